This design comes from an exercise in tuning for small area on the open sky130 flow, not from production work. Where RTL was checked, it was by simulation tests only, not by an equivalence proof against the original. Order is by start time. A run may have started before the one above it ended, and the first run may already hold edits. Some runs may be left out. An edit can pass the tests and still lose a function that they never use. The RTL of run 5 was laid out without a check of its function. In runs 8, 10 and 12 to 23 the design's own scripts or RTL, not TritonCTS, make the clock network. No driver is modelled on the clock port, so clock power and skew are understated where the tree is cut down; a real chip needs a root buffer or a tree.

==> flow/config.mk <==
export PLATFORM = sky130hd
export DESIGN_NAME = pingpong_fft_controller
export DESIGN_NICKNAME = pingpong_fft_controller
export VERILOG_FILES = /design/flow/design.v
export SDC_FILE = /design/flow/constraint.sdc
export NUM_CORES = 4
export LEC_CHECK = 0
export CAP_MARGIN = 20
export CORE_MARGIN = 2
export CORE_UTILIZATION = 40
export SLEW_MARGIN = 20
==> flow/constraint.sdc <==
create_clock -name core_clock -period 5.0 [get_ports {clk}]
set_input_delay 1.0000 -clock core_clock [delete_from_list [all_inputs] [get_ports {clk}]]
set_output_delay 1.0000 -clock core_clock [all_outputs]
set_load 0.01 [all_outputs]
==> flow/design.v <==
`timescale 1ns / 1ps
module pingpong_fft_controller (
    input  wire        clk,
    input  wire        rst,
    input  wire [31:0] fft_data_in,
    input  wire        fft_data_valid,
    output reg  [14:0] bram_addra,
    output reg  [31:0] bram_dina,
    output reg         bram_wea,
    output reg         bram_ena,
    input  wire [31:0] bram_douta,
    output reg  [14:0] bram_addrb,
    output reg  [31:0] bram_dinb,
    output reg         bram_web,
    output reg         bram_enb,
    input  wire [31:0] bram_doutb,
    output reg  [31:0] fft_doppler_input,
    output reg         fft_doppler_valid,
    output reg         fft_doppler_last      
);
    localparam RESET       = 2'd0;
    localparam FILL_FIRST  = 2'd1;
    localparam ACTIVE      = 2'd2;
    reg [1:0]  state;
    reg        active_write_buf;   
    reg        active_read_buf;    
    reg [15:0] wr_counter;
    reg [6:0]  col;
    reg [7:0]  row;
    always @(posedge clk or posedge rst) begin
        if (rst) begin
            state             <= RESET;
            active_write_buf  <= 0;
            active_read_buf   <= 1;
            wr_counter        <= 0;
            col               <= 0;
            row               <= 0;
            fft_doppler_valid <= 0;
            fft_doppler_last  <= 0;
            bram_wea <= 0; bram_ena <= 0; bram_addra <= 0; bram_dina <= 0;
            bram_web <= 0; bram_enb <= 0; bram_addrb <= 0; bram_dinb <= 0;
        end else begin
            fft_doppler_valid <= 0;
            fft_doppler_last  <= 0;
            case (state)
                RESET: begin
                    if (fft_data_valid) begin
                        state      <= FILL_FIRST;
                        wr_counter <= 0;
                    end
                end
                FILL_FIRST: begin
                    if (fft_data_valid) begin
                        bram_addra <= wr_counter;
                        bram_dina  <= fft_data_in;
                        bram_wea   <= 1;
                        bram_ena   <= 1;
                        wr_counter <= wr_counter + 1;
                        if (wr_counter == 32767) begin
                            wr_counter        <= 0;
                            active_write_buf  <= 1;
                            active_read_buf   <= 0;
                            state             <= ACTIVE;
                            col               <= 0;
                            row               <= 0;
                        end
                    end else begin
                        bram_wea <= 0;
                        bram_ena <= 0;
                    end
                end
                ACTIVE: begin
                    if (fft_data_valid) begin
                        wr_counter <= wr_counter + 1;
                        if (active_write_buf == 0) begin
                            bram_addra <= wr_counter;
                            bram_dina  <= fft_data_in;
                            bram_wea   <= 1;
                            bram_ena   <= 1;
                            bram_web   <= 0;
                            bram_enb   <= 0;
                        end else begin
                            bram_addrb <= wr_counter;
                            bram_dinb  <= fft_data_in;
                            bram_web   <= 1;
                            bram_enb   <= 1;
                            bram_wea   <= 0;
                            bram_ena   <= 0;
                        end
                        if (wr_counter == 32767) begin
                            wr_counter       <= 0;
                            active_write_buf <= ~active_write_buf;
                            active_read_buf  <= ~active_read_buf;
                            col              <= 0;
                            row              <= 0;
                        end
                    end else begin
                        bram_wea <= 0; bram_web <= 0;
                        bram_ena <= 0; bram_enb <= 0;
                    end
                    fft_doppler_valid <= 1;
                    fft_doppler_last  <= (row == 8'd255);   
                    if (active_read_buf == 0) begin
                        bram_addra <= col + row * 128;
                        bram_ena   <= 1;
                        fft_doppler_input <= bram_douta;
                    end else begin
                        bram_addrb <= col + row * 128;
                        bram_enb   <= 1;
                        fft_doppler_input <= bram_doutb;
                    end
                    if (row == 8'd255 && col == 7'd127) begin
                        row <= 0;
                        col <= 0;
                        fft_doppler_valid <= 0;
                        fft_doppler_last  <= 0;
                    end else if (row == 8'd255) begin
                        row <= 0;
                        col <= col + 1;
                    end else begin
                        row <= row + 1;
                    end
                end
            endcase
        end
    end
endmodule
==> flow/run.sh <==
#!/bin/bash
# synth_recipe.tcl (not shown) runs the flow's synth.tcl, then flattens the netlist and writes it again
# the make line also repeats each setting of config.mk as NAME=value (left out here)
make -C /OpenROAD-flow-scripts/flow DESIGN_CONFIG=/design/flow/config.mk WORK_HOME=/design/flow/orfs CLKGATE_MAP_FILE= SYNTH_SCRIPT=/design/flow/synth_recipe.tcl finish
==> results.py, run 1 <==
metrics = {
    "drt": {
        "wl_per_cell_um": 18.4,
        "via_per_inst": 5.25,
        "vias": 5423,
        "post-route-drc-count": 0,
        "drtIter0Drc": 269,
        "ant_nets": 0,
        "wl_um": 19100,
        "dr.pass1.iters": 4,
    },
    "global_route": {
        "grt_pass1_wl_um": 30700,
        "antenna_found_initial": 0,
        "grt_max_degree": 85,
        "grt_use_total_pct": 19.8,
        "overflow": 0,
        "grt_pass1_vias": 5668,
    },
    "clocking": {
        "cts_htree_levels": 4,
        "clockRootBuffer": "clkbuf_16",
        "cts_tree": "built",
        "cts_made_buffers": 17,
        "post-cts-setup-buffers": 0,
        "path_clk_slew_ns": 0.06,
        "clock_latency_ns": 0.42,
        "ctsHoldBuffers": 0,
        "cts_resized": 0,
        "cts.sinks": 167,
        "clock_path_buffers": 2,
    },
    "floorplan": {
        "dieArea_mm2": 0.0195,
        "core_mm2": 0.0180,
        "io_pins": 231,
        "die_w_um": 140,
        "row_count": 49,
        "fp.dieH_um": 140,
        "start_util_pct": 40.9,
    },
    "min_path": {
        "hold_path_end": "bram_dinb[28]$_DFFE_PP0P_",
        "min_path_cells": 1,
        "hp-start": "bram_dinb[28]$_DFFE_PP0P_",
        "hold_path.class": "reg -> reg",
    },
    "synth": {
        "synth_edf_count": 32,
        "ys.flop_type": "dfrtp_1",
        "ys_ff_latch": 167,
        "synth.avg_cell_area_um2": 13.0,
        "ys_seq_area_share_pct": 58.9,
        "synth-async-reset-ratio_pct": 80.8,
        "synthesis.area_mm2": 0.00737,
        "yosysWarnings": 1,
        "yosysUniqueCellTypes": 58,
        "syn-num-nets": 675,
        "syn_inst": 569,
    },
    "sta": {
        "setup_viol": 0,
        "fmax_ghz": 0.339,
        "slew_viol_final": 0,
        "clock_skew_ns": 0.00652,
        "worst_pin_slew_ns": 0.986,
        "fin_crit_ns": 2.95,
        "slew_headroom_pct": 34.1,
        "setup_tns_ns": 0,
        "hold_viol": 0,
        "layout_setup_ws_ns": 2.05,
        "post-route-period-util_pct": 59.0,
        "rsz0062_at_grt": "no",
    },
    "placement": {
        "dpl.cell_count": 1001,
        "portBuffers": 230,
        "pre_cts_slack_ns": 1.60,
        "gp_congestion": 0.809,
        "dp_hpwl_um": 13700,
    },
    "worst_setup_path": {
        "r2r-start": "state[0]$_DFFE_PP0P_",
        "start_kind": "input port",
        "worst-path-max-fanout": 21,
        "rr_endpoint": "bram_addrb[5]$_DFFE_PP0P_",
        "critPathCaptureType": "register",
        "critPathRequiredTime_ns": 5.30,
        "worst_r2r_path_depth": 7,
        "worstSetupPathType": "in -> reg",
        "r2r_setup_slack_ns": 2.10,
        "arrival_ns": 3.25,
    },
    "cells_and_area": {
        "n_fill_cell": 1455,
        "insertedDiodeCount": 0,
        "fin_nets": 897,
        "synthToLayoutAreaGrowth_pct": 43.2,
        "instances_no_fill": 1033,
        "post_route_cells_drive_above_1_share_pct": 18.7,
        "postLayoutCoreUtil_pct": 58.6,
    },
    "run": {
        "max_cap_viol_count": 0,
    },
    "run_status": {
        "status": "complete, no violations",
    },
}
synth_stat cells, types with 2 or more instances:
cell	n	area [µm²]
a21oi_1	42	210
a221o_1	3	30.0
a22o_1	6	52.6
a31oi_1	2	12.5
and2_1	2	12.5
and3_1	9	56.3
buf_1	4	15.0
buf_2	7	35.0
clkbuf_1	20	75.1
dfrtp_1	134	3350
edfxtp_1	32	961
ha_1	7	87.6
inv_1	13	48.8
mux2_2	97	1090
mux2i_1	36	360
nand2_1	16	60.1
nand2b_1	4	25.0
nand3_1	17	85.1
nand4_1	6	37.5
nand4_4	2	42.5
nor2_1	41	154
nor2b_1	3	18.8
nor3_1	3	15.0
nor4_1	2	12.5
o21a_1	2	15.0
o21ai_0	12	60.1
o22ai_1	2	12.5
o2bb2ai_1	2	17.5
o311ai_0	2	17.5
o31ai_1	6	45.0
or4_1	6	45.0
xnor2_1	3	26.3
metrics by stage:
stage / area (µm²) / hold slack, ns
floorplan: 7370 / 0.481
CTS: 10600 / 0.507
global placement: 9900 / 0.489
finish: 10600 / 0.504
global route: 10600 / 0.513
detailed placement: 9910 / 0.493
critical path, stage by stage:
cell,delay (ns)
clkdlybuf4s50_1,0.64
a21bo_2,0.31
nor2_2,0.50
buf_4,0.40
mux2_2,0.38
cell families after synthesis:
kind of cell	after synthesis	synth area share, %
xor+xnor	3	0.356
fa+ha+maj	7	1.19
buf+inv	45	2.43
simple gates	121	9.13
compound gates	93	8.35
flops	167	58.9
mux	133	19.7
placed cells by master (no fill, tap or decap), types with 3 or more instances in the layout:
cell type	netlist	layout
clkdlybuf4s50_1	0	230
dfrtp_1	134	134
mux2_2	97	97
a21oi_1	42	41
nor2_1	41	39
mux2i_1	36	36
edfxtp_1	32	32
clkbuf_16	0	18
nand3_1	17	16
nand2_1	16	16
inv_1	13	12
o21ai_0	12	11
and3_1	9	9
ha_1	7	7
nand4_1	6	6
a22o_1	6	6
o31ai_1	6	6
or4_1	6	6
nand2b_1	4	4
bufinv_16	0	4
buf_4	0	4
nor2b_1	3	3
nor3_1	3	3
a221o_1	3	3
xnor2_1	3	3
clkinv_4	0	3
worst max path at each step:
stage / start / endpoint / slack, ns / cells past startpoint
5_1_grt: state[0]$_DFFE_PP0P_ / bram_addrb[4]$_DFFE_PP0P_ / 1.79 / 7
3_5_place_dp: fft_data_valid / bram_dina[29]$_DFFE_PP0P_ / 1.60 / 5
6_report: fft_data_valid / bram_dina[5]$_DFFE_PP0P_ / 2.05 / 5
4_1_cts: fft_data_valid / bram_dina[29]$_DFFE_PP0P_ / 2.03 / 5
2_1_floorplan: rst / active_write_buf$_DFFE_PP0P_ / 0.39 / 1
3_3_place_gp: fft_data_valid / bram_dina[2]$_DFFE_PP0P_ / 1.63 / 5
routing by layer:
layer,up-vias,routed length (µm),GRT usage [%]
li1,2533,-,-
met1,2658,7950,24.8
met2,212,9140,32.5
met3,20,1730,7.33
met4,0,234,5.53
met5,-,0,0
registers in the layout, indices dropped and copies added (netlist names), 2 cells and up:
signal / cells
bram_dinb: 32
wr_counter: 16
row: 8
bram_dina: 32
bram_addra: 15
state: 2
col: 7
fft_doppler_input: 32
bram_addrb: 15
final cells by class:
cell class,instances,area [µm²],area share [%]
Sequential cell,167,4340,41.1
Multi-Input combinational cell,357,2880,27.3
Timing Repair Buffer,235,2350,22.3
Clock buffer,22,485,4.60
Tap cell,229,287,2.71
Clock inverter,10,166,1.58
Inverter,13,51.3,0.486
Power of run 1 is not shown: the default activity estimate is doubtful for this run.
==> inputs of run 2 (changes only) <==
==> flow/design.v (replaced) <==
`timescale 1ns / 1ps
module pingpong_fft_controller (
    input  wire        clk,
    input  wire        rst,
    input  wire [31:0] fft_data_in,
    input  wire        fft_data_valid,
    output wire [14:0] bram_addra,
    output wire [31:0] bram_dina,
    output wire        bram_wea,
    output wire        bram_ena,
    input  wire [31:0] bram_douta,
    output wire [14:0] bram_addrb,
    output wire [31:0] bram_dinb,
    output wire        bram_web,
    output wire        bram_enb,
    input  wire [31:0] bram_doutb,
    output reg  [31:0] fft_doppler_input,
    output wire        fft_doppler_valid,
    output wire        fft_doppler_last
);
    reg        started;    
    reg        act;        
    reg        wr;         
    reg        rp;         
    reg [14:0] wlast;      
    reg [14:0] rlast;      
    reg [31:0] din;
    wire swapped   = wr & (&wlast);         
    wire active    = act | swapped;         
    wire rbuf      = rp ^ swapped;          
    wire row_wrap  = &rlast[14:7];
    always @(posedge clk or posedge rst) begin
        if (rst) begin
            started <= 1'b0;
            act     <= 1'b0;
            wr      <= 1'b0;
            rp      <= 1'b1;
            wlast   <= 15'h7fff;
            rlast   <= 15'h7fff;
        end else begin
            started <= started | fft_data_valid;
            act     <= active;
            wr      <= started & fft_data_valid;
            rp      <= rbuf;
            if (started & fft_data_valid)
                wlast <= wlast + 15'd1;
            if (active) begin
                rlast[14:7] <= rlast[14:7] + 8'd1;
                if (row_wrap)
                    rlast[6:0] <= rlast[6:0] + 7'd1;
                else if (swapped)
                    rlast[6:0] <= 7'd0;
            end
        end
    end
    always @(posedge clk) begin
        din               <= fft_data_in;
        fft_doppler_input <= rbuf ? bram_doutb : bram_douta;
    end
    assign bram_addra = rp ? wlast : rlast;
    assign bram_addrb = rp ? rlast : wlast;
    assign bram_dina  = din;
    assign bram_dinb  = din;
    assign bram_wea   = rp;
    assign bram_web   = ~rp;
    assign bram_ena   = (act & ~rp) | (wr & rp);
    assign bram_enb   = (act & rp) | (wr & ~rp);
    assign fft_doppler_valid = ~(&rlast);
    assign fft_doppler_last  = row_wrap;
endmodule
==> run 2 against run 1 <==
Net effect:
- setup slack got worse by 0.63 ns
- via count decreased by 43%
- synthesized area decreased by 45%
- die area decreased by 44%
- maximum frequency decreased by 18%
- critical path type is now reg -> out
- critical endpoint is now fft_doppler_valid
- largest cell class is now non-clock buffers
- highest routed layer unchanged
==> results.py, run 2 <==
metrics = {
    "synth": {
        "ys_ff_latch": 98,
        "synth_fa_ha_area_share_pct": 0.930,
        "synth.avg_cell_area_um2": 12.6,
        "synth_common_cells": "dfxtp_1, buf_4, mux2_2",
        "yosysUniqueCellTypes": 30,
        "syn-num-nets": 422,
        "synth_edf_count": 0,
        "synth_area_leaders": "dfxtp_1, dfstp_2, mux2_4",
        "ys.flop_type": "dfxtp_1",
        "synthDominantCellAreaShare_pct": 31.8,
        "yosysWarnings": 1,
        "ys_seq_area_share_pct": 53.8,
        "synth_top_family_by_area": "multiplexers",
        "synth_compound_area_share_pct": 0.837,
        "synthesis.area_mm2": 0.00404,
        "synth-xor-area-share_pct": 5.24,
        "yosysMostFrequentCell": "dfxtp_1",
        "synthMuxAreaShare_pct": 20.0,
        "syn_inst": 320,
        "synth_top_area_cell": "dfxtp_1",
        "synthSimpleGateAreaFrac_pct": 10.6,
        "synth-async-reset-ratio_pct": 34.7,
    },
    "worst_setup_path": {
        "start_kind": "register",
        "slowest_delay_ns": 0.59,
        "worstSetupPathType": "reg -> out",
        "rr_endpoint": "fft_doppler_input[5]$_DFF_P_",
        "r2r-start": "wlast[0]$_DFFE_PP1P_",
        "path_depth": 5,
        "cp.buffers_inverters": 1,
        "critPathCaptureType": "output port",
        "critPathRequiredTime_ns": 4.00,
        "cp_cell_sequence": "ha_1, nand3_1, or2_2, or4_1, clkdlybuf4s50_1",
        "critPathTopFamily": "simple AND/OR/NAND/NOR gates",
        "worst-path-max-fanout": 5,
        "arrival_ns": 2.58,
        "r2r_setup_slack_ns": 1.74,
        "cpMaxStageDelayCell": "dfstp_2",
        "worst_r2r_path_depth": 6,
    },
    "drt": {
        "post-route-drc-count": 0,
        "vias": 3104,
        "dr.max_layer_used": "met4",
        "wl_per_cell_um": 17.3,
        "via_per_inst": 4.72,
        "dr_wl_met3_um": 731,
        "m1WireLength_um": 4590,
        "ant_nets": 0,
        "drtIter0Drc": 129,
        "wl_um": 11400,
        "dr.pass1.iters": 4,
        "wl_met2_um": 5790,
    },
    "placement": {
        "gp_congestion": 0.769,
        "portBuffers": 230,
        "dp_hpwl_um": 9030,
        "placedInstanceArea_mm2": 0.00620,
        "pre_cts_slack_ns": 1.73,
    },
    "sta": {
        "setup_viol": 0,
        "layout_setup_ws_ns": 1.42,
        "slew_headroom_pct": 38.4,
        "clock_skew_ns": 0.00831,
        "post-route-period-util_pct": 71.7,
        "setup_tns_ns": 0,
        "fin_crit_ns": 3.58,
        "worst_pin_slew_ns": 0.918,
        "slew_viol_final": 0,
        "fmax_ghz": 0.279,
        "hold_viol": 0,
        "rsz0062_at_grt": "no",
    },
    "global_route": {
        "grt_pass1_vias": 2975,
        "grt_use_total_pct": 20.7,
        "grt_pass1_wl_um": 17200,
        "overflow": 0,
        "grt_max_degree": 38,
        "antenna_found_initial": 0,
    },
    "clocking": {
        "cts_made_buffers": 9,
        "clock_latency_ns": 0.36,
        "clock_path_buffers": 2,
        "post-cts-setup-buffers": 0,
        "cts_htree_levels": 3,
        "clockRootBuffer": "clkbuf_8",
        "cts.sinks": 98,
        "cts_tree": "built",
        "cts_resized": 0,
        "path_clk_slew_ns": 0.09,
        "ctsHoldBuffers": 0,
    },
    "min_path": {
        "hold_path_end": "rlast[8]$_DFFE_PP1P_",
        "hold_path.class": "reg -> reg",
        "hp-start": "rlast[8]$_DFFE_PP1P_",
        "min_path_cells": 2,
    },
    "cells_and_area": {
        "post_route_cells_drive_above_1_share_pct": 21.7,
        "postLayoutCoreUtil_pct": 65.4,
        "layout_commonest_cell": "clkdlybuf4s50_1",
        "fin_nets": 622,
        "insertedDiodeCount": 0,
        "synthToLayoutAreaGrowth_pct": 58.4,
        "final_cell_mix": "clkdlybuf4s50_1, dfxtp_1, mux2_2",
        "reg.largest.list": "din: 32 flops, fft_doppler_input: 32 flops",
        "final_cell_area_mm2": 0.00639,
    },
    "run_status": {
        "status": "complete, no violations",
    },
    "floorplan": {
        "fp.dieH_um": 104,
        "dieArea_mm2": 0.0109,
        "start_util_pct": 41.3,
        "die_w_um": 104,
        "row_count": 36,
        "core_mm2": 0.00977,
        "io_pins": 231,
    },
    "run": {
        "max_cap_viol_count": 0,
    },
}
## run 2: changes by cell type in the layout (fill, tap and decap cells not counted), sizes merged, moves of 10 or more
| cell | delta |
|---|---|
| clkbuf | -11 |
| xnor2 | +15 |
| dfstp | +30 |
| mux2 | -35 |
| dfrtp | -131 |
| nor2 | -36 |
| mux2i | -36 |
| edfxtp | -32 |
| o21ai | -10 |
| a21oi | -42 |
| dfxtp | +64 |
## run 2: worst min-delay path, delay by kind of cell (launching register included)
family	cells	cell delay [ns]
flops	1	0.40
simple gates	2	0.10
## run 2: per-layer routing
layer / vias to the layer above / GRT usage, %
li1: 1471 / -
met1: 1484 / 24.3
met2: 130 / 35.7
met3: 19 / 5.64
met4: 0 / 8.11
met5: - / 0
## run 2: stage by stage
step	hold WS, ns	instances
6_report	0.498	658
2_1_floorplan	0.445	320
4_1_cts	0.502	658
3_3_place_gp	0.475	642
3_5_place_dp	0.487	642
5_1_grt	0.539	658
## run 2: cell families (layout without fill, tap and decap cells)
logic type | count (synthesis) | after routing
buffers and inverters | 51 | 256
AO/OA/AOI/OAI | 5 | 5
flip-flops | 98 | 98
XOR/XNOR | 22 | 22
adder cells (fa/ha/maj) | 3 | 3
multiplexers | 62 | 62
AND/OR/NAND/NOR | 79 | 79
## run 2: worst max path at each step
| stage | slack (ns) | from | to |
|---|---|---|---|
| global route | 1.32 | rlast[0]$_DFFE_PP1P_ | fft_doppler_valid |
| global placement | 1.79 | wlast[0]$_DFFE_PP1P_ | fft_doppler_input[14]$_DFF_P_ |
| finish | 1.42 | rlast[1]$_DFFE_PP1P_ | fft_doppler_valid |
| floorplan | 2.36 | rlast[0]$_DFFE_PP1P_ | fft_doppler_valid |
| CTS | 1.39 | rlast[0]$_DFFE_PP1P_ | fft_doppler_valid |
| detailed placement | 1.73 | wlast[0]$_DFFE_PP1P_ | fft_doppler_input[8]$_DFF_P_ |
## run 2: final cells by class
cell class / instances / area, µm²
clock buffers: 11 / 131
clock inverters: 5 / 56.3
fillers: 797 / 3380
inverters: 8 / 30.0
multi-input cells: 171 / 1520
flip-flops and latches: 98 / 2170
well taps: 133 / 166
repair buffers: 232 / 2320
Power of run 2 is not shown: the default activity estimate is doubtful for this run.
==> inputs of run 3 (changes only) <==
--- a/flow/design.v
+++ b/flow/design.v
@@ -22,34 +22,34 @@
     reg        act;        
     reg        wr;         
     reg        rp;         
-    reg [14:0] wlast;      
-    reg [14:0] rlast;      
+    reg [14:0] wn;         
+    reg [14:0] rn;         
     reg [31:0] din;
-    wire swapped   = wr & (&wlast);         
+    wire swapped   = wr & ~(|wn);           
     wire active    = act | swapped;         
     wire rbuf      = rp ^ swapped;          
-    wire row_wrap  = &rlast[14:7];
+    wire row_wrap  = ~(|rn[14:7]);
     always @(posedge clk or posedge rst) begin
         if (rst) begin
             started <= 1'b0;
             act     <= 1'b0;
             wr      <= 1'b0;
             rp      <= 1'b1;
-            wlast   <= 15'h7fff;
-            rlast   <= 15'h7fff;
+            wn      <= 15'd0;
+            rn      <= 15'd0;
         end else begin
             started <= started | fft_data_valid;
             act     <= active;
             wr      <= started & fft_data_valid;
             rp      <= rbuf;
             if (started & fft_data_valid)
-                wlast <= wlast + 15'd1;
+                wn <= wn - 15'd1;
             if (active) begin
-                rlast[14:7] <= rlast[14:7] + 8'd1;
+                rn[14:7] <= rn[14:7] - 8'd1;
                 if (row_wrap)
-                    rlast[6:0] <= rlast[6:0] + 7'd1;
+                    rn[6:0] <= rn[6:0] - 7'd1;
                 else if (swapped)
-                    rlast[6:0] <= 7'd0;
+                    rn[6:0] <= 7'h7f;
             end
         end
     end
@@ -57,14 +57,14 @@
         din               <= fft_data_in;
         fft_doppler_input <= rbuf ? bram_doutb : bram_douta;
     end
-    assign bram_addra = rp ? wlast : rlast;
-    assign bram_addrb = rp ? rlast : wlast;
+    assign bram_addra = ~(rp ? wn : rn);
+    assign bram_addrb = ~(rp ? rn : wn);
     assign bram_dina  = din;
     assign bram_dinb  = din;
     assign bram_wea   = rp;
     assign bram_web   = ~rp;
     assign bram_ena   = (act & ~rp) | (wr & rp);
     assign bram_enb   = (act & rp) | (wr & ~rp);
-    assign fft_doppler_valid = ~(&rlast);
+    assign fft_doppler_valid = |rn;
     assign fft_doppler_last  = row_wrap;
 endmodule
==> run 3 against run 2 <==
Net effect:
- hold slack better by 0.019 ns
- clock-buffer cell count unchanged
- setup slack better by 0.078 ns
- die area grew 0.77%
- still clean on timing, DRC and antenna
- via count is 0.68% lower
- non-clock buffer count is the same
- maximum frequency up 2.2%
- largest cell class unchanged
- flip-flop and latch count is the same
- critical path type unchanged
==> results.py, run 3 <==
metrics = {
    "run_status": {
        "status": "complete, no violations",
    },
    "floorplan": {
        "die_w_um": 105,
        "row_count": 36,
        "core_mm2": 0.00982,
        "start_util_pct": 41.4,
        "fp.dieH_um": 105,
        "dieArea_mm2": 0.0110,
        "io_pins": 231,
    },
    "synth": {
        "synth_edf_count": 0,
        "syn-num-nets": 423,
        "ys_seq_area_share_pct": 52.4,
        "yosysMostFrequentCell": "dfxtp_1",
        "yosysUniqueCellTypes": 51,
        "synth.avg_cell_area_um2": 12.8,
        "synth_common_cells": "dfxtp_1, dfrtp_1, buf_4",
        "yosysWarnings": 1,
        "synthesis.area_mm2": 0.00407,
        "synth_area_leaders": "dfxtp_1, dfrtp_1, mux2_4",
        "synth_top_area_cell": "dfxtp_1",
        "synth-async-reset-ratio_pct": 34.7,
        "ys.flop_type": "dfxtp_1",
        "synthDominantCellAreaShare_pct": 31.5,
        "syn_inst": 319,
        "ys_ff_latch": 98,
    },
    "cells_and_area": {
        "seq_area_mm2": 0.00213,
        "reg.largest.list": "din: 32 flops, fft_doppler_input: 32 flops",
        "multi_input_area_mm2": 0.00157,
        "n_fill_cell": 829,
        "post_route_cells_drive_above_1_share_pct": 11.7,
        "final_cell_mix": "clkdlybuf4s50_1, dfxtp_1, dfrtp_1",
        "layout_commonest_cell": "clkdlybuf4s50_1",
        "instances_no_fill": 655,
        "fin_nets": 621,
        "insertedDiodeCount": 0,
        "synthToLayoutAreaGrowth_pct": 58.4,
    },
    "global_route": {
        "overflow": 0,
        "antenna_found_initial": 1,
        "grt_pass1_wl_um": 17500,
        "grt_use_total_pct": 21.0,
        "grt_pass1_vias": 2988,
        "grt_max_degree": 36,
    },
    "clocking": {
        "cts_made_buffers": 9,
        "clock_latency_ns": 0.36,
        "post-cts-setup-buffers": 0,
        "path_clk_slew_ns": 0.09,
        "clockRootBuffer": "clkbuf_8",
        "cts_htree_levels": 3,
        "cts.sinks": 98,
        "clock_path_buffers": 2,
        "ctsHoldBuffers": 0,
        "cts_resized": 0,
        "cts_tree": "built",
    },
    "drt": {
        "via_per_inst": 4.71,
        "wl_per_cell_um": 17.6,
        "vias": 3083,
        "post-route-drc-count": 0,
        "dr.pass1.iters": 4,
        "wl_um": 11500,
        "ant_nets": 0,
        "drtIter0Drc": 82,
    },
    "worst_setup_path": {
        "r2r-start": "wn[0]$_DFFE_PP0P_",
        "worstSetupStartpoint": "rn[9]$_DFFE_PP0P_",
        "worst-path-max-fanout": 8,
        "worstSetupPathType": "reg -> out",
        "critPathCaptureType": "output port",
        "arrival_ns": 2.51,
        "start_kind": "register",
        "critPathRequiredTime_ns": 4.00,
    },
    "sta": {
        "worst_pin_slew_ns": 1.04,
        "rsz0062_at_grt": "no",
        "fin_crit_ns": 3.51,
        "setup_viol": 0,
        "setup_tns_ns": 0,
        "post-route-period-util_pct": 70.1,
        "hold_viol": 0,
        "layout_setup_ws_ns": 1.49,
        "slew_viol_final": 0,
        "fmax_ghz": 0.285,
        "slew_headroom_pct": 30.6,
        "clock_skew_ns": 0.0151,
    },
    "min_path": {
        "hold_path.class": "reg -> reg",
        "hp-start": "started$_DFF_PP0_",
    },
    "placement": {
        "pre_cts_slack_ns": 1.89,
        "portBuffers": 230,
        "gp_congestion": 0.799,
        "dp_hpwl_um": 9430,
        "dpl.cell_count": 639,
    },
    "run": {
        "max_cap_viol_count": 0,
    },
}
[run 3: layer usage]
metal	up-vias	wire [µm]	GRT usage [%]
met2	127	6050	38.1
met1	1459	4420	23.2
li1	1474	-	-
met4	2	286	8.00
met3	21	767	5.55
met5	-	13	0
[run 3: path summary, 6_finish.rpt]
check	slack (ns)	cells after the start	to
max in group asynchronous	3.61	3	rp$_DFF_PP1_
min	0.52	1	started$_DFF_PP0_
max reg2reg	2.23	7	fft_doppler_input[1]$_DFF_P_
max	1.49	3	fft_doppler_valid
min in group asynchronous	1.03	3	rn[10]$_DFFE_PP0P_
min reg2reg	0.52	1	started$_DFF_PP0_
[run 3: area by class of cell]
class / count / area share (%)
multi-input combinational: 164 / 24.4
clock inverter: 5 / 0.932
tap: 133 / 2.58
inverter: 12 / 0.699
sequential: 98 / 33.1
clock buffer: 11 / 2.35
timing repair buffer: 232 / 36.0
[run 3: logic make-up after synthesis]
group           count (synthesis)  synth area share (%)
simple gates                   56                  9.20
fa+ha+maj                       5                  1.54
xor+xnor                       20                  4.77
compound gates                 19                  3.63
buf+inv                        57                  8.95
mux                            64                  19.5
flops                          98                  52.4
[run 3: critical path: stages, from the launching register on]
cell and delay, ns:
dfrtp_1 0.44, or4_1 0.71, or4_1 0.51, clkdlybuf4s50_1 0.49
[run 3: through the flow]
step,util [%],instance area (µm²),hold WS [ns]
final,65.6,6440,0.517
after global routing,65.6,6440,0.531
after CTS,65.6,6440,0.520
after detailed placement,63.5,6230,0.504
after global placement,63.5,6230,0.490
after floorplan,-,4070,0.468
Power of run 3 is not shown: the default activity estimate is doubtful for this run.
==> inputs of run 4 (changes only) <==
==> flow/flow/run.sh (new file) <==
#!/bin/bash
# Own layout flow: the standard ORFS flow, with two changes:
#  - the port buffers that global placement inserts use sky130_fd_sc_hd__buf_1;
#  - after repair_design, cells on paths with slack to spare are downsized.
set -euo pipefail
here=$(pwd)
export BUFFER_PORTS_ARGS="-buffer_cell sky130_fd_sc_hd__buf_1"
export POST_RESIZE_TCL="$here/flow/post_resize.tcl"
bash standard.sh synth > "$here/synth.log" 2>&1
bash standard.sh finish > "$here/layout.log" 2>&1
==> flow/flow/post_resize.tcl (new file) <==
# Downsize cells that have timing slack to spare.
log_cmd repair_timing -setup -recover_power 100 -match_cell_footprint
==> flow/standard.sh (new file) <==
#!/bin/bash
# synth_recipe.tcl (not shown) runs the flow's synth.tcl, then flattens the netlist and writes it again
# the make line also repeats each setting of config.mk as NAME=value (left out here)
make -C /OpenROAD-flow-scripts/flow DESIGN_CONFIG=/design/flow/config.mk WORK_HOME=/design/flow/orfs CLKGATE_MAP_FILE= SYNTH_SCRIPT=/design/flow/synth_recipe.tcl "${@:-finish}"
removed: flow/run.sh
==> run 4 against run 3 <==
Net effect:
- first-iteration DRC count rose by 29%
- synthesized cell count stayed put
- global-route usage down 3.1 points
- critical path depth stayed put
- synthesized area unchanged
- flip-flop and latch count unchanged
- die area is the same
- wire length down 15%
- sequential share of layout area grew 10 points
- clock skew down 0.00097 ns
- non-clock buffer count rose by 2
- register-to-register slack improved by 0.09 ns
- critical endpoint unchanged
- highest routed layer unchanged
==> results.py, run 4 <==
metrics = {
    "synth": {
        "synth-async-reset-ratio_pct": 34.7,
        "ys.flop_type": "dfxtp_1",
        "synth_common_cells": "dfxtp_1, dfrtp_1, buf_4",
        "synthDominantCellAreaShare_pct": 31.5,
        "synth_top_area_cell": "dfxtp_1",
        "syn-num-nets": 423,
        "yosysWarnings": 1,
        "synth_area_leaders": "dfxtp_1, dfrtp_1, mux2_4",
        "synth_edf_count": 0,
        "yosysMostFrequentCell": "dfxtp_1",
        "yosysUniqueCellTypes": 51,
        "synth.avg_cell_area_um2": 12.8,
        "synthesis.area_mm2": 0.00407,
        "syn_inst": 319,
        "ys_seq_area_share_pct": 52.4,
        "ys_ff_latch": 98,
    },
    "cells_and_area": {
        "instances_no_fill": 657,
        "reg.largest.list": "din: 32 flops, fft_doppler_input: 32 flops",
        "post_route_cells_drive_above_1_share_pct": 8.21,
        "synthToLayoutAreaGrowth_pct": 21.6,
        "n_fill_cell": 951,
        "layout_commonest_cell": "buf_1",
        "insertedDiodeCount": 0,
        "fin_nets": 623,
        "final_cell_mix": "buf_1, dfxtp_1, dfrtp_1",
    },
    "sta": {
        "fin_crit_ns": 3.17,
        "slew_viol_final": 0,
        "fmax_ghz": 0.316,
        "worst_pin_slew_ns": 1.02,
        "rsz0062_at_grt": "no",
        "hold_viol": 0,
        "setup_viol": 0,
        "post-route-period-util_pct": 63.4,
        "setup_tns_ns": 0,
        "layout_setup_ws_ns": 1.83,
        "slew_headroom_pct": 32.2,
        "clock_skew_ns": 0.0141,
        "finalHoldWorstSlack_ns": 0.520,
    },
    "clocking": {
        "path_clk_slew_ns": 0.10,
        "ctsHoldBuffers": 0,
        "clockRootBuffer": "clkbuf_8",
        "cts_tree": "built",
        "cts_resized": 0,
        "cts_made_buffers": 9,
        "post-cts-setup-buffers": 0,
        "clock_path_buffers": 2,
        "clock_latency_ns": 0.36,
        "cts_htree_levels": 3,
        "cts.sinks": 98,
    },
    "placement": {
        "gp_congestion": 0.834,
        "portBuffers": 230,
        "pre_cts_slack_ns": 1.28,
        "dpl.cell_count": 639,
        "dp_hpwl_um": 7900,
    },
    "global_route": {
        "grt_pass1_vias": 2862,
        "grt_pass1_wl_um": 15300,
        "grt_use_total_pct": 17.9,
        "overflow": 0,
        "grt_max_degree": 36,
        "antenna_found_initial": 1,
    },
    "floorplan": {
        "die_w_um": 105,
        "fp.dieH_um": 105,
        "core_mm2": 0.00982,
        "row_count": 36,
        "io_pins": 231,
        "dieArea_mm2": 0.0110,
        "start_util_pct": 41.4,
    },
    "worst_setup_path": {
        "slowest_delay_ns": 0.69,
        "start_kind": "register",
        "critPathCaptureType": "output port",
        "worstSetupPathType": "reg -> out",
        "worst-path-max-fanout": 8,
        "cp_common_cell": "or4_1",
        "critPathRequiredTime_ns": 4.00,
        "cpMaxStageDelayCell": "or4_1",
        "arrival_ns": 2.17,
        "cp_cell_sequence": "or4_1, or4_1, buf_1",
    },
    "drt": {
        "via_per_inst": 4.57,
        "wl_per_cell_um": 15.0,
        "vias": 3000,
        "drtIter0Drc": 106,
        "post-route-drc-count": 0,
        "dr.pass1.iters": 4,
        "ant_nets": 0,
        "wl_um": 9850,
    },
    "min_path": {
        "hold_path.class": "reg -> reg",
    },
    "run": {
        "max_cap_viol_count": 0,
    },
    "run_status": {
        "status": "complete, no violations",
    },
}
==> run 4: cell counts after synthesis <==
No cell type changed its count.
==> run 4: through the flow <==
stage          util, %  instance area, µm²
5_1_grt           50.4                4950
3_3_place_gp      48.8                4790
6_report          50.4                4950
2_1_floorplan        -                4070
3_5_place_dp      47.9                4700
4_1_cts           49.9                4900
==> run 4: layout make-up <==
type	instances	area (µm²)	area share, %
Inverter	12	45.0	0.910
Timing Repair Buffer	234	913	18.5
Tap cell	133	166	3.36
Clock buffer	9	124	2.50
Sequential cell	98	2130	43.1
Clock inverter	7	81.3	1.64
Multi-Input combinational cell	164	1480	30.0
==> run 4: final timing paths <==
path | start | end | slack [ns] | cells past startpoint
max | rn[9]$_DFFE_PP0P_ | fft_doppler_valid | 1.83 | 3
max reg2reg | wn[1]$_DFFE_PP0P_ | fft_doppler_input[2]$_DFF_P_ | 2.32 | 8
min reg2reg | rn[12]$_DFFE_PP0P_ | rn[12]$_DFFE_PP0P_ | 0.52 | 1
min in group asynchronous | rst | rn[10]$_DFFE_PP0P_ | 0.62 | 3
max in group asynchronous | rst | rp$_DFF_PP1_ | 3.89 | 4
min | rn[12]$_DFFE_PP0P_ | rn[12]$_DFFE_PP0P_ | 0.52 | 1
==> run 4: routing by layer <==
metal  vias to the layer above  global-route usage, %  wire (µm)
met5                         -                      0         13
met4                         2                   7.43        208
met3                        16                   3.49        585
met2                       120                   30.8       4970
met1                      1385                   21.8       4070
li1                       1477                      -          -
==> run 4: worst max-delay path, delay by kind of cell (launching register included) <==
kind	cells	cell delay, ns
buffers and inverters	1	0.15
flip-flops	1	0.44
AND/OR/NAND/NOR	2	1.22
==> run 4: cell families (layout without fill, tap and decap cells) <==
kind of cell               Yosys count  in the layout  synth area share (%)
buffers and inverters               57            262                  8.95
and+or+nand+nor                     56             56                  9.20
muxes                               64             64                  19.5
xor gates and xnor gates            20             20                  4.77
AOI/OAI and AO/OA                   19             19                  3.63
adders and majority gates            5              5                  1.54
DFF                                 98             98                  52.4
Power of run 4 is not shown: the default activity estimate is doubtful for this run.
==> inputs of run 5 (changes only) <==
==> flow/design.v (replaced) <==
`timescale 1ns / 1ps
module pingpong_fft_controller (
    input  wire        clk,
    input  wire        rst,
    input  wire [31:0] fft_data_in,
    input  wire        fft_data_valid,
    output wire [14:0] bram_addra,
    output wire [31:0] bram_dina,
    output wire        bram_wea,
    output wire        bram_ena,
    input  wire [31:0] bram_douta,
    output wire [14:0] bram_addrb,
    output wire [31:0] bram_dinb,
    output wire        bram_web,
    output wire        bram_enb,
    input  wire [31:0] bram_doutb,
    output reg  [31:0] fft_doppler_input,
    output wire        fft_doppler_valid,
    output wire        fft_doppler_last
);
    reg        started;    
    reg        act;        
    reg        wr;         
    reg        sw;         
    reg        nx_a;       
    reg        nx_b;       
    reg        rd_a;       
    reg        rd_b;       
    reg [14:0] wn;         
    reg [14:0] rn;         
    reg [31:0] din;
    wire write     = started & fft_data_valid;       
    wire swap      = write & (wn == 15'd1);          
    wire row_wrap  = ~(|rn[14:7]);
    always @(posedge clk or posedge rst) begin
        if (rst) begin
            started <= 1'b0;
            act     <= 1'b0;
            wr      <= 1'b0;
            sw      <= 1'b0;
            nx_a    <= 1'b0;
            nx_b    <= 1'b1;
            rd_a    <= 1'b0;
            rd_b    <= 1'b1;
            wn      <= 15'd0;
        end else begin
            started <= started | fft_data_valid;
            act     <= act | sw;
            wr      <= write;
            sw      <= swap;
            if (swap) begin
                nx_a <= nx_b;
                nx_b <= nx_a;
            end
            rd_a    <= nx_a;
            rd_b    <= nx_b;
            if (write)
                wn <= wn - 15'd1;
        end
    end
    always @(posedge clk) begin
        if (!act) begin
            rn <= 15'h7fff;
        end else begin
            rn[14:7] <= rn[14:7] - 8'd1;
            if (row_wrap)
                rn[6:0] <= rn[6:0] - 7'd1;
            else if (sw)
                rn[6:0] <= 7'h7f;
        end
    end
    always @(posedge clk) begin
        din               <= fft_data_in;
        fft_doppler_input <= ({32{nx_a}} & bram_douta) | ({32{nx_b}} & bram_doutb);
    end
    assign bram_addra = ~(({15{rd_b}} & wn) | ({15{rd_a}} & rn));
    assign bram_addrb = ~(({15{rd_a}} & wn) | ({15{rd_b}} & rn));
    assign bram_dina  = din;
    assign bram_dinb  = din;
    assign bram_wea   = rd_b;
    assign bram_web   = rd_a;
    assign bram_ena   = (act & rd_a) | (wr & rd_b);
    assign bram_enb   = (act & rd_b) | (wr & rd_a);
    assign fft_doppler_valid = act & (|rn);
    assign fft_doppler_last  = row_wrap;
endmodule
==> flow/flow/run.sh (replaced) <==
#!/bin/bash
# Own layout flow: the standard ORFS flow (standard.sh), with these changes:
#  - synthesis maps logic with an area-oriented ABC script (flow/abc_area.script)
#    instead of ORFS's speed script; everything else in synthesis is the standard flow's own
#    script (synth_recipe.tcl), so the registers are the standard ones;
#  - the port buffers that global placement inserts are sky130_fd_sc_hd__buf_1;
#  - after repair_design, cells on paths with slack to spare are downsized;
#  - CTS inserts no dummy loads.
# Each step's full output goes to a log file in this folder (and ORFS's own logs
# under orfs/logs).
set -euo pipefail
here=$(pwd)
{
  echo 'proc abc {args} {'
  echo '  set i [lsearch -exact $args -script]'
  echo "  if {\$i >= 0} { lset args [expr {\$i + 1}] {$here/flow/abc_area.script} }"
  echo '  yosys abc {*}$args'
  echo '}'
  cat "$here/synth_recipe.tcl"
} > "$here/own_synth.tcl"
export BUFFER_PORTS_ARGS="-buffer_cell sky130_fd_sc_hd__buf_1"
export POST_RESIZE_TCL="$here/flow/post_resize.tcl"
export CTS_ARGS="-sink_clustering_enable -repair_clock_nets -dont_use_dummy_load"
bash standard.sh SYNTH_SCRIPT="$here/own_synth.tcl" synth > "$here/synth.log" 2>&1
bash standard.sh SYNTH_SCRIPT="$here/own_synth.tcl" finish > "$here/layout.log" 2>&1
==> flow/flow/abc_area.script (new file) <==
strash
&get -n
&fraig -x
&put
dc2
strash
&get -n
&dch -f
&nf -R 1000
&put
buffer -c
topo
dnsize -c
==> run 5 against run 4 <==
Net effect:
- via count is 3.0% higher
- critical path type unchanged
- core utilization is 0.61 points higher
- largest cell class unchanged
- non-clock buffer count is 3 lower
- sequential share of layout area is 5.0 points higher
- synthesized cell count is 2.2% higher
- die area is 9.4% lower
==> results.py, run 5 <==
metrics = {
    "worst_setup_path": {
        "worst-path-max-fanout": 33,
        "critPathCaptureType": "output port",
        "arrival_ns": 1.97,
        "worstSetupPathType": "reg -> out",
        "critPathRequiredTime_ns": 4.00,
        "start_kind": "register",
    },
    "cells_and_area": {
        "multi_input_area_mm2": 0.00116,
        "reg.largest.list": "din: 32 flops, fft_doppler_input: 32 flops",
        "postLayoutCoreUtil_pct": 51.0,
        "synthToLayoutAreaGrowth_pct": 22.4,
        "insertedDiodeCount": 0,
        "post_route_cells_drive_above_1_share_pct": 2.91,
        "layout_commonest_cell": "buf_1",
        "final_cell_mix": "buf_1, dfxtp_1, a22o_1",
        "n_fill_cell": 842,
        "seq_area_mm2": 0.00216,
        "fin_nets": 621,
    },
    "sta": {
        "rsz0062_at_grt": "no",
        "worst_pin_slew_ns": 1.05,
        "setup_viol": 0,
        "setup_tns_ns": 0,
        "fin_crit_ns": 2.97,
        "post-route-period-util_pct": 59.4,
        "slew_headroom_pct": 30.3,
        "clock_skew_ns": 0.0230,
        "hold_viol": 0,
        "slew_viol_final": 0,
        "fmax_ghz": 0.336,
    },
    "synth": {
        "ys.flop_type": "dfxtp_1",
        "synth.avg_cell_area_um2": 11.3,
        "synth_top_area_cell": "dfxtp_1",
        "ys_seq_area_share_pct": 58.9,
        "syn_inst": 326,
        "synth_area_leaders": "dfxtp_1, dfrtp_1, a22o_1",
        "synth-async-reset-ratio_pct": 22.5,
        "yosysUniqueCellTypes": 35,
        "synth_common_cells": "dfxtp_1, a22o_1, buf_4",
        "synthDominantCellAreaShare_pct": 43.1,
        "yosysMostFrequentCell": "dfxtp_1",
        "yosysWarnings": 1,
        "ys_ff_latch": 102,
        "synth_edf_count": 0,
        "synthesis.area_mm2": 0.00367,
        "syn-num-nets": 430,
    },
    "clocking": {
        "path_clk_slew_ns": 0.08,
        "ctsHoldBuffers": 0,
        "clockRootBuffer": "clkbuf_8",
        "post-cts-setup-buffers": 0,
        "clock_latency_ns": 0.36,
        "cts.sinks": 102,
        "cts_resized": 0,
        "cts_htree_levels": 3,
        "cts_tree": "built",
        "clock_path_buffers": 2,
        "cts_made_buffers": 9,
    },
    "placement": {
        "portBuffers": 230,
        "dp_hpwl_um": 6810,
        "gp_congestion": 0.816,
    },
    "drt": {
        "via_per_inst": 4.96,
        "ant_nets": 0,
        "post-route-drc-count": 0,
        "wl_um": 8820,
        "vias": 3089,
        "drtIter0Drc": 78,
        "wl_per_cell_um": 14.2,
        "dr.pass1.iters": 5,
    },
    "floorplan": {
        "core_mm2": 0.00881,
        "start_util_pct": 41.7,
        "row_count": 34,
        "die_w_um": 99.8,
        "dieArea_mm2": 0.00995,
        "io_pins": 231,
        "fp.dieH_um": 99.8,
    },
    "global_route": {
        "grt_pass1_wl_um": 13200,
        "grt_pass1_vias": 2857,
        "antenna_found_initial": 0,
        "overflow": 0,
        "grt_max_degree": 36,
        "grt_use_total_pct": 16.9,
    },
    "run_status": {
        "status": "complete, no violations",
    },
    "min_path": {
        "hold_path.class": "reg -> reg",
    },
    "run": {
        "max_cap_viol_count": 0,
    },
}
run 5: cell count changes after synthesis, moves of 5 or more:
cell      before  now
a22oi_1        0   30
clkbuf_1       8   19
dfxtp_1       64   79
dfrtp_1       33   21
mux2i_1       30    0
nand2_1        5   14
nand3_1        1    8
o21ai_0        2   10
mux2_4        29    0
xnor2_1       12    7
a22o_1         0   34
run 5: final timing paths:
path | to | start | slack (ns) | cells past startpoint
max in group asynchronous | wn[8]$_DFFE_PP0P_ | rst | 3.64 | 2
max | bram_enb | rd_b$_DFF_PP1_ | 2.03 | 2
max reg2reg | rn[6]$_SDFFE_PN1P_ | rn[12]$_SDFF_PN1_ | 2.88 | 6
min in group asynchronous | act$_DFF_PP0_ | rst | 0.80 | 2
min | rn[7]$_SDFF_PN1_ | rn[7]$_SDFF_PN1_ | 0.46 | 1
min reg2reg | rn[7]$_SDFF_PN1_ | rn[7]$_SDFF_PN1_ | 0.46 | 1
run 5: worst max-delay path, cell delays in order, from the launching register on:
cell	delay (ns)
dfstp_1	1.21
a22o_1	0.27
buf_1	0.15
run 5: cells by family after synthesis:
logic type,Yosys count,share of synthesized area (%)
AOI/OAI and AO/OA,83,17.5
xor gates and xnor gates,15,3.58
adders and majority gates,5,1.71
buffers and inverters,60,9.41
DFF,102,58.9
muxes,2,0.614
and+or+nand+nor,59,8.29
run 5: metal layers:
metal / part of all wire [%] / vias to the layer above / GRT usage [%] / routed length [µm]
li1: - / 1498 / - / -
met1: 39 / 1414 / 20.2 / 3420
met2: 51 / 160 / 28.4 / 4460
met3: 8.4 / 17 / 4.57 / 739
met4: 2.2 / 0 / 7.48 / 194
met5: 0 / - / 0 / 0
run 5: final cells by class:
cell class / instances / share of cell area (%)
clock buffers: 9 / 2.76
well taps: 108 / 3.01
flip-flops and latches: 102 / 48.1
repair buffers: 231 / 19.5
multi-input cells: 164 / 25.9
inverters: 9 / 0.752
run 5: metrics by stage:
stage	hold WS (ns)	cell area [µm²]	setup slack, ns	instances
floorplan	0.352	3670	2.82	326
global placement	0.427	4360	2.56	613
detailed placement	0.433	4360	2.41	613
CTS	0.454	4480	2.02	622
global route	0.477	4490	1.87	623
finish	0.455	4490	2.03	623
Power of run 5 is not shown: the default activity estimate is doubtful for this run.
==> inputs of run 6 (changes only) <==
--- a/flow/design.v
+++ b/flow/design.v
@@ -40,9 +40,6 @@
             sw      <= 1'b0;
             nx_a    <= 1'b0;
             nx_b    <= 1'b1;
-            rd_a    <= 1'b0;
-            rd_b    <= 1'b1;
-            wn      <= 15'd0;
         end else begin
             started <= started | fft_data_valid;
             act     <= act | sw;
@@ -52,11 +49,17 @@
                 nx_a <= nx_b;
                 nx_b <= nx_a;
             end
-            rd_a    <= nx_a;
-            rd_b    <= nx_b;
-            if (write)
-                wn <= wn - 15'd1;
         end
+    end
+    always @(posedge clk) begin
+        rd_a <= nx_a;
+        rd_b <= nx_b;
+    end
+    always @(posedge clk) begin
+        if (!started)
+            wn <= 15'd0;
+        else if (write)
+            wn <= wn - 15'd1;
     end
     always @(posedge clk) begin
         if (!act) begin
==> flow/flow/abc_area.script (replaced) <==
strash
dc2
balance
rewrite
refactor
balance
rewrite
rewrite -z
balance
refactor -z
rewrite -z
balance
&get -n
&dch -f
&nf -R 1000
&put
topo
dnsize -c
==> run 6 against run 5 <==
Net effect:
- still clean on timing, DRC and antenna
- maximum frequency rose by 7.0%
- setup slack improved by 0.20 ns
- die area down 3.3%
- final cell count up 2.7%
- global-route usage is 1.8 points higher
- hold slack got worse by 0.019 ns
- critical path depth is 4 higher
- clock skew is 0.0036 ns higher
- first-iteration DRC count increased by 67%
- register-to-register slack lost 0.29 ns
- sequential share of layout area down 1.2 points
- critical path type unchanged
==> results.py, run 6 <==
metrics = {
    "run_status": {
        "status": "complete, no violations",
    },
    "worst_setup_path": {
        "critPathTopFamily": "simple AND/OR/NAND/NOR gates",
        "critPathRequiredTime_ns": 4.00,
        "critPathCaptureType": "output port",
        "worst-path-max-fanout": 6,
        "slowest_delay_ns": 0.37,
        "cp_cell_sequence": "nor3_1, and2_0, nand2_1, o21ai_0, nand2_1, buf_1",
        "worstSetupPathType": "reg -> out",
        "cp.buffers_inverters": 1,
        "cp_common_cell": "nand2_1",
        "start_kind": "register",
        "r2r_setup_slack_ns": 2.59,
        "cpMaxStageDelayCell": "dfxtp_1",
        "arrival_ns": 1.78,
    },
    "cells_and_area": {
        "final_cell_mix": "buf_1, dfxtp_1, a22o_1",
        "insertedDiodeCount": 0,
        "fin_nets": 638,
        "synthToLayoutAreaGrowth_pct": 25.1,
        "multi_input_area_mm2": 0.00119,
        "final_cell_area_mm2": 0.00443,
        "layout_commonest_cell": "buf_1",
        "postLayoutCoreUtil_pct": 51.3,
        "seq_area_mm2": 0.00208,
        "post_route_cells_drive_above_1_share_pct": 2.44,
        "reg.largest.list": "din: 32 flops, fft_doppler_input: 32 flops",
        "n_fill_cell": 839,
    },
    "floorplan": {
        "row_count": 34,
        "die_w_um": 98.1,
        "core_mm2": 0.00864,
        "start_util_pct": 41.0,
        "dieArea_mm2": 0.00963,
        "io_pins": 231,
        "fp.dieH_um": 98.1,
    },
    "synth": {
        "synth_common_cells": "dfxtp_1, a22o_1, buf_4",
        "synth_area_leaders": "dfxtp_1, a22o_1, buf_4",
        "synth_top_area_cell": "dfxtp_1",
        "ys_ff_latch": 102,
        "synth.avg_cell_area_um2": 10.9,
        "synthesis.area_mm2": 0.00354,
        "synthDominantCellAreaShare_pct": 54.2,
        "ys.flop_type": "dfxtp_1",
        "yosysWarnings": 1,
        "synth_edf_count": 0,
        "syn_inst": 324,
        "ys_seq_area_share_pct": 58.5,
        "synth-async-reset-ratio_pct": 5.88,
        "yosysUniqueCellTypes": 30,
        "syn-num-nets": 428,
        "yosysMostFrequentCell": "dfxtp_1",
    },
    "placement": {
        "portBuffers": 230,
        "placedInstanceArea_mm2": 0.00431,
        "gp_congestion": 0.810,
        "dp_hpwl_um": 7100,
        "pre_cts_slack_ns": 2.34,
    },
    "drt": {
        "dr.pass1.iters": 4,
        "via_per_inst": 4.91,
        "vias": 3142,
        "wl_per_cell_um": 14.5,
        "ant_nets": 0,
        "wl_um": 9280,
        "post-route-drc-count": 0,
        "drtIter0Drc": 130,
    },
    "sta": {
        "hold_viol": 0,
        "post-route-period-util_pct": 55.5,
        "layout_setup_ws_ns": 2.22,
        "fin_crit_ns": 2.78,
        "clock_skew_ns": 0.0266,
        "worst_pin_slew_ns": 0.639,
        "setup_tns_ns": 0,
        "fmax_ghz": 0.360,
        "slew_viol_final": 0,
        "setup_viol": 0,
        "rsz0062_at_grt": "no",
        "slew_headroom_pct": 57.4,
    },
    "run": {
        "max_cap_viol_count": 0,
    },
    "clocking": {
        "cts_tree": "built",
        "clockRootBuffer": "clkbuf_8",
        "cts_resized": 0,
        "cts_htree_levels": 3,
        "cts_made_buffers": 9,
        "cts.sinks": 102,
        "path_clk_slew_ns": 0.09,
        "post-cts-setup-buffers": 0,
        "ctsHoldBuffers": 0,
        "clock_path_buffers": 2,
        "clock_latency_ns": 0.36,
    },
    "global_route": {
        "use_met2_pct": 31.2,
        "busiest_layer": "met2",
        "use_met1_pct": 24.1,
        "grt_use_total_pct": 18.6,
        "grtUsageMet3_pct": 4.01,
        "overflow": 0,
        "grt_max_degree": 36,
        "grt_pass1_wl_um": 14400,
        "grt_pass1_vias": 2920,
        "antenna_found_initial": 0,
    },
    "min_path": {
        "hold_path.class": "reg -> reg",
    },
}
==> run 6: cell types whose count changed after synthesis, sizes merged, moves of 7 or more <==
| cell | before | now |
|---|---|---|
| clkinv | 0 | 10 |
| dfrtp | 21 | 5 |
| dfxtp | 79 | 96 |
| xor2 | 8 | 0 |
| nand2 | 14 | 28 |
| clkbuf | 19 | 0 |
| inv | 9 | 0 |
| a21oi | 0 | 7 |
| o21ai | 10 | 17 |
==> run 6: stage by stage <==
| stage | hold WS (ns) | instances |
|---|---|---|
| after floorplan | 0.399 | 324 |
| after global placement | 0.428 | 631 |
| after detailed placement | 0.426 | 631 |
| after CTS | 0.443 | 640 |
| after global routing | 0.485 | 640 |
| final | 0.437 | 640 |
==> run 6: layout make-up <==
cell class | count | share of cell area (%)
flip-flops and latches | 102 | 46.9
multi-input cells | 180 | 26.9
repair buffers | 231 | 19.6
well taps | 108 | 3.05
clock buffers | 9 | 2.79
inverters | 10 | 0.847
==> run 6: cells by family after synthesis <==
group / Yosys count / synth area share, %
compound gates: 101 / 21.0
xor+xnor: 6 / 1.48
fa+ha+maj: 5 / 1.77
buf+inv: 42 / 7.84
flops: 102 / 58.5
simple gates: 68 / 9.43
==> run 6: final timing paths <==
path                       cells after the start         startpoint            endpoint
setup / recovery                               6   rn[9]$_SDFF_PN1_   fft_doppler_valid
hold / removal                                 1   rn[7]$_SDFF_PN1_    rn[7]$_SDFF_PN1_
setup reg to reg                               9  rn[12]$_SDFF_PN1_  rn[6]$_SDFFE_PN1P_
hold reg to reg                                1   rn[7]$_SDFF_PN1_    rn[7]$_SDFF_PN1_
max in group asynchronous                      2                rst    nx_b$_DFFE_PP1P_
min in group asynchronous                      2                rst       act$_DFF_PP0_
==> run 6: layer usage <==
metal	vias to the layer above	part of all wire, %
li1	1567	-
met1	1442	42
met2	123	50
met3	10	6.3
met4	0	1.2
met5	-	0
==> run 6: worst reg2reg max path, delay by kind of cell, from the launching register on <==
family,cells,cell delay [ns]
AO/OA/AOI/OAI,3,0.46
buffers and inverters,1,0.29
flip-flops,1,0.36
AND/OR/NAND/NOR,5,1.16
Power of run 6 is not shown: the default activity estimate is doubtful for this run.
==> inputs of run 7 (changes only) <==
--- a/flow/config.mk
+++ b/flow/config.mk
@@ -7,5 +7,5 @@
 export LEC_CHECK = 0
 export CAP_MARGIN = 20
 export CORE_MARGIN = 2
-export CORE_UTILIZATION = 40
+export CORE_UTILIZATION = 65
 export SLEW_MARGIN = 20
==> run 7 against run 6 <==
Net effect:
- maximum frequency decreased by 4.5%
- synthesized area unchanged
- final cell count decreased by 6.1%
- critical path depth unchanged
- non-clock buffer count decreased by 1
- first-iteration DRC count increased by 37%
- register-to-register slack got worse by 0.07 ns
- die area decreased by 37%
- still clean on timing, DRC and antenna
- wire length increased by 13%
- sequential share of layout area increased by 0.47 points
- flip-flop and latch count unchanged
- critical endpoint unchanged
==> results.py, run 7 <==
metrics = {
    "run_status": {
        "status": "complete, no violations",
    },
    "clocking": {
        "cts_htree_levels": 3,
        "post-cts-setup-buffers": 0,
        "cts_tree": "built",
        "clockRootBuffer": "clkbuf_8",
        "clock_path_buffers": 2,
        "clock_latency_ns": 0.34,
        "cts.sinks": 102,
        "cts_made_buffers": 9,
        "cts_resized": 0,
        "ctsHoldBuffers": 0,
        "path_clk_slew_ns": 0.07,
    },
    "cells_and_area": {
        "reg.largest.list": "din: 32 flops, fft_doppler_input: 32 flops",
        "synthToLayoutAreaGrowth_pct": 23.8,
        "multi_input_area_mm2": 0.00120,
        "insertedDiodeCount": 0,
        "seq_area_mm2": 0.00208,
        "n_fill_cell": 298,
        "layout_commonest_cell": "buf_1",
        "fin_nets": 637,
        "final_cell_mix": "buf_1, dfxtp_1, a22o_1",
        "post_route_cells_drive_above_1_share_pct": 2.45,
    },
    "global_route": {
        "grt_max_degree": 36,
        "antenna_found_initial": 0,
        "grt_pass1_vias": 3005,
        "grt_use_total_pct": 32.3,
        "use_met1_pct": 38.2,
        "use_met2_pct": 55.2,
        "grt_pass1_wl_um": 15000,
        "grtUsageMet3_pct": 7.56,
        "busiest_layer": "met2",
        "overflow": 0,
    },
    "worst_setup_path": {
        "critPathRequiredTime_ns": 4.00,
        "cpMaxStageDelayCell": "dfxtp_1",
        "cp_common_cell": "nand2_1",
        "slowest_delay_ns": 0.38,
        "critPathCaptureType": "output port",
        "start_kind": "register",
        "cp_cell_sequence": "nor3_1, and2_0, nand2_1, o21ai_0, nand2_1, buf_1",
        "worst-path-max-fanout": 6,
        "arrival_ns": 1.91,
        "worstSetupPathType": "reg -> out",
    },
    "placement": {
        "dp_hpwl_um": 7940,
        "gp_congestion": 0.865,
        "portBuffers": 230,
    },
    "sta": {
        "rsz0062_at_grt": "no",
        "worst_pin_slew_ns": 1.09,
        "fin_crit_ns": 2.91,
        "slew_headroom_pct": 27.1,
        "setup_viol": 0,
        "slew_viol_final": 0,
        "hold_viol": 0,
        "clock_skew_ns": 0.0233,
        "fmax_ghz": 0.344,
        "post-route-period-util_pct": 58.1,
        "setup_tns_ns": 0,
    },
    "floorplan": {
        "core_mm2": 0.00517,
        "row_count": 26,
        "io_pins": 231,
        "die_w_um": 77.8,
        "dieArea_mm2": 0.00606,
        "fp.dieH_um": 77.8,
        "start_util_pct": 68.5,
    },
    "synth": {
        "synthDominantCellAreaShare_pct": 54.2,
        "synth_common_cells": "dfxtp_1, a22o_1, buf_4",
        "synth_top_area_cell": "dfxtp_1",
        "syn_inst": 324,
        "synth.avg_cell_area_um2": 10.9,
        "yosysWarnings": 1,
        "ys.flop_type": "dfxtp_1",
        "yosysMostFrequentCell": "dfxtp_1",
        "synth-async-reset-ratio_pct": 5.88,
        "ys_ff_latch": 102,
        "synth_edf_count": 0,
        "syn-num-nets": 428,
        "synthesis.area_mm2": 0.00354,
        "synth_area_leaders": "dfxtp_1, a22o_1, buf_4",
        "ys_seq_area_share_pct": 58.5,
        "yosysUniqueCellTypes": 30,
    },
    "drt": {
        "via_per_inst": 5.60,
        "drtIter0Drc": 178,
        "post-route-drc-count": 0,
        "ant_nets": 0,
        "vias": 3367,
        "wl_per_cell_um": 17.4,
        "wl_um": 10500,
        "dr.pass1.iters": 5,
    },
    "min_path": {
        "hold_path.class": "reg -> reg",
    },
    "run": {
        "max_cap_viol_count": 0,
    },
}
==> run 7: layout make-up <==
class	instances	area share, %
Clock buffer	9	2.82
Sequential cell	102	47.3
Timing Repair Buffer	230	19.7
Inverter	10	0.856
Tap cell	70	2.00
Multi-Input combinational cell	180	27.3
==> run 7: final timing paths <==
| check | startpoint | endpoint | slack, ns | cells past startpoint |
|---|---|---|---|---|
| setup / recovery | rn[9]$_SDFF_PN1_ | fft_doppler_valid | 2.09 | 6 |
| hold / removal | rn[7]$_SDFF_PN1_ | rn[7]$_SDFF_PN1_ | 0.44 | 1 |
| setup reg to reg | rn[12]$_SDFF_PN1_ | rn[6]$_SDFFE_PN1P_ | 2.52 | 8 |
| hold reg to reg | rn[7]$_SDFF_PN1_ | rn[7]$_SDFF_PN1_ | 0.44 | 1 |
| max in group asynchronous | rst | nx_b$_DFFE_PP1P_ | 4.23 | 2 |
| min in group asynchronous | rst | act$_DFF_PP0_ | 0.54 | 2 |
==> run 7: cell families (layout without fill, tap and decap cells) <==
family | Yosys count | count (layout) | synth area share [%]
adder cells (fa/ha/maj) | 5 | 5 | 1.77
AND/OR/NAND/NOR | 68 | 68 | 9.43
AO/OA/AOI/OAI | 101 | 101 | 21.0
buffers and inverters | 42 | 249 | 7.84
XOR/XNOR | 6 | 6 | 1.48
flip-flops | 102 | 102 | 58.5
==> run 7: routing by layer <==
metal  part of all wire [%]  wire length [µm]  vias up
li1                       -                 -     1560
met4                    4.1               429        0
met1                     37              3820     1580
met5                      0                 0        -
met2                     52              5390      195
met3                    7.8               814       32
==> run 7: stage by stage <==
step	std cells	hold slack, ns	cell area (µm²)	utilization, %	worst slack (ns)
after global routing	601	0.468	4390	84.8	1.98
final	601	0.439	4390	84.8	2.09
after global placement	592	0.412	4250	82.2	2.39
after detailed placement	592	0.423	4250	82.2	2.21
after floorplan	324	0.399	3540	-	2.46
after CTS	601	0.440	4380	84.6	1.92
==> run 7: critical path, delay by kind of cell, from the launching register on <==
kind                   cells  cell delay (ns)
AND/OR/NAND/NOR            4             0.81
AO/OA/AOI/OAI              1             0.25
buffers and inverters      1             0.14
flip-flops                 1             0.38
Power of run 7 is not shown: the default activity estimate is doubtful for this run.
==> inputs of run 8 (changes only) <==
--- a/flow/design.v
+++ b/flow/design.v
@@ -18,10 +18,8 @@
     output wire        fft_doppler_valid,
     output wire        fft_doppler_last
 );
-    reg        started;    
     reg        act;        
     reg        wr;         
-    reg        sw;         
     reg        nx_a;       
     reg        nx_b;       
     reg        rd_a;       
@@ -29,25 +27,25 @@
     reg [14:0] wn;         
     reg [14:0] rn;         
     reg [31:0] din;
+    wire started   = nx_a | nx_b;                    
     wire write     = started & fft_data_valid;       
     wire swap      = write & (wn == 15'd1);          
+    wire sw        = wr & (wn == 15'd0);             
     wire row_wrap  = ~(|rn[14:7]);
     always @(posedge clk or posedge rst) begin
         if (rst) begin
-            started <= 1'b0;
             act     <= 1'b0;
             wr      <= 1'b0;
-            sw      <= 1'b0;
             nx_a    <= 1'b0;
-            nx_b    <= 1'b1;
+            nx_b    <= 1'b0;
         end else begin
-            started <= started | fft_data_valid;
             act     <= act | sw;
             wr      <= write;
-            sw      <= swap;
             if (swap) begin
                 nx_a <= nx_b;
                 nx_b <= nx_a;
+            end else if (!started && fft_data_valid) begin
+                nx_b <= 1'b1;
             end
         end
     end
--- a/flow/flow/run.sh
+++ b/flow/flow/run.sh
@@ -5,7 +5,8 @@
 #    script (synth_recipe.tcl), so the registers are the standard ones;
 #  - the port buffers that global placement inserts are sky130_fd_sc_hd__buf_1;
 #  - after repair_design, cells on paths with slack to spare are downsized;
-#  - CTS inserts no dummy loads.
+#  - CTS inserts no dummy loads, and after CTS the clock tree is rebuilt as one
+#    root buffer and a few leaf buffers (flow/post_cts.tcl).
 # Each step's full output goes to a log file in this folder (and ORFS's own logs
 # under orfs/logs).
 set -euo pipefail
@@ -21,5 +22,7 @@
 export BUFFER_PORTS_ARGS="-buffer_cell sky130_fd_sc_hd__buf_1"
 export POST_RESIZE_TCL="$here/flow/post_resize.tcl"
 export CTS_ARGS="-sink_clustering_enable -repair_clock_nets -dont_use_dummy_load"
+export POST_CTS_TCL="$here/flow/post_cts.tcl"
+export CT_ROOT=sky130_fd_sc_hd__clkbuf_4 CT_LEAF=sky130_fd_sc_hd__clkbuf_8 CT_LEAVES=5
 bash standard.sh SYNTH_SCRIPT="$here/own_synth.tcl" synth > "$here/synth.log" 2>&1
 bash standard.sh SYNTH_SCRIPT="$here/own_synth.tcl" finish > "$here/layout.log" 2>&1
==> flow/flow/clock_tree.tcl (new file) <==
# Rebuild the clock tree as one root buffer driving CT_LEAVES leaf buffers,
# each placed at the centre of a cluster of flip-flops (k-means on position).
proc ct_rebuild {root_master leaf_master nleaves} {
  set block [ord::get_db_block]
  set db [ord::get_db]
  set clk [$block findNet clk]
  # Collect sinks below the existing clock buffers and remove those buffers.
  set sinks {}
  set todo [list $clk]
  set dead_insts {}
  set dead_nets {}
  while {[llength $todo]} {
    set net [lindex $todo 0]
    set todo [lrange $todo 1 end]
    foreach it [$net getITerms] {
      if {![$it isInputSignal] && [$it getIoType] ne "INPUT"} continue
      set inst [$it getInst]
      set m [[$inst getMaster] getName]
      if {[string match "sky130_fd_sc_hd__clkbuf_*" $m] || [string match "sky130_fd_sc_hd__clkinv*" $m] || [string match "clkload*" [$inst getName]]} {
        lappend dead_insts $inst
        foreach o [$inst getITerms] {
          if {[$o isOutputSignal] && [$o getNet] ne "NULL"} { lappend todo [$o getNet]; lappend dead_nets [$o getNet] }
        }
      } else {
        lappend sinks $it
      }
    }
  }
  foreach it $sinks { $it disconnect }
  foreach inst $dead_insts { odb::dbInst_destroy $inst }
  foreach net $dead_nets { odb::dbNet_destroy $net }
  # Sink positions.
  set pts {}
  foreach it $sinks {
    set bb [[$it getInst] getBBox]
    lappend pts [list [expr {([$bb xMin] + [$bb xMax]) / 2}] [expr {([$bb yMin] + [$bb yMax]) / 2}]]
  }
  set n [llength $sinks]
  # k-means, seeded by sorting on angle around the centre.
  set cx 0; set cy 0
  foreach p $pts { set cx [expr {$cx + [lindex $p 0]}]; set cy [expr {$cy + [lindex $p 1]}] }
  set cx [expr {double($cx) / $n}]; set cy [expr {double($cy) / $n}]
  set cent {}
  for {set k 0} {$k < $nleaves} {incr k} {
    set a [expr {2 * 3.14159265 * ($k + 0.5) / $nleaves}]
    lappend cent [list [expr {$cx + 20000 * cos($a)}] [expr {$cy + 20000 * sin($a)}]]
  }
  set cap [expr {int(ceil(double($n) / $nleaves)) + 2}]
  for {set iter 0} {$iter < 30} {incr iter} {
    # balanced assignment: greedy by distance with a size cap
    set pairs {}
    for {set i 0} {$i < $n} {incr i} {
      for {set k 0} {$k < $nleaves} {incr k} {
        set d [expr {abs([lindex $pts $i 0] - [lindex $cent $k 0]) + abs([lindex $pts $i 1] - [lindex $cent $k 1])}]
        lappend pairs [list $d $i $k]
      }
    }
    set pairs [lsort -real -index 0 $pairs]
    set asg [lrepeat $n -1]
    set cnt [lrepeat $nleaves 0]
    foreach pr $pairs {
      lassign $pr d i k
      if {[lindex $asg $i] >= 0 || [lindex $cnt $k] >= $cap} continue
      lset asg $i $k
      lset cnt $k [expr {[lindex $cnt $k] + 1}]
    }
    set newc {}
    for {set k 0} {$k < $nleaves} {incr k} {
      set sx 0; set sy 0; set c 0
      for {set i 0} {$i < $n} {incr i} {
        if {[lindex $asg $i] == $k} { set sx [expr {$sx + [lindex $pts $i 0]}]; set sy [expr {$sy + [lindex $pts $i 1]}]; incr c }
      }
      if {$c} { lappend newc [list [expr {double($sx) / $c}] [expr {double($sy) / $c}]] } else { lappend newc [lindex $cent $k] }
    }
    set cent $newc
  }
  # Root buffer.
  set rnet [odb::dbNet_create $block clknet_root]
  $rnet setSigType CLOCK
  set root [odb::dbInst_create $block [$db findMaster $root_master] clkbuf_root]
  [$root findITerm A] connect $clk
  [$root findITerm X] connect $rnet
  set rx 0; set ry 0
  for {set k 0} {$k < $nleaves} {incr k} {
    set lnet [odb::dbNet_create $block clknet_leaf_$k]
    $lnet setSigType CLOCK
    set leaf [odb::dbInst_create $block [$db findMaster $leaf_master] clkbuf_leaf_$k]
    [$leaf findITerm A] connect $rnet
    [$leaf findITerm X] connect $lnet
    for {set i 0} {$i < $n} {incr i} {
      if {[lindex $asg $i] == $k} { [lindex $sinks $i] connect $lnet }
    }
    set x [expr {int([lindex $cent $k 0])}]; set y [expr {int([lindex $cent $k 1])}]
    $leaf setLocation $x $y
    $leaf setPlacementStatus PLACED
    set rx [expr {$rx + $x}]; set ry [expr {$ry + $y}]
    puts "clock leaf $k: [lindex $cnt $k] sinks at $x $y"
  }
  $root setLocation [expr {$rx / $nleaves}] [expr {$ry / $nleaves}]
  $root setPlacementStatus PLACED
}
==> flow/flow/post_cts.tcl (new file) <==
# Replace the clock tree that CTS built with a two-level tree: one root buffer
# driving a few leaf buffers, each at the centre of a cluster of flip-flops.
source [file join [file dirname [info script]] clock_tree.tcl]
ct_rebuild $::env(CT_ROOT) $::env(CT_LEAF) $::env(CT_LEAVES)
detailed_placement
check_placement -verbose
estimate_parasitics -placement
report_clock_skew
report_worst_slack -max
report_worst_slack -min
==> run 8 against run 7 <==
Net effect:
- maximum frequency decreased by 2.4%
- still clean on timing, DRC and antenna
- synthesized cell count up 2.5%
- setup slack lost 0.073 ns
- final cell count increased by 1.2%
- hold slack worse by 0.023 ns
==> results.py, run 8 <==
metrics = {
    "synth": {
        "yosysMostFrequentCell": "dfxtp_1",
        "syn-num-nets": 436,
        "synthDominantCellAreaShare_pct": 54.8,
        "synth_top_area_cell": "dfxtp_1",
        "ys_seq_area_share_pct": 57.6,
        "synth-async-reset-ratio_pct": 4.00,
        "yosysWarnings": 1,
        "yosysUniqueCellTypes": 27,
        "synth_common_cells": "dfxtp_1, a22o_1, buf_4",
        "ys_ff_latch": 100,
        "synth.avg_cell_area_um2": 10.6,
        "synthesis.area_mm2": 0.00351,
        "ys.flop_type": "dfxtp_1",
        "syn_inst": 332,
        "synth_edf_count": 0,
        "synth_area_leaders": "dfxtp_1, a22o_1, buf_4",
    },
    "floorplan": {
        "dieArea_mm2": 0.00600,
        "start_util_pct": 67.9,
        "io_pins": 231,
        "row_count": 26,
        "core_mm2": 0.00517,
        "fp.dieH_um": 77.5,
        "die_w_um": 77.5,
    },
    "sta": {
        "clock_skew_ns": 0.0175,
        "setup_tns_ns": 0,
        "hold_viol": 0,
        "setup_viol": 0,
        "fin_crit_ns": 2.98,
        "worst_pin_slew_ns": 1.05,
        "slew_viol_final": 0,
        "fmax_ghz": 0.336,
        "rsz0062_at_grt": "no",
        "slew_headroom_pct": 30.1,
        "post-route-period-util_pct": 59.6,
    },
    "drt": {
        "post-route-drc-count": 0,
        "dr.pass1.iters": 6,
        "via_per_inst": 5.56,
        "wl_per_cell_um": 17.1,
        "ant_nets": 0,
        "wl_um": 10400,
        "drtIter0Drc": 235,
        "vias": 3381,
    },
    "worst_setup_path": {
        "worstSetupPathType": "reg -> out",
        "rr_endpoint": "wn[13]$_SDFFE_PN0P_",
        "slowest_delay_ns": 0.43,
        "critPathRequiredTime_ns": 4.00,
        "worst_r2r_path_depth": 10,
        "r2r-start": "nx_a$_DFFE_PP0P_",
        "r2r_setup_slack_ns": 2.22,
        "cp_common_cell": "clkinv_1",
        "arrival_ns": 1.98,
        "cp.buffers_inverters": 3,
        "critPathCaptureType": "output port",
        "critPathTopFamily": "buffers and inverters",
        "worst-path-max-fanout": 7,
        "cpMaxStageDelayCell": "dfxtp_1",
        "start_kind": "register",
        "cp_cell_sequence": "clkinv_1, ha_1, nand2_1, or2_0, clkinv_1, buf_1",
    },
    "min_path": {
        "hold_path.class": "in -> async",
    },
    "global_route": {
        "grt_pass1_wl_um": 15600,
        "antenna_found_initial": 0,
        "overflow": 0,
        "grt_max_degree": 37,
        "use_met1_pct": 37.9,
        "grt_use_total_pct": 33.4,
        "grt_pass1_vias": 3059,
        "grtUsageMet3_pct": 9.30,
        "busiest_layer": "met2",
        "use_met2_pct": 60.3,
    },
    "placement": {
        "portBuffers": 230,
        "gp_congestion": 0.874,
        "dp_hpwl_um": 7960,
    },
    "run": {
        "max_cap_viol_count": 0,
    },
    "run_status": {
        "status": "complete, no violations",
    },
    "cells_and_area": {
        "fin_nets": 644,
        "final_cell_mix": "buf_1, dfxtp_1, a22o_1",
        "insertedDiodeCount": 0,
        "reg.largest.list": "din: 32 flops, fft_doppler_input: 32 flops",
        "synthToLayoutAreaGrowth_pct": 22.7,
        "layout_commonest_cell": "buf_1",
        "post_route_cells_drive_above_1_share_pct": 1.67,
        "postLayoutCoreUtil_pct": 83.3,
    },
    "clocking": {
        "cts.sinks": 100,
        "path_clk_slew_ns": 0.12,
        "clock_latency_ns": 0.41,
    },
}
run 8: worst max path at each step:
stage                     start                   to  slack (ns)  cells after the start
2_1_floorplan  nx_b$_DFFE_PP0P_  wn[13]$_SDFFE_PN0P_        2.14                     10
3_3_place_gp     fft_data_valid  wn[13]$_SDFFE_PN0P_        1.96                     10
3_5_place_dp     fft_data_valid  wn[13]$_SDFFE_PN0P_        1.83                     10
5_1_grt        rn[7]$_SDFF_PN1_     fft_doppler_last        1.84                      6
6_report       rn[7]$_SDFF_PN1_     fft_doppler_last        2.02                      6
run 8: kinds of logic (layout without fill, tap and decap cells):
kind of cell	after synthesis	count (layout)	synth area share [%]
adder cells (fa/ha/maj)	5	5	1.78
flip-flops	100	100	57.6
AND/OR/NAND/NOR	72	72	10.2
AO/OA/AOI/OAI	108	108	21.6
buffers and inverters	44	250	8.13
XOR/XNOR	3	3	0.749
run 8: worst reg2reg max path, cell delays in order, from the launching register on:
cell and delay, ns:
dfrtp_1 0.37, or2_0 0.32, nand2_1 0.17, clkinv_1 0.11, nand2_1 0.10, or4_1 0.48
or2_0 0.27, or3_1 0.37, nor4_1 0.27, o21ai_0 0.13, a21oi_1 0.13
run 8: final cells by class:
cell class / count / area [µm²]
Sequential cell: 100 / 2020
Inverter: 12 / 45.0
Fill cell: 312 / 865
Timing Repair Buffer: 232 / 873
Tap cell: 70 / 87.6
Buffer: 6 / 76.3
Multi-Input combinational cell: 188 / 1200
run 8: routing by layer:
| layer | up-vias | wire (µm) |
|---|---|---|
| met5 | - | 0 |
| met4 | 0 | 354 |
| met3 | 22 | 881 |
| met2 | 188 | 5440 |
| met1 | 1573 | 3710 |
| li1 | 1598 | - |
run 8: stage by stage:
step | instances | hold slack [ns] | instance area (µm²) | setup WS [ns]
global placement | 602 | 0.415 | 4240 | 1.96
detailed placement | 602 | 0.432 | 4230 | 1.83
finish | 608 | 0.416 | 4310 | 2.02
floorplan | 332 | 0.399 | 3510 | 2.14
global route | 608 | 0.421 | 4310 | 1.84
Power of run 8 is not shown: the default activity estimate is doubtful for this run.
==> inputs of run 9 (changes only) <==
--- a/flow/flow/run.sh
+++ b/flow/flow/run.sh
@@ -5,8 +5,7 @@
 #    script (synth_recipe.tcl), so the registers are the standard ones;
 #  - the port buffers that global placement inserts are sky130_fd_sc_hd__buf_1;
 #  - after repair_design, cells on paths with slack to spare are downsized;
-#  - CTS inserts no dummy loads, and after CTS the clock tree is rebuilt as one
-#    root buffer and a few leaf buffers (flow/post_cts.tcl).
+#  - CTS inserts no dummy loads.
 # Each step's full output goes to a log file in this folder (and ORFS's own logs
 # under orfs/logs).
 set -euo pipefail
@@ -22,7 +21,5 @@
 export BUFFER_PORTS_ARGS="-buffer_cell sky130_fd_sc_hd__buf_1"
 export POST_RESIZE_TCL="$here/flow/post_resize.tcl"
 export CTS_ARGS="-sink_clustering_enable -repair_clock_nets -dont_use_dummy_load"
-export POST_CTS_TCL="$here/flow/post_cts.tcl"
-export CT_ROOT=sky130_fd_sc_hd__clkbuf_4 CT_LEAF=sky130_fd_sc_hd__clkbuf_8 CT_LEAVES=5
 bash standard.sh SYNTH_SCRIPT="$here/own_synth.tcl" synth > "$here/synth.log" 2>&1
 bash standard.sh SYNTH_SCRIPT="$here/own_synth.tcl" finish > "$here/layout.log" 2>&1
removed: flow/flow/clock_tree.tcl
removed: flow/flow/post_cts.tcl
==> run 9 against run 8 <==
Net effect:
- register-to-register slack better by 0.03 ns
- first-iteration DRC count is 7.2% higher
- synthesized area stayed put
- flip-flop and latch count stayed put
- setup slack better by 0.068 ns
- core utilization is 0.92 points higher
==> results.py, run 9 <==
metrics = {
    "clocking": {
        "cts_made_buffers": 9,
        "clock_path_buffers": 2,
        "clockRootBuffer": "clkbuf_8",
        "cts_tree": "built",
        "path_clk_slew_ns": 0.07,
        "cts_htree_levels": 3,
        "cts_resized": 0,
        "clock_latency_ns": 0.36,
        "post-cts-setup-buffers": 0,
        "ctsHoldBuffers": 0,
        "cts.sinks": 100,
    },
    "worst_setup_path": {
        "cp_cell_sequence": "clkinv_1, ha_1, nand2_1, or2_0, clkinv_1, buf_1",
        "cpMaxStageDelayCell": "dfxtp_1",
        "worstSetupStartpoint": "rn[7]$_SDFF_PN1_",
        "worstSetupPathType": "reg -> out",
        "start_kind": "register",
        "slowest_delay_ns": 0.42,
        "cp_common_cell": "clkinv_1",
        "r2r_setup_slack_ns": 2.25,
        "critPathCaptureType": "output port",
        "worst-path-max-fanout": 7,
        "rr_endpoint": "wn[13]$_SDFFE_PN0P_",
        "worst_r2r_path_depth": 10,
        "critPathRequiredTime_ns": 4.00,
        "r2r-start": "nx_a$_DFFE_PP0P_",
        "arrival_ns": 1.91,
    },
    "synth": {
        "syn-num-nets": 436,
        "yosysWarnings": 1,
        "synth_top_area_cell": "dfxtp_1",
        "synthDominantCellAreaShare_pct": 54.8,
        "syn_inst": 332,
        "yosysUniqueCellTypes": 27,
        "ys.flop_type": "dfxtp_1",
        "synthesis.area_mm2": 0.00351,
        "ys_seq_area_share_pct": 57.6,
        "synth_area_leaders": "dfxtp_1, a22o_1, buf_4",
        "synth-async-reset-ratio_pct": 4.00,
        "ys_ff_latch": 100,
        "synth_edf_count": 0,
        "synth.avg_cell_area_um2": 10.6,
        "synth_common_cells": "dfxtp_1, a22o_1, buf_4",
        "yosysMostFrequentCell": "dfxtp_1",
    },
    "floorplan": {
        "row_count": 26,
        "dieArea_mm2": 0.00600,
        "die_w_um": 77.5,
        "io_pins": 231,
        "fp.dieH_um": 77.5,
        "start_util_pct": 67.9,
        "core_mm2": 0.00517,
    },
    "drt": {
        "wl_per_cell_um": 16.9,
        "drtIter0Drc": 252,
        "vias": 3399,
        "post-route-drc-count": 0,
        "wl_um": 10300,
        "via_per_inst": 5.56,
        "ant_nets": 0,
        "dr.pass1.iters": 7,
    },
    "global_route": {
        "antenna_found_initial": 0,
        "grt_use_total_pct": 34.4,
        "overflow": 0,
        "grt_pass1_vias": 3129,
        "grt_max_degree": 37,
        "grt_pass1_wl_um": 15600,
    },
    "run_status": {
        "status": "complete, no violations",
    },
    "sta": {
        "fin_crit_ns": 2.91,
        "slew_viol_final": 0,
        "setup_viol": 0,
        "clock_skew_ns": 0.0230,
        "worst_pin_slew_ns": 1.06,
        "post-route-period-util_pct": 58.2,
        "slew_headroom_pct": 29.3,
        "hold_viol": 0,
        "fmax_ghz": 0.343,
        "rsz0062_at_grt": "no",
        "setup_tns_ns": 0,
    },
    "cells_and_area": {
        "final_cell_mix": "buf_1, dfxtp_1, a22o_1",
        "insertedDiodeCount": 0,
        "fin_nets": 647,
        "reg.largest.list": "din: 32 flops, fft_doppler_input: 32 flops",
        "post_route_cells_drive_above_1_share_pct": 2.22,
        "synthToLayoutAreaGrowth_pct": 24.1,
        "n_fill_cell": 309,
        "layout_commonest_cell": "buf_1",
    },
    "placement": {
        "gp_congestion": 0.874,
        "dp_hpwl_um": 7960,
        "portBuffers": 230,
    },
    "min_path": {
        "min_path_cells": 1,
        "hp-start": "rn[7]$_SDFF_PN1_",
        "hold_path.class": "reg -> reg",
        "hold_path_end": "rn[7]$_SDFF_PN1_",
    },
    "run": {
        "max_cap_viol_count": 0,
    },
}
## run 9: worst max-delay path by stage
stage                          end  depth (start not counted)
3_3_place_gp   wn[13]$_SDFFE_PN0P_                         10
2_1_floorplan  wn[13]$_SDFFE_PN0P_                         10
5_1_grt           fft_doppler_last                          6
4_1_cts          fft_doppler_valid                          8
3_5_place_dp   wn[13]$_SDFFE_PN0P_                         10
6_report          fft_doppler_last                          6
## run 9: metrics by stage
| step | cell area [µm²] | cells | setup WS (ns) | hold slack (ns) | util (%) |
|---|---|---|---|---|---|
| floorplan | 3510 | 332 | 2.14 | 0.399 | - |
| global placement | 4240 | 602 | 1.96 | 0.415 | 81.9 |
| detailed placement | 4230 | 602 | 1.83 | 0.432 | 81.7 |
| CTS | 4350 | 611 | 2.12 | 0.447 | 84.1 |
| global route | 4360 | 611 | 1.92 | 0.464 | 84.2 |
| finish | 4360 | 611 | 2.09 | 0.452 | 84.2 |
## run 9: kinds of logic (layout without fill, tap and decap cells)
family | count (synthesis) | in the layout | synth area share (%)
buf+inv | 44 | 253 | 8.13
compound gates | 108 | 108 | 21.6
simple gates | 72 | 72 | 10.2
flops | 100 | 100 | 57.6
xor+xnor | 3 | 3 | 0.749
fa+ha+maj | 5 | 5 | 1.78
## run 9: layout make-up
class                      count  area (µm²)  area share, %
inverter                      12        45.0           1.03
timing repair buffer         232         873           20.1
tap                           70        87.6           2.01
sequential                   100        2020           46.5
clock buffer                   9         124           2.84
multi-input combinational    188        1200           27.6
## run 9: metal layers
layer	share of wire, %	vias to the layer above	GRT usage [%]
met2	52	207	59.6
met5	0	-	0
li1	-	1605	-
met1	36	1555	37.9
met4	4.4	0	18.4
met3	8.4	32	10.3
## run 9: critical path: cells and delay by family, from the launching register on
kind                     cells  cell delay (ns)
buffers and inverters        3             0.57
flip-flops                   1             0.42
AND/OR/NAND/NOR              2             0.36
adder cells (fa/ha/maj)      1             0.22
Power of run 9 is not shown: the default activity estimate is doubtful for this run.
==> inputs of run 10 (changes only) <==
==> flow/flow/run.sh (replaced) <==
#!/bin/bash
# Own layout flow: the standard ORFS flow (standard.sh), with these changes:
#  - synthesis maps logic with an area-oriented ABC script (flow/abc_area.script)
#    instead of ORFS's speed script; everything else in synthesis is the standard flow's own
#    script (synth_recipe.tcl), so the registers are the standard ones;
#  - half and full adder cells are not used (added to the platform's
#    DONT_USE_CELLS), which leaves adders to ABC as plain logic;
#  - the port buffers that global placement inserts are sky130_fd_sc_hd__buf_1;
#  - after repair_design, cells on paths with slack to spare are downsized;
#  - CTS inserts no dummy loads, and after CTS the clock tree is rebuilt as one
#    root buffer and a few leaf buffers (flow/post_cts.tcl).
# Each step's full output goes to a log file in this folder (and ORFS's own logs
# under orfs/logs).
set -euo pipefail
here=$(pwd)
{
  echo 'proc abc {args} {'
  echo '  set i [lsearch -exact $args -script]'
  echo "  if {\$i >= 0} { lset args [expr {\$i + 1}] {$here/flow/abc_area.script} }"
  echo '  yosys abc {*}$args'
  echo '}'
  cat "$here/synth_recipe.tcl"
} > "$here/own_synth.tcl"
# The platform's own DONT_USE_CELLS, then the adder cells.
dont_use="sky130_fd_sc_hd__probe_p_8 sky130_fd_sc_hd__probec_p_8 sky130_fd_sc_hd__lpflow_bleeder_1 sky130_fd_sc_hd__lpflow_clkbufkapwr_1 sky130_fd_sc_hd__lpflow_clkbufkapwr_16 sky130_fd_sc_hd__lpflow_clkbufkapwr_2 sky130_fd_sc_hd__lpflow_clkbufkapwr_4 sky130_fd_sc_hd__lpflow_clkbufkapwr_8 sky130_fd_sc_hd__lpflow_clkinvkapwr_1 sky130_fd_sc_hd__lpflow_clkinvkapwr_16 sky130_fd_sc_hd__lpflow_clkinvkapwr_2 sky130_fd_sc_hd__lpflow_clkinvkapwr_4 sky130_fd_sc_hd__lpflow_clkinvkapwr_8 sky130_fd_sc_hd__lpflow_decapkapwr_12 sky130_fd_sc_hd__lpflow_decapkapwr_3 sky130_fd_sc_hd__lpflow_decapkapwr_4 sky130_fd_sc_hd__lpflow_decapkapwr_6 sky130_fd_sc_hd__lpflow_decapkapwr_8 sky130_fd_sc_hd__lpflow_inputiso0n_1 sky130_fd_sc_hd__lpflow_inputiso0p_1 sky130_fd_sc_hd__lpflow_inputiso1n_1 sky130_fd_sc_hd__lpflow_inputiso1p_1 sky130_fd_sc_hd__lpflow_inputisolatch_1 sky130_fd_sc_hd__lpflow_isobufsrc_1 sky130_fd_sc_hd__lpflow_isobufsrc_16 sky130_fd_sc_hd__lpflow_isobufsrc_2 sky130_fd_sc_hd__lpflow_isobufsrc_4 sky130_fd_sc_hd__lpflow_isobufsrc_8 sky130_fd_sc_hd__lpflow_isobufsrckapwr_16 sky130_fd_sc_hd__lpflow_lsbuf_lh_hl_isowell_tap_1 sky130_fd_sc_hd__lpflow_lsbuf_lh_hl_isowell_tap_2 sky130_fd_sc_hd__lpflow_lsbuf_lh_hl_isowell_tap_4 sky130_fd_sc_hd__lpflow_lsbuf_lh_isowell_4 sky130_fd_sc_hd__lpflow_lsbuf_lh_isowell_tap_1 sky130_fd_sc_hd__lpflow_lsbuf_lh_isowell_tap_2 sky130_fd_sc_hd__lpflow_lsbuf_lh_isowell_tap_4"
dont_use+=" sky130_fd_sc_hd__ha_1 sky130_fd_sc_hd__ha_2 sky130_fd_sc_hd__ha_4 sky130_fd_sc_hd__fa_1 sky130_fd_sc_hd__fa_2 sky130_fd_sc_hd__fa_4 sky130_fd_sc_hd__fah_1 sky130_fd_sc_hd__fahcin_1 sky130_fd_sc_hd__fahcon_1"
export BUFFER_PORTS_ARGS="-buffer_cell sky130_fd_sc_hd__buf_1"
export POST_RESIZE_TCL="$here/flow/post_resize.tcl"
export CTS_ARGS="-sink_clustering_enable -repair_clock_nets -dont_use_dummy_load"
export POST_CTS_TCL="$here/flow/post_cts.tcl"
export CT_ROOT=sky130_fd_sc_hd__clkbuf_4 CT_LEAF=sky130_fd_sc_hd__clkbuf_8 CT_LEAVES=6
bash standard.sh SYNTH_SCRIPT="$here/own_synth.tcl" "DONT_USE_CELLS=$dont_use" synth > "$here/synth.log" 2>&1
bash standard.sh SYNTH_SCRIPT="$here/own_synth.tcl" "DONT_USE_CELLS=$dont_use" finish > "$here/layout.log" 2>&1
==> flow/flow/clock_tree.tcl: back to that of run 8 <==
==> flow/flow/post_cts.tcl (new file) <==
# Replace the clock tree that CTS built with a two-level tree: one root buffer
# driving a few leaf buffers, each at the centre of a cluster of flip-flops.
source [file join [file dirname [info script]] clock_tree.tcl]
ct_rebuild $::env(CT_ROOT) $::env(CT_LEAF) $::env(CT_LEAVES)
detailed_placement
check_placement -verbose
estimate_parasitics -placement
report_clock_skew
report_worst_slack -max
report_worst_slack -min
==> run 10 against run 9 <==
Net effect:
- sequential share of layout area grew 2.2 points
- first-iteration DRC count shrank 46%
- clock skew shrank 0.0035 ns
- core utilization shrank 1.8 points
- synthesized area shrank 4.7%
- critical path depth grew 3
- hold slack lost 0.0030 ns
- via count shrank 10%
- final cell count shrank 5.4%
- flip-flop and latch count is the same
- critical path type unchanged
==> results.py, run 10 <==
metrics = {
    "run_status": {
        "status": "complete, no violations",
    },
    "worst_setup_path": {
        "critPathRequiredTime_ns": 4.00,
        "arrival_ns": 3.07,
        "worstSetupPathType": "reg -> out",
        "worst-path-max-fanout": 6,
        "start_kind": "register",
        "critPathCaptureType": "output port",
    },
    "cells_and_area": {
        "synthToLayoutAreaGrowth_pct": 24.2,
        "reg.largest.list": "din: 32 flops, fft_doppler_input: 32 flops",
        "n_fill_cell": 354,
        "final_cell_mix": "buf_1, dfxtp_1, a22o_1",
        "layout_commonest_cell": "buf_1",
        "insertedDiodeCount": 0,
        "fin_nets": 609,
        "post_route_cells_drive_above_1_share_pct": 1.77,
    },
    "placement": {
        "gp_congestion": 0.887,
        "dp_hpwl_um": 6690,
        "portBuffers": 230,
    },
    "sta": {
        "rsz0062_at_grt": "no",
        "setup_tns_ns": 0,
        "fin_crit_ns": 4.07,
        "slew_viol_final": 0,
        "clock_skew_ns": 0.0195,
        "post-route-period-util_pct": 81.3,
        "setup_viol": 0,
        "hold_viol": 0,
        "worst_pin_slew_ns": 1.06,
        "slew_headroom_pct": 28.9,
        "fmax_ghz": 0.246,
    },
    "floorplan": {
        "die_w_um": 75.7,
        "row_count": 26,
        "fp.dieH_um": 75.7,
        "core_mm2": 0.00504,
        "io_pins": 231,
        "start_util_pct": 66.4,
        "dieArea_mm2": 0.00574,
    },
    "synth": {
        "yosysWarnings": 1,
        "syn_inst": 301,
        "synthesis.area_mm2": 0.00335,
        "synth-async-reset-ratio_pct": 4.00,
        "yosysUniqueCellTypes": 25,
        "synth_common_cells": "dfxtp_1, a22o_1, buf_4",
        "synth_edf_count": 0,
        "ys.flop_type": "dfxtp_1",
        "ys_ff_latch": 100,
        "synth.avg_cell_area_um2": 11.1,
        "syn-num-nets": 400,
        "synthDominantCellAreaShare_pct": 57.4,
        "ys_seq_area_share_pct": 60.4,
        "synth_top_area_cell": "dfxtp_1",
        "synth_area_leaders": "dfxtp_1, a22o_1, buf_4",
        "yosysMostFrequentCell": "dfxtp_1",
    },
    "global_route": {
        "grt_pass1_vias": 2452,
        "grt_max_degree": 39,
        "grt_pass1_wl_um": 11700,
        "antenna_found_initial": 0,
        "grt_use_total_pct": 26.6,
        "overflow": 0,
    },
    "drt": {
        "drtIter0Drc": 135,
        "vias": 3049,
        "ant_nets": 0,
        "post-route-drc-count": 0,
        "via_per_inst": 5.28,
        "wl_per_cell_um": 15.3,
        "wl_um": 8860,
        "dr.pass1.iters": 4,
    },
    "min_path": {
        "hold_path.class": "in -> async",
    },
    "clocking": {
        "cts.sinks": 100,
        "clock_latency_ns": 0.40,
        "path_clk_slew_ns": 0.11,
    },
    "run": {
        "max_cap_viol_count": 0,
    },
}
[run 10: metal layers]
metal | track usage [%] | wire length [µm]
met5 | 0 | 0
met4 | 4.48 | 83
met3 | 9.13 | 915
met2 | 44.3 | 4320
met1 | 34.1 | 3540
[run 10: through the flow]
stage / instance area [µm²] / worst slack (ns) / hold WS, ns / cells / util [%]
after floorplan: 3350 / 1.62 / 0.408 / 301 / -
after global placement: 4070 / 1.47 / 0.426 / 571 / 80.7
after detailed placement: 4060 / 1.40 / 0.433 / 571 / 80.6
after global routing: 4160 / 0.726 / 0.454 / 578 / 82.4
final: 4160 / 0.934 / 0.449 / 578 / 82.4
[run 10: layout make-up]
cell class                      instances  area (µm²)  area share, %
Buffer                                  7        90.1           2.17
Inverter                                4        15.0          0.361
Multi-Input combinational cell        165        1070           25.7
Sequential cell                       100        2020           48.6
Tap cell                               70        87.6           2.11
Timing Repair Buffer                  232         873           21.0
[run 10: worst paths after layout]
check,startpoint,to,depth (start not counted),slack (ns)
max,rn[8]$_SDFF_PN1_,fft_doppler_valid,9,0.93
min,rst,act$_DFF_PP0_,2,0.45
max reg2reg,rn[8]$_SDFF_PN1_,rn[4]$_SDFFE_PN1P_,9,2.19
min reg2reg,rn[7]$_SDFF_PN1_,rn[7]$_SDFF_PN1_,1,0.46
max in group asynchronous,rst,nx_a$_DFFE_PP0P_,2,4.40
min in group core_clock,rn[7]$_SDFF_PN1_,rn[7]$_SDFF_PN1_,1,0.46
[run 10: kinds of logic (layout without fill, tap and decap cells)]
| family | after synthesis | after routing | synth area share (%) |
|---|---|---|---|
| AND/OR/NAND/NOR | 59 | 59 | 8.60 |
| buffers and inverters | 36 | 243 | 7.63 |
| AO/OA/AOI/OAI | 98 | 98 | 21.2 |
| XOR/XNOR | 8 | 8 | 2.09 |
| flip-flops | 100 | 100 | 60.4 |
[run 10: critical path: stages (launching register included)]
cell      delay [ns]
dfxtp_1         0.36
or3_1           0.39
or2_0           0.27
or3_1           0.38
or3_1           0.43
clkinv_1        0.13
nand3_1         0.11
or2_0           0.28
o21a_1          0.19
buf_1           0.12
Power of run 10 is not shown: the default activity estimate is doubtful for this run.
==> inputs of run 11 (changes only) <==
--- a/flow/config.mk
+++ b/flow/config.mk
@@ -7,5 +7,5 @@
 export LEC_CHECK = 0
 export CAP_MARGIN = 20
 export CORE_MARGIN = 2
-export CORE_UTILIZATION = 65
+export CORE_UTILIZATION = 80
 export SLEW_MARGIN = 20
==> run 11 against run 10 <==
Net effect:
- the run now fails in global placement
- synthesized cell count did not move
- synthesized area is the same
==> results.py, run 11 <==
metrics = {
    "synth": {
        "yosysMostFrequentCell": "dfxtp_1",
        "syn-num-nets": 400,
        "ys_seq_area_share_pct": 60.4,
        "synth_top_area_cell": "dfxtp_1",
        "synthDominantCellAreaShare_pct": 57.4,
        "synth_area_leaders": "dfxtp_1, a22o_1, buf_4",
        "ys_ff_latch": 100,
        "synth.avg_cell_area_um2": 11.1,
        "ys.flop_type": "dfxtp_1",
        "synth_edf_count": 0,
        "yosysWarnings": 1,
        "yosysUniqueCellTypes": 25,
        "syn_inst": 301,
        "synth-async-reset-ratio_pct": 4.00,
        "synth_common_cells": "dfxtp_1, a22o_1, buf_4",
        "synthesis.area_mm2": 0.00335,
    },
    "placement": {
        "portBuffers": 230,
    },
    "floorplan": {
        "die_w_um": 68.7,
        "io_pins": 231,
        "fp.dieH_um": 68.7,
        "row_count": 23,
        "start_util_pct": 83.6,
    },
    "run_status": {
        "status": "aborted with a tool error",
        "stop_stage": "global placement",
        "error": "[ERROR GPL-0301] Utilization 106.724 % exceeds 100%.",
    },
}
## run 11: cell counts after synthesis
Identical to the previous run, type by type.
## run 11: logic make-up after synthesis
kind of cell	share of synthesized area, %
AO/OA/AOI/OAI	21.2
XOR/XNOR	2.09
buffers and inverters	7.63
flip-flops	60.4
AND/OR/NAND/NOR	8.60
==> inputs of run 12 (changes only) <==
--- a/flow/flow/run.sh
+++ b/flow/flow/run.sh
@@ -28,6 +28,6 @@
 export POST_RESIZE_TCL="$here/flow/post_resize.tcl"
 export CTS_ARGS="-sink_clustering_enable -repair_clock_nets -dont_use_dummy_load"
 export POST_CTS_TCL="$here/flow/post_cts.tcl"
-export CT_ROOT=sky130_fd_sc_hd__clkbuf_4 CT_LEAF=sky130_fd_sc_hd__clkbuf_8 CT_LEAVES=6
+export CT_ROOT=sky130_fd_sc_hd__clkbuf_4 CT_LEAF=sky130_fd_sc_hd__clkbuf_8 CT_LEAVES=5
 bash standard.sh SYNTH_SCRIPT="$here/own_synth.tcl" "DONT_USE_CELLS=$dont_use" synth > "$here/synth.log" 2>&1
 bash standard.sh SYNTH_SCRIPT="$here/own_synth.tcl" "DONT_USE_CELLS=$dont_use" finish > "$here/layout.log" 2>&1
--- a/flow/config.mk
+++ b/flow/config.mk
@@ -7,5 +7,5 @@
 export LEC_CHECK = 0
 export CAP_MARGIN = 20
 export CORE_MARGIN = 2
-export CORE_UTILIZATION = 80
+export CORE_UTILIZATION = 72
 export SLEW_MARGIN = 20
==> run 12 against run 11 <==
Net effect:
- now clean on timing, DRC and antenna
- synthesized cell count is the same
- synthesized area did not move
==> results.py, run 12 <==
metrics = {
    "synth": {
        "synth.avg_cell_area_um2": 11.1,
        "synth-xor-area-share_pct": 2.09,
        "ys_seq_area_share_pct": 60.4,
        "synthSimpleGateAreaFrac_pct": 8.60,
        "synthDominantCellAreaShare_pct": 57.4,
        "synth_top_family_by_area": "compound AO/OA/AOI/OAI gates",
        "yosysUniqueCellTypes": 25,
        "yosysWarnings": 1,
        "synth_common_cells": "dfxtp_1, a22o_1, buf_4",
        "syn_inst": 301,
        "synth_area_leaders": "dfxtp_1, a22o_1, buf_4",
        "synth_edf_count": 0,
        "synth_top_area_cell": "dfxtp_1",
        "ys_ff_latch": 100,
        "synthesis.area_mm2": 0.00335,
        "synth_fa_ha_area_share_pct": 0,
        "ys.flop_type": "dfxtp_1",
        "synth-async-reset-ratio_pct": 4.00,
        "yosysMostFrequentCell": "dfxtp_1",
        "synth_compound_area_share_pct": 21.2,
        "synthMuxAreaShare_pct": 0,
        "syn-num-nets": 400,
    },
    "drt": {
        "wl_per_cell_um": 20.7,
        "vias": 3396,
        "dr.pass1.iters": 6,
        "ant_nets": 0,
        "wl_um": 11600,
        "via_per_inst": 6.08,
        "post-route-drc-count": 0,
        "drtIter0Drc": 331,
    },
    "global_route": {
        "grt_pass1_vias": 3201,
        "antenna_found_initial": 0,
        "overflow": 0,
        "grt_max_degree": 40,
        "grt_use_total_pct": 43.5,
        "grt_pass1_wl_um": 17100,
    },
    "worst_setup_path": {
        "worstSetupPathType": "reg -> out",
        "start_kind": "register",
        "worst-path-max-fanout": 6,
        "critPathCaptureType": "output port",
        "arrival_ns": 3.09,
        "critPathRequiredTime_ns": 4.00,
    },
    "sta": {
        "hold_viol": 0,
        "fmax_ghz": 0.244,
        "fin_crit_ns": 4.09,
        "clock_skew_ns": 0.0162,
        "rsz0062_at_grt": "no",
        "worst_pin_slew_ns": 0.813,
        "setup_tns_ns": 0,
        "finalHoldWorstSlack_ns": 0.430,
        "setup_viol": 0,
        "post-route-period-util_pct": 81.8,
        "slew_headroom_pct": 45.8,
        "slew_viol_final": 0,
    },
    "cells_and_area": {
        "layout_commonest_cell": "buf_1",
        "fin_nets": 608,
        "n_fill_cell": 151,
        "insertedDiodeCount": 0,
        "post_route_cells_drive_above_1_share_pct": 1.97,
        "final_cell_mix": "buf_1, dfxtp_1, a22o_1",
        "reg.largest.list": "din: 32 flops, fft_doppler_input: 32 flops",
        "synthToLayoutAreaGrowth_pct": 23.2,
    },
    "clocking": {
        "clock_latency_ns": 0.41,
        "path_clk_slew_ns": 0.12,
        "cts.sinks": 100,
    },
    "min_path": {
        "hold_path.class": "in -> async",
    },
    "placement": {
        "dp_hpwl_um": 7930,
        "portBuffers": 230,
        "gp_congestion": 0.870,
    },
    "floorplan": {
        "core_mm2": 0.00441,
        "fp.dieH_um": 72.2,
        "row_count": 24,
        "io_pins": 231,
        "dieArea_mm2": 0.00521,
        "start_util_pct": 75.8,
        "die_w_um": 72.2,
    },
    "run": {
        "max_cap_viol_count": 0,
    },
    "run_status": {
        "status": "complete, no violations",
    },
}
[run 12: through the flow]
stage                     setup slack (ns)  cells  cell area (µm²)  utilization (%)
after floorplan                       1.62    301             3350                -
after global placement                1.50    553             4050             91.7
after detailed placement             0.806    553             4040             91.6
after global routing                 0.802    559             4120             93.4
final                                0.909    559             4120             93.4
[run 12: area by class of cell]
| class | count | area, µm² | area share [%] |
|---|---|---|---|
| plain buffers | 6 | 76.3 | 1.85 |
| flip-flops and latches | 100 | 2020 | 49.1 |
| repair buffers | 232 | 873 | 21.2 |
| multi-input cells | 165 | 1070 | 25.9 |
| well taps | 52 | 65.1 | 1.58 |
| inverters | 4 | 15.0 | 0.364 |
[run 12: critical path: stages, from the launching register on]
cell and delay, ns:
dfxtp_1 0.35, or3_1 0.42, or2_0 0.28, or3_1 0.38
or3_1 0.43, clkinv_1 0.13, nand3_1 0.11, or2_0 0.28
o21a_1 0.19, buf_1 0.12
[run 12: worst paths after layout]
check / endpoint / cells after the start / slack (ns) / from
setup / recovery: fft_doppler_valid / 9 / 0.91 / rn[9]$_SDFF_PN1_
hold / removal: nx_a$_DFFE_PP0P_ / 2 / 0.43 / rst
setup reg to reg: wn[13]$_SDFFE_PN0P_ / 10 / 1.42 / nx_a$_DFFE_PP0P_
hold reg to reg: rn[7]$_SDFF_PN1_ / 1 / 0.46 / rn[7]$_SDFF_PN1_
max in group asynchronous: act$_DFF_PP0_ / 2 / 4.42 / rst
min in group core_clock: rn[7]$_SDFF_PN1_ / 1 / 0.46 / rn[7]$_SDFF_PN1_
[run 12: routing by layer]
metal | vias up | global-route usage [%] | share of wire (%)
met4 | 0 | 20.1 | 4.4
met3 | 55 | 13.3 | 12
li1 | 1488 | - | -
met1 | 1574 | 52.1 | 34
met2 | 279 | 71.8 | 50
met5 | - | 0 | 0
[run 12: cell families after synthesis]
| kind of cell | after synthesis |
|---|---|
| flops | 100 |
| compound gates | 98 |
| simple gates | 59 |
| buf+inv | 36 |
| xor+xnor | 8 |
Power of run 12 is not shown: the default activity estimate is doubtful for this run.
==> inputs of run 13 (changes only) <==
--- a/flow/flow/run.sh
+++ b/flow/flow/run.sh
@@ -28,6 +28,6 @@
 export POST_RESIZE_TCL="$here/flow/post_resize.tcl"
 export CTS_ARGS="-sink_clustering_enable -repair_clock_nets -dont_use_dummy_load"
 export POST_CTS_TCL="$here/flow/post_cts.tcl"
-export CT_ROOT=sky130_fd_sc_hd__clkbuf_4 CT_LEAF=sky130_fd_sc_hd__clkbuf_8 CT_LEAVES=5
+export CT_ROOT=sky130_fd_sc_hd__inv_6 CT_LEAF=sky130_fd_sc_hd__inv_8 CT_LEAVES=5
 bash standard.sh SYNTH_SCRIPT="$here/own_synth.tcl" "DONT_USE_CELLS=$dont_use" synth > "$here/synth.log" 2>&1
 bash standard.sh SYNTH_SCRIPT="$here/own_synth.tcl" "DONT_USE_CELLS=$dont_use" finish > "$here/layout.log" 2>&1
--- a/flow/flow/clock_tree.tcl
+++ b/flow/flow/clock_tree.tcl
@@ -1,5 +1,13 @@
 # Rebuild the clock tree as one root buffer driving CT_LEAVES leaf buffers,
 # each placed at the centre of a cluster of flip-flops (k-means on position).
+# The output pin of a one-input cell (X of a buffer, Y of an inverter).
+proc ct_out {inst} {
+  foreach it [$inst getITerms] {
+    if {[$it isOutputSignal]} { return $it }
+  }
+  error "no output pin on [$inst getName]"
+}
+
 proc ct_rebuild {root_master leaf_master nleaves} {
   set block [ord::get_db_block]
   set db [ord::get_db]
@@ -16,7 +24,7 @@
       if {![$it isInputSignal] && [$it getIoType] ne "INPUT"} continue
       set inst [$it getInst]
       set m [[$inst getMaster] getName]
-      if {[string match "sky130_fd_sc_hd__clkbuf_*" $m] || [string match "sky130_fd_sc_hd__clkinv*" $m] || [string match "clkload*" [$inst getName]]} {
+      if {[string match "clkbuf_*" [$inst getName]] || [string match "clkload*" [$inst getName]] || [string match "clkinv*" [$inst getName]]} {
         lappend dead_insts $inst
         foreach o [$inst getITerms] {
           if {[$o isOutputSignal] && [$o getNet] ne "NULL"} { lappend todo [$o getNet]; lappend dead_nets [$o getNet] }
@@ -79,14 +87,14 @@
   $rnet setSigType CLOCK
   set root [odb::dbInst_create $block [$db findMaster $root_master] clkbuf_root]
   [$root findITerm A] connect $clk
-  [$root findITerm X] connect $rnet
+  [ct_out $root] connect $rnet
   set rx 0; set ry 0
   for {set k 0} {$k < $nleaves} {incr k} {
     set lnet [odb::dbNet_create $block clknet_leaf_$k]
     $lnet setSigType CLOCK
     set leaf [odb::dbInst_create $block [$db findMaster $leaf_master] clkbuf_leaf_$k]
     [$leaf findITerm A] connect $rnet
-    [$leaf findITerm X] connect $lnet
+    [ct_out $leaf] connect $lnet
     for {set i 0} {$i < $n} {incr i} {
       if {[lindex $asg $i] == $k} { [lindex $sinks $i] connect $lnet }
     }
--- a/flow/config.mk
+++ b/flow/config.mk
@@ -7,5 +7,5 @@
 export LEC_CHECK = 0
 export CAP_MARGIN = 20
 export CORE_MARGIN = 2
-export CORE_UTILIZATION = 72
+export CORE_UTILIZATION = 65
 export SLEW_MARGIN = 20
==> run 13 against run 12 <==
Net effect:
- still clean
- die area up 10%
- first-iteration DRC count is 66% lower
- sequential share of layout area shrank 0.16 points
- global-route usage shrank 17 points
- synthesized cell count stayed put
==> results.py, run 13 <==
metrics = {
    "run_status": {
        "status": "complete, no violations",
    },
    "drt": {
        "wl_per_cell_um": 15.5,
        "dr.pass1.iters": 4,
        "post-route-drc-count": 0,
        "dr_wl_met3_um": 808,
        "dr.max_layer_used": "met4",
        "ant_nets": 0,
        "wl_met2_um": 4410,
        "via_per_inst": 5.27,
        "m1WireLength_um": 3600,
        "wl_um": 8920,
        "vias": 3042,
        "drtIter0Drc": 112,
    },
    "clocking": {
        "cts.sinks": 100,
        "path_clk_slew_ns": 0.09,
        "clock_latency_ns": 0.19,
    },
    "sta": {
        "slew_viol_final": 0,
        "post-route-period-util_pct": 77.0,
        "rsz0062_at_grt": "no",
        "setup_tns_ns": 0,
        "worst_pin_slew_ns": 1.06,
        "fmax_ghz": 0.260,
        "fin_crit_ns": 3.85,
        "hold_viol": 0,
        "slew_headroom_pct": 29.1,
        "setup_viol": 0,
        "clock_skew_ns": 0.0121,
    },
    "cells_and_area": {
        "n_fill_cell": 360,
        "instances_no_fill": 577,
        "postLayoutCoreUtil_pct": 81.9,
        "layout_commonest_cell": "buf_1",
        "final_cell_area_mm2": 0.00413,
        "insertedDiodeCount": 0,
        "fin_nets": 608,
        "post_route_cells_drive_above_1_share_pct": 1.58,
        "reg.largest.list": "din: 32 flops, fft_doppler_input: 32 flops",
        "final_cell_mix": "buf_1, dfxtp_1, a22o_1",
        "synthToLayoutAreaGrowth_pct": 23.5,
    },
    "floorplan": {
        "start_util_pct": 66.4,
        "io_pins": 231,
        "row_count": 26,
        "dieArea_mm2": 0.00574,
        "core_mm2": 0.00504,
        "die_w_um": 75.7,
        "fp.dieH_um": 75.7,
    },
    "synth": {
        "syn-num-nets": 400,
        "yosysMostFrequentCell": "dfxtp_1",
        "synth_edf_count": 0,
        "ys_ff_latch": 100,
        "synthDominantCellAreaShare_pct": 57.4,
        "ys.flop_type": "dfxtp_1",
        "synth-async-reset-ratio_pct": 4.00,
        "yosysWarnings": 1,
        "synth.avg_cell_area_um2": 11.1,
        "synthesis.area_mm2": 0.00335,
        "synth_top_area_cell": "dfxtp_1",
        "synth_area_leaders": "dfxtp_1, a22o_1, buf_4",
        "ys_seq_area_share_pct": 60.4,
        "synth_common_cells": "dfxtp_1, a22o_1, buf_4",
        "yosysUniqueCellTypes": 25,
        "syn_inst": 301,
    },
    "worst_setup_path": {
        "critPathRequiredTime_ns": 4.00,
        "worstSetupPathType": "reg -> out",
        "arrival_ns": 2.85,
        "critPathTopFamily": "simple AND/OR/NAND/NOR gates",
        "cp_cell_sequence": "or3_1, or2_0, or3_1, or3_1, clkinv_1, nand3_1, or2_0, o21a_1, buf_1",
        "cp_common_cell": "or3_1",
        "slowest_delay_ns": 0.44,
        "worst-path-max-fanout": 6,
        "critPathCaptureType": "output port",
        "cp.buffers_inverters": 2,
        "cpMaxStageDelayCell": "or3_1",
        "start_kind": "register",
    },
    "placement": {
        "dpl.cell_count": 571,
        "portBuffers": 230,
        "gp_congestion": 0.887,
        "dp_hpwl_um": 6690,
        "placedInstanceArea_mm2": 0.00406,
    },
    "global_route": {
        "antenna_found_initial": 0,
        "grt_pass1_vias": 2461,
        "grt_use_total_pct": 26.9,
        "overflow": 0,
        "grt_pass1_wl_um": 11800,
        "grt_max_degree": 39,
    },
    "min_path": {
        "hold_path.class": "reg -> reg",
    },
    "run": {
        "max_cap_viol_count": 0,
    },
}
## run 13: worst paths after layout
path	startpoint	end	slack (ns)	depth (start not counted)
min in group asynchronous	rst	act$_DFF_PP0_	0.69	2
worst min register to register	rn[7]$_SDFF_PN1_	rn[7]$_SDFF_PN1_	0.46	1
worst min-delay path	rn[7]$_SDFF_PN1_	rn[7]$_SDFF_PN1_	0.46	1
worst max register to register	rn[8]$_SDFF_PN1_	rn[4]$_SDFFE_PN1P_	2.19	9
max in group asynchronous	rst	nx_b$_DFFE_PP0P_	4.19	2
worst max-delay path	rn[8]$_SDFF_PN1_	fft_doppler_valid	1.15	9
## run 13: metrics by stage
stage	hold WS [ns]	setup slack [ns]
global placement	0.426	1.47
global route	0.487	0.969
detailed placement	0.433	1.40
floorplan	0.408	1.62
finish	0.456	1.15
## run 13: metal layers
layer  up-vias  global-route usage [%]
met3        10                    8.20
met4         0                    4.87
li1       1493                       -
met1      1407                    34.7
met5         -                       0
met2       132                    45.3
## run 13: worst reg2reg max path, delay by kind of cell (launching register included)
kind	cells	cell delay, ns
buf+inv	1	0.13
flops	1	0.36
simple gates	7	2.01
compound gates	1	0.18
## run 13: final cells by class
type	count	area [µm²]	area share, %
inverter	10	80.1	1.94
multi-input combinational	165	1070	25.9
sequential	100	2020	48.9
timing repair buffer	232	873	21.1
tap	70	87.6	2.12
## run 13: kinds of logic after synthesis
| family | synth area share, % |
|---|---|
| flip-flops | 60.4 |
| XOR/XNOR | 2.09 |
| AND/OR/NAND/NOR | 8.60 |
| AO/OA/AOI/OAI | 21.2 |
| buffers and inverters | 7.63 |
Power of run 13 is not shown: the default activity estimate is doubtful for this run.
==> inputs of run 14 (changes only) <==
--- a/flow/flow/run.sh
+++ b/flow/flow/run.sh
@@ -28,6 +28,6 @@
 export POST_RESIZE_TCL="$here/flow/post_resize.tcl"
 export CTS_ARGS="-sink_clustering_enable -repair_clock_nets -dont_use_dummy_load"
 export POST_CTS_TCL="$here/flow/post_cts.tcl"
-export CT_ROOT=sky130_fd_sc_hd__inv_6 CT_LEAF=sky130_fd_sc_hd__inv_8 CT_LEAVES=5
+export CT_ROOT=sky130_fd_sc_hd__inv_6 CT_LEAF=sky130_fd_sc_hd__inv_8 CT_LEAVES=6
 bash standard.sh SYNTH_SCRIPT="$here/own_synth.tcl" "DONT_USE_CELLS=$dont_use" synth > "$here/synth.log" 2>&1
 bash standard.sh SYNTH_SCRIPT="$here/own_synth.tcl" "DONT_USE_CELLS=$dont_use" finish > "$here/layout.log" 2>&1
==> run 14 against run 13 <==
Net effect:
- flip-flop and latch count stayed put
- critical path type unchanged
- critical endpoint unchanged
- still clean
- largest cell class unchanged
- first-iteration DRC count is 12% lower
- register-to-register slack hardly changed
==> results.py, run 14 <==
metrics = {
    "run_status": {
        "status": "complete, no violations",
    },
    "synth": {
        "yosysMostFrequentCell": "dfxtp_1",
        "synth_edf_count": 0,
        "yosysWarnings": 1,
        "synth_area_leaders": "dfxtp_1, a22o_1, buf_4",
        "syn-num-nets": 400,
        "synth_top_area_cell": "dfxtp_1",
        "yosysUniqueCellTypes": 25,
        "syn_inst": 301,
        "ys.flop_type": "dfxtp_1",
        "synth.avg_cell_area_um2": 11.1,
        "synthesis.area_mm2": 0.00335,
        "synthDominantCellAreaShare_pct": 57.4,
        "ys_seq_area_share_pct": 60.4,
        "ys_ff_latch": 100,
        "synth-async-reset-ratio_pct": 4.00,
        "synth_common_cells": "dfxtp_1, a22o_1, buf_4",
    },
    "placement": {
        "gp_congestion": 0.887,
        "placedInstanceArea_mm2": 0.00406,
        "dp_hpwl_um": 6690,
        "portBuffers": 230,
        "pre_cts_slack_ns": 1.40,
    },
    "cells_and_area": {
        "final_cell_area_mm2": 0.00414,
        "fin_nets": 609,
        "post_route_cells_drive_above_1_share_pct": 1.77,
        "synthToLayoutAreaGrowth_pct": 23.8,
        "n_fill_cell": 354,
        "reg.largest.list": "din: 32 flops, fft_doppler_input: 32 flops",
        "insertedDiodeCount": 0,
        "seq_area_mm2": 0.00202,
        "final_cell_mix": "buf_1, dfxtp_1, a22o_1",
        "layout_commonest_cell": "buf_1",
        "multi_input_area_mm2": 0.00107,
    },
    "global_route": {
        "grt_pass1_vias": 2454,
        "grt_use_total_pct": 26.5,
        "grt_pass1_wl_um": 11600,
        "overflow": 0,
        "grt_max_degree": 39,
        "antenna_found_initial": 0,
    },
    "sta": {
        "worst_pin_slew_ns": 1.09,
        "layout_setup_ws_ns": 1.14,
        "post-route-period-util_pct": 77.3,
        "hold_viol": 0,
        "setup_tns_ns": 0,
        "clock_skew_ns": 0.0178,
        "fmax_ghz": 0.259,
        "rsz0062_at_grt": "no",
        "fin_crit_ns": 3.86,
        "slew_headroom_pct": 26.9,
        "slew_viol_final": 0,
        "setup_viol": 0,
    },
    "floorplan": {
        "row_count": 26,
        "io_pins": 231,
        "start_util_pct": 66.4,
        "fp.dieH_um": 75.7,
        "die_w_um": 75.7,
        "core_mm2": 0.00504,
        "dieArea_mm2": 0.00574,
    },
    "drt": {
        "drtIter0Drc": 99,
        "vias": 3069,
        "via_per_inst": 5.31,
        "wl_per_cell_um": 15.2,
        "dr.pass1.iters": 4,
        "post-route-drc-count": 0,
        "wl_um": 8800,
        "ant_nets": 0,
    },
    "worst_setup_path": {
        "worst_r2r_path_depth": 9,
        "start_kind": "register",
        "worst-path-max-fanout": 6,
        "critPathCaptureType": "output port",
        "worstSetupPathType": "reg -> out",
        "arrival_ns": 2.86,
        "critPathRequiredTime_ns": 4.00,
    },
    "min_path": {
        "min_path_cells": 1,
        "hold_path.class": "reg -> reg",
    },
    "run": {
        "max_cap_viol_count": 0,
    },
    "clocking": {
        "clock_latency_ns": 0.20,
        "cts.sinks": 100,
        "path_clk_slew_ns": 0.09,
    },
}
-- run 14: worst paths after layout --
check	from	to	slack, ns
min	rn[7]$_SDFF_PN1_	rn[7]$_SDFF_PN1_	0.45
max in group asynchronous	rst	nx_a$_DFFE_PP0P_	4.18
max	rn[8]$_SDFF_PN1_	fft_doppler_valid	1.14
min reg2reg	rn[7]$_SDFF_PN1_	rn[7]$_SDFF_PN1_	0.45
max reg2reg	rn[8]$_SDFF_PN1_	rn[4]$_SDFFE_PN1P_	2.19
min in group asynchronous	rst	act$_DFF_PP0_	0.68
-- run 14: kinds of logic (layout without fill, tap and decap cells) --
logic type,after synthesis,after routing,synth area share (%)
xor+xnor,8,8,2.09
simple gates,59,59,8.60
buf+inv,36,243,7.63
flops,100,100,60.4
compound gates,98,98,21.2
-- run 14: layout make-up --
| cell class | instances | area share (%) |
|---|---|---|
| well taps | 70 | 2.11 |
| multi-input cells | 165 | 25.8 |
| inverters | 11 | 2.20 |
| repair buffers | 232 | 21.1 |
| flip-flops and latches | 100 | 48.8 |
-- run 14: metal layers --
metal  global-route usage [%]  share of wire, %
met1                     33.5                40
met5                        0                 0
met2                     44.4                49
met3                     9.26               9.7
met4                     4.87              0.85
-- run 14: critical path, cell delays in order (launching register included) --
cell,delay (ns)
dfxtp_1,0.36
or3_1,0.39
or2_0,0.27
or3_1,0.38
or3_1,0.44
clkinv_1,0.13
nand3_1,0.11
or2_0,0.28
o21a_1,0.19
buf_1,0.12
-- run 14: per-stage QoR --
step	utilization [%]	cells	hold WS, ns
finish	82.2	578	0.455
global route	82.2	578	0.485
detailed placement	80.6	571	0.433
global placement	80.7	571	0.426
floorplan	-	301	0.408
Power of run 14 is not shown: the default activity estimate is doubtful for this run.
==> inputs of run 15 (changes only) <==
--- a/flow/flow/run.sh
+++ b/flow/flow/run.sh
@@ -28,6 +28,6 @@
 export POST_RESIZE_TCL="$here/flow/post_resize.tcl"
 export CTS_ARGS="-sink_clustering_enable -repair_clock_nets -dont_use_dummy_load"
 export POST_CTS_TCL="$here/flow/post_cts.tcl"
-export CT_ROOT=sky130_fd_sc_hd__inv_6 CT_LEAF=sky130_fd_sc_hd__inv_8 CT_LEAVES=6
+export CT_ROOT=sky130_fd_sc_hd__inv_6 CT_LEAF=sky130_fd_sc_hd__inv_8 CT_LEAVES=5
 bash standard.sh SYNTH_SCRIPT="$here/own_synth.tcl" "DONT_USE_CELLS=$dont_use" synth > "$here/synth.log" 2>&1
 bash standard.sh SYNTH_SCRIPT="$here/own_synth.tcl" "DONT_USE_CELLS=$dont_use" finish > "$here/layout.log" 2>&1
--- a/flow/config.mk
+++ b/flow/config.mk
@@ -8,4 +8,5 @@
 export CAP_MARGIN = 20
 export CORE_MARGIN = 2
 export CORE_UTILIZATION = 65
+export GPL_TIMING_DRIVEN = 0
 export SLEW_MARGIN = 20
==> run 15 against run 14 <==
Net effect:
- die area did not move
- hold slack improved by 0.033 ns
- first-iteration DRC count rose by 55%
- critical path type unchanged
- critical endpoint unchanged
==> results.py, run 15 <==
metrics = {
    "drt": {
        "dr.pass1.iters": 5,
        "vias": 3230,
        "drtIter0Drc": 153,
        "dr_wl_met3_um": 920,
        "dr.max_layer_used": "met4",
        "wl_met2_um": 4890,
        "m1WireLength_um": 3860,
        "wl_per_cell_um": 16.2,
        "post-route-drc-count": 0,
        "ant_nets": 0,
        "via_per_inst": 5.32,
        "wl_um": 9800,
    },
    "synth": {
        "syn-num-nets": 400,
        "yosysMostFrequentCell": "dfxtp_1",
        "yosysWarnings": 1,
        "ys_ff_latch": 100,
        "ys.flop_type": "dfxtp_1",
        "synth_common_cells": "dfxtp_1, a22o_1, buf_4",
        "synth_top_area_cell": "dfxtp_1",
        "syn_inst": 301,
        "ys_seq_area_share_pct": 60.4,
        "synth.avg_cell_area_um2": 11.1,
        "synth-async-reset-ratio_pct": 4.00,
        "synthDominantCellAreaShare_pct": 57.4,
        "yosysUniqueCellTypes": 25,
        "synthesis.area_mm2": 0.00335,
        "synth_area_leaders": "dfxtp_1, a22o_1, buf_4",
        "synth_edf_count": 0,
    },
    "global_route": {
        "grt_use_total_pct": 30.4,
        "grt_pass1_wl_um": 13100,
        "grt_pass1_vias": 2697,
        "grt_max_degree": 40,
        "antenna_found_initial": 0,
        "overflow": 0,
    },
    "floorplan": {
        "core_mm2": 0.00504,
        "dieArea_mm2": 0.00574,
        "fp.dieH_um": 75.7,
        "io_pins": 231,
        "row_count": 26,
        "start_util_pct": 66.4,
        "die_w_um": 75.7,
    },
    "clocking": {
        "path_clk_slew_ns": 0.09,
        "cts.sinks": 100,
        "clock_latency_ns": 0.20,
    },
    "placement": {
        "gp_congestion": 0.847,
        "placedInstanceArea_mm2": 0.00430,
        "portBuffers": 230,
        "dp_hpwl_um": 7190,
    },
    "sta": {
        "post-route-period-util_pct": 78.5,
        "hold_viol": 0,
        "worst_pin_slew_ns": 0.860,
        "rsz0062_at_grt": "no",
        "slew_viol_final": 0,
        "fmax_ghz": 0.255,
        "setup_tns_ns": 0,
        "clock_skew_ns": 0.0150,
        "setup_viol": 0,
        "slew_headroom_pct": 42.5,
        "fin_crit_ns": 3.92,
    },
    "run_status": {
        "status": "complete, no violations",
    },
    "worst_setup_path": {
        "start_kind": "register",
        "arrival_ns": 2.92,
        "critPathRequiredTime_ns": 4.00,
        "critPathCaptureType": "output port",
        "worst-path-max-fanout": 6,
        "worstSetupPathType": "reg -> out",
    },
    "run": {
        "max_cap_viol_count": 0,
    },
    "cells_and_area": {
        "final_cell_mix": "buf_1, dfxtp_1, a22o_1",
        "reg.largest.list": "din: 32 flops, fft_doppler_input: 32 flops",
        "n_fill_cell": 296,
        "fin_nets": 638,
        "synthToLayoutAreaGrowth_pct": 30.5,
        "postLayoutCoreUtil_pct": 86.6,
        "final_cell_area_mm2": 0.00437,
        "post_route_cells_drive_above_1_share_pct": 7.82,
        "layout_commonest_cell": "buf_1",
        "insertedDiodeCount": 0,
    },
    "min_path": {
        "hold_path.class": "reg -> reg",
    },
}
==> run 15: cell counts after synthesis <==
Identical to the previous run, type by type.
==> run 15: cell type report <==
cell class / count / area [µm²] / area share, %
plain buffers: 32 / 240 / 5.50
inverters: 10 / 80.1 / 1.83
multi-input cells: 165 / 1070 / 24.5
flip-flops and latches: 100 / 2030 / 46.4
well taps: 70 / 87.6 / 2.01
repair buffers: 230 / 863 / 19.8
==> run 15: final timing paths <==
check	start	endpoint	slack, ns	cells after the start
worst max-delay path	rn[9]$_SDFF_PN1_	fft_doppler_valid	1.08	9
worst min-delay path	rn[7]$_SDFF_PN1_	rn[7]$_SDFF_PN1_	0.49	1
worst max register to register	nx_b$_DFFE_PP0P_	wn[13]$_SDFFE_PN0P_	1.62	9
worst min register to register	rn[7]$_SDFF_PN1_	rn[7]$_SDFF_PN1_	0.49	1
max in group asynchronous	rst	nx_b$_DFFE_PP0P_	4.19	2
min in group asynchronous	rst	nx_a$_DFFE_PP0P_	0.68	2
==> run 15: cells by family (layout without fill, tap and decap cells) <==
logic type	after synthesis	in the layout	synth area share [%]
flip-flops	100	100	60.4
buffers and inverters	36	272	7.63
AND/OR/NAND/NOR	59	59	8.60
XOR/XNOR	8	8	2.09
AO/OA/AOI/OAI	98	98	21.2
==> run 15: through the flow <==
step / cells / hold slack (ns) / setup slack [ns]
2_1_floorplan: 301 / 0.408 / 1.62
3_3_place_gp: 601 / 0.433 / 1.41
3_5_place_dp: 601 / 0.462 / 1.27
5_1_grt: 607 / 0.516 / 0.880
6_report: 607 / 0.488 / 1.08
==> run 15: routing by layer <==
| layer | GRT usage [%] | vias to the layer above |
|---|---|---|
| met3 | 8.99 | 12 |
| met2 | 53.6 | 154 |
| met5 | 0 | - |
| li1 | - | 1552 |
| met1 | 36.9 | 1512 |
| met4 | 6.04 | 0 |
==> run 15: worst max-delay path, stage by stage, from the launching register on <==
cell	delay, ns
dfxtp_1	0.34
or3_1	0.43
or2_0	0.30
or3_1	0.39
or3_1	0.43
clkinv_1	0.12
nand3_1	0.11
or2_0	0.29
o21a_1	0.19
buf_1	0.12
Power of run 15 is not shown: the default activity estimate is doubtful for this run.
==> inputs of run 16 (changes only) <==
--- a/flow/flow/abc_area.script
+++ b/flow/flow/abc_area.script
@@ -14,5 +14,10 @@
 &dch -f
 &nf -R 1000
 &put
+strash
+&get -n
+&dch -f
+&nf -R 1000
+&put
 topo
 dnsize -c
==> run 16 against run 15 <==
Net effect:
- clock skew shrank 0.0087 ns
- setup slack improved by 0.21 ns
- critical endpoint unchanged
- critical path depth shrank 1
- via count increased by 1.8%
- largest cell class unchanged
- register-to-register slack improved by 0.50 ns
- hold slack got worse by 0.028 ns
- global-route usage grew 1.2 points
- die area about the same
- wire length shrank 1.9%
- sequential share of layout area about the same
- still clean
- maximum frequency rose by 5.7%
- critical path type unchanged
- core utilization hardly changed
==> results.py, run 16 <==
metrics = {
    "sta": {
        "worst_pin_slew_ns": 0.842,
        "setup_viol": 0,
        "fmax_ghz": 0.269,
        "hold_viol": 0,
        "clock_skew_ns": 0.00630,
        "slew_viol_final": 0,
        "finalHoldWorstSlack_ns": 0.460,
        "fin_crit_ns": 3.71,
        "rsz0062_at_grt": "no",
        "setup_tns_ns": 0,
        "slew_headroom_pct": 43.6,
        "post-route-period-util_pct": 74.3,
    },
    "worst_setup_path": {
        "worstSetupPathType": "reg -> out",
        "critPathTopFamily": "simple AND/OR/NAND/NOR gates",
        "worst-path-max-fanout": 6,
        "slowest_delay_ns": 0.44,
        "cpMaxStageDelayCell": "or3_1",
        "cp_common_cell": "or3_1",
        "start_kind": "register",
        "worstSetupStartpoint": "rn[8]$_SDFF_PN1_",
        "critPathRequiredTime_ns": 4.00,
        "r2r-start": "rn[8]$_SDFF_PN1_",
        "critPathCaptureType": "output port",
        "arrival_ns": 2.71,
        "cp_cell_sequence": "or3_1, or2_0, or3_1, or3_1, clkinv_1, nand3_1, o31a_1, buf_1",
        "cp.buffers_inverters": 2,
    },
    "run_status": {
        "status": "complete, no violations",
    },
    "placement": {
        "dp_hpwl_um": 7460,
        "portBuffers": 230,
        "gp_congestion": 0.847,
        "dpl.cell_count": 600,
    },
    "synth": {
        "synth_edf_count": 0,
        "ys_ff_latch": 100,
        "synth-async-reset-ratio_pct": 4.00,
        "syn-num-nets": 399,
        "syn_inst": 300,
        "synthDominantCellAreaShare_pct": 57.4,
        "synth_top_area_cell": "dfxtp_1",
        "yosysMostFrequentCell": "dfxtp_1",
        "ys.flop_type": "dfxtp_1",
        "synthesis.area_mm2": 0.00335,
        "yosysWarnings": 1,
        "yosysUniqueCellTypes": 27,
        "ys_seq_area_share_pct": 60.4,
        "synth.avg_cell_area_um2": 11.2,
        "synth_area_leaders": "dfxtp_1, a22o_1, buf_4",
        "synth_common_cells": "dfxtp_1, a22o_1, buf_4",
    },
    "global_route": {
        "grt_use_total_pct": 31.6,
        "antenna_found_initial": 0,
        "grt_max_degree": 41,
        "grt_pass1_vias": 2894,
        "overflow": 0,
        "grt_pass1_wl_um": 13600,
    },
    "drt": {
        "vias": 3288,
        "drtIter0Drc": 143,
        "post-route-drc-count": 0,
        "ant_nets": 0,
        "dr.pass1.iters": 4,
        "wl_um": 9620,
        "wl_per_cell_um": 15.9,
        "via_per_inst": 5.43,
    },
    "run": {
        "max_cap_viol_count": 0,
    },
    "floorplan": {
        "fp.dieH_um": 75.8,
        "core_mm2": 0.00504,
        "dieArea_mm2": 0.00574,
        "row_count": 26,
        "io_pins": 231,
        "die_w_um": 75.8,
        "start_util_pct": 66.4,
    },
    "cells_and_area": {
        "post_route_cells_drive_above_1_share_pct": 7.84,
        "insertedDiodeCount": 0,
        "seq_area_mm2": 0.00203,
        "synthToLayoutAreaGrowth_pct": 30.5,
        "multi_input_area_mm2": 0.00107,
        "final_cell_mix": "buf_1, dfxtp_1, a22o_1",
        "n_fill_cell": 277,
        "instances_no_fill": 606,
        "fin_nets": 637,
        "postLayoutCoreUtil_pct": 86.7,
        "layout_commonest_cell": "buf_1",
        "reg.largest.list": "din: 32 flops, fft_doppler_input: 32 flops",
    },
    "min_path": {
        "hp-start": "rn[7]$_SDFF_PN1_",
        "hold_path.class": "reg -> reg",
    },
    "clocking": {
        "cts.sinks": 100,
        "path_clk_slew_ns": 0.09,
        "clock_latency_ns": 0.19,
    },
}
[run 16: cell types whose count changed in the layout (fill, tap and decap cells not counted), sizes merged, moves of 2 or more]
| cell | previous run | this run |
|---|---|---|
| nand2 | 12 | 10 |
| nand2b | 0 | 2 |
| nor2b | 0 | 2 |
| nor3 | 5 | 3 |
| or2 | 4 | 1 |
[run 16: worst register-to-register path, stage by stage (launching register included)]
cell      delay (ns)
dfxtp_1         0.36
or3_1           0.40
or2_0           0.29
or3_1           0.40
or3_1           0.44
and2_0          0.20
nand2b_1        0.19
or3_1           0.34
nand2_1         0.08
nand3_1         0.07
[run 16: kinds of logic (layout without fill, tap and decap cells)]
family,count (synthesis),after routing,share of synthesized area [%]
compound gates,98,98,21.3
xor+xnor,8,8,2.09
buf+inv,36,272,7.62
flops,100,100,60.4
mux,1,1,0.336
simple gates,57,57,8.30
[run 16: final timing paths]
path                                       to  slack (ns)  depth (start not counted)
max in group asynchronous    nx_a$_DFFE_PP0P_        4.24                          2
setup reg to reg           rn[4]$_SDFFE_PN1P_        2.12                          9
min in group asynchronous    nx_b$_DFFE_PP0P_        0.62                          2
hold / removal               rn[7]$_SDFF_PN1_        0.46                          1
hold reg to reg              rn[7]$_SDFF_PN1_        0.46                          1
setup / recovery            fft_doppler_valid        1.29                          8
[run 16: layer usage]
metal / routed length (µm) / track usage, %
met5: 0 / 0
met3: 772 / 7.94
met4: 452 / 16.4
met2: 5000 / 57.8
met1: 3400 / 33.0
[run 16: cell type report]
| type | count | share of cell area [%] |
|---|---|---|
| flip-flops and latches | 100 | 46.4 |
| multi-input cells | 164 | 24.5 |
| repair buffers | 230 | 19.8 |
| plain buffers | 32 | 5.50 |
| well taps | 70 | 2.00 |
| inverters | 10 | 1.83 |
[run 16: stage by stage]
| stage | cell area [µm²] | setup WS (ns) |
|---|---|---|
| 5_1_grt | 4370 | 1.17 |
| 3_5_place_dp | 4300 | 1.53 |
| 6_report | 4370 | 1.29 |
| 3_3_place_gp | 4300 | 1.58 |
| 2_1_floorplan | 3350 | 1.79 |
Power of run 16 is not shown: the default activity estimate is doubtful for this run.
==> inputs of run 17 (changes only) <==
--- a/flow/flow/run.sh
+++ b/flow/flow/run.sh
@@ -25,6 +25,7 @@
 dont_use="sky130_fd_sc_hd__probe_p_8 sky130_fd_sc_hd__probec_p_8 sky130_fd_sc_hd__lpflow_bleeder_1 sky130_fd_sc_hd__lpflow_clkbufkapwr_1 sky130_fd_sc_hd__lpflow_clkbufkapwr_16 sky130_fd_sc_hd__lpflow_clkbufkapwr_2 sky130_fd_sc_hd__lpflow_clkbufkapwr_4 sky130_fd_sc_hd__lpflow_clkbufkapwr_8 sky130_fd_sc_hd__lpflow_clkinvkapwr_1 sky130_fd_sc_hd__lpflow_clkinvkapwr_16 sky130_fd_sc_hd__lpflow_clkinvkapwr_2 sky130_fd_sc_hd__lpflow_clkinvkapwr_4 sky130_fd_sc_hd__lpflow_clkinvkapwr_8 sky130_fd_sc_hd__lpflow_decapkapwr_12 sky130_fd_sc_hd__lpflow_decapkapwr_3 sky130_fd_sc_hd__lpflow_decapkapwr_4 sky130_fd_sc_hd__lpflow_decapkapwr_6 sky130_fd_sc_hd__lpflow_decapkapwr_8 sky130_fd_sc_hd__lpflow_inputiso0n_1 sky130_fd_sc_hd__lpflow_inputiso0p_1 sky130_fd_sc_hd__lpflow_inputiso1n_1 sky130_fd_sc_hd__lpflow_inputiso1p_1 sky130_fd_sc_hd__lpflow_inputisolatch_1 sky130_fd_sc_hd__lpflow_isobufsrc_1 sky130_fd_sc_hd__lpflow_isobufsrc_16 sky130_fd_sc_hd__lpflow_isobufsrc_2 sky130_fd_sc_hd__lpflow_isobufsrc_4 sky130_fd_sc_hd__lpflow_isobufsrc_8 sky130_fd_sc_hd__lpflow_isobufsrckapwr_16 sky130_fd_sc_hd__lpflow_lsbuf_lh_hl_isowell_tap_1 sky130_fd_sc_hd__lpflow_lsbuf_lh_hl_isowell_tap_2 sky130_fd_sc_hd__lpflow_lsbuf_lh_hl_isowell_tap_4 sky130_fd_sc_hd__lpflow_lsbuf_lh_isowell_4 sky130_fd_sc_hd__lpflow_lsbuf_lh_isowell_tap_1 sky130_fd_sc_hd__lpflow_lsbuf_lh_isowell_tap_2 sky130_fd_sc_hd__lpflow_lsbuf_lh_isowell_tap_4"
 dont_use+=" sky130_fd_sc_hd__ha_1 sky130_fd_sc_hd__ha_2 sky130_fd_sc_hd__ha_4 sky130_fd_sc_hd__fa_1 sky130_fd_sc_hd__fa_2 sky130_fd_sc_hd__fa_4 sky130_fd_sc_hd__fah_1 sky130_fd_sc_hd__fahcin_1 sky130_fd_sc_hd__fahcon_1"
 export BUFFER_PORTS_ARGS="-buffer_cell sky130_fd_sc_hd__buf_1"
+export PRE_GLOBAL_PLACE_TCL="$here/flow/pre_global_place.tcl"
 export POST_RESIZE_TCL="$here/flow/post_resize.tcl"
 export CTS_ARGS="-sink_clustering_enable -repair_clock_nets -dont_use_dummy_load"
 export POST_CTS_TCL="$here/flow/post_cts.tcl"
==> flow/flow/abc_area.script (replaced) <==
strash
dc2
balance
rewrite
refactor
balance
rewrite
rewrite -z
balance
refactor -z
rewrite -z
balance
&get -n
&dch -f
&nf -R 1000
&put
topo
dnsize -c
==> flow/flow/pre_global_place.tcl (new file) <==
# Global placement is not timing driven here, so remove the buffers that
# synthesis inserted, as timing-driven global placement would.
remove_buffers
==> run 17 against run 16 <==
Net effect:
- still clean on timing, DRC and antenna
- via count is 7.8% lower
- synthesized cell count increased by 0.33%
- wire length is 6.3% lower
- hold slack improved by 0.0062 ns
- flip-flop and latch count did not move
- global-route usage fell by 3.3 points
- clock skew rose by 0.0086 ns
- synthesized area hardly changed
- setup slack worse by 0.24 ns
- critical endpoint unchanged
- highest routed layer unchanged
==> results.py, run 17 <==
metrics = {
    "run_status": {
        "status": "complete, no violations",
    },
    "cells_and_area": {
        "insertedDiodeCount": 0,
        "final_cell_mix": "buf_1, dfxtp_1, a22o_1",
        "n_fill_cell": 339,
        "fin_nets": 606,
        "post_route_cells_drive_above_1_share_pct": 1.78,
        "layout_commonest_cell": "buf_1",
        "synthToLayoutAreaGrowth_pct": 23.3,
        "reg.largest.list": "din: 32 flops, fft_doppler_input: 32 flops",
    },
    "clocking": {
        "path_clk_slew_ns": 0.10,
        "cts.sinks": 100,
        "clock_latency_ns": 0.19,
    },
    "sta": {
        "hold_viol": 0,
        "post-route-period-util_pct": 79.1,
        "slew_headroom_pct": 28.9,
        "layout_setup_ws_ns": 1.04,
        "clock_skew_ns": 0.0149,
        "fmax_ghz": 0.253,
        "finalHoldWorstSlack_ns": 0.466,
        "fin_crit_ns": 3.96,
        "setup_tns_ns": 0,
        "rsz0062_at_grt": "no",
        "slew_viol_final": 0,
        "setup_viol": 0,
        "worst_pin_slew_ns": 1.07,
    },
    "run": {
        "max_cap_viol_count": 0,
    },
    "worst_setup_path": {
        "start_kind": "register",
        "cpMaxStageDelayCell": "or3_1",
        "critPathCaptureType": "output port",
        "arrival_ns": 2.96,
        "critPathRequiredTime_ns": 4.00,
        "slowest_delay_ns": 0.44,
        "cp_common_cell": "or3_1",
        "worstSetupPathType": "reg -> out",
        "worst-path-max-fanout": 6,
        "cp_cell_sequence": "or3_1, or2_0, or3_1, or3_1, clkinv_1, nand3_1, or2_0, o21a_1, buf_1",
    },
    "global_route": {
        "grt_pass1_wl_um": 12300,
        "antenna_found_initial": 0,
        "grt_max_degree": 40,
        "grt_use_total_pct": 28.2,
        "overflow": 0,
        "grt_pass1_vias": 2569,
    },
    "synth": {
        "synth_fa_ha_area_share_pct": 0,
        "synth_top_area_cell": "dfxtp_1",
        "yosysMostFrequentCell": "dfxtp_1",
        "synth_area_leaders": "dfxtp_1, a22o_1, buf_4",
        "synth_compound_area_share_pct": 21.2,
        "synth.avg_cell_area_um2": 11.1,
        "synth_edf_count": 0,
        "ys.flop_type": "dfxtp_1",
        "synthesis.area_mm2": 0.00335,
        "synth-async-reset-ratio_pct": 4.00,
        "synth-xor-area-share_pct": 2.09,
        "ys_ff_latch": 100,
        "synthDominantCellAreaShare_pct": 57.4,
        "yosysUniqueCellTypes": 25,
        "synth_common_cells": "dfxtp_1, a22o_1, buf_4",
        "yosysWarnings": 1,
        "synth_top_family_by_area": "compound AO/OA/AOI/OAI gates",
        "syn_inst": 301,
        "synthSimpleGateAreaFrac_pct": 8.60,
        "syn-num-nets": 400,
        "synthMuxAreaShare_pct": 0,
        "ys_seq_area_share_pct": 60.4,
    },
    "min_path": {
        "hold_path.class": "reg -> reg",
    },
    "drt": {
        "ant_nets": 0,
        "drtIter0Drc": 173,
        "post-route-drc-count": 0,
        "wl_um": 9010,
        "vias": 3030,
        "dr.pass1.iters": 4,
        "via_per_inst": 5.27,
        "wl_per_cell_um": 15.7,
    },
    "placement": {
        "pre_cts_slack_ns": 1.28,
        "dp_hpwl_um": 6580,
        "gp_congestion": 0.833,
        "portBuffers": 230,
    },
    "floorplan": {
        "die_w_um": 75.7,
        "row_count": 26,
        "io_pins": 231,
        "start_util_pct": 66.4,
        "dieArea_mm2": 0.00574,
        "fp.dieH_um": 75.7,
        "core_mm2": 0.00504,
    },
}
==> run 17: cell count changes after synthesis, sizes merged, moves of 2 or more <==
cell / previous run / this run
or2: 1 / 4
nand2: 10 / 12
nand2b: 2 / 0
nor2b: 2 / 0
nor3: 3 / 5
==> run 17: path summary, 6_finish.rpt <==
kind	startpoint	cells past startpoint	endpoint	slack [ns]
worst max-delay path	rn[9]$_SDFF_PN1_	9	fft_doppler_valid	1.04
worst min-delay path	rn[7]$_SDFF_PN1_	1	rn[7]$_SDFF_PN1_	0.47
worst max register to register	nx_b$_DFFE_PP0P_	9	wn[13]$_SDFFE_PN0P_	1.69
worst min register to register	rn[7]$_SDFF_PN1_	1	rn[7]$_SDFF_PN1_	0.47
max in group asynchronous	rst	2	act$_DFF_PP0_	4.21
min in group asynchronous	rst	2	nx_a$_DFFE_PP0P_	0.65
==> run 17: routing by layer <==
metal | share of wire, % | global-route usage [%]
met2 | 50 | 47.4
met4 | 1.4 | 6.04
met1 | 40 | 36.3
met3 | 9.1 | 8.20
met5 | 0 | 0
==> run 17: per-stage QoR <==
stage,util [%],instance area [µm²],std cells
2_1_floorplan,-,3350,301
3_3_place_gp,80.4,4060,569
3_5_place_dp,80.4,4060,569
5_1_grt,81.8,4130,575
6_report,81.8,4130,575
==> run 17: critical path, delay by kind of cell, from the launching register on <==
kind / cells / cell delay [ns]
AND/OR/NAND/NOR: 6 / 1.96
flip-flops: 1 / 0.34
buffers and inverters: 2 / 0.25
AO/OA/AOI/OAI: 1 / 0.20
==> run 17: final cells by class <==
| cell class | instances | area (µm²) | area share, % |
|---|---|---|---|
| multi-input combinational | 165 | 1070 | 25.9 |
| inverter | 10 | 80.1 | 1.94 |
| timing repair buffer | 230 | 863 | 20.9 |
| sequential | 100 | 2030 | 49.1 |
| tap | 70 | 87.6 | 2.12 |
==> run 17: logic make-up after synthesis <==
group           count (synthesis)
compound gates                 98
xor+xnor                        8
buf+inv                        36
flops                         100
simple gates                   59
Power of run 17 is not shown: the default activity estimate is doubtful for this run.
==> inputs of run 18 (changes only) <==
--- a/flow/flow/run.sh
+++ b/flow/flow/run.sh
@@ -8,7 +8,8 @@
 #  - the port buffers that global placement inserts are sky130_fd_sc_hd__buf_1;
 #  - after repair_design, cells on paths with slack to spare are downsized;
 #  - CTS inserts no dummy loads, and after CTS the clock tree is rebuilt as one
-#    root buffer and a few leaf buffers (flow/post_cts.tcl).
+#    root inverter driving a few leaf inverters, each at the centre of a
+#    cluster of flip-flops (flow/post_cts.tcl); the two inversions cancel.
 # Each step's full output goes to a log file in this folder (and ORFS's own logs
 # under orfs/logs).
 set -euo pipefail
@@ -25,7 +26,6 @@
 dont_use="sky130_fd_sc_hd__probe_p_8 sky130_fd_sc_hd__probec_p_8 sky130_fd_sc_hd__lpflow_bleeder_1 sky130_fd_sc_hd__lpflow_clkbufkapwr_1 sky130_fd_sc_hd__lpflow_clkbufkapwr_16 sky130_fd_sc_hd__lpflow_clkbufkapwr_2 sky130_fd_sc_hd__lpflow_clkbufkapwr_4 sky130_fd_sc_hd__lpflow_clkbufkapwr_8 sky130_fd_sc_hd__lpflow_clkinvkapwr_1 sky130_fd_sc_hd__lpflow_clkinvkapwr_16 sky130_fd_sc_hd__lpflow_clkinvkapwr_2 sky130_fd_sc_hd__lpflow_clkinvkapwr_4 sky130_fd_sc_hd__lpflow_clkinvkapwr_8 sky130_fd_sc_hd__lpflow_decapkapwr_12 sky130_fd_sc_hd__lpflow_decapkapwr_3 sky130_fd_sc_hd__lpflow_decapkapwr_4 sky130_fd_sc_hd__lpflow_decapkapwr_6 sky130_fd_sc_hd__lpflow_decapkapwr_8 sky130_fd_sc_hd__lpflow_inputiso0n_1 sky130_fd_sc_hd__lpflow_inputiso0p_1 sky130_fd_sc_hd__lpflow_inputiso1n_1 sky130_fd_sc_hd__lpflow_inputiso1p_1 sky130_fd_sc_hd__lpflow_inputisolatch_1 sky130_fd_sc_hd__lpflow_isobufsrc_1 sky130_fd_sc_hd__lpflow_isobufsrc_16 sky130_fd_sc_hd__lpflow_isobufsrc_2 sky130_fd_sc_hd__lpflow_isobufsrc_4 sky130_fd_sc_hd__lpflow_isobufsrc_8 sky130_fd_sc_hd__lpflow_isobufsrckapwr_16 sky130_fd_sc_hd__lpflow_lsbuf_lh_hl_isowell_tap_1 sky130_fd_sc_hd__lpflow_lsbuf_lh_hl_isowell_tap_2 sky130_fd_sc_hd__lpflow_lsbuf_lh_hl_isowell_tap_4 sky130_fd_sc_hd__lpflow_lsbuf_lh_isowell_4 sky130_fd_sc_hd__lpflow_lsbuf_lh_isowell_tap_1 sky130_fd_sc_hd__lpflow_lsbuf_lh_isowell_tap_2 sky130_fd_sc_hd__lpflow_lsbuf_lh_isowell_tap_4"
 dont_use+=" sky130_fd_sc_hd__ha_1 sky130_fd_sc_hd__ha_2 sky130_fd_sc_hd__ha_4 sky130_fd_sc_hd__fa_1 sky130_fd_sc_hd__fa_2 sky130_fd_sc_hd__fa_4 sky130_fd_sc_hd__fah_1 sky130_fd_sc_hd__fahcin_1 sky130_fd_sc_hd__fahcon_1"
 export BUFFER_PORTS_ARGS="-buffer_cell sky130_fd_sc_hd__buf_1"
-export PRE_GLOBAL_PLACE_TCL="$here/flow/pre_global_place.tcl"
 export POST_RESIZE_TCL="$here/flow/post_resize.tcl"
 export CTS_ARGS="-sink_clustering_enable -repair_clock_nets -dont_use_dummy_load"
 export POST_CTS_TCL="$here/flow/post_cts.tcl"
==> flow/flow/post_cts.tcl (replaced) <==
# Replace the clock tree that CTS built with a two-level tree: one root cell
# driving a few leaf cells (buffers, or inverters at both levels), each leaf at
# the centre of a cluster of flip-flops.
source [file join [file dirname [info script]] clock_tree.tcl]
ct_rebuild $::env(CT_ROOT) $::env(CT_LEAF) $::env(CT_LEAVES)
detailed_placement
check_placement -verbose
estimate_parasitics -placement
report_clock_skew
report_worst_slack -max
report_worst_slack -min
--- a/flow/config.mk
+++ b/flow/config.mk
@@ -8,5 +8,4 @@
 export CAP_MARGIN = 20
 export CORE_MARGIN = 2
 export CORE_UTILIZATION = 65
-export GPL_TIMING_DRIVEN = 0
 export SLEW_MARGIN = 20
removed: flow/flow/pre_global_place.tcl
==> run 18 against run 17 <==
Net effect:
- die area unchanged
- synthesized area is the same
- final cell count rose by 0.35%
- sequential share of layout area is 0.17 points lower
- largest cell class unchanged
- setup slack better by 0.11 ns
- critical path depth unchanged
- global-route usage shrank 1.3 points
- wire length decreased by 0.99%
- register-to-register slack better by 0.50 ns
- core utilization up 0.12 points
==> results.py, run 18 <==
metrics = {
    "synth": {
        "ys_seq_area_share_pct": 60.4,
        "synth_compound_area_share_pct": 21.2,
        "synth-xor-area-share_pct": 2.09,
        "ys_ff_latch": 100,
        "ys.flop_type": "dfxtp_1",
        "synthMuxAreaShare_pct": 0,
        "yosysMostFrequentCell": "dfxtp_1",
        "synth_top_area_cell": "dfxtp_1",
        "synth_edf_count": 0,
        "synth.avg_cell_area_um2": 11.1,
        "syn-num-nets": 400,
        "yosysUniqueCellTypes": 25,
        "yosysWarnings": 1,
        "syn_inst": 301,
        "synthesis.area_mm2": 0.00335,
        "synth_area_leaders": "dfxtp_1, a22o_1, buf_4",
        "synth-async-reset-ratio_pct": 4.00,
        "synth_fa_ha_area_share_pct": 0,
        "synthDominantCellAreaShare_pct": 57.4,
        "synthSimpleGateAreaFrac_pct": 8.60,
        "synth_top_family_by_area": "compound AO/OA/AOI/OAI gates",
        "synth_common_cells": "dfxtp_1, a22o_1, buf_4",
    },
    "clocking": {
        "clock_latency_ns": 0.19,
        "cts.sinks": 100,
        "path_clk_slew_ns": 0.09,
    },
    "cells_and_area": {
        "synthToLayoutAreaGrowth_pct": 23.5,
        "fin_nets": 608,
        "post_route_cells_drive_above_1_share_pct": 1.58,
        "layout_commonest_cell": "buf_1",
        "reg.largest.list": "din: 32 flops, fft_doppler_input: 32 flops",
        "final_cell_mix": "buf_1, dfxtp_1, a22o_1",
        "insertedDiodeCount": 0,
    },
    "sta": {
        "worst_pin_slew_ns": 1.06,
        "slew_headroom_pct": 29.1,
        "clock_skew_ns": 0.0121,
        "slew_viol_final": 0,
        "layout_setup_ws_ns": 1.15,
        "post-route-period-util_pct": 77.0,
        "fin_crit_ns": 3.85,
        "rsz0062_at_grt": "no",
        "fmax_ghz": 0.260,
        "hold_viol": 0,
        "setup_tns_ns": 0,
        "setup_viol": 0,
    },
    "floorplan": {
        "core_mm2": 0.00504,
        "start_util_pct": 66.4,
        "row_count": 26,
        "io_pins": 231,
        "die_w_um": 75.7,
        "fp.dieH_um": 75.7,
        "dieArea_mm2": 0.00574,
    },
    "worst_setup_path": {
        "slowest_delay_ns": 0.44,
        "start_kind": "register",
        "cp_common_cell": "or3_1",
        "cp_cell_sequence": "or3_1, or2_0, or3_1, or3_1, clkinv_1, nand3_1, or2_0, o21a_1, buf_1",
        "cpMaxStageDelayCell": "or3_1",
        "critPathCaptureType": "output port",
        "worstSetupPathType": "reg -> out",
        "critPathRequiredTime_ns": 4.00,
        "worst-path-max-fanout": 6,
        "arrival_ns": 2.85,
    },
    "min_path": {
        "hold_path.class": "reg -> reg",
    },
    "global_route": {
        "grt_pass1_vias": 2461,
        "grt_pass1_wl_um": 11800,
        "antenna_found_initial": 0,
        "overflow": 0,
        "grt_use_total_pct": 26.9,
        "grt_max_degree": 39,
    },
    "run_status": {
        "status": "complete, no violations",
    },
    "placement": {
        "gp_congestion": 0.887,
        "pre_cts_slack_ns": 1.40,
        "portBuffers": 230,
        "dp_hpwl_um": 6690,
    },
    "drt": {
        "wl_met2_um": 4410,
        "via_per_inst": 5.27,
        "drtIter0Drc": 112,
        "dr_wl_met3_um": 808,
        "vias": 3042,
        "dr.pass1.iters": 4,
        "wl_um": 8920,
        "wl_per_cell_um": 15.5,
        "post-route-drc-count": 0,
        "dr.max_layer_used": "met4",
        "ant_nets": 0,
        "m1WireLength_um": 3600,
    },
    "run": {
        "max_cap_viol_count": 0,
    },
}
==> run 18: cell counts after synthesis <==
Identical to the previous run, type by type.
==> run 18: path summary, 6_finish.rpt <==
check	start	to	slack [ns]	cells past startpoint
worst max-delay path	rn[8]$_SDFF_PN1_	fft_doppler_valid	1.15	9
worst min-delay path	rn[7]$_SDFF_PN1_	rn[7]$_SDFF_PN1_	0.46	1
worst max register to register	rn[8]$_SDFF_PN1_	rn[4]$_SDFFE_PN1P_	2.19	9
worst min register to register	rn[7]$_SDFF_PN1_	rn[7]$_SDFF_PN1_	0.46	1
max in group asynchronous	rst	nx_b$_DFFE_PP0P_	4.19	2
min in group asynchronous	rst	act$_DFF_PP0_	0.69	2
==> run 18: stage by stage <==
step | std cells | utilization [%] | cell area, µm² | hold slack (ns)
6_report | 577 | 81.9 | 4130 | 0.456
5_1_grt | 577 | 81.9 | 4130 | 0.487
3_5_place_dp | 571 | 80.6 | 4060 | 0.433
3_3_place_gp | 571 | 80.7 | 4070 | 0.426
2_1_floorplan | 301 | - | 3350 | 0.408
==> run 18: cell families after synthesis <==
logic type,Yosys count
simple gates,59
buf+inv,36
xor+xnor,8
compound gates,98
flops,100
==> run 18: critical path, delay by kind of cell, from the launching register on <==
family / cells / cell delay, ns
AO/OA/AOI/OAI: 1 / 0.19
buffers and inverters: 2 / 0.25
flip-flops: 1 / 0.36
AND/OR/NAND/NOR: 6 / 1.87
==> run 18: area by class of cell <==
class | count | area, µm²
inverters | 10 | 80.1
flip-flops and latches | 100 | 2020
well taps | 70 | 87.6
repair buffers | 232 | 873
multi-input cells | 165 | 1070
fillers | 360 | 911
==> run 18: metal layers <==
metal	track usage [%]	up-vias
li1	-	1493
met1	34.7	1407
met2	45.3	132
met3	8.20	10
met4	4.87	0
met5	0	-
Power of run 18 is not shown: the default activity estimate is doubtful for this run.
==> inputs of run 19 (changes only) <==
--- a/flow/flow/run.sh
+++ b/flow/flow/run.sh
@@ -26,6 +26,7 @@
 dont_use="sky130_fd_sc_hd__probe_p_8 sky130_fd_sc_hd__probec_p_8 sky130_fd_sc_hd__lpflow_bleeder_1 sky130_fd_sc_hd__lpflow_clkbufkapwr_1 sky130_fd_sc_hd__lpflow_clkbufkapwr_16 sky130_fd_sc_hd__lpflow_clkbufkapwr_2 sky130_fd_sc_hd__lpflow_clkbufkapwr_4 sky130_fd_sc_hd__lpflow_clkbufkapwr_8 sky130_fd_sc_hd__lpflow_clkinvkapwr_1 sky130_fd_sc_hd__lpflow_clkinvkapwr_16 sky130_fd_sc_hd__lpflow_clkinvkapwr_2 sky130_fd_sc_hd__lpflow_clkinvkapwr_4 sky130_fd_sc_hd__lpflow_clkinvkapwr_8 sky130_fd_sc_hd__lpflow_decapkapwr_12 sky130_fd_sc_hd__lpflow_decapkapwr_3 sky130_fd_sc_hd__lpflow_decapkapwr_4 sky130_fd_sc_hd__lpflow_decapkapwr_6 sky130_fd_sc_hd__lpflow_decapkapwr_8 sky130_fd_sc_hd__lpflow_inputiso0n_1 sky130_fd_sc_hd__lpflow_inputiso0p_1 sky130_fd_sc_hd__lpflow_inputiso1n_1 sky130_fd_sc_hd__lpflow_inputiso1p_1 sky130_fd_sc_hd__lpflow_inputisolatch_1 sky130_fd_sc_hd__lpflow_isobufsrc_1 sky130_fd_sc_hd__lpflow_isobufsrc_16 sky130_fd_sc_hd__lpflow_isobufsrc_2 sky130_fd_sc_hd__lpflow_isobufsrc_4 sky130_fd_sc_hd__lpflow_isobufsrc_8 sky130_fd_sc_hd__lpflow_isobufsrckapwr_16 sky130_fd_sc_hd__lpflow_lsbuf_lh_hl_isowell_tap_1 sky130_fd_sc_hd__lpflow_lsbuf_lh_hl_isowell_tap_2 sky130_fd_sc_hd__lpflow_lsbuf_lh_hl_isowell_tap_4 sky130_fd_sc_hd__lpflow_lsbuf_lh_isowell_4 sky130_fd_sc_hd__lpflow_lsbuf_lh_isowell_tap_1 sky130_fd_sc_hd__lpflow_lsbuf_lh_isowell_tap_2 sky130_fd_sc_hd__lpflow_lsbuf_lh_isowell_tap_4"
 dont_use+=" sky130_fd_sc_hd__ha_1 sky130_fd_sc_hd__ha_2 sky130_fd_sc_hd__ha_4 sky130_fd_sc_hd__fa_1 sky130_fd_sc_hd__fa_2 sky130_fd_sc_hd__fa_4 sky130_fd_sc_hd__fah_1 sky130_fd_sc_hd__fahcin_1 sky130_fd_sc_hd__fahcon_1"
 export BUFFER_PORTS_ARGS="-buffer_cell sky130_fd_sc_hd__buf_1"
+export PRE_GLOBAL_PLACE_TCL="$here/flow/pre_global_place.tcl"
 export POST_RESIZE_TCL="$here/flow/post_resize.tcl"
 export CTS_ARGS="-sink_clustering_enable -repair_clock_nets -dont_use_dummy_load"
 export POST_CTS_TCL="$here/flow/post_cts.tcl"
==> flow/flow/abc_area.script (replaced) <==
strash
dc2
balance
rewrite
refactor
balance
rewrite
rewrite -z
balance
refactor -z
rewrite -z
balance
dc2
balance
rewrite
refactor
balance
rewrite
rewrite -z
balance
refactor -z
rewrite -z
balance
&get -n
&dch -f
&nf -R 1000 -p
&put
topo
dnsize -c
==> flow/flow/pre_global_place.tcl (new file) <==
# Global placement is not timing driven here, so remove the buffers that
# synthesis inserted, as timing-driven global placement would.
remove_buffers
--- a/flow/config.mk
+++ b/flow/config.mk
@@ -8,4 +8,5 @@
 export CAP_MARGIN = 20
 export CORE_MARGIN = 2
 export CORE_UTILIZATION = 65
+export GPL_TIMING_DRIVEN = 0
 export SLEW_MARGIN = 20
==> run 19 against run 18 <==
Net effect:
- critical path type unchanged
- core utilization hardly changed
- sequential share of layout area increased by 0.076 points
- wire length up 8.2%
- via count rose by 2.1%
- highest routed layer unchanged
- register-to-register slack lost 0.23 ns
==> results.py, run 19 <==
metrics = {
    "drt": {
        "drtIter0Drc": 226,
        "vias": 3105,
        "wl_um": 9660,
        "wl_per_cell_um": 16.7,
        "via_per_inst": 5.36,
        "ant_nets": 0,
        "post-route-drc-count": 0,
        "dr.pass1.iters": 4,
    },
    "sta": {
        "setup_viol": 0,
        "clock_skew_ns": 0.0117,
        "worst_pin_slew_ns": 1.12,
        "finalHoldWorstSlack_ns": 0.472,
        "setup_tns_ns": 0,
        "slew_headroom_pct": 25.3,
        "layout_setup_ws_ns": 1.09,
        "post-route-period-util_pct": 78.2,
        "rsz0062_at_grt": "no",
        "hold_viol": 0,
        "fin_crit_ns": 3.91,
        "slew_viol_final": 0,
        "fmax_ghz": 0.256,
    },
    "cells_and_area": {
        "synthToLayoutAreaGrowth_pct": 23.2,
        "fin_nets": 610,
        "insertedDiodeCount": 0,
        "layout_commonest_cell": "buf_1",
        "final_cell_area_mm2": 0.00413,
        "reg.largest.list": "din: 32 flops, fft_doppler_input: 32 flops",
        "final_cell_mix": "buf_1, dfxtp_1, a22o_1",
        "n_fill_cell": 335,
        "multi_input_area_mm2": 0.00108,
        "post_route_cells_drive_above_1_share_pct": 1.77,
        "seq_area_mm2": 0.00203,
    },
    "floorplan": {
        "dieArea_mm2": 0.00575,
        "start_util_pct": 66.5,
        "row_count": 26,
        "die_w_um": 75.8,
        "fp.dieH_um": 75.8,
        "io_pins": 231,
        "core_mm2": 0.00504,
    },
    "placement": {
        "dp_hpwl_um": 7200,
        "portBuffers": 230,
        "pre_cts_slack_ns": 1.38,
        "gp_congestion": 0.837,
        "placedInstanceArea_mm2": 0.00406,
    },
    "global_route": {
        "grt_use_total_pct": 29.9,
        "grt_pass1_vias": 2591,
        "antenna_found_initial": 0,
        "overflow": 0,
        "grtUsageMet3_pct": 4.37,
        "busiest_layer": "met2",
        "grt_pass1_wl_um": 12900,
        "grt_max_degree": 38,
        "use_met2_pct": 51.6,
        "use_met1_pct": 39.3,
    },
    "synth": {
        "synthDominantCellAreaShare_pct": 57.3,
        "synth_area_leaders": "dfxtp_1, a22o_1, buf_4",
        "synth_fa_ha_area_share_pct": 0,
        "syn_inst": 305,
        "yosysUniqueCellTypes": 27,
        "synthesis.area_mm2": 0.00335,
        "ys.flop_type": "dfxtp_1",
        "synth_common_cells": "dfxtp_1, a22o_1, buf_4",
        "syn-num-nets": 404,
        "synth.avg_cell_area_um2": 11.0,
        "synth_edf_count": 0,
        "ys_ff_latch": 100,
        "synth_compound_area_share_pct": 20.3,
        "synth_top_area_cell": "dfxtp_1",
        "synthMuxAreaShare_pct": 0,
        "synth-xor-area-share_pct": 1.57,
        "yosysMostFrequentCell": "dfxtp_1",
        "synth-async-reset-ratio_pct": 4.00,
        "synthSimpleGateAreaFrac_pct": 10.3,
        "yosysWarnings": 1,
        "synth_top_family_by_area": "compound AO/OA/AOI/OAI gates",
        "ys_seq_area_share_pct": 60.3,
    },
    "clocking": {
        "clock_latency_ns": 0.20,
        "path_clk_slew_ns": 0.11,
        "cts.sinks": 100,
    },
    "worst_setup_path": {
        "arrival_ns": 2.91,
        "critPathRequiredTime_ns": 4.00,
        "slowest_delay_ns": 0.44,
        "cpMaxStageDelayCell": "or3_1",
        "start_kind": "register",
        "worstSetupPathType": "reg -> out",
        "critPathCaptureType": "output port",
        "cp_cell_sequence": "or3_1, or2_0, or3_1, or3_1, clkinv_1, nand3_1, or2_0, o21a_1, buf_1",
        "cp_common_cell": "or3_1",
        "worst-path-max-fanout": 6,
    },
    "run_status": {
        "status": "complete, no violations",
    },
    "min_path": {
        "hold_path.class": "reg -> reg",
    },
    "run": {
        "max_cap_viol_count": 0,
    },
}
[run 19: logic make-up (layout without fill, tap and decap cells)]
family          count (synthesis)  after routing
simple gates                   71             71
buf+inv                        36            240
xor+xnor                        6              6
flops                         100            100
compound gates                 92             92
[run 19: routing by layer]
metal | vias up | wire, µm
met5 | - | 0
met4 | 0 | 242
met3 | 20 | 644
met2 | 143 | 4890
met1 | 1447 | 3890
li1 | 1495 | -
[run 19: worst paths after layout]
path,slack [ns],end,startpoint,cells past startpoint
worst min register to register,0.47,rn[7]$_SDFF_PN1_,rn[7]$_SDFF_PN1_,1
worst min-delay path,0.47,rn[7]$_SDFF_PN1_,rn[7]$_SDFF_PN1_,1
max in group asynchronous,4.23,nx_b$_DFFE_PP0P_,rst,2
worst max-delay path,1.09,fft_doppler_valid,rn[8]$_SDFF_PN1_,9
worst max register to register,1.96,wn[13]$_SDFFE_PN0P_,nx_a$_DFFE_PP0P_,9
min in group asynchronous,0.63,nx_a$_DFFE_PP0P_,rst,2
[run 19: layout make-up]
class	count	share of cell area, %
Timing Repair Buffer	230	20.9
Sequential cell	100	49.0
Tap cell	70	2.12
Multi-Input combinational cell	169	26.0
Inverter	10	1.94
[run 19: worst max-delay path: cells and delay by family, from the launching register on]
kind,cells,cell delay [ns]
AND/OR/NAND/NOR,6,1.89
AO/OA/AOI/OAI,1,0.20
buffers and inverters,2,0.23
flip-flops,1,0.37
[run 19: metrics by stage]
step	utilization, %	instances
2_1_floorplan	-	305
3_3_place_gp	80.6	573
3_5_place_dp	80.6	573
5_1_grt	82.0	579
6_report	82.0	579
Power of run 19 is not shown: the default activity estimate is doubtful for this run.
==> inputs of run 20 (changes only) <==
==> flow/flow/abc_area.script (replaced) <==
strash
dc2
balance
rewrite
refactor
balance
rewrite
rewrite -z
balance
refactor -z
rewrite -z
balance
&get -n
&dch -f
&nf -R 1000
&put
strash
&get -n
&dch -f
&nf -R 1000
&put
topo
dnsize -c
==> run 20 against run 19 <==
Net effect:
- first-iteration DRC count fell by 32%
- clock skew rose by 0.0052 ns
- critical endpoint unchanged
- highest routed layer unchanged
- hold slack got worse by 0.011 ns
- sequential share of layout area barely moved
- final area fell by 0.15%
- synthesized cell count fell by 1.6%
- maximum frequency rose by 4.1%
- global-route usage rose by 0.11 points
==> results.py, run 20 <==
metrics = {
    "worst_setup_path": {
        "worstSetupPathType": "reg -> out",
        "arrival_ns": 2.75,
        "worst-path-max-fanout": 5,
        "worst_r2r_path_depth": 9,
        "start_kind": "register",
        "r2r_setup_slack_ns": 2.07,
        "critPathRequiredTime_ns": 4.00,
        "critPathCaptureType": "output port",
        "rr_endpoint": "rn[4]$_SDFFE_PN1P_",
        "r2r-start": "rn[9]$_SDFF_PN1_",
    },
    "sta": {
        "slew_headroom_pct": 28.0,
        "layout_setup_ws_ns": 1.25,
        "setup_viol": 0,
        "fmax_ghz": 0.266,
        "rsz0062_at_grt": "no",
        "slew_viol_final": 0,
        "worst_pin_slew_ns": 1.08,
        "hold_viol": 0,
        "clock_skew_ns": 0.0169,
        "fin_crit_ns": 3.75,
        "post-route-period-util_pct": 75.1,
        "setup_tns_ns": 0,
    },
    "cells_and_area": {
        "synthToLayoutAreaGrowth_pct": 23.2,
        "fin_nets": 605,
        "layout_commonest_cell": "buf_1",
        "n_fill_cell": 346,
        "post_route_cells_drive_above_1_share_pct": 1.59,
        "insertedDiodeCount": 0,
        "final_cell_mix": "buf_1, dfxtp_1, a22o_1",
        "final_cell_area_mm2": 0.00413,
        "reg.largest.list": "din: 32 flops, fft_doppler_input: 32 flops",
    },
    "drt": {
        "vias": 3109,
        "dr.pass1.iters": 5,
        "via_per_inst": 5.42,
        "ant_nets": 0,
        "wl_um": 8950,
        "drtIter0Drc": 153,
        "post-route-drc-count": 0,
        "wl_per_cell_um": 15.6,
    },
    "floorplan": {
        "row_count": 26,
        "start_util_pct": 66.4,
        "dieArea_mm2": 0.00574,
        "io_pins": 231,
        "die_w_um": 75.8,
        "core_mm2": 0.00504,
        "fp.dieH_um": 75.8,
    },
    "clocking": {
        "path_clk_slew_ns": 0.10,
        "clock_latency_ns": 0.20,
        "cts.sinks": 100,
    },
    "synth": {
        "syn-num-nets": 399,
        "syn_inst": 300,
        "ys_seq_area_share_pct": 60.4,
        "synth_edf_count": 0,
        "yosysMostFrequentCell": "dfxtp_1",
        "ys_ff_latch": 100,
        "synthDominantCellAreaShare_pct": 57.4,
        "synth.avg_cell_area_um2": 11.2,
        "ys.flop_type": "dfxtp_1",
        "yosysWarnings": 1,
        "synthesis.area_mm2": 0.00335,
        "synth_common_cells": "dfxtp_1, a22o_1, buf_4",
        "synth_top_area_cell": "dfxtp_1",
        "synth_area_leaders": "dfxtp_1, a22o_1, buf_4",
        "yosysUniqueCellTypes": 27,
        "synth-async-reset-ratio_pct": 4.00,
    },
    "global_route": {
        "grt_use_total_pct": 30.0,
        "grt_max_degree": 41,
        "grt_pass1_vias": 2769,
        "overflow": 0,
        "grt_pass1_wl_um": 12800,
        "antenna_found_initial": 0,
    },
    "placement": {
        "gp_congestion": 0.859,
        "pre_cts_slack_ns": 1.50,
        "placedInstanceArea_mm2": 0.00406,
        "dp_hpwl_um": 6880,
        "portBuffers": 230,
    },
    "run": {
        "max_cap_viol_count": 0,
    },
    "min_path": {
        "min_path_cells": 1,
        "hold_path.class": "reg -> reg",
        "hold_path_end": "rn[7]$_SDFF_PN1_",
        "hp-start": "rn[7]$_SDFF_PN1_",
    },
    "run_status": {
        "status": "complete, no violations",
    },
}
## run 20: changes by cell type after synthesis, sizes merged, moves of 2 or more
cell	change
nand3	-5
or2	-4
nand2	-5
o22ai	+2
o21ai	+5
xor2	+2
## run 20: worst max-delay path by stage
| stage | start | end | slack (ns) | cells after the start |
|---|---|---|---|---|
| finish | rn[9]$_SDFF_PN1_ | fft_doppler_valid | 1.25 | 8 |
| global route | rn[9]$_SDFF_PN1_ | fft_doppler_valid | 1.09 | 8 |
| detailed placement | rn[9]$_SDFF_PN1_ | fft_doppler_valid | 1.50 | 8 |
| global placement | rn[9]$_SDFF_PN1_ | fft_doppler_valid | 1.57 | 8 |
| floorplan | rn[9]$_SDFF_PN1_ | fft_doppler_valid | 1.79 | 7 |
## run 20: area by class of cell
cell class	instances	area, µm²	area share [%]
Inverter	10	80.1	1.94
Multi-Input combinational cell	164	1070	26.0
Sequential cell	100	2020	49.1
Tap cell	70	87.6	2.12
Timing Repair Buffer	230	863	20.9
## run 20: cells by family after synthesis
group / share of synthesized area [%]
DFF: 60.4
and+or+nand+nor: 8.30
muxes: 0.336
xor gates and xnor gates: 2.09
AOI/OAI and AO/OA: 21.3
buffers and inverters: 7.62
## run 20: critical path: stages (launching register included)
cell and delay (ns):
dfxtp_1 0.35, or3_1 0.41, or2_0 0.30, or3_1 0.40
or3_1 0.45, clkinv_1 0.12, nand3_1 0.13, o31a_1 0.27
buf_1 0.13
## run 20: through the flow
| stage | hold WS (ns) | utilization [%] | std cells |
|---|---|---|---|
| 2_1_floorplan | 0.408 | - | 300 |
| 3_3_place_gp | 0.428 | 80.5 | 568 |
| 3_5_place_dp | 0.444 | 80.5 | 568 |
| 5_1_grt | 0.508 | 81.8 | 574 |
| 6_report | 0.461 | 81.8 | 574 |
## run 20: metal layers
metal	part of all wire [%]	global-route usage (%)	wire length, µm	up-vias
met5	0	0	0	-
met3	8.5	8.99	757	29
met2	53	56.7	4790	165
met1	34	29.9	3030	1433
met4	4.2	13.1	378	0
li1	-	-	-	1482
Power of run 20 is not shown: the default activity estimate is doubtful for this run.
==> inputs of run 21 (changes only) <==
==> flow/flow/abc_area.script (replaced) <==
strash
dc2
balance
rewrite
refactor
balance
rewrite
rewrite -z
balance
refactor -z
rewrite -z
balance
&get -n
&dch -f
&nf -R 1000
&put
topo
dnsize -c
--- a/flow/flow/clock_tree.tcl
+++ b/flow/flow/clock_tree.tcl
@@ -1,5 +1,6 @@
-# Rebuild the clock tree as one root buffer driving CT_LEAVES leaf buffers,
-# each placed at the centre of a cluster of flip-flops (k-means on position).
+# Rebuild the clock tree as one root cell driving nleaves leaf cells (buffers,
+# or inverters at both levels), each leaf placed at the centre of a cluster of
+# flip-flops (k-means on position, with clusters of about equal size).
 # The output pin of a one-input cell (X of a buffer, Y of an inverter).
 proc ct_out {inst} {
   foreach it [$inst getITerms] {
==> run 21 against run 20 <==
Net effect:
- still clean on timing, DRC and antenna
- setup slack got worse by 0.20 ns
- synthesized area is essentially flat
- synthesized cell count increased by 0.33%
- global-route usage shrank 1.8 points
- register-to-register slack got worse by 0.38 ns
- maximum frequency down 5.1%
- final cell count increased by 0.17%
- critical path depth increased by 1
- via count decreased by 2.5%
- clock skew decreased by 0.0020 ns
- final area hardly changed
- critical path type unchanged
==> results.py, run 21 <==
metrics = {
    "run_status": {
        "status": "complete, no violations",
    },
    "synth": {
        "ys_seq_area_share_pct": 60.4,
        "syn-num-nets": 400,
        "synthesis.area_mm2": 0.00335,
        "yosysWarnings": 1,
        "synth_edf_count": 0,
        "ys_ff_latch": 100,
        "syn_inst": 301,
        "yosysMostFrequentCell": "dfxtp_1",
        "synth-async-reset-ratio_pct": 4.00,
        "ys.flop_type": "dfxtp_1",
        "synth_common_cells": "dfxtp_1, a22o_1, buf_4",
        "synth.avg_cell_area_um2": 11.1,
        "yosysUniqueCellTypes": 25,
        "synth_top_area_cell": "dfxtp_1",
        "synth_area_leaders": "dfxtp_1, a22o_1, buf_4",
        "synthDominantCellAreaShare_pct": 57.4,
    },
    "global_route": {
        "grt_use_total_pct": 28.2,
        "use_met2_pct": 47.4,
        "grt_pass1_vias": 2569,
        "grt_pass1_wl_um": 12300,
        "overflow": 0,
        "grtUsageMet3_pct": 8.20,
        "busiest_layer": "met2",
        "antenna_found_initial": 0,
        "use_met1_pct": 36.3,
        "grt_max_degree": 40,
    },
    "worst_setup_path": {
        "critPathRequiredTime_ns": 4.00,
        "start_kind": "register",
        "slowest_delay_ns": 0.44,
        "crit_path_end": "fft_doppler_valid",
        "r2r_setup_slack_ns": 1.69,
        "cp_common_cell": "or3_1",
        "cpMaxStageDelayCell": "or3_1",
        "worst_r2r_path_depth": 9,
        "arrival_ns": 2.96,
        "cp_cell_sequence": "or3_1, or2_0, or3_1, or3_1, clkinv_1, nand3_1, or2_0, o21a_1, buf_1",
        "worstSetupStartpoint": "rn[9]$_SDFF_PN1_",
        "worstSetupPathType": "reg -> out",
        "rr_endpoint": "wn[13]$_SDFFE_PN0P_",
        "worst-path-max-fanout": 6,
        "critPathCaptureType": "output port",
        "r2r-start": "nx_b$_DFFE_PP0P_",
    },
    "drt": {
        "wl_per_cell_um": 15.7,
        "wl_um": 9010,
        "drtIter0Drc": 173,
        "dr.pass1.iters": 4,
        "post-route-drc-count": 0,
        "ant_nets": 0,
        "vias": 3030,
        "via_per_inst": 5.27,
    },
    "floorplan": {
        "start_util_pct": 66.4,
        "io_pins": 231,
        "dieArea_mm2": 0.00574,
        "fp.dieH_um": 75.7,
        "row_count": 26,
        "core_mm2": 0.00504,
        "die_w_um": 75.7,
    },
    "cells_and_area": {
        "synthToLayoutAreaGrowth_pct": 23.3,
        "post_route_cells_drive_above_1_share_pct": 1.78,
        "fin_nets": 606,
        "n_fill_cell": 339,
        "final_cell_mix": "buf_1, dfxtp_1, a22o_1",
        "reg.largest.list": "din: 32 flops, fft_doppler_input: 32 flops",
        "multi_input_area_mm2": 0.00107,
        "layout_commonest_cell": "buf_1",
        "insertedDiodeCount": 0,
        "seq_area_mm2": 0.00203,
    },
    "sta": {
        "fmax_ghz": 0.253,
        "hold_viol": 0,
        "rsz0062_at_grt": "no",
        "setup_viol": 0,
        "slew_viol_final": 0,
        "setup_tns_ns": 0,
        "worst_pin_slew_ns": 1.07,
        "clock_skew_ns": 0.0149,
        "slew_headroom_pct": 28.9,
        "layout_setup_ws_ns": 1.04,
        "post-route-period-util_pct": 79.1,
        "finalHoldWorstSlack_ns": 0.466,
        "fin_crit_ns": 3.96,
    },
    "min_path": {
        "hp-start": "rn[7]$_SDFF_PN1_",
        "hold_path.class": "reg -> reg",
    },
    "placement": {
        "portBuffers": 230,
        "pre_cts_slack_ns": 1.28,
        "dp_hpwl_um": 6580,
        "gp_congestion": 0.833,
    },
    "run": {
        "max_cap_viol_count": 0,
    },
    "clocking": {
        "path_clk_slew_ns": 0.10,
        "cts.sinks": 100,
        "clock_latency_ns": 0.19,
    },
}
run 21: stage by stage:
| stage | utilization, % | area, µm² | instances |
|---|---|---|---|
| after detailed placement | 80.4 | 4060 | 569 |
| after global routing | 81.8 | 4130 | 575 |
| after global placement | 80.4 | 4060 | 569 |
| final | 81.8 | 4130 | 575 |
| after floorplan | - | 3350 | 301 |
run 21: critical path: cells and delay by family (launching register included):
kind                   cells  cell delay, ns
AO/OA/AOI/OAI              1            0.20
buffers and inverters      2            0.25
flip-flops                 1            0.34
AND/OR/NAND/NOR            6            1.96
run 21: how the worst min path moves through the flow:
| stage | endpoint | slack (ns) | cells after the start |
|---|---|---|---|
| after floorplan | rn[7]$_SDFF_PN1_ | 0.41 | 1 |
| after global placement | rn[7]$_SDFF_PN1_ | 0.43 | 1 |
| after detailed placement | rn[7]$_SDFF_PN1_ | 0.44 | 1 |
| after global routing | rn[7]$_SDFF_PN1_ | 0.50 | 1 |
| final | rn[7]$_SDFF_PN1_ | 0.47 | 1 |
run 21: routing by layer:
metal  routed length (µm)  part of all wire, %
met1                 3610                   40
met2                 4470                   50
met3                  817                  9.1
met4                  123                  1.4
met5                    0                    0
run 21: final cells by class:
class	count	share of cell area, %
Inverter	10	1.94
Multi-Input combinational cell	165	25.9
Sequential cell	100	49.1
Tap cell	70	2.12
Timing Repair Buffer	230	20.9
run 21: cells by family (layout without fill, tap and decap cells):
kind of cell | after synthesis | count (layout) | synth area share, %
AO/OA/AOI/OAI | 98 | 98 | 21.2
XOR/XNOR | 8 | 8 | 2.09
buffers and inverters | 36 | 240 | 7.63
flip-flops | 100 | 100 | 60.4
AND/OR/NAND/NOR | 59 | 59 | 8.60
Power of run 21 is not shown: the default activity estimate is doubtful for this run.
==> inputs of run 22 (changes only) <==
--- a/flow/config.mk
+++ b/flow/config.mk
@@ -5,8 +5,8 @@
 export SDC_FILE = /design/flow/constraint.sdc
 export NUM_CORES = 4
 export LEC_CHECK = 0
-export CAP_MARGIN = 20
+export CAP_MARGIN = 0
 export CORE_MARGIN = 2
 export CORE_UTILIZATION = 65
 export GPL_TIMING_DRIVEN = 0
-export SLEW_MARGIN = 20
+export SLEW_MARGIN = 0
==> run 22 against run 21 <==
Net effect:
- global-route usage unchanged
- die area unchanged
- largest cell class unchanged
- clock skew unchanged
- critical endpoint unchanged
- first-iteration DRC count unchanged
- maximum frequency unchanged
- hold slack unchanged
- register-to-register slack worse by 0.50 ns
==> results.py, run 22 <==
metrics = {
    "worst_setup_path": {
        "worstSetupPathType": "reg -> out",
        "worst-path-max-fanout": 6,
        "arrival_ns": 2.96,
        "critPathCaptureType": "output port",
        "start_kind": "register",
        "critPathRequiredTime_ns": 4.00,
    },
    "sta": {
        "clock_skew_ns": 0.0149,
        "rsz0062_at_grt": "no",
        "slew_viol_final": 0,
        "post-route-period-util_pct": 79.1,
        "slew_headroom_pct": 13.8,
        "worst_pin_slew_ns": 1.29,
        "hold_viol": 0,
        "setup_viol": 0,
        "finalHoldWorstSlack_ns": 0.466,
        "setup_tns_ns": 0,
        "fin_crit_ns": 3.96,
        "fmax_ghz": 0.253,
    },
    "run": {
        "max_cap_viol_count": 0,
    },
    "cells_and_area": {
        "n_fill_cell": 337,
        "seq_area_mm2": 0.00202,
        "final_cell_mix": "buf_1, dfxtp_1, a22o_1",
        "final_cell_area_mm2": 0.00412,
        "insertedDiodeCount": 0,
        "synthToLayoutAreaGrowth_pct": 23.2,
        "reg.largest.list": "din: 32 flops, fft_doppler_input: 32 flops",
        "fin_nets": 606,
        "multi_input_area_mm2": 0.00107,
        "post_route_cells_drive_above_1_share_pct": 1.19,
        "layout_commonest_cell": "buf_1",
    },
    "placement": {
        "portBuffers": 230,
        "dp_hpwl_um": 6580,
        "gp_congestion": 0.833,
        "placedInstanceArea_mm2": 0.00406,
    },
    "global_route": {
        "grt_pass1_vias": 2569,
        "grt_max_degree": 40,
        "grt_pass1_wl_um": 12300,
        "grt_use_total_pct": 28.2,
        "overflow": 0,
        "antenna_found_initial": 0,
    },
    "clocking": {
        "path_clk_slew_ns": 0.10,
        "clock_latency_ns": 0.19,
        "cts.sinks": 100,
    },
    "synth": {
        "yosysMostFrequentCell": "dfxtp_1",
        "synth_top_area_cell": "dfxtp_1",
        "synthesis.area_mm2": 0.00335,
        "syn-num-nets": 400,
        "synth_common_cells": "dfxtp_1, a22o_1, buf_4",
        "synthDominantCellAreaShare_pct": 57.4,
        "synth_edf_count": 0,
        "synth.avg_cell_area_um2": 11.1,
        "ys_ff_latch": 100,
        "yosysUniqueCellTypes": 25,
        "syn_inst": 301,
        "synth-async-reset-ratio_pct": 4.00,
        "ys_seq_area_share_pct": 60.4,
        "yosysWarnings": 1,
        "synth_area_leaders": "dfxtp_1, a22o_1, buf_4",
        "ys.flop_type": "dfxtp_1",
    },
    "min_path": {
        "hold_path.class": "reg -> reg",
    },
    "drt": {
        "drtIter0Drc": 173,
        "dr.pass1.iters": 4,
        "wl_per_cell_um": 15.7,
        "via_per_inst": 5.27,
        "ant_nets": 0,
        "post-route-drc-count": 0,
        "wl_um": 9010,
        "vias": 3030,
    },
    "floorplan": {
        "fp.dieH_um": 75.7,
        "io_pins": 231,
        "row_count": 26,
        "die_w_um": 75.7,
        "start_util_pct": 66.4,
        "core_mm2": 0.00504,
        "dieArea_mm2": 0.00574,
    },
    "run_status": {
        "status": "complete, no violations",
    },
}
## run 22: cell counts after synthesis
Identical to the previous run, type by type.
## run 22: final cells by class
cell class                 instances  share of cell area [%]
inverter                          10                    1.94
multi-input combinational        165                    25.9
sequential                       100                    49.1
tap                               70                    2.13
timing repair buffer             230                    20.9
## run 22: per-stage QoR
stage	cells	utilization (%)	setup slack, ns
2_1_floorplan	301	-	1.62
3_3_place_gp	569	80.4	1.38
3_5_place_dp	569	80.4	1.28
5_1_grt	575	81.7	0.858
6_report	575	81.7	1.04
## run 22: worst max-delay path, cell delays in order (launching register included)
cell,delay (ns)
dfxtp_1,0.34
or3_1,0.42
or2_0,0.30
or3_1,0.39
or3_1,0.44
clkinv_1,0.13
nand3_1,0.12
or2_0,0.29
o21a_1,0.20
buf_1,0.12
## run 22: worst paths after layout
path,startpoint,end,slack [ns],cells after the start
worst max-delay path,rn[9]$_SDFF_PN1_,fft_doppler_valid,1.04,9
worst min-delay path,rn[7]$_SDFF_PN1_,rn[7]$_SDFF_PN1_,0.47,1
worst max register to register,nx_a$_DFFE_PP0P_,wn[13]$_SDFFE_PN0P_,1.19,9
worst min register to register,rn[7]$_SDFF_PN1_,rn[7]$_SDFF_PN1_,0.47,1
max in group asynchronous,rst,act$_DFF_PP0_,4.21,2
min in group asynchronous,rst,nx_a$_DFFE_PP0P_,0.66,2
## run 22: kinds of logic after synthesis
kind of cell,Yosys count,synth area share (%)
DFF,100,60.4
AOI/OAI and AO/OA,98,21.2
xor gates and xnor gates,8,2.09
and+or+nand+nor,59,8.60
buffers and inverters,36,7.63
## run 22: routing by layer
metal,part of all wire [%],track usage (%),vias to the layer above,routed length [µm]
met1,40,36.3,1405,3610
met4,1.4,6.04,0,123
met5,0,0,-,0
li1,-,-,1488,-
met2,50,47.4,125,4470
met3,9.1,8.20,12,817
Power of run 22 is not shown: the default activity estimate is doubtful for this run.
==> inputs of run 23 (changes only) <==
--- a/flow/flow/abc_area.script
+++ b/flow/flow/abc_area.script
@@ -14,5 +14,10 @@
 &dch -f
 &nf -R 1000
 &put
+strash
+&get -n
+&dch -f
+&nf -R 1000
+&put
 topo
 dnsize -c
==> run 23 against run 22 <==
Net effect:
- wire length down 0.60%
- die area about the same
- setup slack better by 0.19 ns
- first-iteration DRC count down 17%
- register-to-register slack better by 0.53 ns
- core utilization about the same
- sequential share of layout area about the same
- final area about the same
- still clean on timing, DRC and antenna
- critical path type unchanged
- clock skew up 0.0032 ns
- hold slack worse by 0.0069 ns
- global-route usage up 1.8 points
==> results.py, run 23 <==
metrics = {
    "run_status": {
        "status": "complete, no violations",
    },
    "global_route": {
        "antenna_found_initial": 0,
        "grt_pass1_wl_um": 12800,
        "overflow": 0,
        "grt_max_degree": 41,
        "grt_pass1_vias": 2769,
        "grt_use_total_pct": 30.0,
    },
    "placement": {
        "pre_cts_slack_ns": 1.50,
        "dp_hpwl_um": 6880,
        "gp_congestion": 0.859,
        "portBuffers": 230,
    },
    "min_path": {
        "hold_path.class": "reg -> reg",
        "hp-start": "rn[7]$_SDFF_PN1_",
        "min_path_cells": 1,
    },
    "cells_and_area": {
        "synthToLayoutAreaGrowth_pct": 23.2,
        "reg.largest.list": "din: 32 flops, fft_doppler_input: 32 flops",
        "insertedDiodeCount": 0,
        "layout_commonest_cell": "buf_1",
        "post_route_cells_drive_above_1_share_pct": 1.19,
        "fin_nets": 605,
        "final_cell_mix": "buf_1, dfxtp_1, a22o_1",
    },
    "worst_setup_path": {
        "critPathTopFamily": "simple AND/OR/NAND/NOR gates",
        "path_depth": 8,
        "slowest_delay_ns": 0.46,
        "cp.buffers_inverters": 2,
        "critPathCaptureType": "output port",
        "worstSetupStartpoint": "rn[9]$_SDFF_PN1_",
        "start_kind": "register",
        "worstSetupPathType": "reg -> out",
        "cp_cell_sequence": "or3_1, or2_0, or3_1, or3_1, clkinv_1, nand3_1, o31a_1, buf_1",
        "worst_r2r_path_depth": 8,
        "worst-path-max-fanout": 5,
        "critPathRequiredTime_ns": 4.00,
        "cp_common_cell": "or3_1",
        "r2r-start": "nx_b$_DFFE_PP0P_",
        "cpMaxStageDelayCell": "or3_1",
        "arrival_ns": 2.77,
    },
    "synth": {
        "yosysWarnings": 1,
        "syn_inst": 300,
        "yosysMostFrequentCell": "dfxtp_1",
        "synth_common_cells": "dfxtp_1, a22o_1, buf_4",
        "synth_edf_count": 0,
        "yosysUniqueCellTypes": 27,
        "ys_seq_area_share_pct": 60.4,
        "ys_ff_latch": 100,
        "synthDominantCellAreaShare_pct": 57.4,
        "syn-num-nets": 399,
        "synth.avg_cell_area_um2": 11.2,
        "ys.flop_type": "dfxtp_1",
        "synth_area_leaders": "dfxtp_1, a22o_1, buf_4",
        "synth-async-reset-ratio_pct": 4.00,
        "synthesis.area_mm2": 0.00335,
        "synth_top_area_cell": "dfxtp_1",
    },
    "clocking": {
        "cts.sinks": 100,
        "path_clk_slew_ns": 0.10,
        "clock_latency_ns": 0.20,
    },
    "sta": {
        "finalHoldWorstSlack_ns": 0.459,
        "setup_tns_ns": 0,
        "clock_skew_ns": 0.0181,
        "setup_viol": 0,
        "fmax_ghz": 0.266,
        "hold_viol": 0,
        "fin_crit_ns": 3.77,
        "slew_viol_final": 0,
        "rsz0062_at_grt": "no",
        "slew_headroom_pct": 19.2,
        "layout_setup_ws_ns": 1.23,
        "post-route-period-util_pct": 75.3,
        "worst_pin_slew_ns": 1.21,
    },
    "drt": {
        "drtIter0Drc": 144,
        "vias": 3115,
        "ant_nets": 0,
        "dr.pass1.iters": 4,
        "wl_um": 8960,
        "post-route-drc-count": 0,
        "via_per_inst": 5.43,
        "wl_per_cell_um": 15.6,
    },
    "floorplan": {
        "die_w_um": 75.8,
        "core_mm2": 0.00504,
        "row_count": 26,
        "start_util_pct": 66.4,
        "io_pins": 231,
        "dieArea_mm2": 0.00574,
        "fp.dieH_um": 75.8,
    },
    "run": {
        "max_cap_viol_count": 0,
    },
}
run 23: cell types whose count changed after synthesis, moves of 2 or more:
cell,before,now
or2_0,4,1
nand2_1,12,10
nand2b_1,0,2
nor2b_1,0,2
nor3_1,5,3
run 23: final timing paths:
path | slack, ns | endpoint
max in group asynchronous | 4.25 | nx_a$_DFFE_PP0P_
min in group asynchronous | 0.63 | wr$_DFF_PP0_
worst min register to register | 0.46 | rn[7]$_SDFF_PN1_
worst max-delay path | 1.23 | fft_doppler_valid
worst min-delay path | 0.46 | rn[7]$_SDFF_PN1_
worst max register to register | 1.72 | wn[13]$_SDFFE_PN0P_
run 23: stage by stage:
stage	area (µm²)	std cells	utilization [%]
finish	4120	574	81.8
global route	4120	574	81.8
detailed placement	4060	568	80.5
global placement	4060	568	80.5
floorplan	3350	300	-
run 23: cell type report:
type | count | area, µm²
inverter | 10 | 80.1
timing repair buffer | 230 | 863
tap | 70 | 87.6
sequential | 100 | 2020
fill | 345 | 918
multi-input combinational | 164 | 1070
run 23: worst reg2reg max path: stages, from the launching register on:
cell and delay (ns):
dfrtp_1 1.13, o21ai_0 0.43, clkinv_1 0.18, nand3_1 0.20
or3_1 0.45, or3_1 0.40, nor2_1 0.16, o22ai_1 0.09
a21oi_1 0.18
run 23: logic make-up after synthesis:
logic type	share of synthesized area (%)
AND/OR/NAND/NOR	8.30
multiplexers	0.336
AO/OA/AOI/OAI	21.3
buffers and inverters	7.62
flip-flops	60.4
XOR/XNOR	2.09
run 23: layer usage:
layer  GRT usage (%)  vias to the layer above  routed length, µm
met2            56.7                      159               4760
met4            13.1                        0                369
met5               0                        -                  0
met1            29.9                     1446               3090
li1                -                     1486                  -
met3            8.99                       24                741
Power of run 23 is not shown: the default activity estimate is doubtful for this run.

## what the ideal ports hide
The flow's constraints put no driver on any port. The routed layouts listed below were extracted and timed again, unchanged, in two steps.
Step 1 (the two cells are an assumption about what drives the block):
set clk [get_ports {clk}]
set_driving_cell -lib_cell sky130_fd_sc_hd__clkbuf_16 $clk
set_driving_cell -lib_cell sky130_fd_sc_hd__buf_2 [delete_from_list [all_inputs] $clk]
Step 2 adds t to the input delays and takes it off the output delays; t is the mean of the earliest and latest rising clock arrival at the registers after step 1. Input paths then give back, and output paths get back, about the clock's delay inside the block.
Three values: ideal, step 1, step 2; two values: the first two.
| run | t, ns | setup WS [ns] | hold WS [ns] |
|---|---|---|---|
| run 1 | 0.455 | 2.050 / 2.065 / 1.610 | 0.504 / 0.504 / 0.504 |
| run 2 | 0.392 | 1.417 / 1.383 / 1.742 | 0.498 / 0.498 / 0.498 |
| run 3 | 0.387 | 1.495 / 1.463 / 1.849 | 0.517 / 0.517 / 0.517 |
| run 4 | 0.387 | 1.831 / 1.798 / 2.185 | 0.520 / 0.520 / 0.520 |
| run 5 | 0.367 | 2.028 / 1.995 / 2.363 | 0.455 / 0.455 / 0.455 |
| run 6 | 0.376 | 2.223 / 2.191 / 2.306 | 0.437 / 0.437 / 0.437 |
| run 7 | 0.356 | 2.093 / 2.070 / 2.211 | 0.439 / 0.439 / 0.439 |
| run 8 | 0.432 | 2.020 / 1.991 / 1.735 | 0.416 / 0.407 / 0.463 |
| run 9 | 0.377 | 2.089 / 2.059 / 1.723 | 0.452 / 0.452 / 0.452 |
| run 10 | 0.422 | 0.934 / 0.907 / 1.329 | 0.449 / 0.443 / 0.456 |
| run 12 | 0.428 | 0.909 / 0.882 / 1.310 | 0.430 / 0.436 / 0.460 |
| run 13 | 0.227 | 1.151 / 1.110 / 1.336 | 0.456 / 0.456 / 0.456 |
| run 14 | 0.234 | 1.137 / 1.097 / 1.331 | 0.455 / 0.455 / 0.455 |
| run 15 | 0.235 | 1.076 / 1.033 / 1.268 | 0.488 / 0.488 / 0.488 |
| run 16 | 0.228 | 1.287 / 1.245 / 1.472 | 0.460 / 0.460 / 0.460 |
| run 17 | 0.229 | 1.043 / 1.001 / 1.230 | 0.466 / 0.466 / 0.466 |
| run 18 | 0.227 | 1.151 / 1.110 / 1.336 | 0.456 / 0.456 / 0.456 |
| run 19 | 0.233 | 1.090 / 1.049 / 1.282 | 0.472 / 0.472 / 0.472 |
| run 20 | 0.233 | 1.245 / 1.201 / 1.434 | 0.461 / 0.461 / 0.461 |
| run 21 | 0.229 | 1.043 / 1.001 / 1.230 | 0.466 / 0.466 / 0.466 |
| run 22 | 0.229 | 1.043 / 1.001 / 1.189 | 0.466 / 0.466 / 0.466 |
| run 23 | 0.235 | 1.235 / 1.191 / 1.426 | 0.459 / 0.459 / 0.459 |
After both steps setup and hold are still met in every run listed. The setup slack of run 1, which loses most, moves by +0.015 ns with the drivers and by -0.440 ns with both steps.
